Background: an optimization exercise with open tools, aiming at small area. Do not read the settings as production practice.
Only simulation tests tie the RTL to the original design; equivalence was not proved.
Runs are listed by start time; runs that overlapped did not see each other's results, and the first one shown may already differ from the original design.
Some runs may be left out. An edit can pass the tests and still lose a function that they never use.
Power and IR drop assume default switching activity.

==> flow/design.v <==
`timescale 1ns / 1ps
module Top(
    input CLK,RST,BTNC,BTNU,BTNL,BTNR,BTND,
    input [15:0] SW,
    output [15:0] LED,
    output [7:0] SSEG_CA,
    output [7:0] SSEG_AN
    );
    reg [4:0] i;
    reg [4:0] State;
    reg [3:0] Random [0:3];   
    reg [15:0] RLed;
    reg [4:0]Digit [0:7];
    reg [31:0] Counter;
    reg Clk_1K, Clk_Slow, Clk_Flash, Clk_Slide;
    wire [39:0] Pass;
    reg [4:0] RPass [7:0];   
    reg [4:0] RSave [7:0];    
    wire [7:0] Dp;
    reg [3:0] Value;
    reg [2:0] Sl_Start;
    reg [2:0] Sl_End;
    reg [2:0]  i_Guess;    
    reg [2:0]  iD_Guess;   
    reg  Bity;
    reg [4:0] Score;	 
    reg [2:0] Check_win;	
    reg flag; 
    reg you_lost;
    reg you_won;
    reg Clk_1K_q;      
    wire Tick_1K = Clk_1K & ~Clk_1K_q;    
   always @ (posedge CLK) begin
        if (RST) begin
        Counter <= 32'h00000000;
        Clk_1K <= 1'b0;
        Clk_1K_q <= 1'b0;
        Clk_Slow <= 1'b0;
        Clk_Slide <= 1'b0;
        Clk_Flash <= 1'b0;
        Random[0] <= 4'h0;
        Random[1] <= 4'h0;
        Random[2] <= 4'h0;
        Random[3] <= 4'h0;
        end
        else begin
        Counter <= Counter + 32'h00000001;
        Clk_1K_q <= Clk_1K;
        Clk_1K <= Counter [1];
        Clk_Slow <= Counter[10];
        Clk_Slide <= Counter[9];
        Clk_Flash <= Counter[6];
        if(BTNC) begin
        Random[0]  <= {Counter[2],Counter[4],Counter[7],Counter[3]};
        Random[1]  <= {Counter[6],Counter[7],Counter[19],Counter[1]};
        Random[2]   <= {Counter[5],Counter[9],Counter[13],Counter[20]};
        Random[3] <= {Counter[8],Counter[11],Counter[16],Counter[12]};
        end
        end
        end
    always @ (posedge CLK) begin
    if (RST) begin
    State <= 5'b00000;
    RLed = 16'h0000;
    Score <= 5'b10001;  
    Check_win <= 3'b000;
    for (i=0; i< 4'b1000; i = i + 4'b0001) begin
        RPass[i] <= 5'b00000;
        RSave[i] <= 5'b00000;
    end
    i_Guess <= 3'b000;
    iD_Guess <= 3'b000;
    Value = 4'h0;
    Sl_Start = 3'b000;
    Sl_End = 3'b000;
    flag <= 1'b0;
    you_lost <= 1'b0;
    you_won <= 1'b0;
    end
    else if (Tick_1K)
    case (State)   
      5'b00000 : begin
                you_lost <= 1'b0;
                you_won <= 1'b0;
                Bity = 1'b1;
                for (i=0; i< 4'b1000; i = i + 4'b0001) begin
                    RPass[i] <= 5'b00000;
                    RSave[i] <= 5'b00000;
                end
                i_Guess <= 3'b000;
                iD_Guess <= 3'b000;
                if(BTNC == 1'b1) begin
                    Bity <= 1'b0;    
                    State <= State + 5'b00001;
                end
      end
      5'b00001 : begin
                RPass[7] <= {1'b1,Random[3]};
                RPass[6] <= {1'b1,Random[2]};
                RPass[5] <= {1'b1,Random[1]};
                RPass[4] <= {1'b1,Random[0]};
                RPass[3] <= 5'b00000;
                RPass[2] <= 5'b00000;
                RPass[1] <= 5'b00000;
                RPass[0] <= 5'b00000;
                if(Clk_Flash)State <= State;
                else State <= State+5'b00001;
      end 
      5'b00010 : begin
                RPass[6] <= {1'b1,Random[3]};
                RPass[5] <= {1'b1,Random[2]};
                RPass[4] <= {1'b1,Random[1]};
                RPass[3] <= {1'b1,Random[0]};
                RPass[2] <= 5'b00000;
                RPass[1] <= 5'b00000;
                RPass[0] <= 5'b00000;
                RPass[7] <= 5'b00000;
                if(!Clk_Flash) State <= State;
                else State <= State+5'b00001;     
      end
      5'b00011 : begin
                RPass[5] <= {1'b1,Random[3]};
                RPass[4] <= {1'b1,Random[2]};
                RPass[3] <= {1'b1,Random[1]};
                RPass[2] <= {1'b1,Random[0]};
                RPass[1] <= 5'b00000;
                RPass[0] <= 5'b00000;
                RPass[7] <= 5'b00000;
                RPass[6] <= 5'b00000;
                if(Clk_Flash)State <= State;
                else State <= State+5'b00001;    
      end
      5'b00100 : begin
                RPass[4] <= {1'b1,Random[3]};
                RPass[3] <= {1'b1,Random[2]};
                RPass[2] <= {1'b1,Random[1]};
                RPass[1] <= {1'b1,Random[0]};
                RPass[0] <= 5'b00000;
                RPass[7] <= 5'b00000;
                RPass[6] <= 5'b00000;
                RPass[5] <= 5'b00000;      
                if(!Clk_Flash)State <= State;
                else State <= State+5'b00001;    
      end                  
      5'b00101 : begin
                RPass[3] <= {1'b1,Random[3]};
                RPass[2] <= {1'b1,Random[2]};
                RPass[1] <= {1'b1,Random[1]};
                RPass[0] <= {1'b1,Random[0]};
                RPass[7] <= 5'b00000;
                RPass[6] <= 5'b00000;
                RPass[5] <= 5'b00000;
                RPass[4] <= 5'b00000;
                if(Clk_Flash)State <= State;
                else State <= State+5'b00001;
      end
      5'b00110 : begin
                RPass[3] <= 5'b00000;
                RPass[2] <= {1'b1,Random[3]};
                RPass[1] <= {1'b1,Random[2]};
                RPass[0] <= {1'b1,Random[1]};
                RPass[7] <= 5'b00000;
                RPass[6] <= 5'b00000;
                RPass[5] <= 5'b00000;
                RPass[4] <= 5'b00000;
                if(!Clk_Flash)State <= State;
                else State <= State+5'b00001;      
      end
      5'b00111 : begin
                RPass[3] <= 5'b00000;
                RPass[2] <= 5'b00000;
                RPass[1] <= {1'b1,Random[3]};
                RPass[0] <= {1'b1,Random[2]};
                RPass[7] <= 5'b00000;
                RPass[6] <= 5'b00000;
                RPass[5] <= 5'b00000;
                RPass[4] <= 5'b00000;
                if(Clk_Flash)State <= State;
                else State <= State+5'b00001;      
      end
      5'b01000 : begin
                RPass[3] <= 5'b00000;
                RPass[2] <= 5'b00000;
                RPass[1] <= 5'b00000;
                RPass[0] <= {1'b1,Random[3]};
                RPass[7] <= 5'b00000;
                RPass[6] <= 5'b00000;
                RPass[5] <= 5'b00000;
                RPass[4] <= 5'b00000;
                if(!Clk_Flash)State <= State;
                else State <= State+5'b00001;       
      end    
      5'b01001 : begin
           if (BTNR) begin                       
                RPass[3] <= {1'b1,Random[3]};
                RPass[2] <= {1'b1,Random[2]};
                RPass[1] <= {1'b1,Random[1]};
                RPass[0] <= {1'b1,Random[0]};
                RPass[7] <= 5'b00000;
                RPass[6] <= 5'b00000;
                RPass[5] <= 5'b00000;
                RPass[4] <= 5'b00000;
            end
            else begin
                RPass[6] <= 5'b00000;
                RPass[7] <= 5'b00000;
                RPass[0] <= 5'b00000;
                RPass[1] <= 5'b00000;
                RPass[2] <= 5'b00000;
                RPass[3] <= 5'b00000;
                RPass[4] <= 5'b00000;
                RPass[5] <= 5'b00000;
            end
                if(Clk_Flash)State <= State;
                else begin
                        i_Guess  <= 3'b000;   
                        iD_Guess <= 3'b011;    
                        State <= State + 5'b00001;   
                end
      end 
      5'b01010 : begin    
                flag <= 1'b1;
                if(BTND && Clk_Slow) begin               
                    for (i=0 ; i <5'b10000 ; i = i + 5'b00001) begin   
                        if(SW[i]) Value = i[3:0];   
                    end
                    RPass[3'b111 - i_Guess] <= {1'b1,Value};    
                    if (Value > Random[iD_Guess]) begin   
                        RLed[15] = 1'b1;
                        RLed[0] = 1'b0;
                        RLed[14:1] =14'b00000000000000;
                        State <= 5'b01011;    
                    end
                    else if (Value < Random[iD_Guess]) begin  
                        RLed[15] = 1'b0;
                        RLed[0] = 1'b1; 
                        RLed[14:1] =14'b00000000000000;
                        State <= 5'b01011;    
                    end
                    else if (Value == Random[iD_Guess])begin    
                        RLed = 16'hFFFF;    
                        State <= 5'b01100;      
                    end
               end
      end 
      5'b01011 : begin    
                if (!Clk_Slow && !BTND) begin
                    State = 5'b01010;
                    i_Guess = i_Guess + 3'b001;
                    if (i_Guess == 3'b100) State = 5'b10111;    
                end
      end             
      5'b01100 : begin    
                if (!Clk_Slide) begin   
                    State = State + 5'b00001;    
                    Sl_End = iD_Guess;    
                    Sl_Start = 3'b111 - i_Guess;
                    for (i= 5'b00000; i< 5'b00100 ; i = i + 5'b00001) begin   
                        RSave[i] <= RPass[i];
                    end
                    RSave[7] <= 5'b00000;
                    RSave[6] <= 5'b00000;
                    RSave[5] <= 5'b00000;
                    RSave[4] <= 5'b00000;
                 end
       end
       5'b01101  : begin    
                if (Clk_Slide) begin   
                    RLed = 16'h0000;    
                    State = State + 5'b00001;    
                    RPass[Sl_Start] = RSave[Sl_Start];    
                    Sl_Start = Sl_Start - 3'b001;    
                    RPass[Sl_Start] = {1'b1,Value};    
                    if(Sl_Start == Sl_End) State = 5'b10100;   
                end                    
      end
      5'b01110 : begin   
                if (!Clk_Slide) begin   
                      State = State + 5'b00001;    
                      RPass[Sl_Start] = RSave[Sl_Start];    
                      Sl_Start = Sl_Start - 3'b001;    
                      RPass[Sl_Start] = {1'b1,Value};    
                      if(Sl_Start == Sl_End) State = 5'b10100;   
                end    
      end
      5'b01111 : begin
                if (Clk_Slide) begin   
                      State = State + 5'b00001;    
                      RPass[Sl_Start] = RSave[Sl_Start];    
                      Sl_Start = Sl_Start - 3'b001;    
                      RPass[Sl_Start] = {1'b1,Value};    
                      if(Sl_Start == Sl_End) State = 5'b10100;   
                end        
      end
      5'b10000 : begin
                if (!Clk_Slide) begin   
                      State = State + 5'b00001;    
                      RPass[Sl_Start] = RSave[Sl_Start];    
                      Sl_Start = Sl_Start - 3'b001;    
                      RPass[Sl_Start] = {1'b1,Value};    
                      if(Sl_Start == Sl_End) State = 5'b10100;   
                end         
      end
      5'b10001 : begin
                if (Clk_Slide) begin   
                      State = State + 5'b00001;    
                      RPass[Sl_Start] = RSave[Sl_Start];    
                      Sl_Start = Sl_Start - 3'b001;    
                      RPass[Sl_Start] = {1'b1,Value};    
                      if(Sl_Start == Sl_End) State = 5'b10100;   
                end         
      end
      5'b10010 : begin
                 if (!Clk_Slide) begin   
                      State = State + 5'b00001;    
                      RPass[Sl_Start] = RSave[Sl_Start];    
                      Sl_Start = Sl_Start - 3'b001;    
                      RPass[Sl_Start] = {1'b1,Value};    
                      if(Sl_Start == Sl_End) State = 5'b10100;   
                 end       
      end
      5'b10011 : begin
                if (Clk_Slide) begin   
                      State <= 5'b10100;    
                      RPass[Sl_Start] = RSave[Sl_Start];    
                      Sl_Start = Sl_Start - 3'b001;    
                      RPass[Sl_Start] = {1'b1,Value};    
                end        
      end
      5'b10100 : begin     
                if (!Clk_Slide) begin   
                    State = 5'b01010;   
                    if(iD_Guess == 3'b000) begin
                        State <= 5'b10101;   
                        Score <= Score + 5'b00001;
                    end
                    RSave[7] <= 5'b00000;
                    RSave[6] <= 5'b00000;
                    RSave[5] <= 5'b00000;
                    RSave[4] <= 5'b00000;
                    RPass[7] <= 5'b00000;
                    RPass[6] <= 5'b00000;
                    RPass[5] <= 5'b00000;
                    RPass[4] <= 5'b00000;
                    iD_Guess <= iD_Guess - 3'b001;    
                    i_Guess <= 3'b000;
                end     
      end
      5'b10101 : begin      
                if (flag) begin
                    Check_win <= Check_win + 3'b001; 
                    flag <= 0;
                end
                if(BTNC) State = 5'b00000;     
                if(Clk_Slow) begin
                    RLed <= 8'b11111111;
                    RPass[3] <= {1'b1,Random[3]};
                    RPass[2] <= {1'b1,Random[2]};
                    RPass[1] <= {1'b1,Random[1]};
                    RPass[0] <= {1'b1,Random[0]};
                    RPass[6] <= {Score[4:0]};
                    RPass[5] <= 5'b10000;
                    RPass[4] <= 5'b10000;
                    if (Score == 5'b10110)begin
                        State <= 5'b00000;
                        Score <= 5'b10000;
                    end
                    else State <= State + 5'b00001;              
                end
      end
      5'b10110 : begin     
                if(BTNC) State = 5'b00000;     
                if(!Clk_Slow) begin
                    RLed <= 8'b00000000;
                    RPass[3] <= 5'b00000;
                    RPass[2] <= 5'b00000;
                    RPass[1] <= 5'b00000;
                    RPass[0] <= 5'b00000;
                    RPass[7] <= 5'b00000;
                    RPass[6] <= 5'b00000;
                    RPass[5] <= 5'b00000;
                    RPass[4] <= 5'b00000; 
                    State = State - 5'b00001;              
                end  
      end
       5'b10111 : begin     
                if (flag) begin
                    if (Check_win == 0) begin
                        you_lost <= 1;
                    end
                    else begin
                        Check_win <= Check_win - 3'b001;
                        flag <= 0;
                    end
                end
                if(Check_win == 3'b000)begin
                Score = 5'b10000; 
                end
                if(Check_win == 3'b001)begin
                Score = 5'b10001; 
                end
                if(Check_win == 3'b010)begin
                Score = 5'b10010; 
                end
                if(Check_win == 3'b011)begin
                Score = 5'b10011; 
                end
                if(Check_win == 3'b100)begin
                Score = 5'b10100; 
                end
                if(Check_win == 3'b101)begin
                Score = 5'b10101; 
                end
                 if(BTNC) State <= 5'b00000;     
                 if (Clk_Slow) begin 
                    State <= (you_lost) ? 5'b00000 : State + 5'b00001;
                    RPass[7] <= 5'b11111;
                    RPass[6] <= 5'b10000;
                    RPass[5] <= 5'b10000;
                    RPass[4] <= 5'b10000;
                    RPass[3] <= {1'b1,Random[3]};   
                    RPass[2] <= {1'b1,Random[2]};
                    RPass[1] <= {1'b1,Random[1]};
                    RPass[0] <= {1'b1,Random[0]};                    
                 end
       end
       5'b11000 : begin     
                 if (!Clk_Slow) begin 
                    State =State - 5'b00001;
                    RPass[7] <= 5'b00000;
                    RPass[6] <= 5'b00000;
                    RPass[5] <= 5'b00000;
                    RPass[4] <= 5'b00000;
                 end
                 if(BTNC) State = 5'b00000;     
       end
      default : begin
            RLed <= 8'b10101010;
      end
    endcase
    end
    assign Pass = {RPass[0],RPass[1],RPass[2],RPass[3],RPass[4],RPass[5],RPass[6],RPass[7]};
    assign Dp = 8'h00;
    assign LED = RLed;
    Disp_7seg Inst_A (Pass,Dp,CLK,RST,Tick_1K,Score,SSEG_CA, SSEG_AN);
endmodule
module Disp_7seg(
	input [0:39] Pd,
	input [7:0]  DP,
	input        Clk,
	input        Rst,
	input        Tick,
	input [4:0] Game, 
	output[7:0] SSC,    
	output reg [7:0] SSA);   
    wire    [4:0] Disp [0:7];
    reg     [2:0] Point;
    reg     [4:0] Point_Plus;
    wire [3:0] Digit_to_Show;
    assign {Disp[0],Disp[1],Disp[2],Disp[3],Disp[4],Disp[5],Disp[6],Disp[7]}= Pd;   
    always @(posedge Clk ) begin   
    if (Rst) Point <= 3'b000;
    else if (Tick) Point <= Point + 3'b001;
    end
    assign Digit_to_Show = Disp[Point][3:0];
    Hex_Dig Inst1 (Digit_to_Show,SSC,DP[Point]);
    always @ (*) begin
          Point_Plus = {Disp [Point][4],Point};   
          case (Point_Plus)   
            4'b1000:SSA = ~(8'b00000001);   
            4'b1001:SSA = ~(8'b00000010);   
            4'b1010:SSA = ~(8'b00000100);   
            4'b1011:SSA = ~(8'b00001000);   
            4'b1100:SSA = ~(8'b00010000);   
            4'b1101:SSA = ~(8'b00100000);   
            4'b1110:SSA = ~(8'b01000000);   
            4'b1111:SSA = ~(8'b10000000);   
            default:SSA = ~(8'b00000000);   
     endcase   
    end
endmodule         
module Hex_Dig (         
        input [3:0] Value,
        output reg [7:0] SS,
        input Decimal_Point);
        always @ (*) begin
        case (Value) 
             4'h0:  SS[6:0] = ~(7'b0111111);     
             4'h1:  SS[6:0] = ~(7'b0000110);    
             4'h2:  SS[6:0] = ~(7'b1011011);   
             4'h3:  SS[6:0] = ~(7'b1001111);   
             4'h4:  SS[6:0] = ~(7'b1100110);   
             4'h5:  SS[6:0] = ~(7'b1101101);   
             4'h6:  SS[6:0] = ~(7'b1111101);   
             4'h7:  SS[6:0] = ~(7'b0000111);   
             4'h8:  SS[6:0] = ~(7'b1111111);   
             4'h9:  SS[6:0] = ~(7'b1100111);   
             4'hA:  SS[6:0] = ~(7'b1110111);   
             4'hB:  SS[6:0] = ~(7'b1111100);   
             4'hC:  SS[6:0] = ~(7'b0111001);   
             4'hD:  SS[6:0] = ~(7'b1011110);   
             4'hE:  SS[6:0] = ~(7'b1111001);   
             4'hF:  SS[6:0] = ~(7'b1110001);   
          default:  SS[6:0] = ~(7'b1001001);
        endcase
        SS[7] = ~Decimal_Point;   
           end
endmodule
==> flow/run.sh <==
#!/bin/bash
# synth_recipe.tcl (not shown) runs the flow's synth.tcl, then flattens the netlist and writes it again
# the make line also repeats each setting of config.mk as NAME=value (left out here)
make -C /OpenROAD-flow-scripts/flow DESIGN_CONFIG=/design/flow/config.mk WORK_HOME=/design/flow/orfs CLKGATE_MAP_FILE= SYNTH_SCRIPT=/design/flow/synth_recipe.tcl finish
==> flow/config.mk <==
export PLATFORM = sky130hd
export DESIGN_NAME = Top
export DESIGN_NICKNAME = Top
export VERILOG_FILES = /design/flow/design.v
export SDC_FILE = /design/flow/constraint.sdc
export NUM_CORES = 4
export LEC_CHECK = 0
export CAP_MARGIN = 20
export CORE_MARGIN = 2
export CORE_UTILIZATION = 40
export SLEW_MARGIN = 20
==> flow/constraint.sdc <==
create_clock -name core_clock -period 10.0 [get_ports {CLK}]
set_input_delay 2.0000 -clock core_clock [delete_from_list [all_inputs] [get_ports {CLK}]]
set_output_delay 2.0000 -clock core_clock [all_outputs]
set_load 0.01 [all_outputs]
==> out/qor.csv, run 1 <==
metric,value,unit
outcome,timing/DRC/antenna clean,
drive_gt1_share,6.54,%
post_cts.repair.setup_buffers,0,
htree_levels,4,
ctsLongestPathBuffers,2,
path_clk_slew,60,ps
power.density,126,nW/um^2
synth_cell_type_count,90,
final_common_cell,nor2_1,
die_x,169,um
required,8000,ps
core,26800,um^2
syn_inst,1410,
path_class,reg2out,
stdcell_area,12000,um^2
finalCriticalPeriod,6090,ps
area_growth,10.5,%
ctsHoldBuffers,0,
ys.warnings.count,5,
slew_headroom,28.8,%
route.detailed.drc,0,
ir_drop,0.0972,mV
register_area,3120,um^2
rsz0062_at_grt,no,
met3_usage,5.21,%
synthArstFlopShare,0,%
diodes,0,
clk_latency,440,ps
port_buffers,51,
post-route-util,44.9,%
fp-row-count,60,
postRouteAntennaNets,0,
wl,36600,um
track_usage,25.3,%
tritoncts,done,
dp_hpwl,26700,um
place.gp.congestion,0.967,
place_inst,1700,
synth_seq_cells,140,
nets,1445,
die_h,169,um
drt_iter0_drc,1648,
syn_avg_cell_area,7.72,um^2
skew,11.5,ps
fin_cells,1732,
leakage,4.22,nW
tightestPinTransition,1040,ps
grt_start_max_net_pins,56,
grt_pass1_wl,57100,um
synth_fp_nets,1477,
finalCritPeriodShare,60.9,%
min_path_type,reg2reg,
synth_flop_cell,dfxtp_1,
grt_use_met2,38.8,%
n_fill_cell,2670,
path_max_fanout,15,
worstPathArrival,4090,ps
start_kind,flip-flop,
start_util,40.6,%
cts_root_buffer,clkbuf_16,
slew_violations,0,
grt.overflow.total,0,
synth_edf_count,32,
post_cts_resized,0,
viasPerCell,6.40,
total_power,0.00152,W
io-pin-count,55,
busiest_layer,met2,
setup_viol,0,
clock_sinks,140,
fmax,164,MHz
multi_input_area,7080,um^2
cap_violations,0,
use_met1,36.1,%
avgRoutedWirePerCell,21.1,um
ys_seq_area_share,28.7,%
drt-pass1-iter-count,7,
timing.final.hold_violations,0,
num_vias,11100,
antenna_found_initial,0,
tns,0,ps
layout_common_cells,"148 x nor2_1, 142 x nand2_1, 109 x a21oi_1",
die_area,28600,um^2
end_kind,primary output,
netlist_area,10900,um^2
grt_pass1_vias,9842,
placed_area,11400,um^2
cts_made_buffers,17,
[path summary, 6_finish.rpt]
path / slack [ps] / cells past startpoint / startpoint / end
max: 3910 / 11 / Inst_A.Point[2]$_SDFFE_PP0P_ / SSEG_CA[1]
min: 450 / 2 / RSave[3][3]$_SDFFE_PP0P_ / RSave[3][3]$_SDFFE_PP0P_
max reg2reg: 6070 / 11 / State[0]$_SDFFE_PP0P_ / RPass[5][2]$_DFFE_PP_
min reg2reg: 450 / 2 / RSave[3][3]$_SDFFE_PP0P_ / RSave[3][3]$_SDFFE_PP0P_
[power by group]
part	leakage, nW	switching, W	internal (W)
combinational	2.71	0.000154	0.0000880
sequential	1.21	0.0000135	0.000593
clock	0.303	0.000267	0.000401
total	4.22	0.000434	0.00108
[state kept, by name, indices dropped and copies added (netlist names), 3 cells and up]
name and flops:
Check_win 3, Counter 21, Inst_A.Point 3, RLed 5
RPass 40, RSave 20, Random 15, Score 5
Sl_End 3, Sl_Start 3, State 5, Value 4
iD_Guess 3, i_Guess 3
[worst max-delay path: stages, from the launching register on]
cell             delay, ps
dfxtp_1                640
inv_1                  120
ha_1                   280
nor4_1                 330
nand2_1                270
a21oi_1                430
inv_1                  180
ha_1                   370
nor2_1                 150
o21ba_2                180
o32ai_1                130
clkdlybuf4s50_1        580
[synthesized netlist by cell type, drive strengths merged (8+ instances only)]
cell	count	area share [%]
a211oi	18	1.3
a21o	10	0.69
a21oi	110	5.1
a221oi	26	2.1
a222oi	11	1.0
a22oi	33	2.3
a31oi	17	0.98
and2	8	0.46
and3	8	0.46
buf	39	2.2
clkbuf	76	2.6
dfxtp	108	20
edfxtp	32	8.8
ha	44	5.1
inv	44	1.5
mux2	10	1.0
mux2i	42	3.9
nand2	142	4.9
nand2b	17	0.98
nand3	56	2.6
nand4	15	0.86
nand4b	8	0.64
nor2	149	5.2
nor2b	23	1.3
nor3	41	2.2
nor4	19	1.2
o211ai	14	1.0
o21ai	86	4.0
o22ai	15	0.86
o31ai	8	0.55
or3	25	1.5
xnor2	9	0.72
xor2	13	1.0
[metrics by stage]
step                      hold slack [ps]  worst slack (ps)
after floorplan                       430              5210
after global placement                439              4440
after detailed placement              444              4390
after CTS                             452              3920
after global routing                  472              3500
final                                 453              3910
[metal layers]
metal	part of all wire, %	vias to the layer above
met5	0	-
met2	44	565
li1	-	5201
met3	8.3	92
met4	2.5	0
met1	45	5226
[cells by family (layout without fill, tap and decap cells)]
kind of cell / Yosys count / in the layout / share of synthesized area (%)
DFF: 140 / 140 / 28.7
AOI/OAI and AO/OA: 431 / 431 / 27.0
adders and majority gates: 46 / 46 / 5.24
buffers and inverters: 160 / 141 / 6.40
and+or+nand+nor: 558 / 558 / 26.0
other: 1 / 1 / 0.0344
muxes: 52 / 52 / 4.90
xor gates and xnor gates: 22 / 22 / 1.77
[cell type report]
| type | instances | area share [%] |
|---|---|---|
| multi-input combinational | 1110 | 58.9 |
| sequential | 140 | 26.0 |
| timing repair buffer | 65 | 5.10 |
| clock buffer | 21 | 4.03 |
| tap | 341 | 3.55 |
| inverter | 44 | 1.37 |
| clock inverter | 11 | 1.07 |
==> run 2, diff against run 1 <==
==> flow/design.v (replaced) <==
`timescale 1ns / 1ps
module Top(
    input CLK,RST,BTNC,BTNU,BTNL,BTNR,BTND,
    input [15:0] SW,
    output [15:0] LED,
    output [7:0] SSEG_CA,
    output [7:0] SSEG_AN
    );
    reg [20:0] Counter;
    wire Tick  = Counter[1] & Counter[0];
    wire Flash = Counter[6];
    wire Slide = Counter[9];
    wire Slow  = Counter[10];
    wire [2:0] Point = Counter[4:2];
    reg [20:1] Rc;
    wire [3:0] R0 = {Rc[2],Rc[4],Rc[7],Rc[3]};
    wire [3:0] R1 = {Rc[6],Rc[7],Rc[19],Rc[1]};
    wire [3:0] R2 = {Rc[5],Rc[9],Rc[13],Rc[20]};
    wire [3:0] R3 = {Rc[8],Rc[11],Rc[16],Rc[12]};
    always @(posedge CLK) begin
        if (RST) begin
            Counter <= 21'd0;
            {Rc[20],Rc[19],Rc[16],Rc[13],Rc[12],Rc[11],Rc[9:1]} <= 15'd0;
        end else begin
            Counter <= Counter + 21'd1;
            if (BTNC)
                {Rc[20],Rc[19],Rc[16],Rc[13],Rc[12],Rc[11],Rc[9:1]} <=
                {Counter[20],Counter[19],Counter[16],Counter[13],Counter[12],Counter[11],Counter[9:1]};
        end
    end
    reg [4:0] State;
    reg [4:0] P0, P1, P2, P3, P4, P5, P6, P7;
    reg [2:0] Off;
    reg [3:0] Value;
    reg [2:0] iG;
    reg [1:0] iD;
    reg [4:0] Score;
    reg [2:0] Check_win;
    reg flag, you_lost;
    reg L15, L0, Lhi, Lodd, Leven;
    reg [3:0] Vsw;
    integer k;
    always @(*) begin
        Vsw = Value;
        for (k = 0; k < 16; k = k + 1)
            if (SW[k]) Vsw = k[3:0];
    end
    reg [3:0] Rsel;
    always @(*) begin
        case (iD)
            2'd0: Rsel = R0;
            2'd1: Rsel = R1;
            2'd2: Rsel = R2;
            default: Rsel = R3;
        endcase
    end
    wire anim = (State >= 5'd1) && (State <= 5'd8);
    wire guess = BTND & Slow;
    always @(posedge CLK) begin
        if (RST) begin
            State <= 5'd0;
            {P0,P1,P2,P3,P4,P5,P6,P7} <= 40'd0;
            Off <= 3'd0;
            Value <= 4'd0;
            iG <= 3'd0;
            iD <= 2'd0;
            Score <= 5'b10001;
            Check_win <= 3'd0;
            flag <= 1'b0;
            you_lost <= 1'b0;
            {L15,L0,Lhi,Lodd,Leven} <= 5'd0;
        end else if (Tick) begin
            Off <= anim ? State[2:0] + 3'd3 : 3'd0;
            case (State)
            5'd0: begin
                you_lost <= 1'b0;
                {P0,P1,P2,P3,P4,P5,P6,P7} <= 40'd0;
                iG <= 3'd0;
                iD <= 2'd0;
                if (BTNC) State <= 5'd1;
            end
            5'd1, 5'd2, 5'd3, 5'd4, 5'd5, 5'd6, 5'd7, 5'd8: begin
                P0 <= {1'b1,R0}; P1 <= {1'b1,R1}; P2 <= {1'b1,R2}; P3 <= {1'b1,R3};
                {P4,P5,P6,P7} <= 20'd0;
                if (Flash ^ State[0]) State <= State + 5'd1;
            end
            5'd9: begin
                if (BTNR) begin
                    P0 <= {1'b1,R0}; P1 <= {1'b1,R1}; P2 <= {1'b1,R2}; P3 <= {1'b1,R3};
                end else
                    {P0,P1,P2,P3} <= 20'd0;
                {P4,P5,P6,P7} <= 20'd0;
                if (!Flash) begin
                    iG <= 3'd0;
                    iD <= 2'd3;
                    State <= 5'd10;
                end
            end
            5'd10: begin
                flag <= 1'b1;
                if (guess) begin
                    Value <= Vsw;
                    if (Vsw != Rsel) begin
                        case (iG[1:0])
                            2'd0: P7 <= {1'b1,Vsw};
                            2'd1: P6 <= {1'b1,Vsw};
                            2'd2: P5 <= {1'b1,Vsw};
                            default: P4 <= {1'b1,Vsw};
                        endcase
                        {L15,L0,Lhi,Lodd,Leven} <= (Vsw > Rsel) ? 5'b10000 : 5'b01000;
                        State <= 5'd11;
                    end else begin
                        {L15,L0,Lhi,Lodd,Leven} <= 5'b11111;
                        State <= 5'd12;
                    end
                end
            end
            5'd11: begin
                if (!Slow && !BTND) begin
                    iG <= iG + 3'd1;
                    State <= (iG == 3'd3) ? 5'd23 : 5'd10;
                end
            end
            5'd12: begin
                if (!Slide) State <= 5'd13;
            end
            5'd13, 5'd14, 5'd15, 5'd16, 5'd17, 5'd18, 5'd19: begin
                if (Slide == State[0]) begin
                    {L15,L0,Lhi,Lodd,Leven} <= 5'd0;
                    iG <= iG + 3'd1;
                    State <= (iG + 3'd1 == {1'b1,~iD}) ? 5'd20 : State + 5'd1;
                end
            end
            5'd20: begin
                if (!Slide) begin
                    {P4,P5,P6,P7} <= 20'd0;
                    case (iD)
                        2'd0: P0 <= {1'b1,Value};
                        2'd1: P1 <= {1'b1,Value};
                        2'd2: P2 <= {1'b1,Value};
                        default: P3 <= {1'b1,Value};
                    endcase
                    iD <= iD - 2'd1;
                    iG <= 3'd0;
                    if (iD == 2'd0) begin
                        State <= 5'd21;
                        Score <= Score + 5'd1;
                    end else
                        State <= 5'd10;
                end
            end
            5'd21: begin
                if (flag) begin
                    Check_win <= Check_win + 3'd1;
                    flag <= 1'b0;
                end
                if (Slow) begin
                    {L15,L0,Lhi,Lodd,Leven} <= 5'b01011;
                    P0 <= {1'b1,R0}; P1 <= {1'b1,R1}; P2 <= {1'b1,R2}; P3 <= {1'b1,R3};
                    P6 <= Score;
                    P5 <= 5'b10000;
                    P4 <= 5'b10000;
                    if (Score == 5'b10110) begin
                        State <= 5'd0;
                        Score <= 5'b10000;
                    end else
                        State <= BTNC ? 5'd1 : 5'd22;
                end else if (BTNC)
                    State <= 5'd0;
            end
            5'd22: begin
                if (!Slow) begin
                    {L15,L0,Lhi,Lodd,Leven} <= 5'd0;
                    {P0,P1,P2,P3,P4,P5,P6,P7} <= 40'd0;
                    State <= BTNC ? 5'd31 : 5'd21;
                end else if (BTNC)
                    State <= 5'd0;
            end
            5'd23: begin
                if (flag) begin
                    if (Check_win == 3'd0)
                        you_lost <= 1'b1;
                    else begin
                        Check_win <= Check_win - 3'd1;
                        flag <= 1'b0;
                    end
                end
                if (Check_win <= 3'd5) Score <= {2'b10,Check_win};
                if (Slow) begin
                    State <= you_lost ? 5'd0 : 5'd24;
                    P7 <= 5'b11111;
                    P6 <= 5'b10000;
                    P5 <= 5'b10000;
                    P4 <= 5'b10000;
                    P0 <= {1'b1,R0}; P1 <= {1'b1,R1}; P2 <= {1'b1,R2}; P3 <= {1'b1,R3};
                end else if (BTNC)
                    State <= 5'd0;
            end
            5'd24: begin
                if (!Slow) {P4,P5,P6,P7} <= 20'd0;
                if (BTNC) State <= 5'd0;
                else if (!Slow) State <= 5'd23;
            end
            default: begin
                {L15,L0,Lhi,Lodd,Leven} <= 5'b00010;
            end
            endcase
        end
    end
    assign LED = {L15, Lhi,Lhi,Lhi,Lhi,Lhi,Lhi,Lhi,
                  Lodd,Leven,Lodd,Leven,Lodd,Leven,Lodd, L0};
    wire [3:0] q = {1'b0,Point} + {Off[2],Off};
    reg [4:0] Cell;
    always @(*) begin
        case (q[2:0])
            3'd0: Cell = P0;
            3'd1: Cell = P1;
            3'd2: Cell = P2;
            3'd3: Cell = P3;
            3'd4: Cell = P4;
            3'd5: Cell = P5;
            3'd6: Cell = P6;
            default: Cell = P7;
        endcase
        if (q[3]) Cell = 5'd0;
    end
    wire ovl = (State >= 5'd12) && (State <= 5'd20) && (Point == ~iG);
    wire [4:0] Disp = ovl ? {1'b1,Value} : Cell;
    assign SSEG_AN = Disp[4] ? ~(8'b00000001 << Point) : 8'hFF;
    reg [6:0] Seg;
    always @(*) begin
        case (Disp[3:0])
            4'h0: Seg = 7'b0111111;
            4'h1: Seg = 7'b0000110;
            4'h2: Seg = 7'b1011011;
            4'h3: Seg = 7'b1001111;
            4'h4: Seg = 7'b1100110;
            4'h5: Seg = 7'b1101101;
            4'h6: Seg = 7'b1111101;
            4'h7: Seg = 7'b0000111;
            4'h8: Seg = 7'b1111111;
            4'h9: Seg = 7'b1100111;
            4'hA: Seg = 7'b1110111;
            4'hB: Seg = 7'b1111100;
            4'hC: Seg = 7'b0111001;
            4'hD: Seg = 7'b1011110;
            4'hE: Seg = 7'b1111001;
            default: Seg = 7'b1110001;
        endcase
    end
    assign SSEG_CA = {1'b1, ~Seg};
endmodule
==> run 2 against run 1 <==
Compared with the run above:
- synthesized cell count is 39% lower
- routed wire length shrank 47%
- count of clock-buffer cells in the layout fell by 12
- still clean
- worst hold slack improved by 11 ps
- first-iteration DRC count down 66%
- sequential share of layout area rose by 1.6 points
- flip-flop and latch count shrank 32
- clock skew is 0.70 ps lower
- design area shrank 35%
- worst setup slack got worse by 950 ps
- critical endpoint is now SSEG_CA[3]
==> out/qor.csv, run 2 <==
metric,value,unit,change
synth_edf_count,0,,was 32
core,17300,um^2,was 26800 um^2
stdcell_area,7850,um^2,was 12000 um^2
start_kind,flip-flop,,unchanged
synthArstFlopShare,0,%,unchanged
yosysMostFrequentCell,nor2_1,,unchanged
fp-row-count,48,,was 60
slew_violations,0,,unchanged
path_clk_slew,80,ps,was 60 ps
regMostFlops,Counter,,was RPass
diodes,0,,unchanged
synth_seq_cells,108,,was 140
largest_reg_flops,21,,was 40
synth_flop_cell,dfxtp_1,,unchanged
nets,918,,was 1445
post_cts.repair.setup_buffers,0,,unchanged
route.detailed.drc,0,,unchanged
crit_end,SSEG_CA[3],,was SSEG_CA[1]
synth_simple_gate_area_share,22.5,%,was 26.0%
synth_common_cells,"115 x nor2_1, 108 x dfxtp_1, 56 x nand2_1",,"was 148 x nor2_1, 142 x nand2_1, 109 x a21oi_1"
synth_fp_nets,921,,was 1477
cap_violations,0,,unchanged
port_buffers,51,,unchanged
final_common_cell,nor2_1,,unchanged
use_met1,30.1,%,was 36.1%
timing.final.hold_violations,0,,unchanged
rsz0062_at_grt,no,,unchanged
layout_common_cells,"115 x nor2_1, 108 x dfxtp_1, 56 x nand2_1",,"was 148 x nor2_1, 142 x nand2_1, 109 x a21oi_1"
cts_root_buffer,clkbuf_16,,unchanged
die_area,18800,um^2,was 28600 um^2
synthMuxAreaShare,5.96,%,was 4.90%
die_h,137,um,was 169 um
end_kind,primary output,,unchanged
fmax,142,MHz,was 164 MHz
drt-pass1-iter-count,5,,was 7
crit_top_cell,inv_1,,
num_vias,6326,,was 11100
ir_drop,0.0764,mV,was 0.0972 mV
placed_area,7520,um^2,was 11400 um^2
fin_cells,1092,,was 1732
required,8000,ps,about the same
worstPathArrival,5040,ps,was 4090 ps
clock_sinks,108,,was 140
wl,19300,um,was 36600 um
grt_pass1_vias,5787,,was 9842
clk_latency,370,ps,was 440 ps
dp_hpwl,13900,um,was 26700 um
skew,10.8,ps,was 11.5 ps
grt_use_met2,31.8,%,was 38.8%
syn_avg_cell_area,8.18,um^2,was 7.72 um^2
ys_seq_area_share,30.5,%,was 28.7%
synth-xor-area-share,3.71,%,was 1.77%
synth_compound_area_share,23.5,%,was 27.0%
yosys.area.top_type,dfxtp_1,,unchanged
finalCritPeriodShare,70.4,%,was 60.9%
place_inst,1076,,was 1700
syn_inst,865,,was 1410
path_cells,ha_1 -> inv_1 -> fa_1 -> mux2_2 -> nand2_1 -> a21oi_1 -> a311oi_1 -> o41ai_1 -> inv_1 -> ha_1 -> inv_1 -> nor3_1 -> a31oi_1 -> nand4_1 -> clkdlybuf4s50_1,,was inv_1 -> ha_1 -> nor4_1 -> nand2_1 -> a21oi_1 -> inv_1 -> ha_1 -> nor2_1 -> o21ba_2 -> o32ai_1 -> clkdlybuf4s50_1
cp-startpoint,Counter[2]$_SDFF_PP0_,,was Inst_A.Point[2]$_SDFFE_PP0P_
hold_depth,2,,unchanged
start_util,40.9,%,was 40.6%
avgRoutedWirePerCell,17.7,um,was 21.1 um
synth_top_cells_by_area,"dfxtp_1 31%, nor2_1 6.1%, ha_1 5.5%",,"was dfxtp_1 20%, edfxtp_1 8.8%, nor2_1 5.1%"
drt_iter0_drc,556,,was 1648
tns,0,ps,unchanged
leakage,2.86,nW,was 4.22 nW
cts_made_buffers,9,,was 17
outcome,timing/DRC/antenna clean,,unchanged
path_max_fanout,14,,was 15
path_class,reg2out,,unchanged
synth_cell_type_count,90,,unchanged
r2r_setup_slack,5920,ps,was 6070 ps
track_usage,21.0,%,was 25.3%
grt_pass1_wl,31200,um,was 57100 um
slew_headroom,31.3,%,was 28.8%
grt_start_max_net_pins,93,,was 56
tightestPinTransition,1030,ps,was 1040 ps
total_power,0.000902,W,was 0.00152 W
io-pin-count,55,,unchanged
die_x,137,um,was 169 um
busiest_layer,met2,,unchanged
netlist_area,7080,um^2,was 10900 um^2
reg2regPathDepth,14,,was 11
max_stage_delay,950,ps,was 640 ps
synth_top_area_share,30.5,%,was 19.9%
drive_gt1_share,6.57,%,was 6.54%
area_growth,10.9,%,was 10.5%
timing.rr.start,Value[0]$_SDFFE_PP0P_,,was State[0]$_SDFFE_PP0P_
place.gp.congestion,0.893,,was 0.967
tritoncts,done,,unchanged
ctsHoldBuffers,0,,unchanged
synth_top_family_by_area,compound AO/OA/AOI/OAI gates,,unchanged
grt.overflow.total,0,,unchanged
htree_levels,3,,was 4
ys.warnings.count,1,,was 5
cp_slowest_cell,fa_1,,was dfxtp_1
post_cts_resized,0,,unchanged
min_path_type,reg2reg,,unchanged
ctsLongestPathBuffers,2,,unchanged
power.density,115,nW/um^2,was 126 nW/um^2
setup_viol,0,,unchanged
synthAdderAreaFrac,6.05,%,was 5.24%
worstReg2RegEnd,P4[3]$_SDFFE_PP0P_,,was RPass[5][2]$_DFFE_PP_
finalCriticalPeriod,7040,ps,was 6090 ps
met3_usage,3.37,%,was 5.21%
postRouteAntennaNets,0,,unchanged
antenna_found_initial,0,,unchanged
viasPerCell,5.79,,was 6.40
-- run 2: cell count changes after synthesis, sizes merged, moves of 13 or more --
cell	before	now
ha	44	31
o21ai	86	35
a21oi	110	55
edfxtp	32	0
a221oi	26	3
clkbuf	76	29
nand2	142	56
nor2	149	116
a22oi	33	3
a22o	6	32
or3	25	7
nor4	19	4
nand3	56	26
nor3	41	22
-- run 2: logic make-up after synthesis --
logic type,Yosys count
adder cells (fa/ha/maj),33
other,1
XOR/XNOR,30
multiplexers,38
buffers and inverters,109
AO/OA/AOI/OAI,229
AND/OR/NAND/NOR,317
flip-flops,108
-- run 2: critical path, delay by kind of cell (launching register included) --
family / cells / cell delay (ps)
buffers and inverters: 4 / 890
AND/OR/NAND/NOR: 3 / 350
AO/OA/AOI/OAI: 4 / 890
adder cells (fa/ha/maj): 3 / 1600
flip-flops: 1 / 650
multiplexers: 1 / 280
-- run 2: final cells by class --
type                    count  area (um^2)
clock inverters             7         88.8
repair buffers             59          568
flip-flops and latches    108         2160
multi-input cells         648         4390
fillers                  1767         9450
clock buffers               9          225
well taps                 225          282
inverters                  36          135
-- run 2: worst min path at each step --
stage	slack, ps	to	from
after global placement	450	L15$_SDFFE_PP0P_	L15$_SDFFE_PP0P_
after global routing	490	L15$_SDFFE_PP0P_	L15$_SDFFE_PP0P_
after CTS	470	L15$_SDFFE_PP0P_	L15$_SDFFE_PP0P_
after detailed placement	450	P5[4]$_SDFFE_PP0P_	P5[4]$_SDFFE_PP0P_
after floorplan	440	P5[4]$_SDFFE_PP0P_	P5[4]$_SDFFE_PP0P_
final	460	L15$_SDFFE_PP0P_	L15$_SDFFE_PP0P_
-- run 2: per-stage QoR --
step,hold WS (ps),utilization (%),setup slack [ps]
2_1_floorplan,435,-,4470
3_3_place_gp,453,43.5,3440
3_5_place_dp,452,43.5,3320
4_1_cts,470,45.3,2940
5_1_grt,494,45.4,2510
6_report,463,45.4,2960
-- run 2: metal layers --
layer / part of all wire (%) / up-vias
met4: 2.4 / 0
met3: 4.6 / 30
met5: 0 / -
li1: - / 3113
met2: 44 / 198
met1: 49 / 2985
-- run 2: power breakdown --
part           internal (W)   total, W  switching [W]  leakage (nW)
logic             0.0000339  0.0000807      0.0000468          1.83
clock network      0.000182   0.000379       0.000197         0.153
registers          0.000435   0.000442     0.00000633         0.872
==> run 3, diff against run 2 <==
--- a/flow/design.v
+++ b/flow/design.v
@@ -21,22 +21,27 @@
         if (RST) begin
             Counter <= 21'd0;
-            {Rc[20],Rc[19],Rc[16],Rc[13],Rc[12],Rc[11],Rc[9:1]} <= 15'd0;
         end else begin
             Counter <= Counter + 21'd1;
+        end
+    end
+    always @(posedge CLK) begin
             if (BTNC)
                 {Rc[20],Rc[19],Rc[16],Rc[13],Rc[12],Rc[11],Rc[9:1]} <=
                 {Counter[20],Counter[19],Counter[16],Counter[13],Counter[12],Counter[11],Counter[9:1]};
-        end
-    end
-    reg [4:0] State;
+    end
+    localparam [3:0] S_IDLE = 4'd0,  S_ANIM = 4'd1,  S_ANS  = 4'd2,  S_GUESS = 4'd3,
+                     S_BAD  = 4'd4,  S_GOOD = 4'd5,  S_SL1  = 4'd6,  S_SL0   = 4'd7,
+                     S_NEXT = 4'd8,  S_WIN1 = 4'd9,  S_WIN2 = 4'd10, S_LOSE1 = 4'd11,
+                     S_LOSE2 = 4'd12, S_STUCK = 4'd13;
+    reg [3:0] State;
     reg [4:0] P0, P1, P2, P3, P4, P5, P6, P7;
     reg [2:0] Off;
     reg [3:0] Value;
-    reg [2:0] iG;
+    reg [2:0] iG;       
     reg [1:0] iD;
     reg [4:0] Score;
     reg [2:0] Check_win;
     reg flag, you_lost;
-    reg L15, L0, Lhi, Lodd, Leven;
+    reg Lx, Ly, Lz;    
     reg [3:0] Vsw;
     integer k;
@@ -55,35 +60,35 @@
         endcase
     end
-    wire anim = (State >= 5'd1) && (State <= 5'd8);
     wire guess = BTND & Slow;
+    wire [2:0] iG1 = iG + 3'd1;
     always @(posedge CLK) begin
         if (RST) begin
-            State <= 5'd0;
-            {P0,P1,P2,P3,P4,P5,P6,P7} <= 40'd0;
+            State <= S_IDLE;
+            P0 <= 5'd0;
             Off <= 3'd0;
             Value <= 4'd0;
-            iG <= 3'd0;
-            iD <= 2'd0;
             Score <= 5'b10001;
             Check_win <= 3'd0;
             flag <= 1'b0;
-            you_lost <= 1'b0;
-            {L15,L0,Lhi,Lodd,Leven} <= 5'd0;
+            {Lx,Ly,Lz} <= 3'b000;
         end else if (Tick) begin
-            Off <= anim ? State[2:0] + 3'd3 : 3'd0;
+            Off <= (State == S_ANIM) ? {~iG[2], iG[1:0]} : 3'd0;
             case (State)
-            5'd0: begin
+            S_IDLE: begin
                 you_lost <= 1'b0;
                 {P0,P1,P2,P3,P4,P5,P6,P7} <= 40'd0;
                 iG <= 3'd0;
                 iD <= 2'd0;
-                if (BTNC) State <= 5'd1;
-            end
-            5'd1, 5'd2, 5'd3, 5'd4, 5'd5, 5'd6, 5'd7, 5'd8: begin
+                if (BTNC) State <= S_ANIM;
+            end
+            S_ANIM: begin
                 P0 <= {1'b1,R0}; P1 <= {1'b1,R1}; P2 <= {1'b1,R2}; P3 <= {1'b1,R3};
                 {P4,P5,P6,P7} <= 20'd0;
-                if (Flash ^ State[0]) State <= State + 5'd1;
-            end
-            5'd9: begin
+                if (Flash == iG[0]) begin
+                    iG <= iG1;
+                    if (iG == 3'd7) State <= S_ANS;
+                end
+            end
+            S_ANS: begin
                 if (BTNR) begin
                     P0 <= {1'b1,R0}; P1 <= {1'b1,R1}; P2 <= {1'b1,R2}; P3 <= {1'b1,R3};
@@ -94,8 +99,8 @@
                     iG <= 3'd0;
                     iD <= 2'd3;
-                    State <= 5'd10;
-                end
-            end
-            5'd10: begin
+                    State <= S_GUESS;
+                end
+            end
+            S_GUESS: begin
                 flag <= 1'b1;
                 if (guess) begin
@@ -108,29 +113,29 @@
                             default: P4 <= {1'b1,Vsw};
                         endcase
-                        {L15,L0,Lhi,Lodd,Leven} <= (Vsw > Rsel) ? 5'b10000 : 5'b01000;
-                        State <= 5'd11;
+                        {Lx,Ly,Lz} <= (Vsw > Rsel) ? 3'b001 : 3'b010;
+                        State <= S_BAD;
                     end else begin
-                        {L15,L0,Lhi,Lodd,Leven} <= 5'b11111;
-                        State <= 5'd12;
+                        {Lx,Ly,Lz} <= 3'b111;
+                        State <= S_GOOD;
                     end
                 end
             end
-            5'd11: begin
+            S_BAD: begin
                 if (!Slow && !BTND) begin
-                    iG <= iG + 3'd1;
-                    State <= (iG == 3'd3) ? 5'd23 : 5'd10;
-                end
-            end
-            5'd12: begin
-                if (!Slide) State <= 5'd13;
-            end
-            5'd13, 5'd14, 5'd15, 5'd16, 5'd17, 5'd18, 5'd19: begin
-                if (Slide == State[0]) begin
-                    {L15,L0,Lhi,Lodd,Leven} <= 5'd0;
-                    iG <= iG + 3'd1;
-                    State <= (iG + 3'd1 == {1'b1,~iD}) ? 5'd20 : State + 5'd1;
-                end
-            end
-            5'd20: begin
+                    iG <= iG1;
+                    State <= (iG == 3'd3) ? S_LOSE1 : S_GUESS;
+                end
+            end
+            S_GOOD: begin
+                if (!Slide) State <= S_SL1;
+            end
+            S_SL1, S_SL0: begin
+                if (Slide == (State == S_SL1)) begin
+                    {Lx,Ly,Lz} <= 3'b000;
+                    iG <= iG1;
+                    State <= (iG1 == {1'b1,~iD}) ? S_NEXT : (State == S_SL1) ? S_SL0 : S_SL1;
+                end
+            end
+            S_NEXT: begin
                 if (!Slide) begin
                     {P4,P5,P6,P7} <= 20'd0;
@@ -144,11 +149,11 @@
                     iG <= 3'd0;
                     if (iD == 2'd0) begin
-                        State <= 5'd21;
+                        State <= S_WIN1;
                         Score <= Score + 5'd1;
                     end else
-                        State <= 5'd10;
-                end
-            end
-            5'd21: begin
+                        State <= S_GUESS;
+                end
+            end
+            S_WIN1: begin
                 if (flag) begin
                     Check_win <= Check_win + 3'd1;
@@ -156,5 +161,5 @@
                 end
                 if (Slow) begin
-                    {L15,L0,Lhi,Lodd,Leven} <= 5'b01011;
+                    {Lx,Ly,Lz} <= 3'b110;
                     P0 <= {1'b1,R0}; P1 <= {1'b1,R1}; P2 <= {1'b1,R2}; P3 <= {1'b1,R3};
                     P6 <= Score;
@@ -162,20 +167,20 @@
                     P4 <= 5'b10000;
                     if (Score == 5'b10110) begin
-                        State <= 5'd0;
+                        State <= S_IDLE;
                         Score <= 5'b10000;
                     end else
-                        State <= BTNC ? 5'd1 : 5'd22;
+                        State <= BTNC ? S_ANIM : S_WIN2;
                 end else if (BTNC)
-                    State <= 5'd0;
-            end
-            5'd22: begin
+                    State <= S_IDLE;
+            end
+            S_WIN2: begin
                 if (!Slow) begin
-                    {L15,L0,Lhi,Lodd,Leven} <= 5'd0;
+                    {Lx,Ly,Lz} <= 3'b000;
                     {P0,P1,P2,P3,P4,P5,P6,P7} <= 40'd0;
-                    State <= BTNC ? 5'd31 : 5'd21;
+                    State <= BTNC ? S_STUCK : S_WIN1;
                 end else if (BTNC)
-                    State <= 5'd0;
-            end
-            5'd23: begin
+                    State <= S_IDLE;
+            end
+            S_LOSE1: begin
                 if (flag) begin
                     if (Check_win == 3'd0)
@@ -188,5 +193,5 @@
                 if (Check_win <= 3'd5) Score <= {2'b10,Check_win};
                 if (Slow) begin
-                    State <= you_lost ? 5'd0 : 5'd24;
+                    State <= you_lost ? S_IDLE : S_LOSE2;
                     P7 <= 5'b11111;
                     P6 <= 5'b10000;
@@ -195,17 +200,18 @@
                     P0 <= {1'b1,R0}; P1 <= {1'b1,R1}; P2 <= {1'b1,R2}; P3 <= {1'b1,R3};
                 end else if (BTNC)
-                    State <= 5'd0;
-            end
-            5'd24: begin
+                    State <= S_IDLE;
+            end
+            S_LOSE2: begin
                 if (!Slow) {P4,P5,P6,P7} <= 20'd0;
-                if (BTNC) State <= 5'd0;
-                else if (!Slow) State <= 5'd23;
+                if (BTNC) State <= S_IDLE;
+                else if (!Slow) State <= S_LOSE1;
             end
             default: begin
-                {L15,L0,Lhi,Lodd,Leven} <= 5'b00010;
+                {Lx,Ly,Lz} <= 3'b100;
             end
             endcase
         end
     end
+    wire L15 = Lz, L0 = Ly, Lhi = Lx & Lz, Lodd = Lx, Leven = Lx & Ly;
     assign LED = {L15, Lhi,Lhi,Lhi,Lhi,Lhi,Lhi,Lhi,
                   Lodd,Leven,Lodd,Leven,Lodd,Leven,Lodd, L0};
@@ -225,5 +231,5 @@
         if (q[3]) Cell = 5'd0;
     end
-    wire ovl = (State >= 5'd12) && (State <= 5'd20) && (Point == ~iG);
+    wire ovl = (State == S_GOOD || State == S_SL1 || State == S_SL0 || State == S_NEXT) && (Point == ~iG);
     wire [4:0] Disp = ovl ? {1'b1,Value} : Cell;
     assign SSEG_AN = Disp[4] ? ~(8'b00000001 << Point) : 8'hFF;
==> run 3 against run 2 <==
Compared with the run above:
- worst setup slack gained 140 ps
- critical path depth shrank 4
- register-to-register slack gained 260 ps
- critical path type unchanged
- design area shrank 7.8%
- worst hold slack lost 23 ps
- combinational power shrank 8.6%
- clock power shrank 12%
- area after synthesis shrank 9.0%
- sequential share of layout area grew 9.2 points
- clock skew shrank 1.0 ps
- die area shrank 8.7%
==> out/qor.csv, run 3 <==
metric,value,unit,change
synth_simple_gate_area_share,22.6,%,was 22.5%
path_max_fanout,23,,was 14
start_kind,flip-flop,,unchanged
track_usage,19.7,%,was 21.0%
tightestPinTransition,1080,ps,was 1030 ps
diodes,0,,unchanged
ctsHoldBuffers,0,,unchanged
layout_common_cells,"90 x nand2_1, 85 x nor2_1, 56 x edfxtp_1",,"was 115 x nor2_1, 108 x dfxtp_1, 56 x nand2_1"
synth_compound_area_share,16.4,%,was 23.5%
clock_sinks,105,,was 108
crit_top_cell,inv_1,,unchanged
dp_hpwl,11900,um,was 13900 um
largest_reg_flops,21,,unchanged
route.detailed.drc,0,,unchanged
avgRoutedWirePerCell,16.8,um,was 17.7 um
tritoncts,done,,unchanged
skew,9.75,ps,was 10.8 ps
path_class,reg2out,,unchanged
nets,795,,was 918
synth_seq_cells,105,,was 108
leakage,2.76,nW,was 2.86 nW
antenna_found_initial,0,,unchanged
min_path_type,reg2reg,,unchanged
finalCriticalPeriod,6900,ps,was 7040 ps
synthArstFlopShare,0,%,unchanged
ir_drop,0.0787,mV,was 0.0764 mV
hold_start,Counter[0]$_SDFF_PP0_,,was L15$_SDFFE_PP0P_
postRouteAntennaNets,0,,unchanged
drt-pass1-iter-count,5,,unchanged
synth_flop_cell,edfxtp_1,,was dfxtp_1
finalCritPeriodShare,69.0,%,was 70.4%
io-pin-count,55,,unchanged
die_h,131,um,was 137 um
worstPathArrival,4900,ps,was 5040 ps
timing.rr.start,Value[0]$_SDFFE_PP0P_,,unchanged
placed_area,6960,um^2,was 7520 um^2
max_stage_delay,1150,ps,was 950 ps
drive_gt1_share,5.88,%,was 6.57%
synth_top_cells_by_area,"edfxtp_1 26%, dfxtp_1 15%, ha_1 5.2%",,"was dfxtp_1 31%, nor2_1 6.1%, ha_1 5.5%"
start_util,40.7,%,was 40.9%
slew_headroom,27.7,%,was 31.3%
cts_made_buffers,9,,unchanged
stdcell_area,7240,um^2,was 7850 um^2
tns,0,ps,unchanged
port_buffers,51,,unchanged
synth-xor-area-share,4.49,%,was 3.71%
synthAdderAreaFrac,5.86,%,was 6.05%
fmax,145,MHz,was 142 MHz
reg2regPathDepth,13,,was 14
place.gp.congestion,0.915,,was 0.893
path_cells,inv_1 -> fa_1 -> mux2i_1 -> o21ai_0 -> a22oi_1 -> o31ai_1 -> inv_1 -> ha_1 -> and3_1 -> o311a_1 -> clkdlybuf4s50_1,,was ha_1 -> inv_1 -> fa_1 -> mux2_2 -> nand2_1 -> a21oi_1 -> a311oi_1 -> o41ai_1 -> inv_1 -> ha_1 -> inv_1 -> nor3_1 -> a31oi_1 -> nand4_1 -> clkdlybuf4s50_1
core,15800,um^2,was 17300 um^2
synth_cell_type_count,67,,was 90
synthMuxAreaShare,2.78,%,was 5.96%
required,8000,ps,about the same
setup_viol,0,,unchanged
outcome,timing/DRC/antenna clean,,unchanged
rsz0062_at_grt,no,,unchanged
hold_depth,1,,was 2
path_clk_slew,70,ps,was 80 ps
final_common_cell,nand2_1,,was nor2_1
slew_violations,0,,unchanged
ys_seq_area_share,41.3,%,was 30.5%
synth_fp_nets,783,,was 921
ys.warnings.count,1,,unchanged
end_kind,primary output,,unchanged
wl,16200,um,was 19300 um
synth_common_cells,"90 x nand2_1, 85 x nor2_1, 56 x edfxtp_1",,"was 115 x nor2_1, 108 x dfxtp_1, 56 x nand2_1"
die_area,17100,um^2,was 18800 um^2
post_cts.repair.setup_buffers,0,,unchanged
cp-startpoint,Counter[3]$_SDFF_PP0_,,was Counter[2]$_SDFF_PP0_
area_growth,12.3,%,was 10.9%
cts_root_buffer,clkbuf_16,,unchanged
drt_iter0_drc,383,,was 556
syn_inst,731,,was 865
timing.final.hold_violations,0,,unchanged
viasPerCell,5.49,,was 5.79
synth_top_area_share,26.1,%,was 30.5%
syn_avg_cell_area,8.81,um^2,was 8.18 um^2
yosysMostFrequentCell,nand2_1,,was nor2_1
ctsLongestPathBuffers,2,,unchanged
cap_violations,0,,unchanged
power.density,121,nW/um^2,was 115 nW/um^2
cp_slowest_cell,fa_1,,unchanged
fp-row-count,46,,was 48
regMostFlops,Counter,,unchanged
yosys.area.top_type,edfxtp_1,,was dfxtp_1
grt.overflow.total,0,,unchanged
post_cts_resized,0,,unchanged
htree_levels,3,,unchanged
netlist_area,6440,um^2,was 7080 um^2
synth_top_family_by_area,simple AND/OR/NAND/NOR gates,,was compound AO/OA/AOI/OAI gates
synth_edf_count,56,,was 0
grt_start_max_net_pins,53,,was 93
grt_pass1_vias,4892,,was 5787
clk_latency,360,ps,was 370 ps
grt_pass1_wl,25900,um,was 31200 um
die_x,131,um,was 137 um
num_vias,5296,,was 6326
## run 3: changes by cell type after synthesis, moves of 22 or more
cell      before  now
mux2i_1       32   10
a22o_1        32    0
nand2_1       56   90
nor2_1       115   85
dfxtp_1      108   49
edfxtp_1       0   56
## run 3: routing by layer
layer,part of all wire (%),GRT usage (%),up-vias
met3,5.3,3.30,18
met2,46,31.0,158
met5,0,0,-
li1,-,-,2601
met4,1.5,6.45,0
met1,48,27.9,2519
## run 3: worst max-delay path, delay by kind of cell (launching register included)
family                   cells  cell delay (ps)
AO/OA/AOI/OAI                4             1200
adder cells (fa/ha/maj)      2             1530
buffers and inverters        3              860
flip-flops                   1              600
multiplexers                 1              160
AND/OR/NAND/NOR              1              180
## run 3: through the flow
step	power (W)	worst slack, ps	hold WS (ps)	instances	util, %
2_1_floorplan	0.000520	4780	406	731	-
3_3_place_gp	0.000547	3530	423	948	44.0
5_1_grt	0.000906	2680	470	964	45.7
3_5_place_dp	0.000549	3480	435	948	44.0
4_1_cts	0.000879	3110	447	964	45.7
6_report	0.000873	3100	440	964	45.7
## run 3: kinds of logic after synthesis
| kind of cell | Yosys count |
|---|---|
| and+or+nand+nor | 303 |
| AOI/OAI and AO/OA | 158 |
| DFF | 105 |
| buffers and inverters | 87 |
| xor gates and xnor gates | 33 |
| adders and majority gates | 29 |
| muxes | 15 |
| other | 1 |
## run 3: power breakdown
group	total (W)	switching (W)	internal, W
registers	0.000466	0.00000678	0.000459
clock network	0.000333	0.000158	0.000175
logic	0.0000738	0.0000429	0.0000309
total	0.000873	0.000208	0.000665
## run 3: final cells by class
class,count,area [um^2]
Timing Repair Buffer,57,551
Clock buffer,11,243
Sequential cell,105,2660
Inverter,31,116
Fill cell,1528,8590
Tap cell,216,270
Clock inverter,5,30.0
Multi-Input combinational cell,539,3360
## run 3: worst paths after layout
path                            to  slack, ps
max                     SSEG_CA[3]       3100
min          Counter[0]$_SDFF_PP0_        440
max reg2reg        P7[1]$_DFFE_PP_       6180
min reg2reg  Counter[0]$_SDFF_PP0_        440
==> run 4, diff against run 3 <==
--- a/flow/design.v
+++ b/flow/design.v
@@ -35,5 +35,7 @@
                      S_LOSE2 = 4'd12, S_STUCK = 4'd13;
     reg [3:0] State;
-    reg [4:0] P0, P1, P2, P3, P4, P5, P6, P7;
+    reg [3:0] P0, P1, P2, P3;    
+    reg LV;                      
+    reg [4:0] P4, P5, P6, P7;
     reg [2:0] Off;
     reg [3:0] Value;
@@ -65,6 +67,5 @@
         if (RST) begin
             State <= S_IDLE;
-            P0 <= 5'd0;
-            Off <= 3'd0;
+            Off <= 3'd4;     
             Value <= 4'd0;
             Score <= 5'b10001;
@@ -77,11 +78,12 @@
             S_IDLE: begin
                 you_lost <= 1'b0;
-                {P0,P1,P2,P3,P4,P5,P6,P7} <= 40'd0;
+                {P0,P1,P2,P3} <= 16'd0; LV <= 1'b0;
+                    {P4,P5,P6,P7} <= 20'd0;
                 iG <= 3'd0;
-                iD <= 2'd0;
+                iD <= 2'd3;
                 if (BTNC) State <= S_ANIM;
             end
             S_ANIM: begin
-                P0 <= {1'b1,R0}; P1 <= {1'b1,R1}; P2 <= {1'b1,R2}; P3 <= {1'b1,R3};
+                P0 <= R0; P1 <= R1; P2 <= R2; P3 <= R3; LV <= 1'b1;
                 {P4,P5,P6,P7} <= 20'd0;
                 if (Flash == iG[0]) begin
@@ -92,7 +94,7 @@
             S_ANS: begin
                 if (BTNR) begin
-                    P0 <= {1'b1,R0}; P1 <= {1'b1,R1}; P2 <= {1'b1,R2}; P3 <= {1'b1,R3};
+                    P0 <= R0; P1 <= R1; P2 <= R2; P3 <= R3; LV <= 1'b1;
                 end else
-                    {P0,P1,P2,P3} <= 20'd0;
+                    begin {P0,P1,P2,P3} <= 16'd0; LV <= 1'b0; end
                 {P4,P5,P6,P7} <= 20'd0;
                 if (!Flash) begin
@@ -141,12 +143,13 @@
                     {P4,P5,P6,P7} <= 20'd0;
                     case (iD)
-                        2'd0: P0 <= {1'b1,Value};
-                        2'd1: P1 <= {1'b1,Value};
-                        2'd2: P2 <= {1'b1,Value};
-                        default: P3 <= {1'b1,Value};
+                        2'd0: P0 <= Value;
+                        2'd1: P1 <= Value;
+                        2'd2: P2 <= Value;
+                        default: P3 <= Value;
                     endcase
                     iD <= iD - 2'd1;
                     iG <= 3'd0;
                     if (iD == 2'd0) begin
+                        LV <= 1'b1;
                         State <= S_WIN1;
                         Score <= Score + 5'd1;
@@ -162,5 +165,5 @@
                 if (Slow) begin
                     {Lx,Ly,Lz} <= 3'b110;
-                    P0 <= {1'b1,R0}; P1 <= {1'b1,R1}; P2 <= {1'b1,R2}; P3 <= {1'b1,R3};
+                    P0 <= R0; P1 <= R1; P2 <= R2; P3 <= R3; LV <= 1'b1;
                     P6 <= Score;
                     P5 <= 5'b10000;
@@ -177,5 +180,6 @@
                 if (!Slow) begin
                     {Lx,Ly,Lz} <= 3'b000;
-                    {P0,P1,P2,P3,P4,P5,P6,P7} <= 40'd0;
+                    {P0,P1,P2,P3} <= 16'd0; LV <= 1'b0;
+                    {P4,P5,P6,P7} <= 20'd0;
                     State <= BTNC ? S_STUCK : S_WIN1;
                 end else if (BTNC)
@@ -198,5 +202,5 @@
                     P5 <= 5'b10000;
                     P4 <= 5'b10000;
-                    P0 <= {1'b1,R0}; P1 <= {1'b1,R1}; P2 <= {1'b1,R2}; P3 <= {1'b1,R3};
+                    P0 <= R0; P1 <= R1; P2 <= R2; P3 <= R3; LV <= 1'b1;
                 end else if (BTNC)
                     State <= S_IDLE;
@@ -220,8 +224,8 @@
     always @(*) begin
         case (q[2:0])
-            3'd0: Cell = P0;
-            3'd1: Cell = P1;
-            3'd2: Cell = P2;
-            3'd3: Cell = P3;
+            3'd0: Cell = {LV, P0};
+            3'd1: Cell = {LV | (iD == 2'd0), P1};
+            3'd2: Cell = {LV | ~iD[1], P2};
+            3'd3: Cell = {LV | (iD != 2'd3), P3};
             3'd4: Cell = P4;
             3'd5: Cell = P5;
==> run 4 against run 3 <==
Compared with the run above:
- largest cell class unchanged
- routed wire length increased by 0.29%
- sequential share of layout area shrank 0.59 points
- design area increased by 0.10%
- combinational power rose by 15%
- clock skew about the same
- power up 4.5%
- core utilization rose by 0.38 points
- critical path type unchanged
- still clean on timing, DRC and antenna
- fmax shrank 2.4%
- final cell count is 1.3% lower
- global-route usage rose by 0.070 points
- register-to-register slack better by 100 ps
==> out/qor.csv, run 4 <==
metric,value,unit,change
outcome,timing/DRC/antenna clean,,unchanged
path_max_fanout,23,,unchanged
stdcell_area,7240,um^2,about the same
synth_edf_count,58,,was 56
antenna_found_initial,0,,unchanged
regMostFlops,Counter,,unchanged
synth_fp_nets,771,,was 783
area_growth,13.7,%,was 12.3%
wl,16200,um,about the same
tightestPinTransition,934,ps,was 1080 ps
avgRoutedWirePerCell,17.1,um,was 16.8 um
finalCritPeriodShare,70.7,%,was 69.0%
grt.overflow.total,0,,unchanged
ctsHoldBuffers,0,,unchanged
synth_cell_type_count,76,,was 67
synth_flop_cell,edfxtp_1,,unchanged
ys_seq_area_share,41.2,%,was 41.3%
worstPathArrival,5070,ps,was 4900 ps
timing.rr.start,Value[1]$_SDFFE_PP0P_,,was Value[0]$_SDFFE_PP0P_
clock_sinks,102,,was 105
start_util,40.5,%,was 40.7%
layout_common_cells,"84 x nand2_1, 84 x nor2_1, 58 x edfxtp_1",,"was 90 x nand2_1, 85 x nor2_1, 56 x edfxtp_1"
htree_levels,3,,unchanged
nets,783,,was 795
viasPerCell,5.56,,was 5.49
path_cells,ha_1 -> inv_1 -> fa_1 -> mux4_2 -> mux2_2 -> a22oi_1 -> inv_1 -> ha_1 -> nor2_1 -> a211oi_2 -> a211oi_2 -> clkdlybuf4s50_1,,was inv_1 -> fa_1 -> mux2i_1 -> o21ai_0 -> a22oi_1 -> o31ai_1 -> inv_1 -> ha_1 -> and3_1 -> o311a_1 -> clkdlybuf4s50_1
setup_ws,2930,ps,was 3100 ps
post_cts_resized,0,,unchanged
io-pin-count,55,,unchanged
port_buffers,51,,unchanged
leakage,2.68,nW,was 2.76 nW
grt_start_max_net_pins,47,,was 53
p_int,0.000677,W,was 0.000665 W
place.gp.congestion,0.875,,was 0.915
synth_common_cells,"84 x nand2_1, 84 x nor2_1, 58 x edfxtp_1",,"was 90 x nand2_1, 85 x nor2_1, 56 x edfxtp_1"
p_seq_share,49.8,%,was 53.4%
dp_hpwl,12000,um,was 11900 um
postRouteAntennaNets,0,,unchanged
n_fill_cell,1501,,was 1528
start_kind,flip-flop,,unchanged
post_cts.repair.setup_buffers,0,,unchanged
cap_violations,0,,unchanged
placed_area,6920,um^2,was 6960 um^2
fp-row-count,46,,unchanged
diodes,0,,unchanged
largest_reg_flops,21,,unchanged
skew,9.84,ps,was 9.75 ps
path_class,reg2out,,unchanged
setup_viol,0,,unchanged
swShare,25.8,%,was 23.8%
cts_made_buffers,9,,unchanged
max_stage_delay,1020,ps,was 1150 ps
power_frac_clock,40.8,%,was 38.2%
cp_slowest_cell,fa_1,,unchanged
ctsLongestPathBuffers,2,,unchanged
ys.warnings.count,1,,unchanged
power.density,126,nW/um^2,was 121 nW/um^2
drt-pass1-iter-count,5,,unchanged
grt_pass1_wl,25900,um,about the same
yosys.area.top_type,edfxtp_1,,unchanged
hold_start,Off[0]$_SDFFE_PP0P_,,was Counter[0]$_SDFF_PP0_
drt_iter0_drc,412,,was 383
cts_root_buffer,clkbuf_16,,unchanged
post-place-ws,3360,ps,was 3480 ps
core,15700,um^2,was 15800 um^2
required,8000,ps,about the same
rsz0062_at_grt,no,,unchanged
die_h,130,um,was 131 um
syn_inst,718,,was 731
grt_pass1_vias,4940,,was 4892
switchingPower,0.000235,W,was 0.000208 W
tritoncts,done,,unchanged
comb_power_share,9.3,%,was 8.5%
path_clk_slew,80,ps,was 70 ps
total_power,0.000912,W,was 0.000873 W
timing.final.hold_violations,0,,unchanged
synth_top_cells_by_area,"edfxtp_1 27%, dfxtp_1 14%, ha_1 5.5%",,"was edfxtp_1 26%, dfxtp_1 15%, ha_1 5.2%"
end_kind,primary output,,unchanged
drive_gt1_share,6.26,%,was 5.88%
tns,0,ps,unchanged
synth_top_area_share,27.3,%,was 26.1%
clk_latency,360,ps,about the same
finalCriticalPeriod,7070,ps,was 6900 ps
slew_headroom,37.6,%,was 27.7%
syn_avg_cell_area,8.87,um^2,was 8.81 um^2
netlist_area,6370,um^2,was 6440 um^2
die_area,16900,um^2,was 17100 um^2
min_path_type,reg2reg,,unchanged
post-route-util,46.1,%,was 45.7%
synth_seq_cells,102,,was 105
cp-startpoint,Counter[2]$_SDFF_PP0_,,was Counter[3]$_SDFF_PP0_
slew_violations,0,,unchanged
die_x,130,um,was 131 um
fmax,142,MHz,was 145 MHz
route.detailed.drc,0,,unchanged
ir_drop,0.0882,mV,was 0.0787 mV
synthArstFlopShare,0,%,unchanged
num_vias,5291,,was 5296
track_usage,19.8,%,was 19.7%
## run 4: cell types whose count changed in the layout (fill, tap and decap cells not counted), moves of 4 or more
cell,delta
xnor2_1,-5
or2_2,-4
o211ai_1,-4
nand3b_1,+6
a22oi_1,-6
o21ai_1,+4
and2_1,-4
a22o_1,+4
and3_1,-7
nand2_1,-6
or3_1,+4
dfxtp_1,-5
nand3_1,-5
## run 4: layout make-up
| cell class | count | area (um^2) | area share, % |
|---|---|---|---|
| Inverter | 31 | 116 | 1.61 |
| Clock buffer | 10 | 250 | 3.45 |
| Clock inverter | 6 | 67.6 | 0.933 |
| Tap cell | 216 | 270 | 3.73 |
| Multi-Input combinational cell | 526 | 3340 | 46.1 |
| Timing Repair Buffer | 60 | 578 | 7.98 |
| Sequential cell | 102 | 2620 | 36.2 |
## run 4: routing by layer
metal	up-vias	track usage [%]	part of all wire (%)
met5	-	0	0
met4	0	6.07	1.5
met3	25	3.85	5.4
met2	155	33.3	48
met1	2534	25.9	45
li1	2577	-	-
## run 4: per-stage QoR
stage               hold WS, ps  instances
global placement            454        935
CTS                         472        951
floorplan                   406        718
global route                498        951
detailed placement          460        935
finish                      470        951
## run 4: worst paths after layout
kind / depth (start not counted) / slack, ps / end
worst max-delay path: 12 / 2930 / SSEG_CA[3]
worst min-delay path: 2 / 470 / Off[0]$_SDFFE_PP0P_
worst max register to register: 12 / 6280 / P6[1]$_DFFE_PP_
worst min register to register: 2 / 470 / Off[0]$_SDFFE_PP0P_
## run 4: cells by family (layout without fill, tap and decap cells)
group | count (synthesis) | in the layout | synth area share [%]
AOI/OAI and AO/OA | 161 | 161 | 17.0
adders and majority gates | 30 | 30 | 6.13
buffers and inverters | 90 | 107 | 6.66
other | 1 | 1 | 0.0589
muxes | 14 | 14 | 2.79
xor gates and xnor gates | 28 | 28 | 3.97
DFF | 102 | 102 | 41.2
and+or+nand+nor | 292 | 292 | 22.3
## run 4: power by group through the flow
stage                     sequential, W  clock, W  combinational [W]
after floorplan                0.000461         0          0.0000564
after global placement         0.000464         0          0.0000833
after detailed placement       0.000464         0          0.0000847
after CTS                      0.000455  0.000379          0.0000851
after global routing           0.000456  0.000394          0.0000948
final                          0.000455  0.000373          0.0000852
## run 4: worst max-delay path: cells and delay by family, from the launching register on
kind	cells	cell delay, ps
fa+ha+maj	3	1660
mux	2	860
buf+inv	3	750
flops	1	630
compound gates	3	630
simple gates	1	150
==> run 5, diff against run 4 <==
--- a/flow/config.mk
+++ b/flow/config.mk
@@ -9,3 +9,6 @@
 export CORE_MARGIN = 2
 export CORE_UTILIZATION = 40
+export CTS_BUF_LIST = sky130_fd_sc_hd__clkbuf_8
+export CTS_CLUSTER_DIAMETER = 100
+export CTS_CLUSTER_SIZE = 30
 export SLEW_MARGIN = 20
==> run 5 against run 4 <==
Compared with the run above:
- routed wire length down 0.86%
- power down 8.9%
- register-to-register slack got worse by 30 ps
- highest routed layer unchanged
- design area down 1.3%
- largest power group unchanged
- clock power shrank 22%
- core utilization fell by 0.61 points
- critical path depth stayed put
- non-clock buffer count unchanged
- first-iteration DRC count shrank 1.9%
- final cell count unchanged
- synthesized cell count unchanged
- via count decreased by 0.60%
==> out/qor.csv, run 5 <==
metric,value,unit,change
outcome,timing/DRC/antenna clean,,unchanged
io-pin-count,55,,unchanged
wl,16100,um,was 16200 um
largest_reg_flops,21,,unchanged
ir_drop,0.0615,mV,was 0.0882 mV
comb_power_share,10.2,%,was 9.3%
clock_sinks,102,,unchanged
num_vias,5259,,was 5291
synth_seq_cells,102,,unchanged
slew_headroom,37.3,%,was 37.6%
core,15700,um^2,unchanged
skew,15.3,ps,was 9.84 ps
tightestPinTransition,938,ps,was 934 ps
synth_simple_gate_area_share,22.3,%,unchanged
synth_compound_area_share,17.0,%,unchanged
ys_seq_area_share,41.2,%,unchanged
register_area,2620,um^2,unchanged
synth-xor-area-share,3.97,%,unchanged
post-place-ws,3360,ps,unchanged
layout_common_cells,"84 x nand2_1, 84 x nor2_1, 58 x edfxtp_1",,unchanged
n_fill_cell,1514,,was 1501
diodes,0,,unchanged
tritoncts,done,,unchanged
end_kind,primary output,,unchanged
worstReg2RegEnd,P6[1]$_DFFE_PP_,,unchanged
fmax,140,MHz,was 142 MHz
timing.final.hold_violations,0,,unchanged
ctsHoldBuffers,0,,unchanged
leakage,2.63,nW,was 2.68 nW
antenna_found_initial,0,,unchanged
regMostFlops,Counter,,unchanged
power.density,116,nW/um^2,was 126 nW/um^2
die_area,16900,um^2,unchanged
cts_made_buffers,9,,unchanged
drt-pass1-iter-count,5,,unchanged
tns,0,ps,unchanged
synth_flop_cell,edfxtp_1,,unchanged
grt_start_max_net_pins,47,,unchanged
synth_edf_count,58,,unchanged
cts_root_buffer,clkbuf_8,,was clkbuf_16
cap_violations,0,,unchanged
track_usage,19.6,%,was 19.8%
rsz0062_at_grt,no,,unchanged
min_path_type,reg2reg,,unchanged
route.detailed.drc,0,,unchanged
avgRoutedWirePerCell,16.9,um,was 17.1 um
synthAdderAreaFrac,6.13,%,unchanged
synth_top_family_by_area,simple AND/OR/NAND/NOR gates,,unchanged
fp-row-count,46,,unchanged
nets,783,,unchanged
fin_hold_ws,475,ps,was 470 ps
power_frac_clock,35.0,%,was 40.8%
ctsLongestPathBuffers,2,,unchanged
path_class,reg2out,,unchanged
yosys.area.top_type,edfxtp_1,,unchanged
grt.overflow.total,0,,unchanged
htree_levels,3,,unchanged
clk_latency,400,ps,was 360 ps
p_int,0.000608,W,was 0.000677 W
place.gp.congestion,0.875,,unchanged
setup_ws,2880,ps,was 2930 ps
reg2regPathDepth,12,,unchanged
viasPerCell,5.53,,was 5.56
required,8000,ps,about the same
synthMuxAreaShare,2.79,%,unchanged
multi_input_area,3340,um^2,unchanged
start_util,40.5,%,unchanged
drive_gt1_share,6.26,%,unchanged
postRouteAntennaNets,0,,unchanged
post_cts.repair.setup_buffers,0,,unchanged
grt_pass1_vias,4913,,was 4940
setup_viol,0,,unchanged
post-route-util,45.5,%,was 46.1%
area_growth,12.2,%,was 13.7%
hold_start,Off[0]$_SDFFE_PP0P_,,unchanged
finalCriticalPeriod,7120,ps,was 7070 ps
drt_iter0_drc,404,,was 412
synth_fp_nets,771,,unchanged
synth_cell_type_count,76,,unchanged
post_cts_resized,0,,unchanged
synthArstFlopShare,0,%,unchanged
syn_avg_cell_area,8.87,um^2,unchanged
path_max_fanout,23,,unchanged
hold_depth,2,,unchanged
syn_inst,718,,unchanged
start_kind,flip-flop,,unchanged
die_x,130,um,unchanged
worstPathArrival,5120,ps,was 5070 ps
die_h,130,um,unchanged
netlist_area,6370,um^2,unchanged
dp_hpwl,12000,um,unchanged
synth_common_cells,"84 x nand2_1, 84 x nor2_1, 58 x edfxtp_1",,unchanged
p_seq_share,54.7,%,was 49.8%
switchingPower,0.000223,W,was 0.000235 W
r2r_setup_slack,6250,ps,was 6280 ps
synth_top_cells_by_area,"edfxtp_1 27%, dfxtp_1 14%, ha_1 5.5%",,unchanged
synth_top_area_share,27.3,%,unchanged
hold_end,Off[0]$_SDFFE_PP0P_,,unchanged
slew_violations,0,,unchanged
swShare,26.8,%,was 25.8%
port_buffers,51,,unchanged
finalCritPeriodShare,71.2,%,was 70.7%
ys.warnings.count,1,,unchanged
path_clk_slew,120,ps,was 80 ps
timing.rr.start,Value[1]$_SDFFE_PP0P_,,unchanged
grt_pass1_wl,25700,um,was 25900 um
[run 5: cell counts after synthesis]
Identical to the previous run, type by type.
[run 5: worst max path at each step]
| stage | startpoint | endpoint | slack (ps) | depth (start not counted) |
|---|---|---|---|---|
| 6_report | Counter[2]$_SDFF_PP0_ | SSEG_CA[3] | 2880 | 12 |
| 5_1_grt | Counter[2]$_SDFF_PP0_ | SSEG_CA[3] | 2580 | 12 |
| 4_1_cts | Counter[2]$_SDFF_PP0_ | SSEG_CA[3] | 2890 | 12 |
| 3_5_place_dp | Counter[2]$_SDFF_PP0_ | SSEG_CA[3] | 3360 | 12 |
| 3_3_place_gp | Counter[2]$_SDFF_PP0_ | SSEG_CA[3] | 3420 | 12 |
| 2_1_floorplan | Counter[3]$_SDFF_PP0_ | SSEG_CA[3] | 4210 | 13 |
[run 5: area by class of cell]
| cell class | count | area share [%] |
|---|---|---|
| Sequential cell | 102 | 36.7 |
| Multi-Input combinational cell | 526 | 46.7 |
| Clock buffer | 9 | 1.73 |
| Inverter | 31 | 1.63 |
| Tap cell | 216 | 3.78 |
| Timing Repair Buffer | 60 | 8.09 |
| Clock inverter | 7 | 1.37 |
[run 5: per-layer routing]
| layer | track usage, % | part of all wire (%) | wire length [um] |
|---|---|---|---|
| met5 | 0 | 0 | 0 |
| met4 | 7.40 | 1.6 | 265 |
| met3 | 2.75 | 4.5 | 726 |
| met2 | 32.9 | 48 | 7800 |
| met1 | 25.8 | 45 | 7290 |
[run 5: stage by stage]
stage          power (W)  cells  area [um^2]
6_report        0.000831    951         7150
5_1_grt         0.000864    951         7150
4_1_cts         0.000838    951         7140
3_5_place_dp    0.000549    935         6920
3_3_place_gp    0.000547    935         6920
2_1_floorplan   0.000517    718         6370
[run 5: power groups by stage]
stage / sequential [W] / clock (W) / combinational [W]
after floorplan: 0.000461 / 0 / 0.0000564
after global placement: 0.000464 / 0 / 0.0000833
after detailed placement: 0.000464 / 0 / 0.0000847
after CTS: 0.000455 / 0.000299 / 0.0000851
after global routing: 0.000456 / 0.000313 / 0.0000947
final: 0.000455 / 0.000291 / 0.0000852
[run 5: logic make-up after synthesis]
kind of cell / Yosys count
buffers and inverters: 90
multiplexers: 14
XOR/XNOR: 28
adder cells (fa/ha/maj): 30
flip-flops: 102
AO/OA/AOI/OAI: 161
AND/OR/NAND/NOR: 292
other: 1
[run 5: critical path: stages, from the launching register on]
cell and delay [ps]:
dfxtp_1 640, ha_1 260, inv_1 60, fa_1 1030
mux4_2 580, mux2_2 280, a22oi_1 360, inv_1 140
ha_1 380, nor2_1 150, a211oi_2 60, a211oi_2 210
clkdlybuf4s50_1 560
==> run 6, diff against run 5 <==
==> flow/flow/run.sh (new file) <==
#!/bin/bash
# Own layout flow: the standard synthesis, then the combinational logic
# between the (untouched) registers is re-mapped by ABC for area, then the
# standard ORFS layout from floorplan on, with 1x buffers on the ports.
# Each tool's output goes to a log file in this folder.
set -euo pipefail
W=$(pwd)
R=$W/orfs/results/$FLOW_PLATFORM/Top/base
LIB=$FLOW_HOME/platforms/$FLOW_PLATFORM/lib/sky130_fd_sc_hd__tt_025C_1v80.lib

# 1. standard synthesis
bash standard.sh synth > $W/run_synth.log 2>&1

# 2. re-map the logic between registers; registers and tie cells are kept as
#    black boxes, so their names and cell types stay as synthesis gave them
cp $R/1_2_yosys.v $W/std_netlist.v
DONTUSE=$(grep -oE "sky130_fd_sc_hd__(lpflow|probe)[a-z0-9_]*" $LIB | sort -u | sed 's/^/-dont_use /' | tr '\n' ' ')
KEEP=$(grep -oE "sky130_fd_sc_hd__(e?dfx|e?dfr|e?dfs|sdf|dl|conb)[a-z0-9_]*" $W/std_netlist.v | sort -u | tr '\n' ' ')
cat > $W/resyn.ys <<YS
read_liberty -ignore_miss_func $LIB
blackbox $KEEP
read_verilog $W/std_netlist.v
hierarchy -check -top $FLOW_TOP
flatten
opt -full
abc -liberty $LIB -script $W/flow/area.abc $DONTUSE
opt_clean -purge
stat -liberty $LIB
write_verilog -noattr -nohex -nodec $W/resyn_netlist.v
YS
yosys -s $W/resyn.ys > $W/run_resyn.log 2>&1

# 3. prove the re-mapped netlist equal to the standard one
cat > $W/equiv.ys <<YS
read_liberty -ignore_miss_func $LIB
read_verilog $W/std_netlist.v
rename $FLOW_TOP gold
read_verilog $W/resyn_netlist.v
rename $FLOW_TOP gate
hierarchy -check
flatten
opt_clean
equiv_make gold gate eq
hierarchy -top eq
equiv_simple -seq 2
equiv_status -assert
YS
if yosys -s $W/equiv.ys > $W/run_equiv.log 2>&1 &&
   [ "$(grep -c 'dfxtp\|edfxtp' $W/std_netlist.v)" = "$(grep -c 'dfxtp\|edfxtp' $W/resyn_netlist.v)" ]; then
  cp $W/resyn_netlist.v $R/1_2_yosys.v
  rm -f $R/1_synth.odb
else
  echo "re-mapped netlist not proven equal; using the standard netlist" >> $W/run_equiv.log
fi

# 4. layout from the netlist, 1x buffers on the ports
export BUFFER_PORTS_ARGS="-buffer_cell sky130_fd_sc_hd__buf_1"
bash standard.sh > $W/run_layout.log 2>&1
==> flow/flow/area.abc (new file) <==
strash
&get -n
&fraig -x
&put
scorr
dc2
strash
&get -n
&dch -f
&nf -R 1000
&put
==> flow/standard.sh (new file) <==
#!/bin/bash
# synth_recipe.tcl (not shown) runs the flow's synth.tcl, then flattens the netlist and writes it again
# the make line also repeats each setting of config.mk as NAME=value (left out here)
make -C /OpenROAD-flow-scripts/flow DESIGN_CONFIG=/design/flow/config.mk WORK_HOME=/design/flow/orfs CLKGATE_MAP_FILE= SYNTH_SCRIPT=/design/flow/synth_recipe.tcl "${@:-finish}"
removed: flow/run.sh
==> run 6 against run 5 <==
Compared with the run above:
- still clean
- via count decreased by 4.8%
- flip-flop and latch count unchanged
- worst hold slack lost 26 ps
- area after synthesis down 15%
- die area is 15% lower
- core utilization grew 0.33 points
- count of clock-buffer cells in the layout unchanged
- design area is 15% lower
- sequential share of layout area increased by 6.7 points
- critical path type unchanged
- largest cell class unchanged
==> out/qor.csv, run 6 <==
metric,value,unit,change
area_growth,11.9,%,was 12.2%
antenna_found_initial,0,,unchanged
nets,713,,was 783
skew,8.41,ps,was 15.3 ps
grt_start_max_net_pins,48,,was 47
drt-pass1-iter-count,5,,unchanged
path_clk_slew,100,ps,was 120 ps
dp_hpwl,10900,um,was 12000 um
cp_slowest_cell,dfxtp_1,,was fa_1
slew_violations,0,,unchanged
path_class,reg2out,,unchanged
die_x,120,um,was 130 um
fmax,156,MHz,was 140 MHz
port_buffers,51,,unchanged
end_kind,primary output,,unchanged
avgRoutedWirePerCell,16.9,um,about the same
worstPathArrival,4430,ps,was 5120 ps
ir_drop,0.0514,mV,was 0.0615 mV
clock_sinks,102,,unchanged
swShare,26.0,%,was 26.8%
comb_power_share,8.8,%,was 10.2%
stdcell_area,6040,um^2,was 7150 um^2
viasPerCell,5.75,,was 5.53
tightestPinTransition,997,ps,was 938 ps
syn_inst,620,,was 718
fp-row-count,42,,was 46
timing.final.hold_violations,0,,unchanged
netlist_area,5400,um^2,was 6370 um^2
ys.warnings.count,1,,unchanged
p_int,0.000560,W,was 0.000608 W
regMostFlops,Counter,,unchanged
placed_area,5880,um^2,was 6920 um^2
drt_iter0_drc,417,,was 404
postRouteAntennaNets,0,,unchanged
syn_avg_cell_area,8.71,um^2,was 8.87 um^2
multi_input_area,2740,um^2,was 3340 um^2
leakage,2.12,nW,was 2.63 nW
route.detailed.drc,0,,unchanged
num_vias,5005,,was 5259
cts_root_buffer,clkbuf_8,,unchanged
layout_common_cells,"109 x nand2_1, 84 x nor2_1, 58 x edfxtp_1",,"was 84 x nand2_1, 84 x nor2_1, 58 x edfxtp_1"
tritoncts,done,,unchanged
synth_fp_nets,643,,was 771
setup_viol,0,,unchanged
cap_violations,0,,unchanged
wl,14700,um,was 16100 um
grt_pass1_wl,23900,um,was 25700 um
core,13200,um^2,was 15700 um^2
max_stage_delay,730,ps,was 1030 ps
track_usage,21.3,%,was 19.6%
die_h,120,um,was 130 um
final_common_cell,nand2_1,,
post_cts_resized,0,,unchanged
post_cts.repair.setup_buffers,0,,unchanged
diodes,0,,unchanged
htree_levels,3,,unchanged
grt.overflow.total,0,,unchanged
grt_pass1_vias,4582,,was 4913
place.gp.congestion,0.914,,was 0.875
io-pin-count,55,,unchanged
die_area,14400,um^2,was 16900 um^2
min_path_type,reg2reg,,unchanged
required,8000,ps,about the same
cp_num_buf_inv,4,,was 3
switchingPower,0.000197,W,was 0.000223 W
start_util,41.0,%,was 40.5%
power.density,125,nW/um^2,was 116 nW/um^2
rsz0062_at_grt,no,,unchanged
finalCritPeriodShare,64.3,%,was 71.2%
path_max_fanout,17,,was 23
ctsLongestPathBuffers,2,,unchanged
start_kind,flip-flop,,unchanged
p_seq_share,60.3,%,was 54.7%
tns,0,ps,unchanged
ctsHoldBuffers,0,,unchanged
n_fill_cell,1296,,was 1514
slew_headroom,33.0,%,was 37.3%
largest_reg_flops,21,,unchanged
drive_gt1_share,3.88,%,was 6.26%
power_frac_clock,30.9,%,was 35.0%
clk_latency,390,ps,was 400 ps
finalCriticalPeriod,6430,ps,was 7120 ps
outcome,timing/DRC/antenna clean,,unchanged
cts_made_buffers,9,,unchanged
path_delay_family,simple AND/OR/NAND/NOR gates,,was adder cells
register_area,2620,um^2,unchanged
path_cells,clkinv_1 -> nand2_1 -> nor2_1 -> buf_4 -> a21oi_1 -> nor4_1 -> buf_4 -> nand2b_1 -> o21ai_0 -> nor2b_1 -> mux2i_1 -> o21ai_0 -> buf_1,,was ha_1 -> inv_1 -> fa_1 -> mux4_2 -> mux2_2 -> a22oi_1 -> inv_1 -> ha_1 -> nor2_1 -> a211oi_2 -> a211oi_2 -> clkdlybuf4s50_1
## run 6: through the flow
step	power [W]	utilization (%)	std cells	hold WS, ps	worst slack (ps)
finish	0.000757	45.8	871	449	3570
global route	0.000785	45.8	871	484	3160
CTS	0.000760	45.8	871	456	3660
detailed placement	0.000532	44.6	855	432	4090
global placement	0.000530	44.5	855	418	4220
floorplan	0.000504	-	620	407	4530
## run 6: worst paths after layout
kind | from | endpoint | slack [ps] | depth (start not counted)
worst max-delay path | State[2]$_SDFFE_PP0P_ | SSEG_CA[1] | 3570 | 13
worst min-delay path | Counter[0]$_SDFF_PP0_ | Counter[0]$_SDFF_PP0_ | 450 | 1
worst max register to register | Value[0]$_SDFFE_PP0P_ | P4[3]$_DFFE_PP_ | 6240 | 17
worst min register to register | Counter[0]$_SDFF_PP0_ | Counter[0]$_SDFF_PP0_ | 450 | 1
## run 6: area by class of cell
type	instances	area share, %
Sequential cell	102	43.4
Inverter	12	0.745
Clock buffer	9	2.05
Multi-Input combinational cell	506	45.3
Timing Repair Buffer	59	4.18
Tap cell	176	3.64
Clock inverter	7	0.662
## run 6: per-layer routing
layer	GRT usage, %	up-vias	routed length, um
met4	10.7	0	515
met2	32.4	183	6740
met3	2.74	31	792
li1	-	2445	-
met5	0	-	0
met1	29.8	2346	6700
## run 6: worst reg2reg max path: cells and delay by family, from the launching register on
kind               cells  cell delay, ps
AOI/OAI and AO/OA      5            1780
and+or+nand+nor       12            1130
DFF                    1             470
## run 6: power by group through the flow
stage | Combinational (W) | Sequential, W | Clock [W]
2_1_floorplan | 0.0000410 | 0.000463 | 0
3_3_place_gp | 0.0000644 | 0.000466 | 0
3_5_place_dp | 0.0000657 | 0.000466 | 0
4_1_cts | 0.0000659 | 0.000456 | 0.000238
5_1_grt | 0.0000744 | 0.000457 | 0.000253
6_report | 0.0000668 | 0.000456 | 0.000234
==> run 7, diff against run 6 <==
==> flow/flow/area.abc (replaced) <==
strash
&get -n
&fraig -x
&put
scorr
dc2
strash
&get -n
&deepsyn -T 60
&put
strash
&get -n
&dch -f
&nf -R 1000
&put
strash
&get -n
&dch -f
&nf -R 1000
&put
strash
&get -n
&dch -f
&nf -R 1000
&put
strash
&get -n
&dch -f
&nf -R 1000
&put
strash
&get -n
&dch -f
&nf -R 1000
&put
--- a/flow/config.mk
+++ b/flow/config.mk
@@ -10,5 +10,4 @@
 export CORE_UTILIZATION = 40
 export CTS_BUF_LIST = sky130_fd_sc_hd__clkbuf_8
-export CTS_CLUSTER_DIAMETER = 100
-export CTS_CLUSTER_SIZE = 30
+export GPL_TIMING_DRIVEN = 0
 export SLEW_MARGIN = 20
==> run 7 against run 6 <==
Compared with the run above:
- still clean
- core utilization is 0.48 points lower
- power shrank 3.0%
- area after synthesis decreased by 6.6%
- worst setup slack lost 300 ps
- critical path type unchanged
- largest cell class is now flip-flops and latches
- largest power group unchanged
==> out/qor.csv, run 7 <==
metric,value,unit,change
die_h,116,um,was 120 um
tritoncts,done,,unchanged
setup_viol,0,,unchanged
worstPathArrival,4730,ps,was 4430 ps
viasPerCell,5.58,,was 5.75
drt_iter0_drc,316,,was 417
fmax,149,MHz,was 156 MHz
die_x,116,um,was 120 um
ys.warnings.count,1,,unchanged
port_buffers,51,,unchanged
cap_violations,0,,unchanged
post_cts.repair.setup_buffers,0,,unchanged
diodes,0,,unchanged
core,12500,um^2,was 13200 um^2
ctsLongestPathBuffers,2,,unchanged
regMostFlops,Counter,,unchanged
rsz0062_at_grt,no,,unchanged
cts_root_buffer,clkbuf_8,,unchanged
place.gp.congestion,0.923,,was 0.914
slew_violations,0,,unchanged
cp_num_buf_inv,1,,was 4
netlist_area,5040,um^2,was 5400 um^2
start_kind,flip-flop,,unchanged
wl,13400,um,was 14700 um
path_cells,or2_0 -> nor3b_2 -> a21oi_1 -> nor3_1 -> o21ai_0 -> or2_0 -> nand2_1 -> o21ai_0 -> nand2_1 -> nand4_1 -> o21ai_0 -> buf_1,,was clkinv_1 -> nand2_1 -> nor2_1 -> buf_4 -> a21oi_1 -> nor4_1 -> buf_4 -> nand2b_1 -> o21ai_0 -> nor2b_1 -> mux2i_1 -> o21ai_0 -> buf_1
io-pin-count,55,,unchanged
stdcell_area,5650,um^2,was 6040 um^2
outcome,timing/DRC/antenna clean,,unchanged
nets,645,,was 713
tightestPinTransition,974,ps,was 997 ps
crit_top_cell,o21ai_0,,
grt_start_max_net_pins,33,,was 48
required,8000,ps,about the same
final_common_cell,nand2_1,,unchanged
power.density,130,nW/um^2,was 125 nW/um^2
path_class,reg2out,,unchanged
clk_latency,370,ps,was 390 ps
post_cts_resized,0,,unchanged
drt-pass1-iter-count,5,,unchanged
start_util,40.5,%,was 41.0%
finalCriticalPeriod,6730,ps,was 6430 ps
finalCritPeriodShare,67.3,%,was 64.3%
dp_hpwl,9950,um,was 10900 um
area_growth,12.1,%,was 11.9%
n_fill_cell,1232,,was 1296
skew,10.5,ps,was 8.41 ps
placed_area,5480,um^2,was 5880 um^2
num_vias,4456,,was 5005
total_power,0.000734,W,was 0.000757 W
min_path_type,reg2reg,,unchanged
clock_sinks,102,,unchanged
fp-row-count,41,,was 42
cp_slowest_cell,nor3_1,,was dfxtp_1
die_area,13500,um^2,was 14400 um^2
ctsHoldBuffers,0,,unchanged
path_clk_slew,90,ps,was 100 ps
path_max_fanout,22,,was 17
track_usage,20.4,%,was 21.3%
largest_reg_flops,21,,unchanged
route.detailed.drc,0,,unchanged
syn_inst,559,,was 620
grt_pass1_vias,3991,,was 4582
antenna_found_initial,0,,unchanged
synth_fp_nets,582,,was 643
register_area,2620,um^2,unchanged
end_kind,primary output,,unchanged
path_delay_family,simple AND/OR/NAND/NOR gates,,unchanged
drive_gt1_share,3.03,%,was 3.88%
slew_headroom,34.6,%,was 33.0%
max_stage_delay,830,ps,was 730 ps
timing.final.hold_violations,0,,unchanged
leakage,2.02,nW,was 2.12 nW
avgRoutedWirePerCell,16.8,um,was 16.9 um
syn_avg_cell_area,9.02,um^2,was 8.71 um^2
ir_drop,0.0618,mV,was 0.0514 mV
htree_levels,3,,unchanged
layout_common_cells,"95 x nand2_1, 69 x nor2_1, 58 x edfxtp_1",,"was 109 x nand2_1, 84 x nor2_1, 58 x edfxtp_1"
grt.overflow.total,0,,unchanged
post-route-util,45.3,%,was 45.8%
tns,0,ps,unchanged
grt_pass1_wl,20900,um,was 23900 um
cts_made_buffers,9,,unchanged
fin_hold_ws,448,ps,was 449 ps
postRouteAntennaNets,0,,unchanged
multi_input_area,2380,um^2,was 2740 um^2
==> run 7: final cells by class <==
cell class / instances / share of cell area [%]
Inverter: 13 / 0.863
Timing Repair Buffer: 52 / 3.78
Clock inverter: 6 / 0.664
Sequential cell: 102 / 46.4
Tap cell: 172 / 3.81
Multi-Input combinational cell: 444 / 42.1
Clock buffer: 10 / 2.43
==> run 7: final timing paths <==
kind	endpoint	from	depth (start not counted)	slack, ps
max reg2reg	State[1]$_SDFFE_PP0P_	State[1]$_SDFFE_PP0P_	12	6280
min	Counter[0]$_SDFF_PP0_	Counter[0]$_SDFF_PP0_	1	450
max	SSEG_CA[1]	State[1]$_SDFFE_PP0P_	12	3270
min reg2reg	Counter[0]$_SDFF_PP0_	Counter[0]$_SDFF_PP0_	1	450
==> run 7: metrics by stage <==
step,worst slack (ps),cells
after floorplan,4590,559
after global placement,3380,782
after detailed placement,3780,783
after CTS,3340,799
after global routing,2780,799
final,3270,799
==> run 7: metal layers <==
| layer | wire length (um) | track usage, % | part of all wire (%) | vias to the layer above |
|---|---|---|---|---|
| li1 | - | - | - | 2192 |
| met4 | 255 | 7.22 | 1.9 | 0 |
| met2 | 6030 | 31.7 | 45 | 176 |
| met3 | 923 | 3.58 | 6.9 | 23 |
| met5 | 0 | 0 | 0 | - |
| met1 | 6210 | 28.7 | 46 | 2065 |
==> run 7: power breakdown <==
part | switching (W) | internal [W] | total, W
clock | 0.000143 | 0.0000966 | 0.000239
combinational | 0.0000285 | 0.0000141 | 0.0000426
sequential | 0.00000581 | 0.000446 | 0.000452
total | 0.000177 | 0.000557 | 0.000734
==> run 8, diff against run 7 <==
--- a/flow/design.v
+++ b/flow/design.v
@@ -31,4 +31,5 @@
     end
     localparam [3:0] S_IDLE = 4'd0,  S_ANIM = 4'd1,  S_ANS  = 4'd2,  S_GUESS = 4'd3,
+                     S_ANIM0 = 4'd14, S_ANS0 = 4'd15,
                      S_BAD  = 4'd4,  S_GOOD = 4'd5,  S_SL1  = 4'd6,  S_SL0   = 4'd7,
                      S_NEXT = 4'd8,  S_WIN1 = 4'd9,  S_WIN2 = 4'd10, S_LOSE1 = 4'd11,
@@ -38,5 +39,4 @@
     reg LV;                      
     reg [4:0] P4, P5, P6, P7;
-    reg [2:0] Off;
     reg [3:0] Value;
     reg [2:0] iG;       
@@ -64,8 +64,11 @@
     wire guess = BTND & Slow;
     wire [2:0] iG1 = iG + 3'd1;
+    wire Flash_last = Counter[6] ^ (Counter[5:2] == 4'd0);
+    wire [2:0] iGa = (State == S_ANIM && Flash_last == iG[0]) ? iG1 : iG;
     always @(posedge CLK) begin
         if (RST) begin
             State <= S_IDLE;
-            Off <= 3'd4;     
+            P0 <= 4'd0;
+            LV <= 1'b0;
             Value <= 4'd0;
             Score <= 5'b10001;
@@ -74,5 +77,4 @@
             {Lx,Ly,Lz} <= 3'b000;
         end else if (Tick) begin
-            Off <= (State == S_ANIM) ? {~iG[2], iG[1:0]} : 3'd0;
             case (State)
             S_IDLE: begin
@@ -82,15 +84,13 @@
                 iG <= 3'd0;
                 iD <= 2'd3;
-                if (BTNC) State <= S_ANIM;
-            end
-            S_ANIM: begin
+                if (BTNC) State <= S_ANIM0;
+            end
+            S_ANIM0, S_ANIM: begin
                 P0 <= R0; P1 <= R1; P2 <= R2; P3 <= R3; LV <= 1'b1;
                 {P4,P5,P6,P7} <= 20'd0;
-                if (Flash == iG[0]) begin
-                    iG <= iG1;
-                    if (iG == 3'd7) State <= S_ANS;
-                end
-            end
-            S_ANS: begin
+                iG <= iGa;
+                State <= (Flash == iGa[0] && iGa == 3'd7) ? S_ANS0 : S_ANIM;
+            end
+            S_ANS0, S_ANS: begin
                 if (BTNR) begin
                     P0 <= R0; P1 <= R1; P2 <= R2; P3 <= R3; LV <= 1'b1;
@@ -98,4 +98,5 @@
                     begin {P0,P1,P2,P3} <= 16'd0; LV <= 1'b0; end
                 {P4,P5,P6,P7} <= 20'd0;
+                State <= S_ANS;
                 if (!Flash) begin
                     iG <= 3'd0;
@@ -173,5 +174,5 @@
                         Score <= 5'b10000;
                     end else
-                        State <= BTNC ? S_ANIM : S_WIN2;
+                        State <= BTNC ? S_ANIM0 : S_WIN2;
                 end else if (BTNC)
                     State <= S_IDLE;
@@ -220,4 +221,5 @@
     assign LED = {L15, Lhi,Lhi,Lhi,Lhi,Lhi,Lhi,Lhi,
                   Lodd,Leven,Lodd,Leven,Lodd,Leven,Lodd, L0};
+    wire [2:0] Off = (State == S_ANIM || State == S_ANS0) ? {~iG[2], iG[1:0]} : 3'd0;
     wire [3:0] q = {1'b0,Point} + {Off[2],Off};
     reg [4:0] Cell;
==> run 8 against run 7 <==
Compared with the run above:
- still clean
- non-clock buffer count decreased by 1
- combinational power rose by 78%
- routed wire length grew 0.32%
- critical path depth increased by 5
- worst setup slack got worse by 930 ps
- highest routed layer unchanged
==> out/qor.csv, run 8 <==
metric,value,unit,change
outcome,timing/DRC/antenna clean,,unchanged
layout_common_cells,"80 x nand2_1, 77 x nor2_1, 53 x edfxtp_1",,"was 95 x nand2_1, 69 x nor2_1, 58 x edfxtp_1"
antenna_found_initial,0,,unchanged
die_h,116,um,about the same
num_vias,4623,,was 4456
fin_cells,799,,unchanged
synth_fp_nets,587,,was 582
grt_start_max_net_pins,31,,was 33
ctsLongestPathBuffers,2,,unchanged
drive_gt1_share,2.69,%,was 3.03%
htree_levels,3,,unchanged
place.gp.congestion,0.953,,was 0.923
fmax,131,MHz,was 149 MHz
cp_slowest_cell,and2_0,,was nor3_1
ys.warnings.count,1,,unchanged
power_frac_clock,32.2,%,was 32.6%
cap_violations,0,,unchanged
dp_hpwl,10000,um,was 9950 um
path_class,reg2out,,unchanged
worstPathArrival,5660,ps,was 4730 ps
tns,0,ps,unchanged
post_cts.repair.setup_buffers,0,,unchanged
power.density,135,nW/um^2,was 130 nW/um^2
crit_end,SSEG_CA[5],,was SSEG_CA[1]
finalCriticalPeriod,7660,ps,was 6730 ps
cp_num_buf_inv,1,,unchanged
netlist_area,5040,um^2,about the same
cts_root_buffer,clkbuf_8,,unchanged
regMostFlops,Counter,,unchanged
drt-pass1-iter-count,5,,unchanged
slew_headroom,34.2,%,was 34.6%
clock_sinks,99,,was 102
post-place-ws,2840,ps,was 3780 ps
fin_hold_ws,452,ps,was 448 ps
grt_pass1_wl,21600,um,was 20900 um
cts_made_buffers,9,,unchanged
io-pin-count,55,,unchanged
syn_inst,564,,was 559
swShare,26.2,%,was 24.1%
slew_violations,0,,unchanged
worstReg2RegEnd,P6[4]$_DFFE_PP_,,was State[1]$_SDFFE_PP0P_
largest_reg_flops,21,,unchanged
p_seq_share,57.9,%,was 61.6%
reg2regPathDepth,22,,was 12
place_inst,783,,unchanged
syn_avg_cell_area,8.93,um^2,was 9.02 um^2
required,8000,ps,about the same
core,12200,um^2,was 12500 um^2
timing.rr.start,Value[0]$_SDFFE_PP0P_,,was State[1]$_SDFFE_PP0P_
rsz0062_at_grt,no,,unchanged
start_kind,flip-flop,,unchanged
wl,13500,um,was 13400 um
tightestPinTransition,987,ps,was 974 ps
postRouteAntennaNets,0,,unchanged
leakage,2.00,nW,was 2.02 nW
finalCritPeriodShare,76.6,%,was 67.3%
die_area,13500,um^2,about the same
end_kind,primary output,,unchanged
stdcell_area,5630,um^2,was 5650 um^2
cp-startpoint,State[1]$_SDFFE_PP0P_,,unchanged
path_clk_slew,90,ps,about the same
path_cells,nor3_1 -> and2_0 -> o221ai_1 -> nor3_1 -> nand2b_1 -> nor2_1 -> a21oi_1 -> xnor2_1 -> o21ai_0 -> or2_0 -> nand2_1 -> nor2_1 -> nand2_1 -> o21ai_0 -> o31ai_1 -> a21oi_1 -> buf_1,,was or2_0 -> nor3b_2 -> a21oi_1 -> nor3_1 -> o21ai_0 -> or2_0 -> nand2_1 -> o21ai_0 -> nand2_1 -> nand4_1 -> o21ai_0 -> buf_1
diodes,0,,unchanged
skew,7.22,ps,was 10.5 ps
area_growth,11.7,%,was 12.1%
r2r_setup_slack,6170,ps,was 6280 ps
path_delay_family,simple AND/OR/NAND/NOR gates,,unchanged
tritoncts,done,,unchanged
die_x,116,um,about the same
switchingPower,0.000199,W,was 0.000177 W
viasPerCell,5.79,,was 5.58
path_max_fanout,19,,was 22
final_common_cell,nand2_1,,unchanged
post_cts_resized,0,,unchanged
comb_power_share,10.0,%,was 5.8%
grt.overflow.total,0,,unchanged
port_buffers,51,,unchanged
max_stage_delay,870,ps,was 830 ps
placed_area,5440,um^2,was 5480 um^2
start_util,41.4,%,was 40.5%
fp-row-count,40,,was 41
ctsHoldBuffers,0,,unchanged
setup_viol,0,,unchanged
critical_path_depth,17,,was 12
clk_latency,370,ps,about the same
timing.final.hold_violations,0,,unchanged
p_int,0.000562,W,was 0.000557 W
grt_pass1_vias,4268,,was 3991
min_path_type,reg2reg,,unchanged
setup_ws,2340,ps,was 3270 ps
nets,649,,was 645
avgRoutedWirePerCell,16.8,um,about the same
route.detailed.drc,0,,unchanged
ir_drop,0.0727,mV,was 0.0618 mV
drt_iter0_drc,352,,was 316
track_usage,20.7,%,was 20.4%
hold_depth,2,,was 1
==> run 8: cell types whose count changed in the layout (fill, tap and decap cells not counted), sizes merged, moves of 3 or more <==
cell / delta
or3: -3
o21bai: -5
o311ai: +5
a22oi: +3
nor2: +8
edfxtp: -5
a22o: +11
xor2: +3
o21ai: +10
nand2: -15
or2: +3
nand2b: +3
a21oi: -8
==> run 8: stage by stage <==
stage               total power [W]  util (%)
finish                     0.000761      46.3
global route               0.000791      46.3
floorplan                  0.000496         -
global placement           0.000522      44.7
detailed placement         0.000524      44.7
CTS                        0.000763      46.3
==> run 8: power groups by stage <==
stage           logic, W  clock network (W)  registers, W
3_5_place_dp   0.0000749                  0      0.000449
4_1_cts        0.0000752           0.000248      0.000440
2_1_floorplan  0.0000497                  0      0.000446
3_3_place_gp   0.0000727                  0      0.000449
6_report       0.0000760           0.000245      0.000440
5_1_grt        0.0000850           0.000265      0.000441
==> run 8: layer usage <==
layer  up-vias  wire, um  GRT usage, %  share of wire, %
met1      2189      6130          28.3                46
met5         -         0             0                 0
met2       187      6250          33.8                46
met3        18       891          3.79               6.6
li1       2229         -             -                 -
met4         0       192          6.35               1.4
==> run 8: worst min path at each step <==
stage / from / end / slack, ps
floorplan: LV$_SDFFE_PP0P_ / LV$_SDFFE_PP0P_ / 420
global placement: Counter[20]$_SDFF_PP0_ / Rc[20]$_DFFE_PP_ / 430
detailed placement: LV$_SDFFE_PP0P_ / LV$_SDFFE_PP0P_ / 440
CTS: LV$_SDFFE_PP0P_ / LV$_SDFFE_PP0P_ / 450
global route: LV$_SDFFE_PP0P_ / LV$_SDFFE_PP0P_ / 470
finish: LV$_SDFFE_PP0P_ / LV$_SDFFE_PP0P_ / 450
==> run 8: final cells by class <==
class / instances / area [um^2]
fillers: 1206 / 6530
inverters: 10 / 37.5
repair buffers: 51 / 193
multi-input cells: 455 / 2490
well taps: 168 / 210
clock inverters: 5 / 35.0
clock buffers: 11 / 151
flip-flops and latches: 99 / 2510
==> run 8: worst min-delay path: stages, from the launching register on <==
cell	delay (ps)
dfxtp_1	320
nand2_1	50
nand2_1	40
==> run 9, diff against run 8 <==
--- a/flow/design.v
+++ b/flow/design.v
@@ -30,9 +30,8 @@
                 {Counter[20],Counter[19],Counter[16],Counter[13],Counter[12],Counter[11],Counter[9:1]};
     end
-    localparam [3:0] S_IDLE = 4'd0,  S_ANIM = 4'd1,  S_ANS  = 4'd2,  S_GUESS = 4'd3,
-                     S_ANIM0 = 4'd14, S_ANS0 = 4'd15,
-                     S_BAD  = 4'd4,  S_GOOD = 4'd5,  S_SL1  = 4'd6,  S_SL0   = 4'd7,
-                     S_NEXT = 4'd8,  S_WIN1 = 4'd9,  S_WIN2 = 4'd10, S_LOSE1 = 4'd11,
-                     S_LOSE2 = 4'd12, S_STUCK = 4'd13;
+    localparam [3:0] S_IDLE  = 4'd0,  S_ANIM0 = 4'd1,  S_ANIM  = 4'd2,  S_ANS0  = 4'd3,
+                     S_ANS   = 4'd4,  S_GUESS = 4'd5,  S_BAD   = 4'd6,  S_GOOD  = 4'd7,
+                     S_SLIDE = 4'd8,  S_NEXT  = 4'd9,  S_WINF  = 4'd10, S_WIN   = 4'd11,
+                     S_LOSEF = 4'd12, S_LOSE  = 4'd13, S_LOSEL = 4'd14, S_STUCK = 4'd15;
     reg [3:0] State;
     reg [3:0] P0, P1, P2, P3;    
@@ -44,5 +43,4 @@
     reg [4:0] Score;
     reg [2:0] Check_win;
-    reg flag, you_lost;
     reg Lx, Ly, Lz;    
     reg [3:0] Vsw;
@@ -64,5 +62,10 @@
     wire guess = BTND & Slow;
     wire [2:0] iG1 = iG + 3'd1;
-    wire Flash_last = Counter[6] ^ (Counter[5:2] == 4'd0);
+    wire Z5 = (Counter[5:2] == 4'd0);
+    wire Z8 = Z5 & (Counter[8:6] == 3'd0);
+    wire Z9 = Z8 & ~Counter[9];
+    wire Flash_last = Counter[6] ^ Z5;
+    wire Slow_last  = Counter[10] ^ Z9;
+    wire Slide_edge = Z8;           
     wire [2:0] iGa = (State == S_ANIM && Flash_last == iG[0]) ? iG1 : iG;
     always @(posedge CLK) begin
@@ -74,12 +77,10 @@
             Score <= 5'b10001;
             Check_win <= 3'd0;
-            flag <= 1'b0;
             {Lx,Ly,Lz} <= 3'b000;
         end else if (Tick) begin
             case (State)
             S_IDLE: begin
-                you_lost <= 1'b0;
                 {P0,P1,P2,P3} <= 16'd0; LV <= 1'b0;
-                    {P4,P5,P6,P7} <= 20'd0;
+                {P4,P5,P6,P7} <= 20'd0;
                 iG <= 3'd0;
                 iD <= 2'd3;
@@ -95,6 +96,7 @@
                 if (BTNR) begin
                     P0 <= R0; P1 <= R1; P2 <= R2; P3 <= R3; LV <= 1'b1;
-                end else
-                    begin {P0,P1,P2,P3} <= 16'd0; LV <= 1'b0; end
+                end else begin
+                    {P0,P1,P2,P3} <= 16'd0; LV <= 1'b0;
+                end
                 {P4,P5,P6,P7} <= 20'd0;
                 State <= S_ANS;
@@ -106,5 +108,4 @@
             end
             S_GUESS: begin
-                flag <= 1'b1;
                 if (guess) begin
                     Value <= Vsw;
@@ -127,15 +128,15 @@
                 if (!Slow && !BTND) begin
                     iG <= iG1;
-                    State <= (iG == 3'd3) ? S_LOSE1 : S_GUESS;
+                    State <= (iG == 3'd3) ? S_LOSEF : S_GUESS;
                 end
             end
             S_GOOD: begin
-                if (!Slide) State <= S_SL1;
-            end
-            S_SL1, S_SL0: begin
-                if (Slide == (State == S_SL1)) begin
+                if (!Slide) State <= S_SLIDE;
+            end
+            S_SLIDE: begin
+                if (Slide_edge) begin
                     {Lx,Ly,Lz} <= 3'b000;
                     iG <= iG1;
-                    State <= (iG1 == {1'b1,~iD}) ? S_NEXT : (State == S_SL1) ? S_SL0 : S_SL1;
+                    if (iG1 == {1'b1,~iD}) State <= S_NEXT;
                 end
             end
@@ -153,5 +154,5 @@
                     if (iD == 2'd0) begin
                         LV <= 1'b1;
-                        State <= S_WIN1;
+                        State <= S_WINF;
                         Score <= Score + 5'd1;
                     end else
@@ -159,10 +160,9 @@
                 end
             end
-            S_WIN1: begin
-                if (flag) begin
-                    Check_win <= Check_win + 3'd1;
-                    flag <= 1'b0;
-                end
-                if (Slow) begin
+            S_WINF, S_WIN: begin
+                if (State == S_WINF) Check_win <= Check_win + 3'd1;
+                if (BTNC) State <= S_IDLE;
+                else State <= S_WIN;
+                if (Slow && (State == S_WINF || !Slow_last)) begin
                     {Lx,Ly,Lz} <= 3'b110;
                     P0 <= R0; P1 <= R1; P2 <= R2; P3 <= R3; LV <= 1'b1;
@@ -174,41 +174,32 @@
                         Score <= 5'b10000;
                     end else
-                        State <= BTNC ? S_ANIM0 : S_WIN2;
-                end else if (BTNC)
-                    State <= S_IDLE;
-            end
-            S_WIN2: begin
-                if (!Slow) begin
+                        State <= BTNC ? S_ANIM0 : S_WIN;
+                end
+                if (!Slow && State == S_WIN && Slow_last) begin
                     {Lx,Ly,Lz} <= 3'b000;
                     {P0,P1,P2,P3} <= 16'd0; LV <= 1'b0;
                     {P4,P5,P6,P7} <= 20'd0;
-                    State <= BTNC ? S_STUCK : S_WIN1;
-                end else if (BTNC)
-                    State <= S_IDLE;
-            end
-            S_LOSE1: begin
-                if (flag) begin
-                    if (Check_win == 3'd0)
-                        you_lost <= 1'b1;
-                    else begin
-                        Check_win <= Check_win - 3'd1;
-                        flag <= 1'b0;
+                    State <= BTNC ? S_STUCK : S_WIN;
+                end
+            end
+            S_LOSEF, S_LOSE, S_LOSEL: begin
+                if (State == S_LOSEF && Check_win != 3'd0)
+                    Check_win <= Check_win - 3'd1;
+                if (BTNC) State <= S_IDLE;
+                else if (State == S_LOSEF) State <= (Check_win == 3'd0) ? S_LOSEL : S_LOSE;
+                if (State == S_LOSEF || !Slow_last) begin
+                    if (Check_win <= 3'd5) Score <= {2'b10,Check_win};
+                    if (Slow) begin
+                        State <= (State == S_LOSEL) ? S_IDLE :
+                                 (State == S_LOSEF && Check_win == 3'd0) ? S_LOSEL : S_LOSE;
+                        P7 <= 5'b11111;
+                        P6 <= 5'b10000;
+                        P5 <= 5'b10000;
+                        P4 <= 5'b10000;
+                        P0 <= R0; P1 <= R1; P2 <= R2; P3 <= R3; LV <= 1'b1;
                     end
-                end
-                if (Check_win <= 3'd5) Score <= {2'b10,Check_win};
-                if (Slow) begin
-                    State <= you_lost ? S_IDLE : S_LOSE2;
-                    P7 <= 5'b11111;
-                    P6 <= 5'b10000;
-                    P5 <= 5'b10000;
-                    P4 <= 5'b10000;
-                    P0 <= R0; P1 <= R1; P2 <= R2; P3 <= R3; LV <= 1'b1;
-                end else if (BTNC)
-                    State <= S_IDLE;
-            end
-            S_LOSE2: begin
-                if (!Slow) {P4,P5,P6,P7} <= 20'd0;
-                if (BTNC) State <= S_IDLE;
-                else if (!Slow) State <= S_LOSE1;
+                end else if (!Slow) begin
+                    {P4,P5,P6,P7} <= 20'd0;
+                end
             end
             default: begin
@@ -237,5 +228,5 @@
         if (q[3]) Cell = 5'd0;
     end
-    wire ovl = (State == S_GOOD || State == S_SL1 || State == S_SL0 || State == S_NEXT) && (Point == ~iG);
+    wire ovl = (State == S_GOOD || State == S_SLIDE || State == S_NEXT) && (Point == ~iG);
     wire [4:0] Disp = ovl ? {1'b1,Value} : Cell;
     assign SSEG_AN = Disp[4] ? ~(8'b00000001 << Point) : 8'hFF;
--- a/flow/config.mk
+++ b/flow/config.mk
@@ -8,5 +8,5 @@
 export CAP_MARGIN = 20
 export CORE_MARGIN = 2
-export CORE_UTILIZATION = 40
+export CORE_UTILIZATION = 60
 export CTS_BUF_LIST = sky130_fd_sc_hd__clkbuf_8
 export GPL_TIMING_DRIVEN = 0
==> run 9 against run 8 <==
Compared with the run above:
- fmax grew 17%
- via count grew 0.67%
- critical path type unchanged
- die area shrank 34%
- still clean on timing, DRC and antenna
- core utilization grew 21 points
- global-route usage grew 9.8 points
==> out/qor.csv, run 9 <==
metric,value,unit,change
outcome,timing/DRC/antenna clean,,unchanged
start_kind,flip-flop,,unchanged
place.gp.congestion,0.986,,was 0.953
regMostFlops,Counter,,unchanged
grt_pass1_wl,20900,um,was 21600 um
die_x,94.8,um,was 116 um
syn_inst,565,,was 564
nets,650,,was 649
port_buffers,51,,unchanged
drt_iter0_drc,408,,was 352
cts_root_buffer,clkbuf_8,,unchanged
core,8090,um^2,was 12200 um^2
viasPerCell,6.31,,was 5.79
path_class,reg2out,,unchanged
ys.warnings.count,1,,unchanged
slew_headroom,23.4,%,was 34.2%
comb_power_share,9.8,%,was 10.0%
layout_common_cells,"84 x nand2_1, 73 x nor2_1, 52 x edfxtp_1",,"was 80 x nand2_1, 77 x nor2_1, 53 x edfxtp_1"
drive_gt1_share,2.69,%,about the same
skew,12.2,ps,was 7.22 ps
worstPathArrival,4530,ps,was 5660 ps
power.density,141,nW/um^2,was 135 nW/um^2
die_area,8980,um^2,was 13500 um^2
synth_fp_nets,588,,was 587
timing.final.hold_violations,0,,unchanged
syn_avg_cell_area,8.75,um^2,was 8.93 um^2
grt_pass1_vias,4175,,was 4268
largest_reg_flops,21,,unchanged
postRouteAntennaNets,0,,unchanged
clk_latency,370,ps,about the same
ctsHoldBuffers,0,,unchanged
n_fill_cell,690,,was 1206
route.detailed.drc,0,,unchanged
leakage,1.94,nW,was 2.00 nW
netlist_area,4940,um^2,was 5040 um^2
avgRoutedWirePerCell,18.0,um,was 16.8 um
num_vias,4654,,was 4623
dp_hpwl,9810,um,was 10000 um
post_cts.repair.setup_buffers,0,,unchanged
finalCriticalPeriod,6530,ps,was 7660 ps
path_clk_slew,110,ps,was 90 ps
slew_violations,0,,unchanged
cap_violations,0,,unchanged
total_power,0.000771,W,was 0.000761 W
io-pin-count,55,,unchanged
switchingPower,0.000220,W,was 0.000199 W
post-route-util,67.6,%,was 46.3%
end_kind,primary output,,unchanged
reg2regPathDepth,13,,was 22
p_int,0.000551,W,was 0.000562 W
swShare,28.5,%,was 26.2%
cts_made_buffers,9,,unchanged
tritoncts,done,,unchanged
p_seq_share,56.7,%,was 57.9%
tns,0,ps,unchanged
start_util,61.1,%,was 41.4%
wl,13300,um,was 13500 um
post_cts_resized,0,,unchanged
finalCritPeriodShare,65.3,%,was 76.6%
required,8000,ps,about the same
ir_drop,0.0782,mV,was 0.0727 mV
antenna_found_initial,0,,unchanged
htree_levels,3,,unchanged
ctsLongestPathBuffers,2,,unchanged
rsz0062_at_grt,no,,unchanged
tightestPinTransition,1140,ps,was 987 ps
hold_depth,0,,was 2
track_usage,30.5,%,was 20.7%
grt.overflow.total,0,,unchanged
clock_sinks,97,,was 99
grt_start_max_net_pins,41,,was 31
min_path_type,reg2reg,,unchanged
fp-row-count,33,,was 40
power_frac_clock,33.5,%,was 32.2%
fin_hold_ws,467,ps,was 452 ps
die_h,94.8,um,was 116 um
area_growth,10.7,%,was 11.7%
drt-pass1-iter-count,5,,unchanged
path_max_fanout,23,,was 19
fmax,153,MHz,was 131 MHz
setup_viol,0,,unchanged
diodes,0,,unchanged
final_common_cell,nand2_1,,unchanged
-- run 9: worst max-delay path: stages, from the launching register on --
cell and delay [ps]:
dfxtp_1 820, clkinv_1 400, nand2_1 220, nor2_1 100, nand2_1 170, xor2_1 340
nor2_1 130, a222oi_1 360, o21ai_0 190, a22oi_1 220, o21ai_0 230, nand2b_1 270
nor2_1 140, nor2_1 90, nand2_1 140, nand2_1 70, a21oi_1 110, buf_1 160
-- run 9: final timing paths --
check                                            start                to  slack (ps)
worst max-delay path             State[2]$_SDFFE_PP0P_        SSEG_CA[3]        3470
worst min-delay path            Counter[16]$_SDFF_PP0_  Rc[16]$_DFFE_PP_         470
worst max register to register   Value[1]$_SDFFE_PP0P_   P4[0]$_DFFE_PP_        6050
worst min register to register  Counter[16]$_SDFF_PP0_  Rc[16]$_DFFE_PP_         470
-- run 9: layout make-up --
cell class | count | area (um^2) | share of cell area [%]
repair buffers | 51 | 193 | 3.52
clock inverters | 7 | 78.8 | 1.44
clock buffers | 9 | 124 | 2.26
multi-input cells | 450 | 2410 | 44.1
well taps | 105 | 131 | 2.40
flip-flops and latches | 97 | 2460 | 45.0
inverters | 18 | 67.6 | 1.23
-- run 9: stage by stage --
| stage | worst slack (ps) | std cells | instance area (um^2) |
|---|---|---|---|
| after floorplan | 4950 | 565 | 4940 |
| after global placement | 4050 | 721 | 5270 |
| after detailed placement | 3920 | 721 | 5270 |
| after CTS | 3500 | 737 | 5470 |
| after global routing | 3070 | 737 | 5470 |
| final | 3470 | 737 | 5470 |
-- run 9: routing by layer --
metal	global-route usage, %	up-vias	routed length [um]
met3	4.55	28	1180
li1	-	2232	-
met2	49.5	246	6240
met1	42.6	2148	5610
met4	9.06	0	247
met5	0	-	0
-- run 9: power groups by stage --
| stage | clock (W) | combinational (W) | sequential (W) |
|---|---|---|---|
| CTS | 0.000260 | 0.0000736 | 0.000437 |
| floorplan | 0 | 0.0000488 | 0.000442 |
| global placement | 0 | 0.0000707 | 0.000446 |
| detailed placement | 0 | 0.0000732 | 0.000446 |
| global route | 0.000276 | 0.0000828 | 0.000438 |
| finish | 0.000258 | 0.0000751 | 0.000437 |
==> run 10, diff against run 9 <==
--- a/flow/config.mk
+++ b/flow/config.mk
@@ -9,5 +9,5 @@
 export CORE_MARGIN = 2
 export CORE_UTILIZATION = 60
-export CTS_BUF_LIST = sky130_fd_sc_hd__clkbuf_8
+export CTS_BUF_LIST = sky130_fd_sc_hd__clkbuf_4 sky130_fd_sc_hd__clkbuf_8
 export GPL_TIMING_DRIVEN = 0
 export SLEW_MARGIN = 20
==> run 10 against run 9 <==
Compared with the run above:
- clock skew is 2.7 ps higher
- worst hold slack worse by 14 ps
- register-to-register slack better by 210 ps
- synthesized cell count fell by 0.53%
- largest cell class is now multi-input combinational cells
- sequential share of layout area shrank 0.59 points
- critical path type unchanged
- die area rose by 1.6%
- critical endpoint is now SSEG_CA[6]
- final cell count shrank 0.41%
- area after synthesis is 1.6% higher
- global-route usage is 0.95 points lower
- fmax is 7.4% lower
==> out/qor.csv, run 10 <==
metric,value,unit,change
outcome,timing/DRC/antenna clean,,unchanged
cts_made_buffers,9,,unchanged
fp-row-count,33,,unchanged
drt-pass1-iter-count,5,,unchanged
synth_fp_nets,585,,was 588
skew,14.9,ps,was 12.2 ps
wl_met1,5510,um,was 5610 um
slew_headroom,30.9,%,was 23.4%
grt_pass1_vias,4078,,was 4175
wl_met2,6310,um,was 6240 um
ir_drop,0.0950,mV,was 0.0782 mV
layout_common_cells,"77 x nor2_1, 73 x nand2_1, 52 x edfxtp_1, 52 x a21oi_1, 50 x buf_1",,"was 84 x nand2_1, 73 x nor2_1, 52 x edfxtp_1"
top_layer_used,met4,,unchanged
min_path_type,reg2reg,,unchanged
timing.rr.start,Value[0]$_SDFFE_PP0P_,,was Value[1]$_SDFFE_PP0P_
path_cells,nand2b_1 -> nor2_1 -> o21ai_0 -> a21oi_1 -> xor2_1 -> nand2_1 -> o22ai_1 -> or3_1 -> o21ai_0 -> a22oi_1 -> clkinv_1 -> nor2_1 -> clkinv_1 -> o21ai_0 -> a21oi_1 -> a21oi_1 -> a22o_1 -> a221oi_1 -> buf_1,,was clkinv_1 -> nand2_1 -> nor2_1 -> nand2_1 -> xor2_1 -> nor2_1 -> a222oi_1 -> o21ai_0 -> a22oi_1 -> o21ai_0 -> nand2b_1 -> nor2_1 -> nor2_1 -> nand2_1 -> nand2_1 -> a21oi_1 -> buf_1
track_usage,29.6,%,was 30.5%
cts_root_buffer,clkbuf_8,,unchanged
die_h,95.5,um,was 94.8 um
multi_input_area,2530,um^2,was 2410 um^2
register_area,2460,um^2,unchanged
worstPathArrival,5050,ps,was 4530 ps
antenna_found_initial,0,,unchanged
core,8180,um^2,was 8090 um^2
route.detailed.drc,0,,unchanged
diodes,0,,unchanged
drive_gt1_share,2.70,%,was 2.69%
syn_inst,562,,was 565
viasPerCell,6.36,,was 6.31
post_cts.repair.setup_buffers,0,,unchanged
cp_slowest_cell,dfxtp_1,,unchanged
area_growth,10.3,%,was 10.7%
path_clk_slew,110,ps,about the same
cap_violations,0,,unchanged
port_buffers,51,,unchanged
timing.final.hold_violations,0,,unchanged
dp_hpwl,9700,um,was 9810 um
ctsLongestPathBuffers,2,,unchanged
stdcell_area,5540,um^2,was 5470 um^2
r2r_setup_slack,6260,ps,was 6050 ps
finalCriticalPeriod,7050,ps,was 6530 ps
max_stage_delay,720,ps,was 820 ps
largest_reg_flops,21,,unchanged
wl_met3,1120,um,was 1180 um
setup_viol,0,,unchanged
die_x,95.5,um,was 94.8 um
leakage,1.96,nW,was 1.94 nW
netlist_area,5030,um^2,was 4940 um^2
io-pin-count,55,,unchanged
start_util,61.5,%,was 61.1%
n_fill_cell,711,,was 690
die_area,9130,um^2,was 8980 um^2
num_vias,4670,,was 4654
grt_start_max_net_pins,43,,was 41
wl,13100,um,was 13300 um
placed_area,5350,um^2,was 5270 um^2
setup_ws,2950,ps,was 3470 ps
start_kind,flip-flop,,unchanged
required,8000,ps,about the same
tritoncts,done,,unchanged
cp-startpoint,State[1]$_SDFFE_PP0P_,,was State[2]$_SDFFE_PP0P_
path_class,reg2out,,unchanged
final_common_cell,nor2_1,,was nand2_1
grt_pass1_wl,20500,um,was 20900 um
clock_sinks,97,,unchanged
ctsHoldBuffers,0,,unchanged
post_cts_resized,0,,unchanged
syn_avg_cell_area,8.94,um^2,was 8.75 um^2
finalCritPeriodShare,70.5,%,was 65.3%
ys.warnings.count,1,,unchanged
postRouteAntennaNets,0,,unchanged
regMostFlops,Counter,,unchanged
path_max_fanout,19,,was 23
htree_levels,3,,unchanged
avgRoutedWirePerCell,17.9,um,was 18.0 um
nets,647,,was 650
tns,0,ps,unchanged
slew_violations,0,,unchanged
drt_iter0_drc,441,,was 408
power.density,138,nW/um^2,was 141 nW/um^2
clk_latency,370,ps,about the same
hold_start,P0[1]$_SDFFE_PP0P_,,was Counter[16]$_SDFF_PP0_
fin_hold_ws,453,ps,was 467 ps
grt.overflow.total,0,,unchanged
post-place-ws,3520,ps,was 3920 ps
tightestPinTransition,1040,ps,was 1140 ps
rsz0062_at_grt,no,,unchanged
end_kind,primary output,,unchanged
place.gp.congestion,0.971,,was 0.986
fmax,142,MHz,was 153 MHz
run 10: power breakdown:
group	switching [W]	internal [W]
Sequential	0.0000104	0.000425
Combinational	0.0000513	0.0000272
Clock	0.000151	0.0000973
run 10: final cells by class:
cell class                 count  share of cell area, %
clock buffer                   9                   2.23
timing repair buffer          51                   3.48
multi-input combinational    456                   45.6
tap                          105                   2.37
clock inverter                 7                   1.26
inverter                       9                  0.609
sequential                    97                   44.4
run 10: worst paths after layout:
| path | endpoint | cells past startpoint |
|---|---|---|
| min | P0[1]$_SDFFE_PP0P_ | 2 |
| max reg2reg | P7[4]$_DFFE_PP_ | 23 |
| max | SSEG_CA[6] | 19 |
| min reg2reg | P0[1]$_SDFFE_PP0P_ | 2 |
run 10: critical path: cells and delay by family, from the launching register on:
kind | cells | cell delay, ps
simple gates | 5 | 1210
xor+xnor | 1 | 370
compound gates | 10 | 1970
flops | 1 | 720
buf+inv | 3 | 420
run 10: layer usage:
metal,up-vias,GRT usage (%)
met4,0,7.62
met5,-,0
met3,18,5.14
met1,2174,40.3
met2,227,49.0
li1,2251,-
run 10: through the flow:
stage / utilization, % / power [W] / instances
5_1_grt: 67.8 / 0.000794 / 734
2_1_floorplan: - / 0.000493 / 562
3_5_place_dp: 65.4 / 0.000521 / 718
3_3_place_gp: 65.4 / 0.000518 / 718
6_report: 67.8 / 0.000763 / 734
4_1_cts: 67.8 / 0.000764 / 734
==> run 11, diff against run 10 <==
==> flow/config.mk (replaced) <==
export PLATFORM = sky130hd
export DESIGN_NAME = Top
export DESIGN_NICKNAME = Top
export VERILOG_FILES = /design/flow/design.v
export SDC_FILE = /design/flow/constraint.sdc
export NUM_CORES = 4
export LEC_CHECK = 0
export CAP_MARGIN = 0
export CORE_MARGIN = 2
export CORE_UTILIZATION = 60
export CTS_BUF_LIST = sky130_fd_sc_hd__clkbuf_8
export GPL_TIMING_DRIVEN = 0
export SLEW_MARGIN = 0
==> run 11 against run 10 <==
Compared with the run above:
- global-route usage grew 0.95 points
- power grew 1.0%
- via count shrank 0.34%
- synthesized cell count grew 0.53%
- non-clock buffer count is the same
- routed wire length grew 1.3%
- register-to-register slack lost 210 ps
- combinational power shrank 4.3%
- fmax grew 8.0%
- clock skew shrank 2.7 ps
- flip-flop and latch count is the same
- highest routed layer unchanged
==> out/qor.csv, run 11 <==
metric,value,unit,change
start_util,61.1,%,was 61.5%
die_h,94.8,um,was 95.5 um
grt_start_max_net_pins,41,,was 43
rsz0062_at_grt,no,,unchanged
drt_iter0_drc,408,,was 441
worstPathArrival,4530,ps,was 5050 ps
die_area,8980,um^2,was 9130 um^2
cap_violations,0,,unchanged
area_growth,10.7,%,was 10.3%
path_delay_family,simple AND/OR/NAND/NOR gates,,was compound AO/OA/AOI/OAI gates
layout_common_cells,"84 x nand2_1, 73 x nor2_1, 52 x edfxtp_1",,"was 77 x nor2_1, 73 x nand2_1, 52 x edfxtp_1, 52 x a21oi_1, 50 x buf_1"
power.density,141,nW/um^2,was 138 nW/um^2
viasPerCell,6.31,,was 6.36
path_clk_slew,110,ps,about the same
leakage,1.94,nW,was 1.96 nW
slew_violations,0,,unchanged
finalCritPeriodShare,65.3,%,was 70.5%
drive_gt1_share,2.69,%,was 2.70%
skew,12.2,ps,was 14.9 ps
placed_area,5270,um^2,was 5350 um^2
post_cts.repair.setup_buffers,0,,unchanged
slew_headroom,23.4,%,was 30.9%
tns,0,ps,unchanged
ys.warnings.count,1,,unchanged
grt_pass1_vias,4175,,was 4078
syn_inst,565,,was 562
outcome,timing/DRC/antenna clean,,unchanged
track_usage,30.5,%,was 29.6%
finalCriticalPeriod,6530,ps,was 7050 ps
min_path_type,reg2reg,,unchanged
nets,650,,was 647
avgRoutedWirePerCell,18.0,um,was 17.9 um
num_vias,4654,,was 4670
timing.final.hold_violations,0,,unchanged
cts_made_buffers,9,,unchanged
wl,13300,um,was 13100 um
cp_num_buf_inv,2,,was 3
stdcell_area,5470,um^2,was 5540 um^2
io-pin-count,55,,unchanged
final_common_cell,nand2_1,,was nor2_1
max_stage_delay,820,ps,was 720 ps
core,8090,um^2,was 8180 um^2
synth_fp_nets,588,,was 585
setup_viol,0,,unchanged
netlist_area,4940,um^2,was 5030 um^2
start_kind,flip-flop,,unchanged
postRouteAntennaNets,0,,unchanged
fmax,153,MHz,was 142 MHz
clock_sinks,97,,unchanged
fp-row-count,33,,unchanged
required,8000,ps,about the same
route.detailed.drc,0,,unchanged
dp_hpwl,9810,um,was 9700 um
tritoncts,done,,unchanged
largest_reg_flops,21,,unchanged
place.gp.congestion,0.986,,was 0.971
ctsHoldBuffers,0,,unchanged
post_cts_resized,0,,unchanged
ir_drop,0.0782,mV,was 0.0950 mV
drt-pass1-iter-count,5,,unchanged
clk_latency,370,ps,about the same
end_kind,primary output,,unchanged
regMostFlops,Counter,,unchanged
die_x,94.8,um,was 95.5 um
cts_root_buffer,clkbuf_8,,unchanged
path_class,reg2out,,unchanged
antenna_found_initial,0,,unchanged
path_cells,clkinv_1 -> nand2_1 -> nor2_1 -> nand2_1 -> xor2_1 -> nor2_1 -> a222oi_1 -> o21ai_0 -> a22oi_1 -> o21ai_0 -> nand2b_1 -> nor2_1 -> nor2_1 -> nand2_1 -> nand2_1 -> a21oi_1 -> buf_1,,was nand2b_1 -> nor2_1 -> o21ai_0 -> a21oi_1 -> xor2_1 -> nand2_1 -> o22ai_1 -> or3_1 -> o21ai_0 -> a22oi_1 -> clkinv_1 -> nor2_1 -> clkinv_1 -> o21ai_0 -> a21oi_1 -> a21oi_1 -> a22o_1 -> a221oi_1 -> buf_1
ctsLongestPathBuffers,2,,unchanged
fin_hold_ws,467,ps,was 453 ps
cp_slowest_cell,dfxtp_1,,unchanged
diodes,0,,unchanged
htree_levels,3,,unchanged
port_buffers,51,,unchanged
grt.overflow.total,0,,unchanged
syn_avg_cell_area,8.75,um^2,was 8.94 um^2
tightestPinTransition,1140,ps,was 1040 ps
r2r_setup_slack,6050,ps,was 6260 ps
grt_pass1_wl,20900,um,was 20500 um
path_max_fanout,23,,was 19
run 11: final timing paths:
path                          startpoint          endpoint  cells after the start
hold reg to reg   Counter[16]$_SDFF_PP0_  Rc[16]$_DFFE_PP_                      0
setup reg to reg   Value[1]$_SDFFE_PP0P_   P4[0]$_DFFE_PP_                     13
hold / removal    Counter[16]$_SDFF_PP0_  Rc[16]$_DFFE_PP_                      0
setup / recovery   State[2]$_SDFFE_PP0P_        SSEG_CA[3]                     17
run 11: worst reg2reg max path, stage by stage, from the launching register on:
cell and delay (ps):
dfxtp_1 450, nor3b_1 240, o31ai_1 90, a211oi_1 240
nor3_1 70, o31ai_1 730, nand2_1 190, nand3_1 150
o221ai_1 120, nand2_1 130, o21ai_0 200, or3_1 560
nand2_1 150, o21ai_0 300
run 11: area by class of cell:
| cell class | count | area (um^2) |
|---|---|---|
| Fill cell | 690 | 2620 |
| Clock inverter | 7 | 78.8 |
| Inverter | 18 | 67.6 |
| Timing Repair Buffer | 51 | 193 |
| Multi-Input combinational cell | 450 | 2410 |
| Clock buffer | 9 | 124 |
| Sequential cell | 97 | 2460 |
| Tap cell | 105 | 131 |
run 11: power by group:
part / internal, W / switching [W]
clock network: 0.0000997 / 0.000159
logic: 0.0000252 / 0.0000500
registers: 0.000426 / 0.0000111
run 11: stage by stage:
| step | utilization (%) | worst slack (ps) | std cells | power [W] |
|---|---|---|---|---|
| final | 67.6 | 3470 | 737 | 0.000771 |
| after CTS | 67.6 | 3500 | 737 | 0.000770 |
| after detailed placement | 65.1 | 3920 | 721 | 0.000519 |
| after global placement | 65.1 | 4050 | 721 | 0.000517 |
| after floorplan | - | 4950 | 565 | 0.000491 |
| after global routing | 67.6 | 3070 | 737 | 0.000796 |
run 11: layer usage:
metal	global-route usage [%]	wire, um
met5	0	0
met4	9.06	247
met3	4.55	1180
met2	49.5	6240
met1	42.6	5610
==> run 12, diff against run 11 <==
--- a/flow/flow/run.sh
+++ b/flow/flow/run.sh
@@ -56,3 +56,4 @@
 # 4. layout from the netlist, 1x buffers on the ports
 export BUFFER_PORTS_ARGS="-buffer_cell sky130_fd_sc_hd__buf_1"
+export CTS_ARGS="-sink_clustering_enable -repair_clock_nets -sink_clustering_size 12 -sink_clustering_max_diameter 40 -buf_list sky130_fd_sc_hd__clkbuf_4 -root_buf sky130_fd_sc_hd__clkbuf_8"
 bash standard.sh > $W/run_layout.log 2>&1
--- a/flow/config.mk
+++ b/flow/config.mk
@@ -6,8 +6,8 @@
 export NUM_CORES = 4
 export LEC_CHECK = 0
-export CAP_MARGIN = 0
+export CAP_MARGIN = 20
 export CORE_MARGIN = 2
 export CORE_UTILIZATION = 60
 export CTS_BUF_LIST = sky130_fd_sc_hd__clkbuf_8
 export GPL_TIMING_DRIVEN = 0
-export SLEW_MARGIN = 0
+export SLEW_MARGIN = 20
==> run 12 against run 11 <==
Compared with the run above:
- still clean on timing, DRC and antenna
- clock skew stayed put
- synthesized cell count unchanged
- area after synthesis unchanged
- core utilization unchanged
- critical path type unchanged
- highest routed layer unchanged
==> out/qor.csv, run 12 <==
metric,value,unit,change
outcome,timing/DRC/antenna clean,,unchanged
n_fill_cell,690,,unchanged
cap_violations,0,,unchanged
slew_headroom,23.4,%,unchanged
tns,0,ps,unchanged
drive_gt1_share,2.69,%,unchanged
rsz0062_at_grt,no,,unchanged
leakage,1.94,nW,unchanged
htree_levels,3,,unchanged
die_x,94.8,um,unchanged
worstPathArrival,4530,ps,about the same
fp-row-count,33,,unchanged
cp_num_buf_inv,2,,unchanged
start_kind,flip-flop,,unchanged
antenna_found_initial,0,,unchanged
tightestPinTransition,1140,ps,unchanged
die_area,8980,um^2,unchanged
syn_inst,565,,unchanged
place.gp.congestion,0.986,,unchanged
skew,12.2,ps,unchanged
layout_common_cells,"84 x nand2_1, 73 x nor2_1, 52 x edfxtp_1",,unchanged
post_cts.repair.setup_buffers,0,,unchanged
placed_area,5270,um^2,unchanged
largest_reg_flops,21,,unchanged
timing.final.hold_violations,0,,unchanged
cts_made_buffers,9,,unchanged
path_clk_slew,110,ps,about the same
viasPerCell,6.31,,unchanged
postRouteAntennaNets,0,,unchanged
end_kind,primary output,,unchanged
drt-pass1-iter-count,5,,unchanged
ctsHoldBuffers,0,,unchanged
max_stage_delay,820,ps,about the same
finalCriticalPeriod,6530,ps,unchanged
cp_slowest_cell,dfxtp_1,,unchanged
core,8090,um^2,unchanged
ys.warnings.count,1,,unchanged
fmax,153,MHz,unchanged
slew_violations,0,,unchanged
port_buffers,51,,unchanged
path_delay_family,simple AND/OR/NAND/NOR gates,,unchanged
syn_avg_cell_area,8.75,um^2,unchanged
total_power,0.000771,W,unchanged
route.detailed.drc,0,,unchanged
fin_hold_ws,467,ps,unchanged
grt_start_max_net_pins,41,,unchanged
io-pin-count,55,,unchanged
clk_latency,370,ps,about the same
setup_viol,0,,unchanged
clock_sinks,97,,unchanged
stdcell_area,5470,um^2,unchanged
path_class,reg2out,,unchanged
post-route-util,67.6,%,unchanged
min_path_type,reg2reg,,unchanged
ir_drop,0.0782,mV,unchanged
wl,13300,um,unchanged
required,8000,ps,about the same
diodes,0,,unchanged
track_usage,30.5,%,unchanged
area_growth,10.7,%,unchanged
grt_pass1_wl,20900,um,unchanged
start_util,61.1,%,unchanged
synth_fp_nets,588,,unchanged
netlist_area,4940,um^2,unchanged
grt_pass1_vias,4175,,unchanged
dp_hpwl,9810,um,unchanged
grt.overflow.total,0,,unchanged
finalCritPeriodShare,65.3,%,unchanged
num_vias,4654,,unchanged
power.density,141,nW/um^2,unchanged
post_cts_resized,0,,unchanged
tritoncts,done,,unchanged
nets,650,,unchanged
die_h,94.8,um,unchanged
drt_iter0_drc,408,,unchanged
final_common_cell,nand2_1,,unchanged
avgRoutedWirePerCell,18.0,um,unchanged
cts_root_buffer,clkbuf_8,,unchanged
path_max_fanout,23,,unchanged
regMostFlops,Counter,,unchanged
path_cells,clkinv_1 -> nand2_1 -> nor2_1 -> nand2_1 -> xor2_1 -> nor2_1 -> a222oi_1 -> o21ai_0 -> a22oi_1 -> o21ai_0 -> nand2b_1 -> nor2_1 -> nor2_1 -> nand2_1 -> nand2_1 -> a21oi_1 -> buf_1,,unchanged
ctsLongestPathBuffers,2,,unchanged
[run 12: worst paths after layout]
check / from / endpoint / slack, ps / depth (start not counted)
worst min register to register: Counter[16]$_SDFF_PP0_ / Rc[16]$_DFFE_PP_ / 470 / 0
worst min-delay path: Counter[16]$_SDFF_PP0_ / Rc[16]$_DFFE_PP_ / 470 / 0
worst max-delay path: State[2]$_SDFFE_PP0P_ / SSEG_CA[3] / 3470 / 17
worst max register to register: Value[1]$_SDFFE_PP0P_ / P4[0]$_DFFE_PP_ / 6050 / 13
[run 12: cell type report]
| cell class | instances | area [um^2] | share of cell area, % |
|---|---|---|---|
| inverter | 18 | 67.6 | 1.23 |
| sequential | 97 | 2460 | 45.0 |
| tap | 105 | 131 | 2.40 |
| multi-input combinational | 450 | 2410 | 44.1 |
| clock buffer | 9 | 124 | 2.26 |
| timing repair buffer | 51 | 193 | 3.52 |
| clock inverter | 7 | 78.8 | 1.44 |
[run 12: power by group]
group	total, W	switching [W]	leakage, nW	internal [W]
clock network	0.000258	0.000159	0.104	0.0000997
registers	0.000437	0.0000111	0.831	0.000426
logic	0.0000751	0.0000500	1.01	0.0000252
[run 12: per-layer routing]
layer  part of all wire [%]  GRT usage (%)  vias to the layer above
li1                       -              -                     2232
met1                     42           42.6                     2148
met2                     47           49.5                      246
met3                    8.9           4.55                       28
met4                    1.9           9.06                        0
met5                      0              0                        -
[run 12: per-stage QoR]
stage               cells  setup slack, ps
floorplan             565             4950
global placement      721             4050
detailed placement    721             3920
CTS                   737             3500
global route          737             3070
finish                737             3470
==> run 13, diff against run 12 <==
--- a/flow/design.v
+++ b/flow/design.v
@@ -41,5 +41,5 @@
     reg [2:0] iG;       
     reg [1:0] iD;
-    reg [4:0] Score;
+    reg [4:0] Score;    
     reg [2:0] Check_win;
     reg Lx, Ly, Lz;    
@@ -75,5 +75,5 @@
             LV <= 1'b0;
             Value <= 4'd0;
-            Score <= 5'b10001;
+            Score <= 5'b00001;
             Check_win <= 3'd0;
             {Lx,Ly,Lz} <= 3'b000;
@@ -167,10 +167,10 @@
                     {Lx,Ly,Lz} <= 3'b110;
                     P0 <= R0; P1 <= R1; P2 <= R2; P3 <= R3; LV <= 1'b1;
-                    P6 <= Score;
+                    P6 <= {~Score[4], Score[3:0]};
                     P5 <= 5'b10000;
                     P4 <= 5'b10000;
-                    if (Score == 5'b10110) begin
+                    if (Score == 5'b00110) begin
                         State <= S_IDLE;
-                        Score <= 5'b10000;
+                        Score <= 5'b00000;
                     end else
                         State <= BTNC ? S_ANIM0 : S_WIN;
@@ -189,5 +189,5 @@
                 else if (State == S_LOSEF) State <= (Check_win == 3'd0) ? S_LOSEL : S_LOSE;
                 if (State == S_LOSEF || !Slow_last) begin
-                    if (Check_win <= 3'd5) Score <= {2'b10,Check_win};
+                    if (Check_win <= 3'd5) Score <= {2'b00,Check_win};
                     if (Slow) begin
                         State <= (State == S_LOSEL) ? S_IDLE :
==> flow/flow/run.sh (replaced) <==
#!/bin/bash
# Own layout flow: the standard synthesis, then the combinational logic
# between the (untouched) registers is re-mapped by ABC for area (four runs
# with different seeds in parallel; the smallest one proven equal to the
# standard netlist is kept), then the standard ORFS layout from floorplan on,
# with 1x buffers on the ports. Each tool's output goes to a log file here.
set -euo pipefail
W=$(pwd)
R=$W/orfs/results/$FLOW_PLATFORM/Top/base
LIB=$FLOW_HOME/platforms/$FLOW_PLATFORM/lib/sky130_fd_sc_hd__tt_025C_1v80.lib

# 1. standard synthesis
bash standard.sh synth > $W/run_synth.log 2>&1

# 2. re-map the logic between registers; registers and tie cells are kept as
#    black boxes, so their names and cell types stay as synthesis gave them
cp $R/1_2_yosys.v $W/std_netlist.v
DONTUSE=$(grep -oE "sky130_fd_sc_hd__(lpflow|probe)[a-z0-9_]*" $LIB | sort -u | sed 's/^/-dont_use /' | tr '\n' ' ')
KEEP=$(grep -oE "sky130_fd_sc_hd__(e?dfx|e?dfr|e?dfs|sdf|dl|conb)[a-z0-9_]*" $W/std_netlist.v | sort -u | tr '\n' ' ')
NFF=$(grep -c 'dfxtp\|edfxtp' $W/std_netlist.v)
for S in 0 1 2 3; do
  sed "s/-S SEED/-S $S/" $W/flow/area.abc > $W/area_$S.abc
  cat > $W/resyn_$S.ys <<YS
read_liberty -ignore_miss_func $LIB
blackbox $KEEP
read_verilog $W/std_netlist.v
hierarchy -check -top $FLOW_TOP
flatten
opt -full
abc -liberty $LIB -script $W/area_$S.abc $DONTUSE
opt_clean -purge
tee -o $W/resyn_$S.stat stat -liberty $LIB
write_verilog -noattr -nohex -nodec $W/resyn_$S.v
YS
  (yosys -s $W/resyn_$S.ys > $W/run_resyn_$S.log 2>&1 || true) &
done
wait

# 3. keep the smallest result that is proven equal to the standard netlist
USED=none
for S in $(for S in 0 1 2 3; do
             A=$(grep -s "Chip area" $W/resyn_$S.stat | awk '{print $NF}')
             [ -n "$A" ] && echo "$A $S"
           done | sort -n | awk '{print $2}'); do
  cat > $W/equiv_$S.ys <<YS
read_liberty -ignore_miss_func $LIB
read_verilog $W/std_netlist.v
rename $FLOW_TOP gold
read_verilog $W/resyn_$S.v
rename $FLOW_TOP gate
hierarchy -check
flatten
opt_clean
equiv_make gold gate eq
hierarchy -top eq
equiv_simple -seq 2
equiv_status -assert
YS
  if yosys -s $W/equiv_$S.ys > $W/run_equiv_$S.log 2>&1 &&
     [ "$NFF" = "$(grep -c 'dfxtp\|edfxtp' $W/resyn_$S.v)" ]; then
    cp $W/resyn_$S.v $R/1_2_yosys.v
    rm -f $R/1_synth.odb
    USED=$S
    break
  fi
done
echo "re-mapped netlist used: $USED" > $W/run_choice.log

# 4. layout from the netlist, 1x buffers on the ports
export BUFFER_PORTS_ARGS="-buffer_cell sky130_fd_sc_hd__buf_1"
bash standard.sh > $W/run_layout.log 2>&1
--- a/flow/flow/area.abc
+++ b/flow/flow/area.abc
@@ -7,5 +7,5 @@
 strash
 &get -n
-&deepsyn -T 60
+&deepsyn -T 60 -S SEED
 &put
 strash
==> run 13 against run 12 <==
Compared with the run above:
- worst hold slack lost 2.8 ps
- area after synthesis shrank 0.18%
- register-to-register slack gained 130 ps
- routed wire length shrank 0.86%
- design area is the same
- synthesized cell count grew 1.1%
- final cell count grew 0.81%
- power shrank 1.2%
- sequential power is essentially flat
- worst setup slack lost 920 ps
- largest power group unchanged
==> out/qor.csv, run 13 <==
metric,value,unit,change
grt.overflow.total,0,,unchanged
finalCritPeriodShare,74.4,%,was 65.3%
post_cts.repair.setup_buffers,0,,unchanged
place.gp.congestion,0.987,,was 0.986
ctsHoldBuffers,0,,unchanged
slew_headroom,28.3,%,was 23.4%
area_growth,10.8,%,was 10.7%
drt-pass1-iter-count,6,,was 5
cp_num_buf_inv,1,,was 2
ys.warnings.count,1,,unchanged
slew_violations,0,,unchanged
drt_iter0_drc,534,,was 408
regMostFlops,Counter,,unchanged
fmax,134,MHz,was 153 MHz
finalCriticalPeriod,7440,ps,was 6530 ps
netlist_area,4940,um^2,about the same
total_power,0.000761,W,was 0.000771 W
nets,656,,was 650
path_clk_slew,110,ps,about the same
largest_reg_flops,21,,unchanged
cts_root_buffer,clkbuf_8,,unchanged
cap_violations,0,,unchanged
core,8090,um^2,unchanged
syn_avg_cell_area,8.64,um^2,was 8.75 um^2
r2r_setup_slack,6180,ps,was 6050 ps
tightestPinTransition,1080,ps,was 1140 ps
num_vias,4718,,was 4654
post-place-ws,3270,ps,was 3920 ps
worstPathArrival,5440,ps,was 4530 ps
start_util,61.0,%,was 61.1%
io-pin-count,55,,unchanged
postRouteAntennaNets,0,,unchanged
setup_ws,2560,ps,was 3470 ps
outcome,timing/DRC/antenna clean,,unchanged
fp-row-count,33,,unchanged
clock_sinks,97,,unchanged
ctsLongestPathBuffers,2,,unchanged
die_h,94.7,um,was 94.8 um
die_x,94.7,um,was 94.8 um
tns,0,ps,unchanged
track_usage,30.0,%,was 30.5%
diodes,0,,unchanged
antenna_found_initial,0,,unchanged
required,8000,ps,about the same
syn_inst,571,,was 565
setup_viol,0,,unchanged
path_max_fanout,28,,was 23
layout_common_cells,"96 x nand2_1, 73 x nor2_1, 52 x edfxtp_1",,"was 84 x nand2_1, 73 x nor2_1, 52 x edfxtp_1"
start_kind,flip-flop,,unchanged
reg2regPathDepth,14,,was 13
timing.final.hold_violations,0,,unchanged
hold_start,Counter[0]$_SDFF_PP0_,,was Counter[16]$_SDFF_PP0_
rsz0062_at_grt,no,,unchanged
hold_depth,1,,was 0
grt_pass1_wl,20500,um,was 20900 um
die_area,8970,um^2,was 8980 um^2
end_kind,primary output,,unchanged
viasPerCell,6.35,,was 6.31
path_cells,nand2_1 -> o21ai_0 -> and3_1 -> nor2_1 -> o21ai_0 -> nor2_1 -> a222oi_1 -> nand3_1 -> a22oi_1 -> nor2b_1 -> and2_0 -> nand2_1 -> o21ai_0 -> a21oi_1 -> buf_1,,was clkinv_1 -> nand2_1 -> nor2_1 -> nand2_1 -> xor2_1 -> nor2_1 -> a222oi_1 -> o21ai_0 -> a22oi_1 -> o21ai_0 -> nand2b_1 -> nor2_1 -> nor2_1 -> nand2_1 -> nand2_1 -> a21oi_1 -> buf_1
wl,13200,um,was 13300 um
leakage,2.01,nW,was 1.94 nW
ir_drop,0.0889,mV,was 0.0782 mV
tritoncts,done,,unchanged
grt_pass1_vias,4058,,was 4175
worstReg2RegEnd,State[0]$_SDFFE_PP0P_,,was P4[0]$_DFFE_PP_
route.detailed.drc,0,,unchanged
synth_fp_nets,594,,was 588
path_class,reg2out,,unchanged
drive_gt1_share,2.82,%,was 2.69%
skew,12.9,ps,was 12.2 ps
timing.rr.start,State[2]$_SDFFE_PP0P_,,was Value[1]$_SDFFE_PP0P_
final_common_cell,nand2_1,,unchanged
grt_start_max_net_pins,41,,unchanged
cp_slowest_cell,dfxtp_1,,unchanged
power.density,139,nW/um^2,was 141 nW/um^2
dp_hpwl,9750,um,was 9810 um
min_path_type,reg2reg,,unchanged
hold_end,Counter[0]$_SDFF_PP0_,,was Rc[16]$_DFFE_PP_
post_cts_resized,0,,unchanged
path_delay_family,compound AO/OA/AOI/OAI gates,,was simple AND/OR/NAND/NOR gates
cts_made_buffers,9,,unchanged
clk_latency,370,ps,about the same
port_buffers,51,,unchanged
avgRoutedWirePerCell,17.7,um,was 18.0 um
htree_levels,3,,unchanged
crit_top_cell,o21ai_0,,
max_stage_delay,950,ps,was 820 ps
==> run 13: cell type report <==
class,count,area [um^2]
clock inverter,7,81.3
tap,105,131
timing repair buffer,51,193
multi-input combinational,468,2460
fill,685,2620
clock buffer,9,124
sequential,97,2460
inverter,6,22.5
==> run 13: worst register-to-register path, cell delays in order (launching register included) <==
cell and delay, ps:
dfxtp_1 950, nor2_1 360, nand2_1 260, nor2_1 110, nand2_1 120, and3_1 260, nand2_1 90, a21oi_1 140
clkinv_1 100, a31oi_1 240, o21ai_0 180, o21ai_0 320, nand2b_1 140, nor4_1 330, a211oi_1 90
==> run 13: worst max-delay path by stage <==
| stage | from | end | slack, ps | cells after the start |
|---|---|---|---|---|
| after global routing | State[2]$_SDFFE_PP0P_ | SSEG_CA[1] | 2180 | 15 |
| after CTS | State[2]$_SDFFE_PP0P_ | SSEG_CA[0] | 2820 | 15 |
| final | State[2]$_SDFFE_PP0P_ | SSEG_CA[1] | 2560 | 15 |
| after global placement | State[2]$_SDFFE_PP0P_ | SSEG_CA[0] | 3350 | 15 |
| after detailed placement | State[2]$_SDFFE_PP0P_ | SSEG_CA[0] | 3270 | 15 |
| after floorplan | State[2]$_SDFFE_PP0P_ | SSEG_CA[0] | 4440 | 14 |
==> run 13: metrics by stage <==
step,hold WS (ps),instance area [um^2],utilization [%],instances
6_report,464,5470,67.6,743
4_1_cts,470,5470,67.5,743
3_3_place_gp,427,5260,65.0,727
2_1_floorplan,407,4940,-,571
3_5_place_dp,442,5260,65.0,727
5_1_grt,479,5470,67.6,743
==> run 13: metal layers <==
layer  vias to the layer above  global-route usage, %  share of wire, %
li1                       2259                      -                 -
met1                      2189                   42.4                42
met2                       240                   46.0                47
met3                        30                   6.38               8.8
met4                         0                   10.0               2.1
met5                         -                      0                 0
==> run 13: power breakdown <==
group / internal, W / leakage, nW / total, W / switching [W]
registers: 0.000425 / 0.838 / 0.000434 / 0.00000830
logic: 0.0000228 / 1.07 / 0.0000709 / 0.0000481
clock network: 0.0000999 / 0.103 / 0.000257 / 0.000157
==> run 14, diff against run 13 <==
--- a/flow/flow/run.sh
+++ b/flow/flow/run.sh
@@ -69,3 +69,5 @@
 # 4. layout from the netlist, 1x buffers on the ports
 export BUFFER_PORTS_ARGS="-buffer_cell sky130_fd_sc_hd__buf_1"
+# clock tree as the standard flow builds it, without dummy balancing loads
+export CTS_ARGS="-sink_clustering_enable -repair_clock_nets -sink_clustering_size 30 -sink_clustering_max_diameter 100 -sink_clustering_levels 1 -buf_list sky130_fd_sc_hd__clkbuf_8 -dont_use_dummy_load"
 bash standard.sh > $W/run_layout.log 2>&1
==> run 14 against run 13 <==
Compared with the run above:
- still clean
- register-to-register slack better by 20 ps
- clock power is 22% lower
- combinational power hardly changed
- sequential power hardly changed
- global-route usage hardly changed
- clock skew is 21 ps higher
- via count is 0.66% lower
- count of clock-buffer cells in the layout stayed put
- design area is 1.3% lower
- sequential share of layout area is 0.62 points higher
- largest power group unchanged
- highest routed layer unchanged
==> out/qor.csv, run 14 <==
metric,value,unit,change
fp-row-count,33,,unchanged
timing.final.hold_violations,0,,unchanged
dp_hpwl,9750,um,unchanged
postRouteAntennaNets,0,,unchanged
place.gp.congestion,0.987,,unchanged
area_growth,9.35,%,was 10.8%
die_x,94.7,um,unchanged
viasPerCell,6.37,,was 6.35
drt-pass1-iter-count,7,,was 6
clock_sinks,97,,unchanged
track_usage,30.0,%,about the same
diodes,0,,unchanged
ctsHoldBuffers,0,,unchanged
grt_pass1_vias,4015,,was 4058
htree_levels,3,,unchanged
clk_latency,380,ps,was 370 ps
slew_headroom,29.3,%,was 28.3%
tightestPinTransition,1060,ps,was 1080 ps
ctsLongestPathBuffers,2,,unchanged
finalCritPeriodShare,73.9,%,was 74.4%
tns,0,ps,unchanged
die_area,8970,um^2,unchanged
regMostFlops,Counter,,unchanged
grt.overflow.total,0,,unchanged
n_fill_cell,694,,was 685
fmax,135,MHz,was 134 MHz
num_vias,4687,,was 4718
end_kind,primary output,,unchanged
grt_start_max_net_pins,41,,unchanged
fin_cells,736,,was 743
cap_violations,0,,unchanged
path_class,reg2out,,unchanged
cts_made_buffers,9,,unchanged
final_common_cell,nand2_1,,unchanged
finalCriticalPeriod,7390,ps,was 7440 ps
netlist_area,4940,um^2,unchanged
outcome,timing/DRC/antenna clean,,unchanged
syn_avg_cell_area,8.64,um^2,unchanged
post_cts_resized,0,,unchanged
ys.warnings.count,1,,unchanged
start_util,61.0,%,unchanged
largest_reg_flops,21,,unchanged
drt_iter0_drc,439,,was 534
worstPathArrival,5390,ps,was 5440 ps
wl,13100,um,was 13200 um
rsz0062_at_grt,no,,unchanged
post_cts.repair.setup_buffers,0,,unchanged
slew_violations,0,,unchanged
required,8000,ps,about the same
setup_viol,0,,unchanged
nets,656,,unchanged
antenna_found_initial,0,,unchanged
core,8090,um^2,unchanged
min_path_type,reg2reg,,unchanged
start_kind,flip-flop,,unchanged
place_inst,727,,unchanged
power.density,131,nW/um^2,was 139 nW/um^2
io-pin-count,55,,unchanged
grt_pass1_wl,20500,um,about the same
tritoncts,done,,unchanged
avgRoutedWirePerCell,17.8,um,was 17.7 um
layout_common_cells,"96 x nand2_1, 73 x nor2_1, 52 x edfxtp_1",,unchanged
drive_gt1_share,1.90,%,was 2.82%
syn_inst,571,,unchanged
synth_fp_nets,594,,unchanged
ir_drop,0.0823,mV,was 0.0889 mV
cts_root_buffer,clkbuf_8,,unchanged
path_max_fanout,28,,unchanged
leakage,1.97,nW,was 2.01 nW
skew,33.6,ps,was 12.9 ps
die_h,94.7,um,unchanged
path_clk_slew,110,ps,about the same
port_buffers,51,,unchanged
route.detailed.drc,0,,unchanged
## run 14: cell types whose count changed in the layout (fill, tap and decap cells not counted), sizes merged
cell	before	now
inv	3	0
clkinv	10	6
## run 14: worst paths after layout
check | start | cells past startpoint | end | slack (ps)
worst min register to register | Counter[20]$_SDFF_PP0_ | 0 | Rc[20]$_DFFE_PP_ | 440
worst max-delay path | State[2]$_SDFFE_PP0P_ | 15 | SSEG_CA[1] | 2610
worst min-delay path | Counter[20]$_SDFF_PP0_ | 0 | Rc[20]$_DFFE_PP_ | 440
worst max register to register | State[2]$_SDFFE_PP0P_ | 14 | State[0]$_SDFFE_PP0P_ | 6200
## run 14: report_power, final
part	internal, W	switching, W	total (W)	leakage [nW]
Clock	0.0000809	0.000120	0.000201	0.0647
Combinational	0.0000228	0.0000479	0.0000707	1.07
Sequential	0.000425	0.00000829	0.000434	0.838
## run 14: stage by stage
step	worst slack (ps)	instance area (um^2)	power [W]	utilization [%]	hold slack [ps]
finish	2610	5400	0.000705	66.7	444
global route	2260	5400	0.000731	66.7	453
CTS	2860	5380	0.000705	66.5	447
detailed placement	3270	5260	0.000511	65.0	442
global placement	3350	5260	0.000509	65.0	427
floorplan	4440	4940	0.000484	-	407
## run 14: layout make-up
| class | count | area, um^2 | share of cell area [%] |
|---|---|---|---|
| Tap cell | 105 | 131 | 2.43 |
| Clock buffer | 9 | 124 | 2.29 |
| Inverter | 6 | 22.5 | 0.417 |
| Sequential cell | 97 | 2460 | 45.6 |
| Multi-Input combinational cell | 468 | 2460 | 45.7 |
| Timing Repair Buffer | 51 | 193 | 3.57 |
## run 14: metal layers
| metal | share of wire (%) | vias to the layer above | global-route usage (%) | wire [um] |
|---|---|---|---|---|
| li1 | - | 2244 | - | - |
| met1 | 42 | 2166 | 42.9 | 5510 |
| met2 | 46 | 250 | 45.7 | 6070 |
| met3 | 9.7 | 27 | 6.30 | 1270 |
| met4 | 1.6 | 0 | 9.90 | 212 |
| met5 | 0 | - | 0 | 0 |
## run 14: critical path: stages (launching register included)
cell and delay, ps:
dfxtp_1 960, nand2_1 390, o21ai_0 730, and3_1 480
nor2_1 80, o21ai_0 200, nor2_1 250, a222oi_1 440
nand3_1 120, a22oi_1 440, nor2b_1 170, and2_0 250
nand2_1 130, o21ai_0 100, a21oi_1 140, buf_1 170
==> run 15, diff against run 14 <==
--- a/flow/flow/run.sh
+++ b/flow/flow/run.sh
@@ -70,4 +70,4 @@
 export BUFFER_PORTS_ARGS="-buffer_cell sky130_fd_sc_hd__buf_1"
 # clock tree as the standard flow builds it, without dummy balancing loads
-export CTS_ARGS="-sink_clustering_enable -repair_clock_nets -sink_clustering_size 30 -sink_clustering_max_diameter 100 -sink_clustering_levels 1 -buf_list sky130_fd_sc_hd__clkbuf_8 -dont_use_dummy_load"
+export CTS_ARGS="-sink_clustering_enable -repair_clock_nets -buf_list sky130_fd_sc_hd__clkbuf_8 -dont_use_dummy_load"
 bash standard.sh > $W/run_layout.log 2>&1
==> run 15 against run 14 <==
Compared with the run above:
- still clean on timing, DRC and antenna
- register-to-register slack about the same
- final cell count unchanged
- sequential power about the same
- critical path depth unchanged
- global-route usage unchanged
- power unchanged
- routed wire length unchanged
- sequential share of layout area unchanged
- first-iteration DRC count unchanged
==> out/qor.csv, run 15 <==
metric,value,unit,change
slew_violations,0,,unchanged
postRouteAntennaNets,0,,unchanged
dp_hpwl,9750,um,unchanged
drive_gt1_share,1.90,%,unchanged
viasPerCell,6.37,,unchanged
start_kind,flip-flop,,unchanged
nets,656,,unchanged
fp-row-count,33,,unchanged
clock_sinks,97,,unchanged
diodes,0,,unchanged
track_usage,30.0,%,unchanged
die_h,94.7,um,unchanged
timing.rr.start,State[2]$_SDFFE_PP0P_,,unchanged
die_x,94.7,um,unchanged
required,8000,ps,about the same
worstReg2RegEnd,State[0]$_SDFFE_PP0P_,,unchanged
path_max_fanout,28,,unchanged
reg2regPathDepth,14,,unchanged
syn_inst,571,,unchanged
tightestPinTransition,1060,ps,unchanged
finalCriticalPeriod,7390,ps,unchanged
slew_headroom,29.3,%,unchanged
syn_avg_cell_area,8.64,um^2,unchanged
post_cts.repair.setup_buffers,0,,unchanged
timing.final.hold_violations,0,,unchanged
grt_start_max_net_pins,41,,unchanged
r2r_setup_slack,6200,ps,about the same
setup_viol,0,,unchanged
clk_latency,380,ps,about the same
synth_fp_nets,594,,unchanged
die_area,8970,um^2,unchanged
cts_root_buffer,clkbuf_8,,unchanged
rsz0062_at_grt,no,,unchanged
ctsHoldBuffers,0,,unchanged
cp-startpoint,State[2]$_SDFFE_PP0P_,,unchanged
skew,33.6,ps,unchanged
antenna_found_initial,0,,unchanged
start_util,61.0,%,unchanged
grt.overflow.total,0,,unchanged
grt_pass1_wl,20500,um,unchanged
drt-pass1-iter-count,7,,unchanged
wl,13100,um,unchanged
crit_end,SSEG_CA[1],,unchanged
htree_levels,3,,unchanged
n_fill_cell,694,,unchanged
power.density,131,nW/um^2,unchanged
ys.warnings.count,1,,unchanged
cap_violations,0,,unchanged
drt_iter0_drc,439,,unchanged
worstPathArrival,5390,ps,about the same
outcome,timing/DRC/antenna clean,,unchanged
final_common_cell,nand2_1,,unchanged
regMostFlops,Counter,,unchanged
path_class,reg2out,,unchanged
post_cts_resized,0,,unchanged
end_kind,primary output,,unchanged
min_path_type,reg2reg,,unchanged
total_power,0.000705,W,unchanged
route.detailed.drc,0,,unchanged
fmax,135,MHz,unchanged
core,8090,um^2,unchanged
largest_reg_flops,21,,unchanged
ir_drop,0.0823,mV,unchanged
port_buffers,51,,unchanged
cts_made_buffers,9,,unchanged
finalCritPeriodShare,73.9,%,unchanged
avgRoutedWirePerCell,17.8,um,unchanged
path_clk_slew,110,ps,about the same
num_vias,4687,,unchanged
netlist_area,4940,um^2,unchanged
area_growth,9.35,%,unchanged
layout_common_cells,"96 x nand2_1, 73 x nor2_1, 52 x edfxtp_1",,unchanged
tns,0,ps,unchanged
grt_pass1_vias,4015,,unchanged
io-pin-count,55,,unchanged
ctsLongestPathBuffers,2,,unchanged
place.gp.congestion,0.987,,unchanged
tritoncts,done,,unchanged
leakage,1.97,nW,unchanged
## run 15: where the power goes
group	internal, W	switching (W)	leakage [nW]
combinational	0.0000228	0.0000479	1.07
sequential	0.000425	0.00000829	0.838
clock	0.0000809	0.000120	0.0647
## run 15: final cells by class
cell class | instances | area [um^2] | area share, %
Tap cell | 105 | 131 | 2.43
Sequential cell | 97 | 2460 | 45.6
Inverter | 6 | 22.5 | 0.417
Multi-Input combinational cell | 468 | 2460 | 45.7
Clock buffer | 9 | 124 | 2.29
Timing Repair Buffer | 51 | 193 | 3.57
## run 15: through the flow
| stage | hold slack, ps | worst slack, ps | area (um^2) | cells | utilization [%] |
|---|---|---|---|---|---|
| after floorplan | 407 | 4440 | 4940 | 571 | - |
| after global placement | 427 | 3350 | 5260 | 727 | 65.0 |
| after detailed placement | 442 | 3270 | 5260 | 727 | 65.0 |
| after CTS | 447 | 2860 | 5380 | 736 | 66.5 |
| after global routing | 453 | 2260 | 5400 | 736 | 66.7 |
| final | 444 | 2610 | 5400 | 736 | 66.7 |
## run 15: worst max-delay path, stage by stage, from the launching register on
cell,delay (ps)
dfxtp_1,960
nand2_1,390
o21ai_0,730
and3_1,480
nor2_1,80
o21ai_0,200
nor2_1,250
a222oi_1,440
nand3_1,120
a22oi_1,440
nor2b_1,170
and2_0,250
nand2_1,130
o21ai_0,100
a21oi_1,140
buf_1,170
## run 15: worst min-delay path by stage
stage                                      start  depth (start not counted)                     to
final                     Counter[20]$_SDFF_PP0_                          0       Rc[20]$_DFFE_PP_
after global routing      Counter[20]$_SDFF_PP0_                          0       Rc[20]$_DFFE_PP_
after CTS                 Counter[20]$_SDFF_PP0_                          0       Rc[20]$_DFFE_PP_
after detailed placement  Counter[19]$_SDFF_PP0_                          0       Rc[19]$_DFFE_PP_
after global placement     Counter[0]$_SDFF_PP0_                          1  Counter[0]$_SDFF_PP0_
after floorplan            Counter[0]$_SDFF_PP0_                          1  Counter[0]$_SDFF_PP0_
## run 15: metal layers
layer | GRT usage [%] | vias to the layer above | part of all wire, % | wire (um)
met4 | 9.90 | 0 | 1.6 | 212
met5 | 0 | - | 0 | 0
met3 | 6.30 | 27 | 9.7 | 1270
met2 | 45.7 | 250 | 46 | 6070
met1 | 42.9 | 2166 | 42 | 5510
li1 | - | 2244 | - | -

[afterwards: timing with drivers on the ports]
Ports are ideal in the flow. The routed layouts listed here were re-timed in OpenROAD. Step 1 (the two cells are an assumption about what drives the block):
set clk [get_ports {CLK}]
set_driving_cell -lib_cell sky130_fd_sc_hd__clkbuf_16 $clk
set_driving_cell -lib_cell sky130_fd_sc_hd__buf_2 [delete_from_list [all_inputs] $clk]
Step 2 adds t to the input delays and takes it off the output delays; t is the mean of the earliest and latest rising clock arrival at the registers after step 1. Input paths then give back, and output paths get back, about the clock's delay inside the block. Slacks: no drivers / after step 1 / after step 2; pairs: no drivers / after step 1.
run	shift t [ns]	setup WS [ns]	hold slack, ns	worst slew at a driven data input, ns	cell pins on the clock port's net
run 1	0.482	3.909 / 3.860 / 4.311	0.453 / 0.453 / 0.453	0.04	1
run 2	0.401	2.960 / 2.921 / 3.322	0.463 / 0.463 / 0.463	0.03	1
run 3	0.391	3.101 / 3.062 / 3.453	0.440 / 0.440 / 0.440	0.04	1
run 4	0.399	2.935 / 2.896 / 3.295	0.470 / 0.470 / 0.470	0.05	1
run 5	0.429	2.877 / 2.844 / 3.273	0.475 / 0.475 / 0.475	0.05	1
run 6	0.416	3.574 / 3.540 / 3.956	0.449 / 0.449 / 0.449	0.03	1
run 7	0.402	3.270 / 3.237 / 3.639	0.448 / 0.448 / 0.448	0.04	1
run 8	0.400	2.340 / 2.307 / 2.707	0.452 / 0.452 / 0.452	0.03	1
run 9	0.399	3.475 / 3.442 / 3.841	0.467 / 0.467 / 0.467	0.03	1
run 10	0.401	2.953 / 2.918 / 3.319	0.453 / 0.453 / 0.453	0.03	1
run 11	0.399	3.475 / 3.442 / 3.841	0.467 / 0.467 / 0.467	0.03	1
run 12	0.399	3.475 / 3.442 / 3.841	0.467 / 0.467 / 0.467	0.03	1
run 13	0.400	2.558 / 2.525 / 2.924	0.464 / 0.464 / 0.464	0.03	1
run 14	0.392	2.610 / 2.576 / 2.969	0.444 / 0.444 / 0.444	0.03	1
run 15	0.392	2.610 / 2.576 / 2.969	0.444 / 0.444 / 0.444	0.03	1
After both steps every run listed still meets setup and hold.
